Source: an optimization exercise on an open RTL-to-GDS flow (aim: small area and a short achievable clock period). Production flows keep margins and buffers that such runs may drop. In this exercise RTL edits were held to simulation tests only and were not proved equivalent to the original. Order is by start time. A run may have started before the one above it ended, and the first run may already hold edits. Some runs may be left out. An edit can pass the tests and still lose a function that they never use.

==> flow/design.v <==
module UC (instruction,alucode,op1,op2,imControl,writecode,pcControl,flag,flag1,stackSelect);
  input [31:0] instruction;
  output [2:0] op1;
  output [20:0] op2;
  output flag;
  output flag1;
  output reg [3:0] alucode;
  output reg imControl;
  output reg writecode;
  output reg [4:0] pcControl;
  output reg [1:0] stackSelect;
  localparam [5:0] ADD = 6'd0,SUB=6'd1,MUL=6'd2,DIV=6'd3,
  ADDI=6'd4,SUBI=6'd5,MULI=6'd6,DIVI=6'd7,NOT=6'd8,AND=6'd9,
  OR=6'd10,XOR=6'd11,MOD=6'd12,SL=6'd13,SR=6'd14,JMP=6'd15,
  JE=6'd16,JB=6'd17,JA=6'd18,JNE=6'd19,JBE=6'd20,JAE=6'd21,
  JZ=6'd22,JNZ=6'd23,MOV=6'd24,NOP=6'd25,HLT=6'd26,PUSH=6'd27,
  POP=6'd28,MOVI=6'd29;
  assign op1 = instruction[24:22];
  assign flag = instruction[25];
  assign flag1 = instruction[21];
  assign op2 = instruction[20:0];
  always @(*) begin
    case(instruction[31:26])
      ADD:  begin alucode=4'd1;  imControl=1'd0; writecode=1'd0; pcControl=5'd0;  stackSelect=2'd0; end
      ADDI: begin alucode=4'd1;  imControl=1'd1; writecode=1'd0; pcControl=5'd0;  stackSelect=2'd0; end
      SUB:  begin alucode=4'd2;  imControl=1'd0; writecode=1'd0; pcControl=5'd0;  stackSelect=2'd0; end
      SUBI: begin alucode=4'd2;  imControl=1'd1; writecode=1'd0; pcControl=5'd0;  stackSelect=2'd0; end
      MUL:  begin alucode=4'd3;  imControl=1'd0; writecode=1'd0; pcControl=5'd0;  stackSelect=2'd0; end
      MULI: begin alucode=4'd3;  imControl=1'd1; writecode=1'd0; pcControl=5'd0;  stackSelect=2'd0; end
      DIV:  begin alucode=4'd4;  imControl=1'd0; writecode=1'd0; pcControl=5'd0;  stackSelect=2'd0; end
      DIVI: begin alucode=4'd4;  imControl=1'd1; writecode=1'd0; pcControl=5'd0;  stackSelect=2'd0; end
      NOT:  begin alucode=4'd9;  imControl=1'd0; writecode=1'd0; pcControl=5'd0;  stackSelect=2'd0; end
      AND:  begin alucode=4'd7;  imControl=1'd0; writecode=1'd0; pcControl=5'd0;  stackSelect=2'd0; end
      OR:   begin alucode=4'd6;  imControl=1'd0; writecode=1'd0; pcControl=5'd0;  stackSelect=2'd0; end
      XOR:  begin alucode=4'd11; imControl=1'd0; writecode=1'd0; pcControl=5'd0;  stackSelect=2'd0; end
      MOD:  begin alucode=4'd5;  imControl=1'd0; writecode=1'd0; pcControl=5'd0;  stackSelect=2'd0; end
      SL:   begin alucode=4'd11; imControl=1'd0; writecode=1'd0; pcControl=5'd0;  stackSelect=2'd0; end
      SR:   begin alucode=4'd10; imControl=1'd0; writecode=1'd0; pcControl=5'd0;  stackSelect=2'd0; end
      JMP:  begin alucode=4'd14; imControl=1'd0; writecode=1'd0; pcControl=5'd9;  stackSelect=2'd0; end
      JE:   begin alucode=4'd14; imControl=1'd0; writecode=1'd0; pcControl=5'd1;  stackSelect=2'd0; end
      JB:   begin alucode=4'd14; imControl=1'd0; writecode=1'd0; pcControl=5'd2;  stackSelect=2'd0; end
      JA:   begin alucode=4'd14; imControl=1'd0; writecode=1'd0; pcControl=5'd3;  stackSelect=2'd0; end
      JNE:  begin alucode=4'd14; imControl=1'd0; writecode=1'd0; pcControl=5'd4;  stackSelect=2'd0; end
      JBE:  begin alucode=4'd14; imControl=1'd0; writecode=1'd0; pcControl=5'd5;  stackSelect=2'd0; end
      JAE:  begin alucode=4'd14; imControl=1'd0; writecode=1'd0; pcControl=5'd6;  stackSelect=2'd0; end
      JNZ:  begin alucode=4'd14; imControl=1'd0; writecode=1'd0; pcControl=5'd7;  stackSelect=2'd0; end
      JZ:   begin alucode=4'd14; imControl=1'd0; writecode=1'd0; pcControl=5'd8;  stackSelect=2'd0; end
      NOP:  begin alucode=4'd0;  imControl=1'd0; writecode=1'd0; pcControl=5'd0;  stackSelect=2'd0; end
      HLT:  begin alucode=4'd0;  imControl=1'd0; writecode=1'd0; pcControl=5'd10; stackSelect=2'd0; end
      MOV:  begin alucode=4'd14; imControl=1'd0; writecode=1'd1; pcControl=5'd0;  stackSelect=2'd0; end
      MOVI: begin alucode=4'd14; imControl=1'd1; writecode=1'd1; pcControl=5'd0;  stackSelect=2'd0; end
      PUSH: begin alucode=4'd0;  imControl=1'd1; writecode=1'd0; pcControl=5'd0;  stackSelect=2'd1; end
      POP:  begin alucode=4'd0;  imControl=1'd1; writecode=1'd0; pcControl=5'd0;  stackSelect=2'd2; end
      default: begin alucode=4'd0; imControl=1'd0; writecode=1'd0; pcControl=5'd10; stackSelect=2'd0; end
    endcase
  end
endmodule
module DP (clock,rst,in,butin,alucode,flag,flag1,op1,op2,imControl,pcControl,writecode,stackSelect,PC,result,display1,display2,display3);
  input [17:0] in;
  input butin;
  input clock;
  input rst;
  input imControl;
  input [4:0] pcControl;
  input [3:0] alucode;
  input [2:0] op1;
  input flag;
  input flag1;
  input writecode;
  input [20:0] op2;
  input [1:0] stackSelect;
  output reg [31:0] PC;
  output reg [31:0] result;
  output [6:0] display1;
  output [6:0] display2;
  output [6:0] display3;
  reg [255:0] regs;   
  reg [31:0] stackPointer;
  reg [351:0] RAM;    
  reg lastbut;
  reg [31:0] num1;
  reg [31:0] num2;
  wire [31:0] num3;
  assign num3 = regs[op2[17:15]*32 +: 32];
  reg [31:0] towrite;
  reg [31:0] pcjump;
  reg [31:0] alu;
  reg [31:0] spNext;
  reg [31:0] butword;
  reg        wrRam;
  reg [9:0]  wrAddr;
  reg [31:0] wrData;
  reg        wrReg;
  assign display1 = RAM[6:0];
  assign display2 = RAM[38:32];
  assign display3 = RAM[70:64];
  function [31:0] ramRead;
    input [9:0] a;
    begin
      if (a == 10'd3)
        ramRead = {14'b0, in};
      else if (a == 10'd4)
        ramRead = butword;
      else if (a < 10'd11)
        ramRead = RAM[a[3:0]*32 +: 32];
      else
        ramRead = 32'd0;
    end
  endfunction
  always @(*) begin
    if (lastbut == 1'b0 && butin == 1'b0)
      butword = 32'd1;
    else
      butword = {31'd0, butin};
    if (flag)
      num1 = ramRead(regs[op1*32 +: 10]);
    else
      num1 = regs[op1*32 +: 32];
    if (imControl) begin
      if (op2[20] == 1'b1)
        num2 = {11'b11111111111, op2};
      else
        num2 = {11'b00000000000, op2};
    end
    else begin
      if (flag1)
        num2 = ramRead(regs[op2[20:18]*32 +: 10]);
      else
        num2 = regs[op2[20:18]*32 +: 32];
    end
    case (alucode)
      4'd0: alu = num1;
      4'd1: alu = num1 + num2;
      4'd2: alu = num1 - num2;
      4'd3: alu = num1 * num2;
      4'd4: alu = (num2 == 32'd0) ? 32'hffffffff : num1 / num2;
      4'd5: alu = (num2 == 32'd0) ? num1 : num1 % num2;
      4'd6: alu = num1 | num2;
      4'd7: alu = num1 & num2;
      4'd8: alu = num1 ^ num2;
      4'd9: alu = ~num1;
      4'd10: alu = num1 >> 1;
      4'd11: alu = num1 << 1;
      default: alu = 32'hffffffff;
    endcase
    if (writecode)
      towrite = num2;
    else
      towrite = alu;
    spNext = stackPointer;
    if (stackSelect == 2'd2) begin  
      spNext = stackPointer + 1;
      towrite = ramRead(spNext[9:0]);
    end
    wrRam = 1'b0;
    wrReg = 1'b0;
    wrAddr = regs[op1*32 +: 10];
    wrData = towrite;
    if (pcControl == 5'd0) begin
      if (stackSelect == 2'd1) begin  
        wrRam = 1'b1;
        wrAddr = stackPointer[9:0];
        wrData = num1;
        spNext = stackPointer - 1;
      end
      else if (flag)
        wrRam = 1'b1;
      else
        wrReg = 1'b1;
    end
    case (pcControl)
      5'd0: pcjump = 32'd1;
      5'd1: pcjump = (num1 == num2) ? num3 : 32'd1;
      5'd2: pcjump = (num1 < num2) ? num3 : 32'd1;
      5'd3: pcjump = (num1 > num2) ? num3 : 32'd1;
      5'd4: pcjump = (num1 != num2) ? num3 : 32'd1;
      5'd5: pcjump = (num1 <= num2) ? num3 : 32'd1;
      5'd6: pcjump = (num1 >= num2) ? num3 : 32'd1;
      5'd7: pcjump = (num1 != 32'd0) ? num2 : 32'd1;
      5'd8: pcjump = (num1 == 32'd0) ? num2 : 32'd1;
      5'd9: pcjump = num1;
      default: pcjump = 32'd0;
    endcase
  end
  always @(posedge clock) begin
    if (rst) begin
      PC <= 32'd0;
      result <= 32'd0;
      stackPointer <= 32'd10;
      lastbut <= 1'b0;
      regs <= 256'd0;
      RAM <= 352'd0;
    end
    else begin
      PC <= PC + pcjump;
      result <= alu;
      stackPointer <= spNext;
      lastbut <= butin;
      if (wrReg)
        regs[op1*32 +: 32] <= wrData;
      if (wrRam && wrAddr < 10'd11)
        RAM[wrAddr[3:0]*32 +: 32] <= wrData;
    end
  end
endmodule
module j17_core (
  input         clk,
  input         rst,
  input  [31:0] instr,
  input  [17:0] sw,
  input         btn,
  output [31:0] pc,
  output [31:0] result,
  output [6:0]  display1,
  output [6:0]  display2,
  output [6:0]  display3
);
  wire [3:0]  alucode;
  wire [2:0]  op1;
  wire [20:0] op2;
  wire [4:0]  pcControl;
  wire        flag;
  wire        flag1;
  wire        imControl;
  wire        writecode;
  wire [1:0]  stackSelect;
  UC ControlUnit (
    .instruction(instr),
    .alucode(alucode),
    .op1(op1),
    .op2(op2),
    .imControl(imControl),
    .writecode(writecode),
    .pcControl(pcControl),
    .flag(flag),
    .flag1(flag1),
    .stackSelect(stackSelect)
  );
  DP DataPath (
    .clock(clk),
    .rst(rst),
    .alucode(alucode),
    .in(sw),
    .butin(btn),
    .flag(flag),
    .flag1(flag1),
    .op1(op1),
    .op2(op2),
    .imControl(imControl),
    .pcControl(pcControl),
    .writecode(writecode),
    .stackSelect(stackSelect),
    .PC(pc),
    .result(result),
    .display1(display1),
    .display2(display2),
    .display3(display3)
  );
endmodule
==> flow/run.sh <==
#!/bin/bash
# synth_recipe.tcl (not shown) runs the flow's synth.tcl, then flattens the netlist and writes it again
# the make line also repeats each setting of config.mk as NAME=value (left out here)
make -C /OpenROAD-flow-scripts/flow DESIGN_CONFIG=/design/flow/config.mk WORK_HOME=/design/flow/orfs CLKGATE_MAP_FILE= SYNTH_SCRIPT=/design/flow/synth_recipe.tcl finish
==> flow/config.mk <==
export PLATFORM = sky130hd
export DESIGN_NAME = j17_core
export DESIGN_NICKNAME = j17_core
export VERILOG_FILES = /design/flow/design.v
export SDC_FILE = /design/flow/constraint.sdc
export NUM_CORES = 4
export LEC_CHECK = 0
export CAP_MARGIN = 20
export CORE_MARGIN = 2
export CORE_UTILIZATION = 40
export PLACE_DENSITY = 0.6
export SLEW_MARGIN = 20
==> flow/constraint.sdc <==
create_clock -name core_clock -period 120.0 [get_ports {clk}]
set_input_delay 24.0000 -clock core_clock [delete_from_list [all_inputs] [get_ports {clk}]]
set_output_delay 24.0000 -clock core_clock [all_outputs]
set_load 0.01 [all_outputs]
==> results of run 1 <==
-- placed cells by master, fill, tap and decap left out, drive strengths merged, types with 52 or more instances in the layout --
cell type and instances:
a211oi 156, a21o 207, a21oi 866, a221oi 72, a22o 109, a22oi 67, a31oi 165, and2 90
and3 61, buf 555, clkbuf 110, clkdlybuf4s50 125, dfxtp 683, fa 412, ha 796, inv 762
mux2 110, mux2i 309, mux4 281, nand2 1671, nand2b 82, nand3 285, nand4 80, nor2 994
nor2b 113, nor3 294, nor4 59, o211ai 111, o21a 139, o21ai 849, o21bai 52, o22ai 60
o31ai 70, or2 61, or3 112, xnor2 303, xor2 167
-- synthesized netlist by cell type, types with 32 or more instances --
cell | count | area (µm²)
inv_1 | 747 | 2800
and3_1 | 61 | 382
a2111oi_0 | 43 | 377
xor2_1 | 167 | 1460
o21ai_0 | 811 | 4060
o21ai_1 | 37 | 185
o211ai_1 | 111 | 833
buf_4 | 44 | 330
clkbuf_1 | 539 | 2020
nand4_1 | 79 | 494
a22o_1 | 109 | 955
a211oi_1 | 153 | 1150
mux2_2 | 106 | 1190
a21oi_1 | 860 | 4300
nand2b_1 | 82 | 513
mux2i_1 | 308 | 3080
xnor2_1 | 303 | 2650
o21bai_1 | 52 | 390
nor2_1 | 989 | 3710
ha_1 | 796 | 9960
o21a_1 | 139 | 1040
buf_1 | 111 | 417
nor2b_1 | 113 | 707
mux4_2 | 277 | 6240
buf_2 | 88 | 440
a31oi_1 | 163 | 1020
o31ai_1 | 65 | 488
or3_1 | 111 | 694
fa_1 | 412 | 8250
nor3_1 | 289 | 1450
o221ai_1 | 32 | 280
and2_1 | 85 | 532
a221oi_1 | 71 | 622
a21o_1 | 207 | 1550
nand3_1 | 285 | 1430
nand2_1 | 1668 | 6260
a22oi_1 | 65 | 488
a221o_1 | 42 | 420
o22ai_1 | 59 | 369
nor4_1 | 55 | 344
or2_2 | 60 | 375
dfxtp_1 | 683 | 13700
-- layout make-up --
class	instances	area, µm²	area share
antenna	28	70.1	0.000678
clock inverter	27	437	0.00423
tap	3026	3790	0.0366
inverter	767	2890	0.0279
timing repair buffer	684	5650	0.0547
multi-input combinational	9757	74600	0.722
sequential	683	13700	0.132
clock buffer	108	2200	0.0213
-- cells by family after synthesis --
logic type               Yosys count  synth area share
XOR/XNOR                         472            0.0449
adder cells (fa/ha/maj)         1208             0.196
multiplexers                     696             0.114
flip-flops                       683             0.147
AO/OA/AOI/OAI                   3390             0.238
buffers and inverters           1565            0.0676
AND/OR/NAND/NOR                 3983             0.192
-- repair_timing --
action                     in CTS  in global routing
buffers inserted                3                 22
gates cloned                    2                  6
gates resized for setup        17                176
pin swaps                       2                 16
setup endpoints to repair     588                640
-- metal layers --
metal	part of all wire	global-route usage	vias up
li1	-	-	43000
met1	0.36	0.508	49300
met2	0.41	0.617	7396
met3	0.13	0.136	2177
met4	0.11	0.362	38
met5	0.00053	0	-
-- stage by stage --
step,util,cell area [µm²]
6_report,0.449,103000
5_1_grt,0.448,103000
4_1_cts,0.443,102000
3_3_place_gp,0.431,99300
2_1_floorplan,-,92700
3_5_place_dp,0.431,99400
-- registers in the layout, indices dropped and copies added, names as in the netlist --
signal                 count
DataPath.RAM             352
DataPath.regs            256
DataPath.PC               32
DataPath.result           32
DataPath.stackPointer     10
DataPath.lastbut           1
-- worst max-delay path by stage --
stage                          from                 end  slack (ns)  cells past startpoint
final                     instr[19]   DataPath.regs[79]        4.99                    396
after global routing      instr[18]     DataPath.RAM[8]       -0.40                    402
after CTS                 instr[18]   DataPath.RAM[348]        0.02                    391
after detailed placement  instr[20]   DataPath.regs[29]       -2.30                    389
after global placement    instr[20]  DataPath.regs[253]       -0.57                    385
after floorplan           instr[18]     DataPath.RAM[7]        5.23                    426
-- worst max-delay path, delay by kind of cell --
kind	cells	cell delay, ns
compound gates	205	47.46
fa+ha+maj	31	9.92
buf+inv	36	7.93
mux	8	2.09
simple gates	116	23.79
==> results by group, run 1 <==
CTS
  – H-tree Lvls: 3
  – Clock buffer depth: 3
  – Clock transition at the registers of the reported paths: roughly 0.070 ns
  – Clock tree sinks: between 600 and 700
  – Clock latency on the worst-skew pair: between 0.7 and 0.8 ns
  – Total CTS buffers: 74
  – Root Buffer: clkbuf_16
  – CTS tree: yes
  – # hold bufs at CTS: 0

Drt
  – Drt drc: 0
  – Via count: 102000
  – Pre-antenna DRT Iters: 7
  – ANT nets after route: 0
  – Vias per cell: 6.76
  – Starting DRT DRC Count: ~14000
  – WL per Instance: 34.6 µm
  – Detailed Route WL: 521 mm

Synth
  – Ys Warns: 2
  – Mapped Avg Cell Area: 7.73 µm²
  – Yosys cell types: 120
  – Mapped cell area: 0.0927 mm²
  – Post-synthesis sequential area ratio: 0.147
  – Post-synth EDFFs: 0
  – Synth Register Bits: 683
  – Syn_nets: 13300
  – Post-synthesis async set-or-reset flop share: 0
  – Main synth FF type: dfxtp_1
  – Post-Syn Instances: around 12000

Worst setup path
  – CP most frequent cell: ha_1
  – CP Data Required Time: 120.59 ns
  – CP arrival: 115.61 ns
  – CP Capture Type: register
  – R2r worst-path depth: ~400
  – Reg2reg setup slack: 28.21 ns
  – Worst reg2reg path startpoint: DataPath.regs[1]
  – CP max FO: 47
  – CP Class: in -> reg
  – Crit path launch type: input port
  – CP peak stage delay: 0.70 ns
  – R2r endpoint: DataPath.regs[79]
  – Critical-path top delay cell: or4b_2

GRT
  – Vias in the first global route: 96800
  – Grt total ovfl: 0
  – Tot GR Track Use: 0.425
  – First-pass GRT wire length: 727 mm
  – Initial antenna violation count: 51
  – Pin count of the biggest net entering global routing: 93

STA
  – Tightest Pin Transition: ~1.3 ns
  – Final number of hold-violating endpoints: 0
  – Min Hold Slack: between 0.4 and 0.5 ns
  – Max-slew violation count: 0
  – Final Cycle Share: 0.958
  – Clock Skews: 0.0501 ns
  – Setup violators final: 0
  – Achievable frequency: 8.69 MHz
  – Setup TNS: 0 ns
  – Post-route minimum period: 115.01 ns
  – Worst slew margin: 0.101
  – PnR worst setup slack: 4.99 ns

Worst hold path
  – Min-delay src: DataPath.regs[11]
  – Hold depth: 2
  – Hold Path Class: reg -> reg
  – Hold EP: DataPath.regs[11]

Floorplan
  – Core area: 0.230 mm²
  – Initial Util: 0.403
  – Die ar.: 0.236 mm²
  – Die height: 485 µm
  – I/O pin count: 138
  – Die Span X: ~490 µm
  – FP Rows: 176

Outcome
  – Status: finished clean

Final layout
  – Nets: 13200
  – Area growth syn-to-layout: 11.4%
  – Fillers: 23200
  – Layout cells sized above 1: 0.124
  – Layout Cells excl Fill: around 15000

Placed design
  – Placer Congestion: 1.08
  – Placed cells: 14900
  – Setup Slack @ Placement: -2.30 ns
  – Dpl hpwl: approximately 380 mm
  – I/O Buffers: about 140

Job
  – Max cap viols: 0
Power of run 1 is left out: the tool's default activity adds up to more than one toggle a clock period on the data nets, which glitch-free logic cannot reach.
## Run 2: large edit since run 1, in outline
flow/design.v: 259 -> 5038 lines; modules unchanged: 0
  UC: edited, 57 -> 49 lines
  MD: new, 4857 lines, shown in part
  j17_core: edited, 54 -> 132 lines
  removed: DP
==> module UC as of run 2 <==
module UC (
  input  [31:0] instruction,
  output        is_imm,     
  output        c_add,      
  output        c_sub,      
  output        c_mul,      
  output        c_div,      
  output        c_mod,      
  output        c_not,      
  output        c_and,      
  output        c_or,       
  output        c_shl,      
  output        c_shr,      
  output        c_ones,     
  output        w_alu,      
  output        w_b,        
  output        push,
  output        pop,
  output        j_a,        
  output        j_cmp,      
  output        j_z,        
  output        j_nz,       
  output        halt,       
  output [2:0]  cmp_sel     
);
  wire [5:0] op = instruction[31:26];
  assign is_imm = (op[5:2] == 4'd1) || op == 6'd27 || op == 6'd28 || op == 6'd29;
  assign c_add  = op == 6'd0 || op == 6'd4;
  assign c_sub  = op == 6'd1 || op == 6'd5;
  assign c_mul  = op == 6'd2 || op == 6'd6;
  assign c_div  = op == 6'd3 || op == 6'd7;
  assign c_mod  = op == 6'd12;
  assign c_not  = op == 6'd8;
  assign c_and  = op == 6'd9;
  assign c_or   = op == 6'd10;
  assign c_shl  = op == 6'd11 || op == 6'd13;
  assign c_shr  = op == 6'd14;
  assign c_ones = (op >= 6'd15 && op <= 6'd24) || op == 6'd29;
  assign w_alu  = op <= 6'd14;
  assign w_b    = op == 6'd24 || op == 6'd29;
  assign push   = op == 6'd27;
  assign pop    = op == 6'd28;
  assign j_a    = op == 6'd15;
  assign j_cmp  = op >= 6'd16 && op <= 6'd21;
  assign j_z    = op == 6'd22;
  assign j_nz   = op == 6'd23;
  assign halt   = op == 6'd26 || op >= 6'd30;
  assign cmp_sel = op[2:0];
endmodule
==> module MD as of run 2, first 53 of 4857 lines <==
module MD (
  input         div,
  input  [31:0] a,
  input  [31:0] b,
  output [31:0] acc,
  output [31:0] q
);
  wire [31:0] m = div ? b : a;
  wire [33:0] m3 = {2'b00, m} + {1'b0, m, 1'b0};
  wire [31:0] x1 = div ? ~m : m;
  wire [31:0] x2 = div ? ~{m[30:0], 1'b0} : {m[30:0], 1'b0};
  wire [31:0] x3 = div ? ~m3[31:0] : m3[31:0];
  wire [33:0] hz1, hz2, hz3;   
  assign hz1[0] = 1'b1;
  assign hz1[1] = hz1[0] & ~b[31];
  assign hz1[2] = hz1[1] & ~b[30];
  assign hz1[3] = hz1[2] & ~b[29];
  assign hz1[4] = hz1[3] & ~b[28];
  assign hz1[5] = hz1[4] & ~b[27];
  assign hz1[6] = hz1[5] & ~b[26];
  assign hz1[7] = hz1[6] & ~b[25];
  assign hz1[8] = hz1[7] & ~b[24];
  assign hz1[9] = hz1[8] & ~b[23];
  assign hz1[10] = hz1[9] & ~b[22];
  assign hz1[11] = hz1[10] & ~b[21];
  assign hz1[12] = hz1[11] & ~b[20];
  assign hz1[13] = hz1[12] & ~b[19];
  assign hz1[14] = hz1[13] & ~b[18];
  assign hz1[15] = hz1[14] & ~b[17];
  assign hz1[16] = hz1[15] & ~b[16];
  assign hz1[17] = hz1[16] & ~b[15];
  assign hz1[18] = hz1[17] & ~b[14];
  assign hz1[19] = hz1[18] & ~b[13];
  assign hz1[20] = hz1[19] & ~b[12];
  assign hz1[21] = hz1[20] & ~b[11];
  assign hz1[22] = hz1[21] & ~b[10];
  assign hz1[23] = hz1[22] & ~b[9];
  assign hz1[24] = hz1[23] & ~b[8];
  assign hz1[25] = hz1[24] & ~b[7];
  assign hz1[26] = hz1[25] & ~b[6];
  assign hz1[27] = hz1[26] & ~b[5];
  assign hz1[28] = hz1[27] & ~b[4];
  assign hz1[29] = hz1[28] & ~b[3];
  assign hz1[30] = hz1[29] & ~b[2];
  assign hz1[31] = hz1[30] & ~b[1];
  assign hz1[32] = hz1[31] & ~b[0];
  assign hz2[0] = ~b[31];
  assign hz2[1] = hz2[0] & ~b[30];
  assign hz2[2] = hz2[1] & ~b[29];
  assign hz2[3] = hz2[2] & ~b[28];
  assign hz2[4] = hz2[3] & ~b[27];
  assign hz2[5] = hz2[4] & ~b[26];
  assign hz2[6] = hz2[5] & ~b[25];
==> module j17_core as of run 2 <==
module j17_core (
  input         clk,
  input         rst,
  input  [31:0] instr,
  input  [17:0] sw,
  input         btn,
  output [31:0] pc,
  output [31:0] result,
  output [6:0]  display1,
  output [6:0]  display2,
  output [6:0]  display3
);
  wire is_imm, c_add, c_sub, c_mul, c_div, c_mod, c_not, c_and, c_or, c_shl, c_shr, c_ones;
  wire w_alu, w_b, push, pop, j_a, j_cmp, j_z, j_nz, halt;
  wire [2:0] cmp_sel;
  UC uc (
    .instruction(instr), .is_imm(is_imm), .c_add(c_add), .c_sub(c_sub), .c_mul(c_mul),
    .c_div(c_div), .c_mod(c_mod), .c_not(c_not), .c_and(c_and), .c_or(c_or),
    .c_shl(c_shl), .c_shr(c_shr), .c_ones(c_ones), .w_alu(w_alu), .w_b(w_b),
    .push(push), .pop(pop), .j_a(j_a), .j_cmp(j_cmp), .j_z(j_z), .j_nz(j_nz),
    .halt(halt), .cmp_sel(cmp_sel)
  );
  wire       f   = instr[25];
  wire [2:0] ra  = instr[24:22];
  wire       f1  = instr[21];
  wire [2:0] rb  = instr[20:18];
  wire [2:0] rt  = instr[17:15];
  wire [20:0] imm = instr[20:0];
  reg [31:0] PC, RES;
  reg [31:0] R [0:7];
  reg [31:0] D0, D1, D2, D5, D6, D7, D8, D9, D10;    
  reg [9:0]  SP;                                      
  reg        LB;
  assign pc = PC;
  assign result = RES;
  assign display1 = D0[6:0];
  assign display2 = D1[6:0];
  assign display3 = D2[6:0];
  wire [31:0] bw = (!LB && !btn) ? 32'd1 : {31'd0, btn};
  function [31:0] mrd;
    input [9:0] ad;
    input [31:0] d0, d1, d2, d5, d6, d7, d8, d9, d10, p3, p4;
    begin
      case (ad)
        10'd0: mrd = d0;
        10'd1: mrd = d1;
        10'd2: mrd = d2;
        10'd3: mrd = p3;
        10'd4: mrd = p4;
        10'd5: mrd = d5;
        10'd6: mrd = d6;
        10'd7: mrd = d7;
        10'd8: mrd = d8;
        10'd9: mrd = d9;
        10'd10: mrd = d10;
        default: mrd = 32'd0;
      endcase
    end
  endfunction
  wire [31:0] sw_word = {14'd0, sw};
  wire [31:0] rA = R[ra];
  wire [31:0] rB = R[rb];
  wire [31:0] rT = R[rt];
  wire [9:0]  sp1 = SP + 10'd1;
  wire [9:0]  adB = pop ? sp1 : rB[9:0];
  wire [31:0] mA = mrd(rA[9:0], D0, D1, D2, D5, D6, D7, D8, D9, D10, sw_word, bw);
  wire [31:0] mB = mrd(adB,     D0, D1, D2, D5, D6, D7, D8, D9, D10, sw_word, bw);
  wire [31:0] A = f ? mA : rA;
  wire [31:0] B = is_imm ? {{11{imm[20]}}, imm} : (f1 ? mB : rB);
  wire        sub = !c_add;
  wire [32:0] as = {1'b0, A} + {1'b0, B ^ {32{sub}}} + {32'd0, sub};
  wire        eq = (A == B);
  wire        lt = !as[32];
  reg         cond;
  always @(*) begin
    case (cmp_sel)
      3'd0: cond = eq;
      3'd1: cond = lt;
      3'd2: cond = !lt && !eq;
      3'd3: cond = !eq;
      3'd4: cond = lt || eq;
      default: cond = !lt;
    endcase
  end
  wire az = (A == 32'd0);
  wire [31:0] md_acc, md_q;
  MD md (.div(!c_mul), .a(A), .b(B), .acc(md_acc), .q(md_q));
  wire [31:0] F_lo =
      ({32{c_add | c_sub}} & as[31:0]) |
      ({32{c_not}} & ~A) |
      ({32{c_and}} & (A & B)) |
      ({32{c_or}}  & (A | B)) |
      ({32{c_shl}} & {A[30:0], 1'b0}) |
      ({32{c_shr}} & {1'b0, A[31:1]}) |
      ({32{c_ones}}) |
      ({32{!w_alu && !c_ones}} & A);
  wire [31:0] F = c_div ? md_q : ((c_mul | c_mod) ? md_acc : F_lo);
  wire [31:0] W = pop ? mB : (w_b ? B : F);
  wire do_wr  = w_alu | w_b | pop;
  wire wr_reg = do_wr && !f;
  wire wr_ram = (do_wr && f) || push;
  wire [9:0] wad = push ? SP : rA[9:0];
  reg [31:0] J;
  always @(*) begin
    if (halt) J = 32'd0;
    else if (j_a) J = A;
    else if (j_cmp && cond) J = rT;
    else if ((j_z && az) || (j_nz && !az)) J = B;
    else J = 32'd1;
  end
  wire [31:0] wd = rst ? 32'd0 : W;
  integer k;
  always @(posedge clk) begin
    PC  <= rst ? 32'd0 : PC + J;
    RES <= rst ? 32'd0 : F;
    LB  <= rst ? 1'b0 : btn;
    if (rst) SP <= 10'd10;
    else if (push) SP <= SP - 10'd1;
    else if (pop) SP <= sp1;
    for (k = 0; k < 8; k = k + 1)
      if (rst || (wr_reg && ra == k)) R[k] <= wd;
    if (rst || (wr_ram && wad == 10'd0)) D0 <= wd;
    if (rst || (wr_ram && wad == 10'd1)) D1 <= wd;
    if (rst || (wr_ram && wad == 10'd2)) D2 <= wd;
    if (rst || (wr_ram && wad == 10'd5)) D5 <= wd;
    if (rst || (wr_ram && wad == 10'd6)) D6 <= wd;
    if (rst || (wr_ram && wad == 10'd7)) D7 <= wd;
    if (rst || (wr_ram && wad == 10'd8)) D8 <= wd;
    if (rst || (wr_ram && wad == 10'd9)) D9 <= wd;
    if (rst || (wr_ram && wad == 10'd10)) D10 <= wd;
  end
endmodule
==> run 2 against run 1 <==
Critical endpoint is now R[4][20]. Still clean. Non-clock buffer count shrank 100. Highest routed layer unchanged. Routed wire length is essentially flat. Final cell count shrank 11%. Critical path type unchanged. Sequential cell count shrank 64. Cell area shrank 8.3%. Worst hold slack gained 0.091 ns. Via count shrank 6.6%. Synthesized area shrank 7.7%.
==> results by group, run 2 <==
Worst hold path
  – Min-delay src: SP[9]
  – Hold Path Class: reg -> reg

CTS
  – Clock transition at the registers of the reported paths: 0.07 ns
  – PostCTS Resize Cnt: 0
  – Clock buffer depth: 3
  – Total CTS buffers: 57
  – Clock latency on the worst-skew pair: 0.68 ns
  – Clock tree sinks: around 620
  – Root Buffer: clkbuf_16
  – CTS tree: yes
  – # hold bufs at CTS: 0
  – H-tree Lvls: 2
  – Post CTS Setup Buffer Count: 0

STA
  – Final Cycle Share: 0.874
  – Setup TNS: 0 ns
  – RSZ-0062 raised after global routing: no
  – Tightest Pin Transition: roughly 1.4 ns
  – Min Hold Slack: 0.569 ns
  – Max-slew violation count: 0
  – Achievable frequency: 9.53 MHz
  – Worst slew margin: 0.0591
  – PnR worst setup slack: 15.11 ns
  – Post-route minimum period: 104.89 ns
  – Final number of hold-violating endpoints: 0
  – Clock Skews: 0.0202 ns
  – Setup violators final: 0

Worst setup path
  – Critical-path top delay cell: a22oi_1
  – CP Capture Type: register
  – CP most frequent cell: o21ai_0
  – CP Class: in -> reg
  – CP max FO: 45
  – CP Data Required Time: 120.39 ns
  – CP peak stage delay: between 1 and 1.5 ns
  – CP arrival: 105.28 ns
  – Worst reg2reg path startpoint: SP[0]
  – Crit path launch type: input port
  – CP Launch Point: instr[19]

Drt
  – Detailed Route WL: 521 mm
  – Via count: 95200
  – Drt drc: 0
  – Starting DRT DRC Count: 14600
  – ANT nets after route: 0
  – WL per Instance: 38.9 µm
  – Pre-antenna DRT Iters: 7
  – Vias per cell: 7.10

GRT
  – Pin count of the biggest net entering global routing: 111
  – Vias in the first global route: about 90000
  – Grt total ovfl: 0
  – Tot GR Track Use: 0.460
  – First-pass GRT wire length: 711 mm
  – Initial antenna violation count: 34

Synth
  – Post-synth top area share: 0.191
  – Post-Syn Instances: 10400
  – Post-synthesis sequential area ratio: 0.208
  – Post-synthesis async set-or-reset flop share: 0
  – Count leader, synth: ha_1
  – Mapped Avg Cell Area: 8.24 µm²
  – Post-synth EDFFs: 544
  – Top cells by area, synth: edfxtp_1 (19%), ha_1 (14%), a21oi_1 (5.2%), xnor2_1 (4.1%), o21ai_0 (3.8%)
  – Biggest area consumer among synthesized cells: edfxtp_1
  – Syn_nets: 11600
  – Yosys cell types: around 130
  – Main synth FF type: edfxtp_1
  – Synth Register Bits: 619
  – Ys Warns: 2
  – Mapped cell area: 0.0856 mm²
  – Synth cell count leaders: ha_1 (975), a21oi_1 (886), nor2_1 (857), nand2_1 (804), o21ai_0 (649)

Final layout
  – Nets: 11700
  – Area growth syn-to-layout: 10.6%
  – Max reg flops: 256
  – Layout Cells excl Fill: 13400
  – Most frequent cells in the layout: ha_1 (975), a21oi_1 (865), nor2_1 (846)
  – Layout cells sized above 1: 0.0924
  – Biggest register: R
  – Fillers: 21100
  – Commonest non-fill, non-tap cell in the layout: ha_1

Floorplan
  – I/O pin count: 138
  – Die height: 467 µm
  – Initial Util: 0.403
  – Core area: 0.213 mm²
  – FP Rows: 169
  – Die Span X: 467 µm
  – Die ar.: roughly 0.22 mm²

Placed design
  – I/O Buffers: 137
  – Dpl hpwl: 392 mm
  – Setup Slack @ Placement: 17.40 ns
  – Placer Congestion: between 1 and 1.5
  – Placed cells: 13300

Job
  – Max cap viols: 0

Outcome
  – Status: finished clean
run 2: cell families (layout without fill, tap and decap cells):
group,count (synthesis),after routing,synth area share
buf+inv,917,1085,0.0436
flops,619,619,0.208
xor+xnor,661,661,0.0676
fa+ha+maj,1125,1125,0.178
compound gates,3681,3681,0.292
mux,261,261,0.0354
simple gates,3122,3122,0.175
other cells,0,21,0
run 2: routing by layer:
| metal | vias to the layer above | GRT usage | wire [µm] |
|---|---|---|---|
| li1 | 39800 | - | - |
| met1 | 46100 | 0.546 | 188000 |
| met2 | 7138 | 0.683 | 217000 |
| met3 | 2043 | 0.116 | 58500 |
| met4 | 16 | 0.416 | 57400 |
| met5 | - | 0 | 117 |
run 2: layout make-up:
class                      count  area, µm²  share of cell area
clock inverter                32        263             0.00277
clock buffer                  72       1570              0.0166
multi-input combinational   8850      65200               0.689
sequential                   619      17800               0.188
inverter                     397       1500              0.0158
timing repair buffer         584       4750              0.0501
antenna                       21       52.6            0.000555
tap                         2821       3530              0.0373
run 2: final timing paths:
path,end,slack [ns],cells after the start
worst max-delay path,R[4][20],15.11,283
worst min-delay path,SP[9],0.57,2
worst max register to register,R[4][20],38.72,283
worst min register to register,SP[9],0.57,2
run 2: stage by stage:
stage | util | cell area, µm²
5_1_grt | 0.445 | 94700
2_1_floorplan | - | 85600
3_5_place_dp | 0.436 | 92600
6_report | 0.446 | 94700
3_3_place_gp | 0.435 | 92500
4_1_cts | 0.445 | 94500
run 2: critical path: cells and delay by family:
| kind | cells | cell delay, ns |
|---|---|---|
| muxes | 5 | 1.58 |
| buffers and inverters | 20 | 5.33 |
| and+or+nand+nor | 73 | 19.73 |
| AOI/OAI and AO/OA | 162 | 46.45 |
| adders and majority gates | 20 | 7.29 |
| xor gates and xnor gates | 3 | 0.53 |
Power of run 2 is not shown: the default activity estimate is doubtful for this run.
--- run 3: outline of the changes from run 2 ---
flow/design.v: 5038 -> 3904 lines; modules unchanged: 2
  MD: edited, 4857 -> 3723 lines, shown in part
==> module MD, changes in run 3, first 39 of 7788 lines <==
@@ -160,10 +160,8 @@
   wire pp28_1_0 = p28_1_0[1] & p28_1_0[0];
-  wire gg28_1_1 = g28_1_0[3] | (p28_1_0[3] & g28_1_0[2]);
-  wire pp28_1_1 = p28_1_0[3] & p28_1_0[2];
-  wire gg28_1_2 = g28_1_0[2] | (p28_1_0[2] & gg28_1_0);
-  wire pp28_1_2 = p28_1_0[2] & pp28_1_0;
-  wire gg28_1_3 = gg28_1_1 | (pp28_1_1 & gg28_1_0);
-  wire pp28_1_3 = pp28_1_1 & pp28_1_0;
-  wire gg28_1_4 = g28_1_0[4] | (p28_1_0[4] & gg28_1_3);
-  wire pp28_1_4 = p28_1_0[4] & pp28_1_3;
+  wire gg28_1_1 = g28_1_0[2] | (p28_1_0[2] & gg28_1_0);
+  wire pp28_1_1 = p28_1_0[2] & pp28_1_0;
+  wire gg28_1_2 = g28_1_0[3] | (p28_1_0[3] & gg28_1_1);
+  wire pp28_1_2 = p28_1_0[3] & pp28_1_1;
+  wire gg28_1_3 = g28_1_0[4] | (p28_1_0[4] & gg28_1_2);
+  wire pp28_1_3 = p28_1_0[4] & pp28_1_2;
   wire [3:0] s28_1;
@@ -171,4 +169,4 @@
   assign s28_1[1] = p28_1_0[2] ^ gg28_1_0;
-  assign s28_1[2] = p28_1_0[3] ^ gg28_1_2;
-  assign s28_1[3] = p28_1_0[4] ^ gg28_1_3;
+  assign s28_1[2] = p28_1_0[3] ^ gg28_1_1;
+  assign s28_1[3] = p28_1_0[4] ^ gg28_1_2;
   wire [4:0] g28_2_0, p28_2_0;
@@ -179,10 +177,8 @@
   wire pp28_2_0 = p28_2_0[1] & p28_2_0[0];
-  wire gg28_2_1 = g28_2_0[3] | (p28_2_0[3] & g28_2_0[2]);
-  wire pp28_2_1 = p28_2_0[3] & p28_2_0[2];
-  wire gg28_2_2 = g28_2_0[2] | (p28_2_0[2] & gg28_2_0);
-  wire pp28_2_2 = p28_2_0[2] & pp28_2_0;
-  wire gg28_2_3 = gg28_2_1 | (pp28_2_1 & gg28_2_0);
-  wire pp28_2_3 = pp28_2_1 & pp28_2_0;
-  wire gg28_2_4 = g28_2_0[4] | (p28_2_0[4] & gg28_2_3);
-  wire pp28_2_4 = p28_2_0[4] & pp28_2_3;
+  wire gg28_2_1 = g28_2_0[2] | (p28_2_0[2] & gg28_2_0);
+  wire pp28_2_1 = p28_2_0[2] & pp28_2_0;
+  wire gg28_2_2 = g28_2_0[3] | (p28_2_0[3] & gg28_2_1);
+  wire pp28_2_2 = p28_2_0[3] & pp28_2_1;
+  wire gg28_2_3 = g28_2_0[4] | (p28_2_0[4] & gg28_2_2);
--- a/flow/config.mk
+++ b/flow/config.mk
@@ -7,2 +7,3 @@
 export LEC_CHECK = 0
+export ABC_AREA = 1
 export CAP_MARGIN = 20
==> run 3 against run 2 <==
Die area is 6.2% lower. Core utilization down 0.071 points. Routed wire length fell by 22%. Global-route usage shrank 7.2 points. Sequential share of layout area increased by 1.2 points. Via count down 14%. Cell area fell by 6.2%. Critical path depth rose by 60.
==> results by group, run 3 <==
STA
  – Achievable frequency: roughly 10 MHz
  – Max-slew violation count: 0
  – Clock Skews: 0.0687 ns
  – Post-route minimum period: 97.24 ns
  – Setup violators final: 0
  – Final number of hold-violating endpoints: 0
  – RSZ-0062 raised after global routing: no
  – Setup TNS: 0 ns
  – Tightest Pin Transition: 1.25 ns
  – Final Cycle Share: 0.810
  – Worst slew margin: 0.154

CTS
  – Clock buffer depth: 3
  – Clock latency on the worst-skew pair: slightly above 0.7 ns
  – # hold bufs at CTS: 0
  – Clock transition at the registers of the reported paths: 0.06 ns
  – CTS tree: yes
  – PostCTS Resize Cnt: 0
  – Post CTS Setup Buffer Count: 0
  – Clock tree sinks: 619
  – Total CTS buffers: 61
  – Root Buffer: clkbuf_16
  – H-tree Lvls: 2

Worst setup path
  – Worst reg2reg path startpoint: R[5][4]
  – CP arrival: 97.73 ns
  – R2r endpoint: D5[18]
  – Crit path launch type: input port
  – CP peak stage delay: 0.88 ns
  – CP most frequent cell: nand2_1
  – CP max FO: 34
  – Reg2reg setup slack: about 47 ns
  – CP Data Required Time: 120.49 ns
  – R2r worst-path depth: 343
  – CP Class: in -> reg
  – CP Capture Type: register
  – Critical-path top delay cell: nand4_1

GRT
  – Grt total ovfl: 0
  – Pin count of the biggest net entering global routing: 67
  – First-pass GRT wire length: 573 mm
  – Tot GR Track Use: 0.388
  – Vias in the first global route: 79700
  – Initial antenna violation count: 19

Placed design
  – Placer Congestion: 1.11
  – I/O Buffers: between 100 and 150
  – Cell Area, Placed: 0.0866 mm²
  – Dpl hpwl: 296 mm

Final layout
  – Area growth syn-to-layout: 10.7%
  – Layout cells sized above 1: 0.0840
  – Max reg flops: 256
  – Nets: between 10000 and 15000
  – Most frequent cells in the layout: nand2_1 (1379), inv_1 (1264), ha_1 (992)
  – Commonest non-fill, non-tap cell in the layout: nand2_1
  – Fin area: a little under 0.09 mm²
  – Biggest register: R

Drt
  – Vias per cell: 6.48
  – Starting DRT DRC Count: 11700
  – ANT nets after route: 0
  – Detailed Route WL: around 410 mm
  – WL per Instance: 32.2 µm
  – Via count: 81900
  – Drt drc: 0
  – Pre-antenna DRT Iters: 7

Synth
  – Top cells by area, synth: edfxtp_1 (20%), ha_1 (15%), fa_1 (14%), nand2_1 (6.5%), inv_1 (5.9%)
  – Ys Warns: 2
  – Post-Syn Instances: 9744
  – Post-synth top area share: 0.204
  – Mapped Avg Cell Area: 8.24 µm²
  – Yosys cell types: 84
  – Mapped cell area: 0.0803 mm²
  – Biggest area consumer among synthesized cells: edfxtp_1
  – Post-synth EDFFs: 544
  – Synth Register Bits: 619
  – Synth cell count leaders: nand2_1 (1380), inv_1 (1268), ha_1 (992), a21oi_1 (807), nor2_1 (618)
  – Main synth FF type: edfxtp_1
  – Post-synthesis sequential area ratio: 0.222
  – Syn_nets: around 11000
  – Count leader, synth: nand2_1
  – Post-synthesis async set-or-reset flop share: 0

Floorplan
  – I/O pin count: ~140
  – Core area: 0.200 mm²
  – Die Span X: 452 µm
  – Die ar.: 0.204 mm²
  – Die height: 452 µm
  – Initial Util: 0.402
  – FP Rows: 164

Job
  – Max cap viols: 0

Outcome
  – Status: finished clean

Worst hold path
  – Hold Path Class: reg -> reg
  – Hold EP: SP[7]
  – Hold depth: 2
  – Min-delay src: SP[7]
-- run 3: metal layers --
metal,share of wire,GRT usage
met1,0.35,0.453
met2,0.42,0.587
met4,0.11,0.327
met3,0.12,0.113
met5,0.00026,0
-- run 3: per-stage QoR --
| step | util | hold slack, ns | std cells | worst slack, ns |
|---|---|---|---|---|
| after floorplan | - | 0.528 | 9744 | 43.54 |
| after global placement | 0.433 | 0.567 | 12500 | 24.57 |
| after detailed placement | 0.434 | 0.567 | 12500 | 24.01 |
| after CTS | 0.445 | 0.585 | 12600 | 24.50 |
| after global routing | 0.445 | 0.627 | 12600 | 17.08 |
| final | 0.445 | 0.581 | 12600 | 22.76 |
-- run 3: worst max-delay path: cells and delay by family --
kind                     cells  cell delay, ns
adder cells (fa/ha/maj)     17            5.98
AO/OA/AOI/OAI              126           30.08
buffers and inverters       59           12.74
AND/OR/NAND/NOR            141           24.63
-- run 3: cells by family (layout without fill, tap and decap cells) --
| logic type | count (synthesis) | in the layout | synth area share |
|---|---|---|---|
| other | 0 | 8 | 0 |
| AOI/OAI and AO/OA | 2641 | 2641 | 0.206 |
| xor gates and xnor gates | 334 | 334 | 0.0365 |
| DFF | 619 | 619 | 0.222 |
| and+or+nand+nor | 2953 | 2953 | 0.164 |
| adders and majority gates | 1538 | 1538 | 0.291 |
| buffers and inverters | 1659 | 1892 | 0.0805 |
-- run 3: layout make-up --
type                            instances  area (µm²)
Antenna cell                            8        20.0
Clock buffer                           72        1600
Clock inverter                         44         577
Fill cell                           19600      111000
Inverter                             1327        4990
Multi-Input combinational cell       7466       56700
Sequential cell                       619       17800
Tap cell                             2656        3320
Timing Repair Buffer                  449        3750
-- run 3: worst max path at each step --
stage | from | endpoint | slack, ns | depth (start not counted)
after floorplan | instr[31] | D0[9] | 43.54 | 312
after global placement | instr[27] | R[1][13] | 24.57 | 343
after detailed placement | instr[27] | R[6][13] | 24.01 | 350
after CTS | instr[27] | R[0][13] | 24.50 | 350
after global routing | instr[27] | D5[18] | 17.08 | 348
final | instr[20] | D5[18] | 22.76 | 343
Power of run 3 is left out: the tool's default activity adds up to more than one toggle a clock period on the data nets, which glitch-free logic cannot reach.
==> run 4, diff against run 3 <==
--- a/flow/design.v
+++ b/flow/design.v
@@ -127,3 +127,3 @@
   assign hz2[31] = hz2[30] & ~b[0];
-  wire [33:0] b3 = {2'b00, b} + {1'b0, b, 1'b0};
+  wire [33:0] b3 = m3;   
   assign hz3[0] = ~b3[33] & ~b3[32];
@@ -3843,3 +3843,3 @@
   wire [32:0] as = {1'b0, A} + {1'b0, B ^ {32{sub}}} + {32'd0, sub};
-  wire        eq = (A == B);
+  wire        eq = (as[31:0] == 32'd0);    
   wire        lt = !as[32];
--- a/flow/config.mk
+++ b/flow/config.mk
@@ -10,4 +10,4 @@
 export CORE_MARGIN = 2
-export CORE_UTILIZATION = 40
-export PLACE_DENSITY = 0.6
+export CORE_UTILIZATION = 60
+export PLACE_DENSITY = 0.72
 export SLEW_MARGIN = 20
==> run 4 against run 3 <==
Cell area decreased by 4.9%. Register-to-register slack lost 2.0 ns. Core utilization rose by 22 points. Synthesized area decreased by 3.4%. Via count shrank 0.30%. Non-clock buffer count down 46. Maximum frequency down 2.3%. Final cell count down 11%. Worst setup slack worse by 2.3 ns. Worst hold slack got worse by 0.035 ns. First-iteration DRC count is 16% higher. Highest routed layer unchanged.
==> results by group, run 4 <==
Worst setup path
  – CP Class: in -> reg
  – CP Capture Type: register
  – Critical-path top delay cell: o21ai_0
  – Crit path launch type: input port
  – CP peak stage delay: 1.07 ns
  – CP max FO: 28
  – CP most frequent cell: nand2_1
  – Worst Path Buf+Inv: 50
  – CP Data Required Time: between 100 and 150 ns
  – CP arrival: 99.85 ns
  – Crit-path leading delay family: compound AO/OA/AOI/OAI gates

Final layout
  – Most frequent cells in the layout: nand2_1 (1276), inv_1 (1200), ha_1 (869)
  – Commonest non-fill, non-tap cell in the layout: nand2_1
  – Biggest register: R
  – Nets: 10900
  – Area growth syn-to-layout: 9.06%
  – Final Core Density: 0.661
  – Layout cells sized above 1: 0.0806
  – Layout Cells excl Fill: 11200
  – Max reg flops: 256
  – Fillers: 10800

Outcome
  – Status: finished clean

Synth
  – Main synth FF type: edfxtp_1
  – Biggest area consumer among synthesized cells: edfxtp_1
  – Count leader, synth: nand2_1
  – Post-synth top area share: 0.211
  – Mapped Avg Cell Area: 8.31 µm²
  – Top cells by area, synth: edfxtp_1 (21%), fa_1 (14%), ha_1 (14%), nand2_1 (6.2%), inv_1 (5.9%)
  – Post-Syn Instances: 9330
  – Ys Warns: 2
  – Mapped cell area: a little under 0.08 mm²
  – Post-synthesis sequential area ratio: 0.230
  – Post-synthesis async set-or-reset flop share: 0
  – Yosys cell types: between 80 and 90
  – Synth Register Bits: 619
  – Post-synth EDFFs: about 540
  – Syn_nets: 10800
  – Synth cell count leaders: nand2_1 (1277), inv_1 (1208), ha_1 (869), a21oi_1 (783), o21ai_0 (595)

Drt
  – WL per Instance: 33.3 µm
  – ANT nets after route: 0
  – Pre-antenna DRT Iters: 14
  – Vias per cell: 7.28
  – Via count: around 82000
  – Starting DRT DRC Count: 13600
  – Detailed Route WL: 373 mm
  – Drt drc: 0

STA
  – Final Cycle Share: 0.829
  – Setup TNS: 0 ns
  – Max-slew violation count: 0
  – Post-route minimum period: 99.50 ns
  – RSZ-0062 raised after global routing: no
  – Tightest Pin Transition: approximately 1.3 ns
  – Final number of hold-violating endpoints: 0
  – Worst slew margin: 0.116
  – Setup violators final: 0
  – Achievable frequency: 10.0 MHz
  – Clock Skews: roughly 0.031 ns

CTS
  – Clock latency on the worst-skew pair: 0.71 ns
  – # hold bufs at CTS: 0
  – Post CTS Setup Buffer Count: 0
  – CTS tree: yes
  – Total CTS buffers: 66
  – Clock buffer depth: 3
  – H-tree Lvls: 3
  – Clock transition at the registers of the reported paths: 0.06 ns
  – Root Buffer: clkbuf_16
  – Clock tree sinks: between 600 and 700
  – PostCTS Resize Cnt: 0

GRT
  – GR Layer Usage met1: 0.609
  – Pin count of the biggest net entering global routing: 117
  – Global Route met3 Usage: 0.262
  – Grt total ovfl: 0
  – Gr busiest metal: met2
  – First-pass GRT wire length: 529 mm
  – Tot GR Track Use: 0.554
  – Initial antenna violation count: 39
  – M2 GR Usage: 0.774
  – Vias in the first global route: 78700

Floorplan
  – I/O pin count: ~140
  – FP Rows: between 100 and 150
  – Initial Util: 0.606
  – Die ar.: 0.132 mm²
  – Die Span X: 363 µm
  – Core area: 0.128 mm²
  – Die height: 363 µm

Placed design
  – Placed cells: 11100
  – Dpl hpwl: 264 mm
  – Placer Congestion: ~1.1
  – I/O Buffers: 137

Job
  – Max cap viols: 0

Worst hold path
  – Hold Path Class: reg -> reg
==> run 4: cell count changes in the layout (fill, tap and decap cells not counted), sizes merged, moves of 21 or more <==
cell   change
ha       -123
nor2     -117
nand2    -106
a31oi     -47
buf       -44
inv       -39
o21ai     +34
nand3     +29
a21oi     -26
diode     +23
or2       -22
o22ai     -21
==> run 4: worst paths after layout <==
path	from	to	slack, ns	cells after the start
setup reg to reg	R[7][0]	R[7][6]	45.34	311
setup / recovery	instr[24]	R[7][6]	20.50	311
hold / removal	SP[9]	SP[9]	0.55	2
hold reg to reg	SP[9]	SP[9]	0.55	2
==> run 4: logic make-up after synthesis <==
family / count (synthesis) / share of synthesized area
AND/OR/NAND/NOR: 2745 / 0.160
AO/OA/AOI/OAI: 2595 / 0.209
buffers and inverters: 1619 / 0.0816
adder cells (fa/ha/maj): 1415 / 0.281
flip-flops: 619 / 0.230
XOR/XNOR: 336 / 0.0380
multiplexers: 1 / 0.000129
==> run 4: layer usage <==
layer	part of all wire	up-vias
li1	-	33500
met1	0.31	37700
met2	0.39	7806
met3	0.17	2722
met4	0.12	22
met5	0.0013	-
==> run 4: final cells by class <==
class	instances	area, µm²	area share
multi-input cells	7092	54000	0.639
flip-flops and latches	619	17800	0.211
inverters	1286	4840	0.0572
repair buffers	403	3360	0.0397
well taps	1662	2080	0.0246
clock buffers	75	1720	0.0203
clock inverters	46	602	0.00712
diodes	31	77.6	0.000918
==> run 4: tightest hold or removal path: cells and delay by family (launching register included) <==
| kind | cells | cell delay (ns) |
|---|---|---|
| flops | 1 | 0.35 |
| simple gates | 1 | 0.08 |
| compound gates | 1 | 0.06 |
==> run 4: stage by stage <==
step                      instance area, µm²  setup WS (ns)  hold slack (ns)
after floorplan                        77500          45.54            0.487
after global placement                 82100          25.14            0.517
after detailed placement               82100          23.20            0.534
after CTS                              84400          23.60            0.544
after global routing                   84400          15.94            0.577
final                                  84500          20.50            0.546
Power of run 4 is left out for the same reason.
==> run 5, diff against run 4 <==
--- a/flow/design.v
+++ b/flow/design.v
@@ -127,36 +127,36 @@
   assign hz2[31] = hz2[30] & ~b[0];
-  wire [33:0] b3 = m3;   
-  assign hz3[0] = ~b3[33] & ~b3[32];
-  assign hz3[1] = hz3[0] & ~b3[31];
-  assign hz3[2] = hz3[1] & ~b3[30];
-  assign hz3[3] = hz3[2] & ~b3[29];
-  assign hz3[4] = hz3[3] & ~b3[28];
-  assign hz3[5] = hz3[4] & ~b3[27];
-  assign hz3[6] = hz3[5] & ~b3[26];
-  assign hz3[7] = hz3[6] & ~b3[25];
-  assign hz3[8] = hz3[7] & ~b3[24];
-  assign hz3[9] = hz3[8] & ~b3[23];
-  assign hz3[10] = hz3[9] & ~b3[22];
-  assign hz3[11] = hz3[10] & ~b3[21];
-  assign hz3[12] = hz3[11] & ~b3[20];
-  assign hz3[13] = hz3[12] & ~b3[19];
-  assign hz3[14] = hz3[13] & ~b3[18];
-  assign hz3[15] = hz3[14] & ~b3[17];
-  assign hz3[16] = hz3[15] & ~b3[16];
-  assign hz3[17] = hz3[16] & ~b3[15];
-  assign hz3[18] = hz3[17] & ~b3[14];
-  assign hz3[19] = hz3[18] & ~b3[13];
-  assign hz3[20] = hz3[19] & ~b3[12];
-  assign hz3[21] = hz3[20] & ~b3[11];
-  assign hz3[22] = hz3[21] & ~b3[10];
-  assign hz3[23] = hz3[22] & ~b3[9];
-  assign hz3[24] = hz3[23] & ~b3[8];
-  assign hz3[25] = hz3[24] & ~b3[7];
-  assign hz3[26] = hz3[25] & ~b3[6];
-  assign hz3[27] = hz3[26] & ~b3[5];
-  assign hz3[28] = hz3[27] & ~b3[4];
-  assign hz3[29] = hz3[28] & ~b3[3];
-  assign hz3[30] = hz3[29] & ~b3[2];
-  assign hz3[31] = hz3[30] & ~b3[1];
-  assign hz3[32] = hz3[31] & ~b3[0];
+  wire [32:0] t3;
+  assign t3[0] = 1'b1;
+  assign t3[2] = ~b[1] & (~b[0] | t3[0]);
+  assign t3[4] = ~b[3] & (~b[2] | t3[2]);
+  assign t3[6] = ~b[5] & (~b[4] | t3[4]);
+  assign t3[8] = ~b[7] & (~b[6] | t3[6]);
+  assign t3[10] = ~b[9] & (~b[8] | t3[8]);
+  assign t3[12] = ~b[11] & (~b[10] | t3[10]);
+  assign t3[14] = ~b[13] & (~b[12] | t3[12]);
+  assign t3[16] = ~b[15] & (~b[14] | t3[14]);
+  assign t3[18] = ~b[17] & (~b[16] | t3[16]);
+  assign t3[20] = ~b[19] & (~b[18] | t3[18]);
+  assign t3[22] = ~b[21] & (~b[20] | t3[20]);
+  assign t3[24] = ~b[23] & (~b[22] | t3[22]);
+  assign t3[26] = ~b[25] & (~b[24] | t3[24]);
+  assign t3[28] = ~b[27] & (~b[26] | t3[26]);
+  assign t3[30] = ~b[29] & (~b[28] | t3[28]);
+  assign t3[32] = ~b[31] & (~b[30] | t3[30]);
+  assign hz3[0] = hz1[0] & t3[32];
+  assign hz3[2] = hz1[2] & t3[30];
+  assign hz3[4] = hz1[4] & t3[28];
+  assign hz3[6] = hz1[6] & t3[26];
+  assign hz3[8] = hz1[8] & t3[24];
+  assign hz3[10] = hz1[10] & t3[22];
+  assign hz3[12] = hz1[12] & t3[20];
+  assign hz3[14] = hz1[14] & t3[18];
+  assign hz3[16] = hz1[16] & t3[16];
+  assign hz3[18] = hz1[18] & t3[14];
+  assign hz3[20] = hz1[20] & t3[12];
+  assign hz3[22] = hz1[22] & t3[10];
+  assign hz3[24] = hz1[24] & t3[8];
+  assign hz3[26] = hz1[26] & t3[6];
+  assign hz3[28] = hz1[28] & t3[4];
+  assign hz3[30] = hz1[30] & t3[2];
   wire [31:0] r32 = div ? a : 32'd0;
==> flow/flow/run.sh (new file) <==
#!/bin/bash
set -uo pipefail
bash standard.sh SETUP_SLACK_MARGIN=40 finish > flow_make.log 2>&1
status=$?
tail -n 40 flow_make.log
exit $status
==> flow/standard.sh (new file) <==
#!/bin/bash
# synth_recipe.tcl (not shown) runs the flow's synth.tcl, then flattens the netlist and writes it again
# the make line also repeats each setting of config.mk as NAME=value (left out here)
make -C /OpenROAD-flow-scripts/flow DESIGN_CONFIG=/design/flow/config.mk WORK_HOME=/design/flow/orfs CLKGATE_MAP_FILE= SYNTH_SCRIPT=/design/flow/synth_recipe.tcl "${@:-finish}"
--- a/flow/config.mk
+++ b/flow/config.mk
@@ -10,4 +10,4 @@
 export CORE_MARGIN = 2
-export CORE_UTILIZATION = 60
-export PLACE_DENSITY = 0.72
+export CORE_UTILIZATION = 40
+export PLACE_DENSITY = 0.6
 export SLEW_MARGIN = 20
removed: flow/run.sh
==> run 5 against run 4 <==
Routed wire length is 7.6% higher. Global-route usage down 16 points. Synthesized cell count is 0.65% lower. Still clean on timing, DRC and antenna. Sequential cell count is the same. Non-clock buffer count is 240 higher. Worst hold slack gained 0.022 ns. Count of clock-buffer cells in the layout grew 7. Critical endpoint is now D7[27]. Sequential share of layout area is 1.2 points lower.
==> results by group, run 5 <==
STA
  – Final number of hold-violating endpoints: 0
  – Clock Skews: 0.0706 ns
  – Setup TNS: 0 ns
  – Final Cycle Share: 0.647
  – Achievable frequency: 12.9 MHz
  – RSZ-0062 raised after global routing: no
  – Worst slew margin: 0.105
  – Post-route minimum period: 77.61 ns
  – Tightest Pin Transition: ~1.3 ns
  – Max-slew violation count: 0
  – Setup violators final: 0

CTS
  – Clock latency on the worst-skew pair: 0.72 ns
  – # hold bufs at CTS: 0
  – CTS tree: yes
  – Clock transition at the registers of the reported paths: ~0.070 ns
  – Total CTS buffers: 71
  – Clock buffer depth: 3
  – H-tree Lvls: 3
  – Root Buffer: clkbuf_16
  – Clock tree sinks: a little over 600

Floorplan
  – Die height: between 400 and 500 µm
  – Initial Util: 0.402
  – Die Span X: 443 µm
  – Die ar.: 0.196 mm²
  – I/O pin count: 138
  – Core area: around 0.19 mm²
  – FP Rows: roughly 160

Drt
  – Via count: 79800
  – Vias per cell: 6.52
  – ANT nets after route: 0
  – Drt drc: 0
  – Starting DRT DRC Count: between 10000 and 15000
  – WL per Instance: 32.8 µm
  – Detailed Route WL: 402 mm
  – Pre-antenna DRT Iters: 9

Worst setup path
  – Crit path launch type: input port
  – CP max FO: 25
  – Reg2reg setup slack: around 66 ns
  – CP peak stage delay: 0.49 ns
  – CP Data Required Time: 120.48 ns
  – Worst reg2reg path startpoint: SP[0]
  – CP Class: in -> reg
  – CP Capture Type: register
  – R2r worst-path depth: a little under 300
  – R2r endpoint: D7[27]
  – CP arrival: a little under 80 ns
  – CP most frequent cell: nand2_1
  – Critical-path top delay cell: ha_1

GRT
  – Global Route met3 Usage: 0.106
  – First-pass GRT wire length: 560 mm
  – Initial antenna violation count: 23
  – Gr busiest metal: met2
  – Vias in the first global route: a little under 80000
  – Pin count of the biggest net entering global routing: 109
  – M2 GR Usage: 0.596
  – GR Layer Usage met1: 0.464
  – Tot GR Track Use: 0.395
  – Grt total ovfl: 0

Synth
  – Largest family of logic cells by synthesized area: adder cells
  – Biggest area consumer among synthesized cells: edfxtp_1
  – Main synth FF type: edfxtp_1
  – Count leader, synth: nand2_1
  – Post-synthesis sequential area ratio: 0.231
  – Mapped cell area: just under 0.08 mm²
  – Synth Area in XOR/XNOR: 0.0382
  – Yosys cell types: 88
  – Synth Register Bits: 619
  – Syn_nets: ~11000
  – Synth Area in Simple Gates: 0.151
  – Post-synth top area share: 0.212
  – Synth cell count leaders: nand2_1 (1224), inv_1 (1195), ha_1 (864), a21oi_1 (798), o21ai_0 (588)
  – Post-synthesis mux area share: 0.000389
  – Ys Warns: 2
  – Post-synthesis async set-or-reset flop share: 0
  – Synth Area in Compound Gates: 0.215
  – Mapped Avg Cell Area: between 8 and 9 µm²
  – Top cells by area, synth: edfxtp_1 (21%), fa_1 (14%), ha_1 (14%), nand2_1 (6.0%), inv_1 (5.8%)
  – Synth Area in Adders: 0.282
  – Post-Syn Instances: a little over 9000
  – Post-synth EDFFs: 544

Placed design
  – Placer Congestion: 1.06
  – I/O Buffers: about 140
  – Dpl hpwl: 285 mm

Worst hold path
  – Hold EP: SP[0]
  – Hold depth: 1
  – Hold Path Class: reg -> reg
  – Min-delay src: SP[0]

Final layout
  – Max reg flops: approximately 260
  – Area growth syn-to-layout: 16.0%
  – Storage cell area: about 0.018 mm²
  – Nets: 11100
  – Layout cells sized above 1: 0.139
  – Biggest register: R
  – Fillers: ~19000
  – Area taken by multi-input logic gates: 0.0553 mm²
  – Commonest non-fill, non-tap cell in the layout: nand2_1
  – Most frequent cells in the layout: nand2_1 (1177), inv_1 (1147), ha_1 (863)

Outcome
  – Status: finished clean

Job
  – Max cap viols: 0
[run 5: changes by cell type in the layout (fill, tap and decap cells not counted), moves of 40 or more]
cell	before	now
buf_4	264	464
nand2_1	1276	1177
o21ai_2	31	103
a221oi_1	297	232
inv_1	1200	1147
o211ai_1	64	117
o21ai_0	561	511
nor2_1	503	455
o21ai_1	155	196
a211oi_1	76	36
clkinvlp_4	5	45
[run 5: how the worst max path moves through the flow]
stage,end,startpoint,cells after the start
2_1_floorplan,D0[3],instr[31],282
3_3_place_gp,R[1][8],instr[18],305
3_5_place_dp,R[1][8],instr[30],304
4_1_cts,D10[10],instr[29],321
5_1_grt,R[0][12],instr[19],326
6_report,D7[27],instr[19],293
[run 5: per-layer routing]
metal / share of wire / vias to the layer above
met2: 0.43 / 5726
li1: - / 33800
met1: 0.35 / 38600
met3: 0.11 / 1694
met5: 0.00085 / -
met4: 0.10 / 16
[run 5: through the flow]
| step | cells | area (µm²) | hold slack, ns | worst slack, ns | utilization |
|---|---|---|---|---|---|
| 3_3_place_gp | 11900 | 82900 | 0.534 | 26.59 | 0.432 |
| 3_5_place_dp | 11900 | 82900 | 0.542 | 25.96 | 0.432 |
| 5_1_grt | 12200 | 89400 | 0.572 | 39.45 | 0.466 |
| 2_1_floorplan | 9269 | 77100 | 0.482 | 45.69 | - |
| 4_1_cts | 12100 | 86800 | 0.557 | 40.02 | 0.452 |
| 6_report | 12300 | 89500 | 0.568 | 42.39 | 0.466 |
[run 5: area by class of cell]
type,instances,area share
inverter,1270,0.0559
sequential,619,0.199
tap,2526,0.0353
clock buffer,82,0.0206
timing repair inverter,8,0.000503
antenna,13,0.000364
clock inverter,50,0.00748
timing repair buffer,643,0.0622
multi-input combinational,7040,0.618
[run 5: what timing repair did]
item / 4_1_cts / 5_1_grt
buffers inserted: 44 / 167
gates resized for setup: 266 / 305
pin swaps: 16 / 94
setup endpoints to repair: 576 / 576
cloned: 7 / 8
[run 5: cells by family after synthesis]
logic type,Yosys count
fa+ha+maj,1410
compound gates,2682
xor+xnor,336
buf+inv,1612
flops,619
simple gates,2607
mux,3
[run 5: critical path, delay by kind of cell]
kind	cells	cell delay, ns
buf+inv	48	7.84
compound gates	118	23.27
simple gates	107	15.44
xor+xnor	1	0.16
fa+ha+maj	19	6.96
Power of run 5 is left out for the same reason.
==> run 6, diff against run 5 <==
--- a/flow/design.v
+++ b/flow/design.v
@@ -202,3 +202,6 @@
   assign q[31] = c30_2; assign q[30] = c30_3 | (c30_1 & ~c30_2);
-  wire [31:0] r30 = {(u30_3 ? s30_3 : u30_2 ? s30_2 : u30_1 ? s30_1 : r32[31:30]), r32[29:0]};
+  wire h30 = div ? c30_2 : b[31];
+  wire l30_3 = div ? c30_3 : b[30];
+  wire l30_1 = div ? c30_1 : b[30];
+  wire [31:0] r30 = {(h30 ? (l30_3 ? s30_3 : s30_2) : (l30_1 ? s30_1 : r32[31:30])), r32[29:0]};
   wire [4:0] g28_1_0, p28_1_0;
@@ -261,3 +264,6 @@
   assign q[29] = c28_2; assign q[28] = c28_3 | (c28_1 & ~c28_2);
-  wire [31:0] r28 = {(u28_3 ? s28_3 : u28_2 ? s28_2 : u28_1 ? s28_1 : r30[31:28]), r30[27:0]};
+  wire h28 = div ? c28_2 : b[29];
+  wire l28_3 = div ? c28_3 : b[28];
+  wire l28_1 = div ? c28_1 : b[28];
+  wire [31:0] r28 = {(h28 ? (l28_3 ? s28_3 : s28_2) : (l28_1 ? s28_1 : r30[31:28])), r30[27:0]};
   wire [6:0] g26_1_0, p26_1_0;
@@ -350,3 +356,6 @@
   assign q[27] = c26_2; assign q[26] = c26_3 | (c26_1 & ~c26_2);
-  wire [31:0] r26 = {(u26_3 ? s26_3 : u26_2 ? s26_2 : u26_1 ? s26_1 : r28[31:26]), r28[25:0]};
+  wire h26 = div ? c26_2 : b[27];
+  wire l26_3 = div ? c26_3 : b[26];
+  wire l26_1 = div ? c26_1 : b[26];
+  wire [31:0] r26 = {(h26 ? (l26_3 ? s26_3 : s26_2) : (l26_1 ? s26_1 : r28[31:26])), r28[25:0]};
   wire [8:0] g24_1_0, p24_1_0;
@@ -463,3 +472,6 @@
   assign q[25] = c24_2; assign q[24] = c24_3 | (c24_1 & ~c24_2);
-  wire [31:0] r24 = {(u24_3 ? s24_3 : u24_2 ? s24_2 : u24_1 ? s24_1 : r26[31:24]), r26[23:0]};
+  wire h24 = div ? c24_2 : b[25];
+  wire l24_3 = div ? c24_3 : b[24];
+  wire l24_1 = div ? c24_1 : b[24];
+  wire [31:0] r24 = {(h24 ? (l24_3 ? s24_3 : s24_2) : (l24_1 ? s24_1 : r26[31:24])), r26[23:0]};
   wire [10:0] g22_1_0, p22_1_0;
@@ -603,3 +615,6 @@
   assign q[23] = c22_2; assign q[22] = c22_3 | (c22_1 & ~c22_2);
-  wire [31:0] r22 = {(u22_3 ? s22_3 : u22_2 ? s22_2 : u22_1 ? s22_1 : r24[31:22]), r24[21:0]};
+  wire h22 = div ? c22_2 : b[23];
+  wire l22_3 = div ? c22_3 : b[22];
+  wire l22_1 = div ? c22_1 : b[22];
+  wire [31:0] r22 = {(h22 ? (l22_3 ? s22_3 : s22_2) : (l22_1 ? s22_1 : r24[31:22])), r24[21:0]};
   wire [12:0] g20_1_0, p20_1_0;
@@ -767,3 +782,6 @@
   assign q[21] = c20_2; assign q[20] = c20_3 | (c20_1 & ~c20_2);
-  wire [31:0] r20 = {(u20_3 ? s20_3 : u20_2 ? s20_2 : u20_1 ? s20_1 : r22[31:20]), r22[19:0]};
+  wire h20 = div ? c20_2 : b[21];
+  wire l20_3 = div ? c20_3 : b[20];
+  wire l20_1 = div ? c20_1 : b[20];
+  wire [31:0] r20 = {(h20 ? (l20_3 ? s20_3 : s20_2) : (l20_1 ? s20_1 : r22[31:20])), r22[19:0]};
   wire [14:0] g18_1_0, p18_1_0;
@@ -952,3 +970,6 @@
   assign q[19] = c18_2; assign q[18] = c18_3 | (c18_1 & ~c18_2);
-  wire [31:0] r18 = {(u18_3 ? s18_3 : u18_2 ? s18_2 : u18_1 ? s18_1 : r20[31:18]), r20[17:0]};
+  wire h18 = div ? c18_2 : b[19];
+  wire l18_3 = div ? c18_3 : b[18];
+  wire l18_1 = div ? c18_1 : b[18];
+  wire [31:0] r18 = {(h18 ? (l18_3 ? s18_3 : s18_2) : (l18_1 ? s18_1 : r20[31:18])), r20[17:0]};
   wire [16:0] g16_1_0, p16_1_0;
@@ -1161,3 +1182,6 @@
   assign q[17] = c16_2; assign q[16] = c16_3 | (c16_1 & ~c16_2);
-  wire [31:0] r16 = {(u16_3 ? s16_3 : u16_2 ? s16_2 : u16_1 ? s16_1 : r18[31:16]), r18[15:0]};
+  wire h16 = div ? c16_2 : b[17];
+  wire l16_3 = div ? c16_3 : b[16];
+  wire l16_1 = div ? c16_1 : b[16];
+  wire [31:0] r16 = {(h16 ? (l16_3 ? s16_3 : s16_2) : (l16_1 ? s16_1 : r18[31:16])), r18[15:0]};
   wire [18:0] g14_1_0, p14_1_0;
@@ -1397,3 +1421,6 @@
   assign q[15] = c14_2; assign q[14] = c14_3 | (c14_1 & ~c14_2);
-  wire [31:0] r14 = {(u14_3 ? s14_3 : u14_2 ? s14_2 : u14_1 ? s14_1 : r16[31:14]), r16[13:0]};
+  wire h14 = div ? c14_2 : b[15];
+  wire l14_3 = div ? c14_3 : b[14];
+  wire l14_1 = div ? c14_1 : b[14];
+  wire [31:0] r14 = {(h14 ? (l14_3 ? s14_3 : s14_2) : (l14_1 ? s14_1 : r16[31:14])), r16[13:0]};
   wire [20:0] g12_1_0, p12_1_0;
@@ -1657,3 +1684,6 @@
   assign q[13] = c12_2; assign q[12] = c12_3 | (c12_1 & ~c12_2);
-  wire [31:0] r12 = {(u12_3 ? s12_3 : u12_2 ? s12_2 : u12_1 ? s12_1 : r14[31:12]), r14[11:0]};
+  wire h12 = div ? c12_2 : b[13];
+  wire l12_3 = div ? c12_3 : b[12];
+  wire l12_1 = div ? c12_1 : b[12];
+  wire [31:0] r12 = {(h12 ? (l12_3 ? s12_3 : s12_2) : (l12_1 ? s12_1 : r14[31:12])), r14[11:0]};
   wire [22:0] g10_1_0, p10_1_0;
@@ -1944,3 +1974,6 @@
   assign q[11] = c10_2; assign q[10] = c10_3 | (c10_1 & ~c10_2);
-  wire [31:0] r10 = {(u10_3 ? s10_3 : u10_2 ? s10_2 : u10_1 ? s10_1 : r12[31:10]), r12[9:0]};
+  wire h10 = div ? c10_2 : b[11];
+  wire l10_3 = div ? c10_3 : b[10];
+  wire l10_1 = div ? c10_1 : b[10];
+  wire [31:0] r10 = {(h10 ? (l10_3 ? s10_3 : s10_2) : (l10_1 ? s10_1 : r12[31:10])), r12[9:0]};
   wire [24:0] g8_1_0, p8_1_0;
@@ -2255,3 +2288,6 @@
   assign q[9] = c8_2; assign q[8] = c8_3 | (c8_1 & ~c8_2);
-  wire [31:0] r8 = {(u8_3 ? s8_3 : u8_2 ? s8_2 : u8_1 ? s8_1 : r10[31:8]), r10[7:0]};
+  wire h8 = div ? c8_2 : b[9];
+  wire l8_3 = div ? c8_3 : b[8];
+  wire l8_1 = div ? c8_1 : b[8];
+  wire [31:0] r8 = {(h8 ? (l8_3 ? s8_3 : s8_2) : (l8_1 ? s8_1 : r10[31:8])), r10[7:0]};
   wire [26:0] g6_1_0, p6_1_0;
@@ -2599,3 +2635,6 @@
   assign q[7] = c6_2; assign q[6] = c6_3 | (c6_1 & ~c6_2);
-  wire [31:0] r6 = {(u6_3 ? s6_3 : u6_2 ? s6_2 : u6_1 ? s6_1 : r8[31:6]), r8[5:0]};
+  wire h6 = div ? c6_2 : b[7];
+  wire l6_3 = div ? c6_3 : b[6];
+  wire l6_1 = div ? c6_1 : b[6];
+  wire [31:0] r6 = {(h6 ? (l6_3 ? s6_3 : s6_2) : (l6_1 ? s6_1 : r8[31:6])), r8[5:0]};
   wire [28:0] g4_1_0, p4_1_0;
@@ -2967,3 +3006,6 @@
   assign q[5] = c4_2; assign q[4] = c4_3 | (c4_1 & ~c4_2);
-  wire [31:0] r4 = {(u4_3 ? s4_3 : u4_2 ? s4_2 : u4_1 ? s4_1 : r6[31:4]), r6[3:0]};
+  wire h4 = div ? c4_2 : b[5];
+  wire l4_3 = div ? c4_3 : b[4];
+  wire l4_1 = div ? c4_1 : b[4];
+  wire [31:0] r4 = {(h4 ? (l4_3 ? s4_3 : s4_2) : (l4_1 ? s4_1 : r6[31:4])), r6[3:0]};
   wire [30:0] g2_1_0, p2_1_0;
@@ -3356,3 +3398,6 @@
   assign q[3] = c2_2; assign q[2] = c2_3 | (c2_1 & ~c2_2);
-  wire [31:0] r2 = {(u2_3 ? s2_3 : u2_2 ? s2_2 : u2_1 ? s2_1 : r4[31:2]), r4[1:0]};
+  wire h2 = div ? c2_2 : b[3];
+  wire l2_3 = div ? c2_3 : b[2];
+  wire l2_1 = div ? c2_1 : b[2];
+  wire [31:0] r2 = {(h2 ? (l2_3 ? s2_3 : s2_2) : (l2_1 ? s2_1 : r4[31:2])), r4[1:0]};
   wire [32:0] g0_1_0, p0_1_0;
@@ -3769,3 +3814,6 @@
   assign q[1] = c0_2; assign q[0] = c0_3 | (c0_1 & ~c0_2);
-  wire [31:0] r0 = (u0_3 ? s0_3 : u0_2 ? s0_2 : u0_1 ? s0_1 : r2[31:0]);
+  wire h0 = div ? c0_2 : b[1];
+  wire l0_3 = div ? c0_3 : b[0];
+  wire l0_1 = div ? c0_1 : b[0];
+  wire [31:0] r0 = (h0 ? (l0_3 ? s0_3 : s0_2) : (l0_1 ? s0_1 : r2[31:0]));
   assign acc = r0;
==> run 6 against run 5 <==
Die area is 3.3% higher. Final cell count rose by 2.4%. Worst setup slack better by 0.60 ns. Register-to-register slack better by 0.80 ns. Synthesized area is 3.4% higher. Via count is 0.27% higher. Clock skew is 0.030 ns lower. Highest routed layer unchanged.
==> results by group, run 6 <==
Floorplan
  – I/O pin count: 138
  – Die height: 450 µm
  – Die ar.: 0.203 mm²
  – Die Span X: 450 µm
  – Initial Util: 0.403
  – Core area: 0.198 mm²
  – FP Rows: 163

Drt
  – Pre-antenna DRT Iters: 12
  – WL per Instance: 30.9 µm
  – Vias per cell: 6.38
  – ANT nets after route: 0
  – Via count: 80000
  – Starting DRT DRC Count: 10600
  – Detailed Route WL: between 300 and 400 mm
  – Drt drc: 0

Worst setup path
  – CP peak stage delay: 0.56 ns
  – Crit path launch type: input port
  – Worst Path Buf+Inv: 57
  – CP Launch Point: instr[23]
  – Crit path capture: D7[16]
  – CP Class: in -> reg
  – CP max FO: 44
  – CP Capture Type: register
  – CP most frequent cell: nand2_1
  – Critical-path top delay cell: clkdlybuf4s50_1
  – Worst reg2reg path startpoint: SP[0]
  – Reg2reg setup slack: 66.59 ns
  – R2r endpoint: D7[16]
  – CP arrival: 77.41 ns
  – R2r worst-path depth: 294
  – Levels on crit path: 282
  – Crit-path leading delay family: compound AO/OA/AOI/OAI gates
  – CP Data Required Time: about 120 ns

GRT
  – First-pass GRT wire length: between 500 and 600 mm
  – Grt total ovfl: 0
  – Initial antenna violation count: 13
  – Pin count of the biggest net entering global routing: 59
  – Tot GR Track Use: 0.368
  – Vias in the first global route: just under 80000

Outcome
  – Status: finished clean

STA
  – Clock Skews: 0.0404 ns
  – Setup TNS: 0 ns
  – Final Cycle Share: 0.642
  – Achievable frequency: 13.0 MHz
  – RSZ-0062 raised after global routing: no
  – Final number of hold-violating endpoints: 0
  – Setup violators final: 0
  – Worst slew margin: 0.182
  – Tightest Pin Transition: 1.23 ns
  – Max-slew violation count: 0
  – Post-route minimum period: 77.01 ns

Synth
  – Post-synthesis sequential area ratio: 0.224
  – Synth Register Bits: 619
  – Syn_nets: 11100
  – Synth cell count leaders: nand2_1 (1399), inv_1 (1173), ha_1 (864), a21oi_1 (795), o21ai_0 (609)
  – Top cells by area, synth: edfxtp_1 (20%), fa_1 (14%), ha_1 (14%), nand2_1 (6.6%), inv_1 (5.5%)
  – Biggest area consumer among synthesized cells: edfxtp_1
  – Post-synth top area share: 0.205
  – Ys Warns: 2
  – Main synth FF type: edfxtp_1
  – Post-synth EDFFs: 544
  – Post-Syn Instances: about 9600
  – Count leader, synth: nand2_1
  – Post-synthesis async set-or-reset flop share: 0
  – Yosys cell types: 101
  – Mapped cell area: 0.0797 mm²
  – Mapped Avg Cell Area: between 8 and 9 µm²

CTS
  – Clock buffer depth: 3
  – Clock tree sinks: 619
  – Clock latency on the worst-skew pair: 0.68 ns
  – H-tree Lvls: 2
  – # hold bufs at CTS: 0
  – CTS tree: yes
  – Total CTS buffers: 61
  – Root Buffer: clkbuf_16
  – Clock transition at the registers of the reported paths: 0.07 ns

Final layout
  – Layout Cells excl Fill: between 10000 and 15000
  – Most frequent cells in the layout: nand2_1 (1366), inv_1 (1146), ha_1 (864)
  – Max reg flops: 256
  – Commonest non-fill, non-tap cell in the layout: nand2_1
  – Layout cells sized above 1: 0.114
  – Area growth syn-to-layout: 11.7%
  – Biggest register: R
  – Nets: 11300

Placed design
  – Placed cells: 12300
  – Placer Congestion: 1.08
  – I/O Buffers: 137
  – Dpl hpwl: between 200 and 300 mm

Worst hold path
  – Min-delay src: SP[4]
  – Hold Path Class: reg -> reg

Job
  – Max cap viols: 0
-- run 6: repair_timing --
item / in CTS / in global routing
pin swaps: 8 / 27
gates cloned: 5 / 3
buffers inserted: 26 / 79
endpoints found under the setup margin: 576 / 576
gates resized for setup: 142 / 173
-- run 6: cell type report --
| class | count | area [µm²] |
|---|---|---|
| Fill cell | 19400 | 109000 |
| Multi-Input combinational cell | 7354 | 56300 |
| Sequential cell | 619 | 17800 |
| Inverter | 1247 | 4860 |
| Timing Repair Buffer | 552 | 4620 |
| Tap cell | 2640 | 3300 |
| Clock buffer | 71 | 1560 |
| Clock inverter | 42 | 457 |
| Timing Repair inverter | 7 | 40.0 |
| Antenna cell | 14 | 35.0 |
-- run 6: through the flow --
stage / hold slack, ns / utilization / instance area [µm²] / setup WS, ns
CTS: 0.524 / 0.444 / 87700 / 40.03
floorplan: 0.480 / - / 79700 / 47.93
finish: 0.532 / 0.450 / 89000 / 42.99
global placement: 0.524 / 0.430 / 84900 / 31.85
global route: 0.568 / 0.450 / 89000 / 39.81
detailed placement: 0.517 / 0.430 / 84900 / 30.70
-- run 6: logic make-up (layout without fill, tap and decap cells) --
logic type	Yosys count	in the layout	synth area share
AO/OA/AOI/OAI	2667	2667	0.209
XOR/XNOR	344	344	0.0378
adder cells (fa/ha/maj)	1410	1410	0.273
buffers and inverters	1617	1919	0.0900
flip-flops	619	619	0.224
multiplexers	1	1	0.000126
other	0	14	0
AND/OR/NAND/NOR	2931	2932	0.166
-- run 6: worst register-to-register path, delay by kind of cell (launching register included) --
family | cells | cell delay (ns)
DFF | 1 | 0.48
and+or+nand+nor | 120 | 18.10
adders and majority gates | 22 | 7.54
buffers and inverters | 51 | 8.51
AOI/OAI and AO/OA | 101 | 18.47
-- run 6: routing by layer --
layer	wire, µm	global-route usage	share of wire
met5	24	0	0.000062
met4	41300	0.324	0.11
met1	139000	0.440	0.36
met2	164000	0.552	0.42
met3	43900	0.0881	0.11
-- run 6: worst min-delay path by stage --
stage	end	slack (ns)	cells past startpoint
2_1_floorplan	SP[4]	0.48	2
3_3_place_gp	SP[4]	0.52	2
3_5_place_dp	SP[4]	0.52	2
4_1_cts	SP[4]	0.52	2
5_1_grt	SP[9]	0.57	2
6_report	SP[4]	0.53	2
Power of run 6 is left out for the same reason.
==> run 7, diff against run 6 <==
==> flow/design.v: back to that of run 5 <==
==> flow/flow/run.sh (replaced) <==
#!/bin/bash
set -uo pipefail
bash standard.sh SETUP_SLACK_MARGIN=40 SETUP_MOVE_SEQUENCE=sizeup SKIP_PIN_SWAP=1 \
  SKIP_GATE_CLONING=1 finish > flow_make.log 2>&1
status=$?
tail -n 40 flow_make.log
exit $status
==> run 7 against run 6 <==
Critical path type unchanged. Synthesized area down 3.3%. Critical endpoint is now D2[23]. First-iteration DRC count down 2.5%. Largest cell class unchanged. Sequential share of layout area down 0.13 points. Count of clock-buffer cells in the layout increased by 11.
==> results by group, run 7 <==
Final layout
  – Commonest non-fill, non-tap cell in the layout: inv_1
  – Most frequent cells in the layout: inv_1 (1129), nand2_1 (1120), ha_1 (832)
  – Area taken by multi-input logic gates: ~0.057 mm²
  – Fillers: about 19000
  – Storage cell area: 0.0178 mm²
  – Area growth syn-to-layout: 16.2%
  – Max reg flops: 256
  – Nets: 10900
  – Layout Cells excl Fill: roughly 12000
  – Biggest register: R
  – Layout cells sized above 1: 0.146

Drt
  – Vias per cell: 6.55
  – Via count: 78700
  – ANT nets after route: 0
  – Starting DRT DRC Count: 10300
  – Drt drc: 0
  – WL per Instance: 33.2 µm
  – Detailed Route WL: about 400 mm
  – Pre-antenna DRT Iters: 9

Placed design
  – Dpl hpwl: roughly 290 mm
  – I/O Buffers: 137
  – Placed cells: 11900
  – Placer Congestion: 1.06
  – Setup Slack @ Placement: 25.96 ns

Worst setup path
  – Worst Path Buf+Inv: 48
  – Crit path launch type: input port
  – Levels on crit path: between 300 and 400
  – Crit-path leading delay family: compound AO/OA/AOI/OAI gates
  – CP Capture Type: register
  – R2r endpoint: D2[23]
  – Critical-path top delay cell: a21oi_4
  – CP Class: in -> reg
  – CP arrival: 77.88 ns
  – R2r worst-path depth: 303
  – Reg2reg setup slack: 65.89 ns
  – CP most frequent cell: nand2_1
  – CP max FO: 36
  – CP peak stage delay: approximately 0.60 ns
  – Worst reg2reg path startpoint: SP[0]
  – CP Data Required Time: 120.38 ns

STA
  – PnR worst setup slack: 42.49 ns
  – Achievable frequency: around 13 MHz
  – RSZ-0062 raised after global routing: no
  – Final Cycle Share: 0.646
  – Post-route minimum period: 77.51 ns
  – Max-slew violation count: 0
  – Clock Skews: between 0.06 and 0.07 ns
  – Worst slew margin: 0.120
  – Tightest Pin Transition: 1.32 ns
  – Setup TNS: 0 ns
  – Setup violators final: 0
  – Final number of hold-violating endpoints: 0

CTS
  – Root Buffer: clkbuf_16
  – Clock buffer depth: 3
  – Clock tree sinks: 619
  – Post CTS Setup Buffer Count: 0
  – Clock latency on the worst-skew pair: between 0.7 and 0.8 ns
  – H-tree Lvls: 3
  – Clock transition at the registers of the reported paths: 0.07 ns
  – CTS tree: yes
  – Total CTS buffers: 71

Floorplan
  – Die Span X: about 440 µm
  – Die ar.: slightly below 0.2 mm²
  – Core area: 0.192 mm²
  – FP Rows: 161
  – Initial Util: 0.402
  – I/O pin count: ~140
  – Die height: roughly 440 µm

GRT
  – Tot GR Track Use: 0.394
  – Initial antenna violation count: 19
  – Pin count of the biggest net entering global routing: ~110
  – Vias in the first global route: 76600
  – Grt total ovfl: 0
  – First-pass GRT wire length: 559 mm

Worst hold path
  – Hold EP: SP[4]
  – Hold depth: 2
  – Min-delay src: SP[4]
  – Hold Path Class: reg -> reg

Synth
  – Main synth FF type: edfxtp_1
  – Top cells by area, synth: edfxtp_1 (21%), fa_1 (14%), ha_1 (14%), nand2_1 (6.0%), inv_1 (5.8%)
  – Count leader, synth: nand2_1
  – Synth Register Bits: between 600 and 700
  – Post-Syn Instances: ~9300
  – Post-synth EDFFs: roughly 540
  – Yosys cell types: just under 90
  – Post-synthesis sequential area ratio: 0.231
  – Mapped Avg Cell Area: approximately 8.3 µm²
  – Synth cell count leaders: nand2_1 (1224), inv_1 (1195), ha_1 (864), a21oi_1 (798), o21ai_0 (588)
  – Mapped cell area: 0.0771 mm²
  – Post-synth top area share: 0.212
  – Post-synthesis async set-or-reset flop share: 0
  – Ys Warns: 2
  – Biggest area consumer among synthesized cells: edfxtp_1
  – Syn_nets: 10700

Outcome
  – Status: finished clean

Job
  – Max cap viols: 0
## run 7: cell count changes in the layout (fill, tap and decap cells not counted), sizes merged, moves of 44 or more
cell    before   now
a221oi     153   239
o211ai     272   118
o21ai      704   837
buf        419   301
nand2     1485  1272
a21boi      57    13
nor2       565   517
## run 7: logic make-up after synthesis
group                      synth area share
and+or+nand+nor                       0.151
muxes                              0.000389
buffers and inverters                0.0822
adders and majority gates             0.282
AOI/OAI and AO/OA                     0.215
xor gates and xnor gates             0.0382
DFF                                   0.231
## run 7: repair_timing
item                       CTS  global route
cloned                       0             0
hold buffers                 0             0
gates resized for setup    365           694
setup endpoints to repair  576           576
## run 7: metal layers
metal,global-route usage,up-vias,part of all wire
met2,0.595,5507,0.43
met1,0.467,38100,0.36
met5,0.00342,-,0.00075
met4,0.338,10,0.11
li1,-,33300,-
met3,0.102,1741,0.11
## run 7: area by class of cell
type,count,area share
multi-input combinational,7038,0.638
sequential,619,0.199
inverter,1270,0.0567
timing repair buffer,428,0.0426
tap,2526,0.0353
clock buffer,82,0.0205
clock inverter,50,0.00747
antenna,11,0.000307
## run 7: worst max-delay path by stage
stage / startpoint / endpoint / slack [ns]
5_1_grt: instr[20] / D8[20] / 39.67
6_report: instr[19] / D2[23] / 42.49
4_1_cts: instr[31] / R[1][17] / 40.04
2_1_floorplan: instr[31] / D0[3] / 45.69
3_3_place_gp: instr[18] / R[1][8] / 26.59
3_5_place_dp: instr[30] / R[1][8] / 25.96
## run 7: through the flow
stage	instance area (µm²)	hold WS, ns	util
6_report	89600	0.563	0.467
2_1_floorplan	77100	0.482	-
4_1_cts	86800	0.557	0.452
3_5_place_dp	82900	0.542	0.432
3_3_place_gp	82900	0.534	0.432
5_1_grt	89600	0.566	0.467
## run 7: worst register-to-register path, delay by kind of cell, from the launching register on
family	cells	cell delay, ns
fa+ha+maj	17	5.18
simple gates	120	16.85
xor+xnor	1	0.25
flops	1	0.46
compound gates	119	23.26
buf+inv	46	7.81
Power of run 7 is left out for the same reason.
==> run 8, diff against run 7 <==
==> flow/flow/run.sh (replaced) <==
#!/bin/bash
set -uo pipefail
bash standard.sh SETUP_SLACK_MARGIN=40 SETUP_MOVE_SEQUENCE=sizeup SKIP_PIN_SWAP=1 \
  SKIP_GATE_CLONING=1 BUFFER_PORTS_ARGS="-buffer_cell sky130_fd_sc_hd__buf_2" finish > flow_make.log 2>&1
status=$?
tail -n 40 flow_make.log
exit $status
--- a/flow/config.mk
+++ b/flow/config.mk
@@ -11,2 +11,3 @@
 export CORE_UTILIZATION = 40
+export CTS_BUF_LIST = sky130_fd_sc_hd__clkbuf_8
 export PLACE_DENSITY = 0.6
==> run 8 against run 7 <==
Synthesized cell count stayed put. Routed wire length shrank 0.88%. Critical path type unchanged. First-iteration DRC count increased by 0.45%. Sequential share of layout area grew 0.42 points. Clock skew increased by 0.026 ns. Core utilization down 0.95 points. Still clean on timing, DRC and antenna. Largest cell class unchanged. Global-route usage is 0.32 points lower.
==> results by group, run 8 <==
Outcome
  – Status: finished clean

CTS
  – Root Buffer: clkbuf_8
  – Clock tree sinks: between 600 and 700
  – H-tree Lvls: 3
  – PostCTS Resize Cnt: between 200 and 300
  – CTS tree: yes
  – Post CTS Setup Buffer Count: 0
  – Clock buffer depth: 3
  – Clock transition at the registers of the reported paths: 0.06 ns
  – Total CTS buffers: about 110
  – Clock latency on the worst-skew pair: 0.85 ns
  – # hold bufs at CTS: 0

Placed design
  – Dpl hpwl: 285 mm
  – I/O Buffers: 137
  – Placer Congestion: 1.07

Worst setup path
  – CP peak stage delay: around 0.54 ns
  – CP Capture Type: register
  – Worst reg2reg path startpoint: SP[0]
  – CP max FO: 27
  – Crit path launch type: input port
  – Reg2reg setup slack: approximately 66 ns
  – CP arrival: 78.15 ns
  – Critical-path top delay cell: clkinvlp_4
  – R2r endpoint: D1[21]
  – CP Class: in -> reg
  – CP most frequent cell: nand2_1
  – R2r worst-path depth: roughly 290
  – CP Data Required Time: between 100 and 150 ns

Drt
  – ANT nets after route: 0
  – Detailed Route WL: 396 mm
  – Drt drc: 0
  – WL per Instance: 32.7 µm
  – Vias per cell: between 6 and 7
  – Pre-antenna DRT Iters: 7
  – Starting DRT DRC Count: 10400
  – Via count: slightly below 80000

STA
  – Tightest Pin Transition: roughly 1.3 ns
  – Achievable frequency: 12.9 MHz
  – Setup TNS: 0 ns
  – RSZ-0062 raised after global routing: no
  – Clock Skews: between 0.08 and 0.09 ns
  – Final number of hold-violating endpoints: 0
  – Final Cycle Share: 0.646
  – Max-slew violation count: 0
  – Worst slew margin: 0.154
  – Post-route minimum period: 77.51 ns
  – Setup violators final: 0

Worst hold path
  – Hold Path Class: reg -> reg
  – Hold EP: SP[4]
  – Min-delay src: SP[4]
  – Hold depth: 2

Floorplan
  – Initial Util: 0.402
  – Die height: about 440 µm
  – Die ar.: 0.196 mm²
  – Core area: about 0.19 mm²
  – FP Rows: 161
  – I/O pin count: 138
  – Die Span X: 443 µm

Synth
  – Ys Warns: 2
  – Syn_nets: 10700
  – Biggest area consumer among synthesized cells: edfxtp_1
  – Post-synth top area share: 0.212
  – Top cells by area, synth: edfxtp_1 (21%), fa_1 (14%), ha_1 (14%), nand2_1 (6.0%), inv_1 (5.8%)
  – Synth Register Bits: roughly 620
  – Mapped cell area: 0.0771 mm²
  – Synth cell count leaders: nand2_1 (1224), inv_1 (1195), ha_1 (864), a21oi_1 (798), o21ai_0 (588)
  – Post-synth EDFFs: ~540
  – Mapped Avg Cell Area: 8.32 µm²
  – Count leader, synth: nand2_1
  – Post-synthesis sequential area ratio: 0.231
  – Yosys cell types: between 80 and 90
  – Main synth FF type: edfxtp_1
  – Post-Syn Instances: 9269
  – Post-synthesis async set-or-reset flop share: 0

Final layout
  – Max reg flops: 256
  – Commonest non-fill, non-tap cell in the layout: inv_1
  – Area growth syn-to-layout: 13.8%
  – Nets: 10900
  – Layout cells sized above 1: 0.150
  – Most frequent cells in the layout: inv_1 (1154), nand2_1 (1144), ha_1 (844)
  – Biggest register: R
  – Fillers: 18800

Job
  – Max cap viols: 0

GRT
  – Initial antenna violation count: 18
  – Grt total ovfl: 0
  – Vias in the first global route: roughly 77000
  – Tot GR Track Use: 0.391
  – First-pass GRT wire length: 558 mm
  – Pin count of the biggest net entering global routing: between 80 and 90
[run 8: cell count changes in the layout (fill, tap and decap cells not counted), sizes merged]
cell           previous run  this run
buf                     301       432
bufinv                   11         9
clkbuf                   84       110
clkdlybuf4s50           122         0
clkinv                   54        74
clkinvlp                 43        36
diode                    11        14
dlymetal6s2s              3         0
inv                    1212      1241
[run 8: worst max-delay path, delay by kind of cell]
kind | cells | cell delay (ns)
AO/OA/AOI/OAI | 114 | 23.80
AND/OR/NAND/NOR | 111 | 15.11
buffers and inverters | 47 | 8.38
XOR/XNOR | 1 | 0.14
adder cells (fa/ha/maj) | 19 | 6.34
[run 8: metrics by stage]
step           utilization  hold WS, ns  instances  instance area, µm²  setup slack [ns]
2_1_floorplan            -        0.482       9269               77100             45.69
3_3_place_gp         0.429        0.527      11900               82300             27.37
3_5_place_dp         0.429        0.548      11900               82300             26.19
4_1_cts              0.446        0.561      12100               85500             40.01
5_1_grt              0.457        0.622      12100               87700             39.71
6_report             0.457        0.563      12100               87800             42.49
[run 8: final cells by class]
cell class	instances	area, µm²	share of cell area
multi-input cells	7038	56300	0.642
flip-flops and latches	619	17800	0.203
inverters	1270	4990	0.0568
repair buffers	434	3200	0.0365
well taps	2526	3160	0.0360
clock buffers	108	1490	0.0169
clock inverters	90	751	0.00855
diodes	14	35.0	0.000399
[run 8: worst max path at each step]
stage	start	to	slack [ns]	depth (start not counted)
2_1_floorplan	instr[31]	D0[3]	45.69	282
3_3_place_gp	instr[18]	D10[8]	27.37	299
3_5_place_dp	instr[18]	D10[8]	26.19	298
4_1_cts	instr[30]	R[2][12]	40.01	315
5_1_grt	instr[26]	D1[16]	39.71	302
6_report	instr[28]	D1[21]	42.49	292
[run 8: layer usage]
layer	routed length [µm]	track usage
met5	27	0.00855
met4	43600	0.350
met3	43700	0.0931
met2	169000	0.593
met1	139000	0.460
[run 8: cell families (layout without fill, tap and decap cells)]
| kind of cell | count (synthesis) | count (layout) | share of synthesized area |
|---|---|---|---|
| other cells | 0 | 14 | 0 |
| compound gates | 2682 | 2682 | 0.215 |
| simple gates | 2607 | 2607 | 0.151 |
| fa+ha+maj | 1410 | 1410 | 0.282 |
| flops | 619 | 619 | 0.231 |
| buf+inv | 1612 | 1902 | 0.0822 |
| mux | 3 | 3 | 0.000389 |
| xor+xnor | 336 | 336 | 0.0382 |
Power of run 8 is left out for the same reason.
==> run 9, diff against run 8 <==
--- a/flow/design.v
+++ b/flow/design.v
@@ -62,67 +62,147 @@
   wire [33:0] hz1, hz2, hz3;   
+  wire ob0_1 = b[30] | b[31];
+  wire ob0_3 = b[28] | b[29];
+  wire ob0_5 = b[26] | b[27];
+  wire ob0_7 = b[24] | b[25];
+  wire ob0_9 = b[22] | b[23];
+  wire ob0_11 = b[20] | b[21];
+  wire ob0_13 = b[18] | b[19];
+  wire ob0_15 = b[16] | b[17];
+  wire ob0_17 = b[14] | b[15];
+  wire ob0_19 = b[12] | b[13];
+  wire ob0_21 = b[10] | b[11];
+  wire ob0_23 = b[8] | b[9];
+  wire ob0_25 = b[6] | b[7];
+  wire ob0_27 = b[4] | b[5];
+  wire ob0_29 = b[2] | b[3];
+  wire ob0_31 = b[0] | b[1];
+  wire ob1_2 = b[29] | ob0_1;
+  wire ob1_3 = ob0_3 | ob0_1;
+  wire ob1_6 = b[25] | ob0_5;
+  wire ob1_7 = ob0_7 | ob0_5;
+  wire ob1_10 = b[21] | ob0_9;
+  wire ob1_11 = ob0_11 | ob0_9;
+  wire ob1_14 = b[17] | ob0_13;
+  wire ob1_15 = ob0_15 | ob0_13;
+  wire ob1_18 = b[13] | ob0_17;
+  wire ob1_19 = ob0_19 | ob0_17;
+  wire ob1_22 = b[9] | ob0_21;
+  wire ob1_23 = ob0_23 | ob0_21;
+  wire ob1_26 = b[5] | ob0_25;
+  wire ob1_27 = ob0_27 | ob0_25;
+  wire ob1_30 = b[1] | ob0_29;
+  wire ob1_31 = ob0_31 | ob0_29;
+  wire ob2_4 = b[27] | ob1_3;
+  wire ob2_5 = ob0_5 | ob1_3;
+  wire ob2_6 = ob1_6 | ob1_3;
+  wire ob2_7 = ob1_7 | ob1_3;
+  wire ob2_12 = b[19] | ob1_11;
+  wire ob2_13 = ob0_13 | ob1_11;
+  wire ob2_14 = ob1_14 | ob1_11;
+  wire ob2_15 = ob1_15 | ob1_11;
+  wire ob2_20 = b[11] | ob1_19;
+  wire ob2_21 = ob0_21 | ob1_19;
+  wire ob2_22 = ob1_22 | ob1_19;
+  wire ob2_23 = ob1_23 | ob1_19;
+  wire ob2_28 = b[3] | ob1_27;
+  wire ob2_29 = ob0_29 | ob1_27;
+  wire ob2_30 = ob1_30 | ob1_27;
+  wire ob2_31 = ob1_31 | ob1_27;
+  wire ob3_8 = b[23] | ob2_7;
+  wire ob3_9 = ob0_9 | ob2_7;
+  wire ob3_10 = ob1_10 | ob2_7;
+  wire ob3_11 = ob1_11 | ob2_7;
+  wire ob3_12 = ob2_12 | ob2_7;
+  wire ob3_13 = ob2_13 | ob2_7;
+  wire ob3_14 = ob2_14 | ob2_7;
+  wire ob3_15 = ob2_15 | ob2_7;
+  wire ob3_24 = b[7] | ob2_23;
+  wire ob3_25 = ob0_25 | ob2_23;
+  wire ob3_26 = ob1_26 | ob2_23;
+  wire ob3_27 = ob1_27 | ob2_23;
+  wire ob3_28 = ob2_28 | ob2_23;
+  wire ob3_29 = ob2_29 | ob2_23;
+  wire ob3_30 = ob2_30 | ob2_23;
+  wire ob3_31 = ob2_31 | ob2_23;
+  wire ob4_16 = b[15] | ob3_15;
+  wire ob4_17 = ob0_17 | ob3_15;
+  wire ob4_18 = ob1_18 | ob3_15;
+  wire ob4_19 = ob1_19 | ob3_15;
+  wire ob4_20 = ob2_20 | ob3_15;
+  wire ob4_21 = ob2_21 | ob3_15;
+  wire ob4_22 = ob2_22 | ob3_15;
+  wire ob4_23 = ob2_23 | ob3_15;
+  wire ob4_24 = ob3_24 | ob3_15;
+  wire ob4_25 = ob3_25 | ob3_15;
+  wire ob4_26 = ob3_26 | ob3_15;
+  wire ob4_27 = ob3_27 | ob3_15;
+  wire ob4_28 = ob3_28 | ob3_15;
+  wire ob4_29 = ob3_29 | ob3_15;
+  wire ob4_30 = ob3_30 | ob3_15;
+  wire ob4_31 = ob3_31 | ob3_15;
   assign hz1[0] = 1'b1;
-  assign hz1[1] = hz1[0] & ~b[31];
-  assign hz1[2] = hz1[1] & ~b[30];
-  assign hz1[3] = hz1[2] & ~b[29];
-  assign hz1[4] = hz1[3] & ~b[28];
-  assign hz1[5] = hz1[4] & ~b[27];
-  assign hz1[6] = hz1[5] & ~b[26];
-  assign hz1[7] = hz1[6] & ~b[25];
-  assign hz1[8] = hz1[7] & ~b[24];
-  assign hz1[9] = hz1[8] & ~b[23];
-  assign hz1[10] = hz1[9] & ~b[22];
-  assign hz1[11] = hz1[10] & ~b[21];
-  assign hz1[12] = hz1[11] & ~b[20];
-  assign hz1[13] = hz1[12] & ~b[19];
-  assign hz1[14] = hz1[13] & ~b[18];
-  assign hz1[15] = hz1[14] & ~b[17];
-  assign hz1[16] = hz1[15] & ~b[16];
-  assign hz1[17] = hz1[16] & ~b[15];
-  assign hz1[18] = hz1[17] & ~b[14];
-  assign hz1[19] = hz1[18] & ~b[13];
-  assign hz1[20] = hz1[19] & ~b[12];
-  assign hz1[21] = hz1[20] & ~b[11];
-  assign hz1[22] = hz1[21] & ~b[10];
-  assign hz1[23] = hz1[22] & ~b[9];
-  assign hz1[24] = hz1[23] & ~b[8];
-  assign hz1[25] = hz1[24] & ~b[7];
-  assign hz1[26] = hz1[25] & ~b[6];
-  assign hz1[27] = hz1[26] & ~b[5];
-  assign hz1[28] = hz1[27] & ~b[4];
-  assign hz1[29] = hz1[28] & ~b[3];
-  assign hz1[30] = hz1[29] & ~b[2];
-  assign hz1[31] = hz1[30] & ~b[1];
-  assign hz1[32] = hz1[31] & ~b[0];
+  assign hz1[1] = ~b[31];
+  assign hz1[2] = ~ob0_1;
+  assign hz1[3] = ~ob1_2;
+  assign hz1[4] = ~ob1_3;
+  assign hz1[5] = ~ob2_4;
+  assign hz1[6] = ~ob2_5;
+  assign hz1[7] = ~ob2_6;
+  assign hz1[8] = ~ob2_7;
+  assign hz1[9] = ~ob3_8;
+  assign hz1[10] = ~ob3_9;
+  assign hz1[11] = ~ob3_10;
+  assign hz1[12] = ~ob3_11;
+  assign hz1[13] = ~ob3_12;
+  assign hz1[14] = ~ob3_13;
+  assign hz1[15] = ~ob3_14;
+  assign hz1[16] = ~ob3_15;
+  assign hz1[17] = ~ob4_16;
+  assign hz1[18] = ~ob4_17;
+  assign hz1[19] = ~ob4_18;
+  assign hz1[20] = ~ob4_19;
+  assign hz1[21] = ~ob4_20;
+  assign hz1[22] = ~ob4_21;
+  assign hz1[23] = ~ob4_22;
+  assign hz1[24] = ~ob4_23;
+  assign hz1[25] = ~ob4_24;
+  assign hz1[26] = ~ob4_25;
+  assign hz1[27] = ~ob4_26;
+  assign hz1[28] = ~ob4_27;
+  assign hz1[29] = ~ob4_28;
+  assign hz1[30] = ~ob4_29;
+  assign hz1[31] = ~ob4_30;
+  assign hz1[32] = ~ob4_31;
   assign hz2[0] = ~b[31];
-  assign hz2[1] = hz2[0] & ~b[30];
-  assign hz2[2] = hz2[1] & ~b[29];
-  assign hz2[3] = hz2[2] & ~b[28];
-  assign hz2[4] = hz2[3] & ~b[27];
-  assign hz2[5] = hz2[4] & ~b[26];
-  assign hz2[6] = hz2[5] & ~b[25];
-  assign hz2[7] = hz2[6] & ~b[24];
-  assign hz2[8] = hz2[7] & ~b[23];
-  assign hz2[9] = hz2[8] & ~b[22];
-  assign hz2[10] = hz2[9] & ~b[21];
-  assign hz2[11] = hz2[10] & ~b[20];
-  assign hz2[12] = hz2[11] & ~b[19];
-  assign hz2[13] = hz2[12] & ~b[18];
-  assign hz2[14] = hz2[13] & ~b[17];
-  assign hz2[15] = hz2[14] & ~b[16];
-  assign hz2[16] = hz2[15] & ~b[15];
-  assign hz2[17] = hz2[16] & ~b[14];
-  assign hz2[18] = hz2[17] & ~b[13];
-  assign hz2[19] = hz2[18] & ~b[12];
-  assign hz2[20] = hz2[19] & ~b[11];
-  assign hz2[21] = hz2[20] & ~b[10];
-  assign hz2[22] = hz2[21] & ~b[9];
-  assign hz2[23] = hz2[22] & ~b[8];
-  assign hz2[24] = hz2[23] & ~b[7];
-  assign hz2[25] = hz2[24] & ~b[6];
-  assign hz2[26] = hz2[25] & ~b[5];
-  assign hz2[27] = hz2[26] & ~b[4];
-  assign hz2[28] = hz2[27] & ~b[3];
-  assign hz2[29] = hz2[28] & ~b[2];
-  assign hz2[30] = hz2[29] & ~b[1];
-  assign hz2[31] = hz2[30] & ~b[0];
+  assign hz2[1] = ~ob0_1;
+  assign hz2[2] = ~ob1_2;
+  assign hz2[3] = ~ob1_3;
+  assign hz2[4] = ~ob2_4;
+  assign hz2[5] = ~ob2_5;
+  assign hz2[6] = ~ob2_6;
+  assign hz2[7] = ~ob2_7;
+  assign hz2[8] = ~ob3_8;
+  assign hz2[9] = ~ob3_9;
+  assign hz2[10] = ~ob3_10;
+  assign hz2[11] = ~ob3_11;
+  assign hz2[12] = ~ob3_12;
+  assign hz2[13] = ~ob3_13;
+  assign hz2[14] = ~ob3_14;
+  assign hz2[15] = ~ob3_15;
+  assign hz2[16] = ~ob4_16;
+  assign hz2[17] = ~ob4_17;
+  assign hz2[18] = ~ob4_18;
+  assign hz2[19] = ~ob4_19;
+  assign hz2[20] = ~ob4_20;
+  assign hz2[21] = ~ob4_21;
+  assign hz2[22] = ~ob4_22;
+  assign hz2[23] = ~ob4_23;
+  assign hz2[24] = ~ob4_24;
+  assign hz2[25] = ~ob4_25;
+  assign hz2[26] = ~ob4_26;
+  assign hz2[27] = ~ob4_27;
+  assign hz2[28] = ~ob4_28;
+  assign hz2[29] = ~ob4_29;
+  assign hz2[30] = ~ob4_30;
+  assign hz2[31] = ~ob4_31;
   wire [32:0] t3;
@@ -202,3 +282,6 @@
   assign q[31] = c30_2; assign q[30] = c30_3 | (c30_1 & ~c30_2);
-  wire [31:0] r30 = {(u30_3 ? s30_3 : u30_2 ? s30_2 : u30_1 ? s30_1 : r32[31:30]), r32[29:0]};
+  wire h30 = div ? c30_2 : b[31];
+  wire l30_3 = div ? c30_3 : b[30];
+  wire l30_1 = div ? c30_1 : b[30];
+  wire [31:0] r30 = {(h30 ? (l30_3 ? s30_3 : s30_2) : (l30_1 ? s30_1 : r32[31:30])), r32[29:0]};
   wire [4:0] g28_1_0, p28_1_0;
@@ -261,3 +344,6 @@
   assign q[29] = c28_2; assign q[28] = c28_3 | (c28_1 & ~c28_2);
-  wire [31:0] r28 = {(u28_3 ? s28_3 : u28_2 ? s28_2 : u28_1 ? s28_1 : r30[31:28]), r30[27:0]};
+  wire h28 = div ? c28_2 : b[29];
+  wire l28_3 = div ? c28_3 : b[28];
+  wire l28_1 = div ? c28_1 : b[28];
+  wire [31:0] r28 = {(h28 ? (l28_3 ? s28_3 : s28_2) : (l28_1 ? s28_1 : r30[31:28])), r30[27:0]};
   wire [6:0] g26_1_0, p26_1_0;
@@ -350,3 +436,6 @@
   assign q[27] = c26_2; assign q[26] = c26_3 | (c26_1 & ~c26_2);
-  wire [31:0] r26 = {(u26_3 ? s26_3 : u26_2 ? s26_2 : u26_1 ? s26_1 : r28[31:26]), r28[25:0]};
+  wire h26 = div ? c26_2 : b[27];
+  wire l26_3 = div ? c26_3 : b[26];
+  wire l26_1 = div ? c26_1 : b[26];
+  wire [31:0] r26 = {(h26 ? (l26_3 ? s26_3 : s26_2) : (l26_1 ? s26_1 : r28[31:26])), r28[25:0]};
   wire [8:0] g24_1_0, p24_1_0;
@@ -463,3 +552,6 @@
   assign q[25] = c24_2; assign q[24] = c24_3 | (c24_1 & ~c24_2);
-  wire [31:0] r24 = {(u24_3 ? s24_3 : u24_2 ? s24_2 : u24_1 ? s24_1 : r26[31:24]), r26[23:0]};
+  wire h24 = div ? c24_2 : b[25];
+  wire l24_3 = div ? c24_3 : b[24];
+  wire l24_1 = div ? c24_1 : b[24];
+  wire [31:0] r24 = {(h24 ? (l24_3 ? s24_3 : s24_2) : (l24_1 ? s24_1 : r26[31:24])), r26[23:0]};
   wire [10:0] g22_1_0, p22_1_0;
@@ -603,3 +695,6 @@
   assign q[23] = c22_2; assign q[22] = c22_3 | (c22_1 & ~c22_2);
-  wire [31:0] r22 = {(u22_3 ? s22_3 : u22_2 ? s22_2 : u22_1 ? s22_1 : r24[31:22]), r24[21:0]};
+  wire h22 = div ? c22_2 : b[23];
+  wire l22_3 = div ? c22_3 : b[22];
+  wire l22_1 = div ? c22_1 : b[22];
+  wire [31:0] r22 = {(h22 ? (l22_3 ? s22_3 : s22_2) : (l22_1 ? s22_1 : r24[31:22])), r24[21:0]};
   wire [12:0] g20_1_0, p20_1_0;
@@ -767,3 +862,6 @@
   assign q[21] = c20_2; assign q[20] = c20_3 | (c20_1 & ~c20_2);
-  wire [31:0] r20 = {(u20_3 ? s20_3 : u20_2 ? s20_2 : u20_1 ? s20_1 : r22[31:20]), r22[19:0]};
+  wire h20 = div ? c20_2 : b[21];
+  wire l20_3 = div ? c20_3 : b[20];
+  wire l20_1 = div ? c20_1 : b[20];
+  wire [31:0] r20 = {(h20 ? (l20_3 ? s20_3 : s20_2) : (l20_1 ? s20_1 : r22[31:20])), r22[19:0]};
   wire [14:0] g18_1_0, p18_1_0;
@@ -952,3 +1050,6 @@
   assign q[19] = c18_2; assign q[18] = c18_3 | (c18_1 & ~c18_2);
-  wire [31:0] r18 = {(u18_3 ? s18_3 : u18_2 ? s18_2 : u18_1 ? s18_1 : r20[31:18]), r20[17:0]};
+  wire h18 = div ? c18_2 : b[19];
+  wire l18_3 = div ? c18_3 : b[18];
+  wire l18_1 = div ? c18_1 : b[18];
+  wire [31:0] r18 = {(h18 ? (l18_3 ? s18_3 : s18_2) : (l18_1 ? s18_1 : r20[31:18])), r20[17:0]};
   wire [16:0] g16_1_0, p16_1_0;
@@ -1161,3 +1262,6 @@
   assign q[17] = c16_2; assign q[16] = c16_3 | (c16_1 & ~c16_2);
-  wire [31:0] r16 = {(u16_3 ? s16_3 : u16_2 ? s16_2 : u16_1 ? s16_1 : r18[31:16]), r18[15:0]};
+  wire h16 = div ? c16_2 : b[17];
+  wire l16_3 = div ? c16_3 : b[16];
+  wire l16_1 = div ? c16_1 : b[16];
+  wire [31:0] r16 = {(h16 ? (l16_3 ? s16_3 : s16_2) : (l16_1 ? s16_1 : r18[31:16])), r18[15:0]};
   wire [18:0] g14_1_0, p14_1_0;
@@ -1397,3 +1501,6 @@
   assign q[15] = c14_2; assign q[14] = c14_3 | (c14_1 & ~c14_2);
-  wire [31:0] r14 = {(u14_3 ? s14_3 : u14_2 ? s14_2 : u14_1 ? s14_1 : r16[31:14]), r16[13:0]};
+  wire h14 = div ? c14_2 : b[15];
+  wire l14_3 = div ? c14_3 : b[14];
+  wire l14_1 = div ? c14_1 : b[14];
+  wire [31:0] r14 = {(h14 ? (l14_3 ? s14_3 : s14_2) : (l14_1 ? s14_1 : r16[31:14])), r16[13:0]};
   wire [20:0] g12_1_0, p12_1_0;
@@ -1657,3 +1764,6 @@
   assign q[13] = c12_2; assign q[12] = c12_3 | (c12_1 & ~c12_2);
-  wire [31:0] r12 = {(u12_3 ? s12_3 : u12_2 ? s12_2 : u12_1 ? s12_1 : r14[31:12]), r14[11:0]};
+  wire h12 = div ? c12_2 : b[13];
+  wire l12_3 = div ? c12_3 : b[12];
+  wire l12_1 = div ? c12_1 : b[12];
+  wire [31:0] r12 = {(h12 ? (l12_3 ? s12_3 : s12_2) : (l12_1 ? s12_1 : r14[31:12])), r14[11:0]};
   wire [22:0] g10_1_0, p10_1_0;
@@ -1944,3 +2054,6 @@
   assign q[11] = c10_2; assign q[10] = c10_3 | (c10_1 & ~c10_2);
-  wire [31:0] r10 = {(u10_3 ? s10_3 : u10_2 ? s10_2 : u10_1 ? s10_1 : r12[31:10]), r12[9:0]};
+  wire h10 = div ? c10_2 : b[11];
+  wire l10_3 = div ? c10_3 : b[10];
+  wire l10_1 = div ? c10_1 : b[10];
+  wire [31:0] r10 = {(h10 ? (l10_3 ? s10_3 : s10_2) : (l10_1 ? s10_1 : r12[31:10])), r12[9:0]};
   wire [24:0] g8_1_0, p8_1_0;
@@ -2255,3 +2368,6 @@
   assign q[9] = c8_2; assign q[8] = c8_3 | (c8_1 & ~c8_2);
-  wire [31:0] r8 = {(u8_3 ? s8_3 : u8_2 ? s8_2 : u8_1 ? s8_1 : r10[31:8]), r10[7:0]};
+  wire h8 = div ? c8_2 : b[9];
+  wire l8_3 = div ? c8_3 : b[8];
+  wire l8_1 = div ? c8_1 : b[8];
+  wire [31:0] r8 = {(h8 ? (l8_3 ? s8_3 : s8_2) : (l8_1 ? s8_1 : r10[31:8])), r10[7:0]};
   wire [26:0] g6_1_0, p6_1_0;
@@ -2599,3 +2715,6 @@
   assign q[7] = c6_2; assign q[6] = c6_3 | (c6_1 & ~c6_2);
-  wire [31:0] r6 = {(u6_3 ? s6_3 : u6_2 ? s6_2 : u6_1 ? s6_1 : r8[31:6]), r8[5:0]};
+  wire h6 = div ? c6_2 : b[7];
+  wire l6_3 = div ? c6_3 : b[6];
+  wire l6_1 = div ? c6_1 : b[6];
+  wire [31:0] r6 = {(h6 ? (l6_3 ? s6_3 : s6_2) : (l6_1 ? s6_1 : r8[31:6])), r8[5:0]};
   wire [28:0] g4_1_0, p4_1_0;
@@ -2967,3 +3086,6 @@
   assign q[5] = c4_2; assign q[4] = c4_3 | (c4_1 & ~c4_2);
-  wire [31:0] r4 = {(u4_3 ? s4_3 : u4_2 ? s4_2 : u4_1 ? s4_1 : r6[31:4]), r6[3:0]};
+  wire h4 = div ? c4_2 : b[5];
+  wire l4_3 = div ? c4_3 : b[4];
+  wire l4_1 = div ? c4_1 : b[4];
+  wire [31:0] r4 = {(h4 ? (l4_3 ? s4_3 : s4_2) : (l4_1 ? s4_1 : r6[31:4])), r6[3:0]};
   wire [30:0] g2_1_0, p2_1_0;
@@ -3356,3 +3478,6 @@
   assign q[3] = c2_2; assign q[2] = c2_3 | (c2_1 & ~c2_2);
-  wire [31:0] r2 = {(u2_3 ? s2_3 : u2_2 ? s2_2 : u2_1 ? s2_1 : r4[31:2]), r4[1:0]};
+  wire h2 = div ? c2_2 : b[3];
+  wire l2_3 = div ? c2_3 : b[2];
+  wire l2_1 = div ? c2_1 : b[2];
+  wire [31:0] r2 = {(h2 ? (l2_3 ? s2_3 : s2_2) : (l2_1 ? s2_1 : r4[31:2])), r4[1:0]};
   wire [32:0] g0_1_0, p0_1_0;
@@ -3769,3 +3894,6 @@
   assign q[1] = c0_2; assign q[0] = c0_3 | (c0_1 & ~c0_2);
-  wire [31:0] r0 = (u0_3 ? s0_3 : u0_2 ? s0_2 : u0_1 ? s0_1 : r2[31:0]);
+  wire h0 = div ? c0_2 : b[1];
+  wire l0_3 = div ? c0_3 : b[0];
+  wire l0_1 = div ? c0_1 : b[0];
+  wire [31:0] r0 = (h0 ? (l0_3 ? s0_3 : s0_2) : (l0_1 ? s0_1 : r2[31:0]));
   assign acc = r0;
==> run 9 against run 8 <==
Die area grew 4.2%. Synthesized cell count grew 8.7%. Largest cell class unchanged. Final cell count grew 6.8%. Sequential share of layout area shrank 0.21 points. Synthesized area grew 4.3%. Core utilization shrank 1.3 points. First-iteration DRC count grew 3.3%. Clock skew shrank 0.014 ns. Cell area grew 1.0%. Non-clock buffer count shrank 28.
==> results by group, run 9 <==
Outcome
  – Status: finished clean

GRT
  – Pin count of the biggest net entering global routing: 91
  – Tot GR Track Use: 0.380
  – Grt total ovfl: 0
  – First-pass GRT wire length: 564 mm
  – Initial antenna violation count: 24
  – Vias in the first global route: 78900

Synth
  – Post-synthesis mux area share: 0
  – Biggest area consumer among synthesized cells: edfxtp_1
  – Synth Area in Adders: 0.270
  – Synth Area in XOR/XNOR: 0.0375
  – Synth Area in Simple Gates: 0.193
  – Post-Syn Instances: 10100
  – Synth Register Bits: approximately 620
  – Post-synth EDFFs: 544
  – Post-synthesis async set-or-reset flop share: 0
  – Main synth FF type: edfxtp_1
  – Ys Warns: 2
  – Yosys cell types: 82
  – Syn_nets: 11500
  – Post-synth top area share: 0.203
  – Mapped Avg Cell Area: 7.99 µm²
  – Synth cell count leaders: nand2_1 (1735), inv_1 (1226), ha_1 (864), a21oi_1 (762), o21ai_0 (673)
  – Post-synthesis sequential area ratio: 0.222
  – Synth Area in Compound Gates: 0.193
  – Top cells by area, synth: edfxtp_1 (20%), fa_1 (14%), ha_1 (13%), nand2_1 (8.1%), inv_1 (5.7%)
  – Count leader, synth: nand2_1
  – Mapped cell area: between 0.08 and 0.09 mm²
  – Largest family of logic cells by synthesized area: adder cells

Worst setup path
  – Crit path launch type: input port
  – CP Data Required Time: 120.64 ns
  – CP peak stage delay: 0.61 ns
  – Critical-path top delay cell: a21boi_0
  – CP max FO: 42
  – R2r endpoint: D8[16]
  – Worst reg2reg path startpoint: SP[0]
  – Reg2reg setup slack: 66.41 ns
  – R2r worst-path depth: 283
  – CP arrival: approximately 77 ns
  – CP Class: in -> reg
  – CP most frequent cell: nand2_1
  – CP Capture Type: register

Job
  – Max cap viols: 0

Floorplan
  – Die ar.: 0.205 mm²
  – Initial Util: 0.402
  – FP Rows: 164
  – Die height: roughly 450 µm
  – Core area: 0.200 mm²
  – Die Span X: 452 µm
  – I/O pin count: 138

Drt
  – Vias per cell: 6.30
  – ANT nets after route: 0
  – Drt drc: 0
  – Pre-antenna DRT Iters: 7
  – Detailed Route WL: 399 mm
  – Starting DRT DRC Count: approximately 11000
  – WL per Instance: between 30 and 40 µm
  – Via count: 81400

STA
  – Final Cycle Share: 0.640
  – Setup violators final: 0
  – Post-route minimum period: 76.83 ns
  – Worst slew margin: 0.133
  – RSZ-0062 raised after global routing: no
  – Max-slew violation count: 0
  – Clock Skews: 0.0755 ns
  – Achievable frequency: 13.0 MHz
  – Tightest Pin Transition: 1.30 ns
  – Setup TNS: 0 ns
  – Final number of hold-violating endpoints: 0

Worst hold path
  – Min-delay src: SP[6]
  – Hold depth: 2
  – Hold EP: SP[6]
  – Hold Path Class: reg -> reg

Placed design
  – Dpl hpwl: 290 mm
  – Placer Congestion: 1.04
  – I/O Buffers: ~140
  – Placed cells: 12700

Final layout
  – Area growth syn-to-layout: 10.3%
  – Layout cells sized above 1: 0.118
  – Nets: 11600
  – Biggest register: R
  – Layout Cells excl Fill: between 10000 and 15000
  – Max reg flops: 256
  – Commonest non-fill, non-tap cell in the layout: nand2_1
  – Final Core Density: 0.444
  – Most frequent cells in the layout: nand2_1 (1687), inv_1 (1224), ha_1 (864)
  – Fillers: 20000

CTS
  – Root Buffer: clkbuf_8
  – H-tree Lvls: 3
  – Total CTS buffers: 99
  – CTS tree: yes
  – Clock buffer depth: 3
  – Clock tree sinks: 619
  – Clock latency on the worst-skew pair: 0.87 ns
  – Clock transition at the registers of the reported paths: 0.07 ns
  – # hold bufs at CTS: 0
==> run 9: changes by cell type in the layout (fill, tap and decap cells not counted), sizes merged, moves of 69 or more <==
cell    previous run  this run
nor2             517       593
o211ai           118       235
nand2           1272      1821
a221oi           239       133
o22ai            218       141
nand3            446       553
nand4            208       277
==> run 9: per-stage QoR <==
stage / worst slack [ns] / hold slack (ns) / area (µm²)
after global placement: 30.82 / 0.533 / 85200
after global routing: 39.92 / 0.593 / 88700
after detailed placement: 30.43 / 0.537 / 85200
final: 43.17 / 0.556 / 88700
after floorplan: 48.17 / 0.482 / 80400
after CTS: 40.04 / 0.549 / 87700
==> run 9: worst max-delay path, delay by kind of cell <==
kind                       cells  cell delay [ns]
AOI/OAI and AO/OA            105            22.31
xor gates and xnor gates       3             0.48
adders and majority gates     24             8.19
buffers and inverters         50             8.42
and+or+nand+nor              102            13.79
==> run 9: logic make-up after synthesis <==
logic type / Yosys count
simple gates: 3462
fa+ha+maj: 1410
buf+inv: 1699
flops: 619
xor+xnor: 344
compound gates: 2537
==> run 9: final cells by class <==
cell class | count | area [µm²] | area share
clock buffer | 111 | 1530 | 0.0172
clock inverter | 71 | 542 | 0.00611
tap | 2656 | 3320 | 0.0375
inverter | 1296 | 4990 | 0.0563
sequential | 619 | 17800 | 0.201
timing repair buffer | 406 | 2940 | 0.0332
multi-input combinational | 7753 | 57500 | 0.648
antenna | 11 | 27.5 | 0.000310
==> run 9: worst max path at each step <==
| stage | startpoint | end | cells after the start |
|---|---|---|---|
| 3_5_place_dp | instr[24] | R[0][3] | 291 |
| 6_report | instr[24] | D9[16] | 284 |
| 5_1_grt | instr[24] | D0[2] | 299 |
| 3_3_place_gp | instr[24] | D0[9] | 298 |
| 2_1_floorplan | instr[27] | D0[1] | 281 |
| 4_1_cts | instr[24] | D7[25] | 298 |
==> run 9: metal layers <==
metal,global-route usage,vias to the layer above,share of wire,wire length (µm)
li1,-,35300,-,-
met1,0.454,39000,0.36,144000
met2,0.581,5455,0.43,172000
met3,0.0911,1641,0.11,43500
met4,0.309,18,0.10,40000
met5,0,-,0.00034,135
==> run 9: timing repair <==
item | 4_1_cts | 5_1_grt
endpoints found under the setup margin | 576 | 576
pin swaps | 0 | 0
setup buffers | 0 | 0
resized for setup | 127 | 237
Power of run 9 is left out for the same reason.
==> run 10, diff against run 9 <==
--- a/flow/config.mk
+++ b/flow/config.mk
@@ -8,3 +8,3 @@
 export ABC_AREA = 1
-export CAP_MARGIN = 20
+export CAP_MARGIN = 10
 export CORE_MARGIN = 2
@@ -13,2 +13,2 @@
 export PLACE_DENSITY = 0.6
-export SLEW_MARGIN = 20
+export SLEW_MARGIN = 10
==> run 10 against run 9 <==
Highest routed layer unchanged. Sequential share of layout area hardly changed. Final cell count is 0.12% lower. Critical endpoint is now D0[28]. Non-clock buffer count did not move. Die area is the same. Cell area decreased by 0.22%. Largest cell class unchanged. Synthesized area unchanged. Global-route usage decreased by 0.082 points. Count of clock-buffer cells in the layout is 9 lower.
==> results by group, run 10 <==
Floorplan
  – Initial Util: 0.402
  – Die ar.: 0.205 mm²
  – Core area: between 0.15 and 0.2 mm²
  – Die height: 452 µm
  – Die Span X: 452 µm
  – I/O pin count: 138
  – FP Rows: between 150 and 200

Worst setup path
  – CP Capture Type: register
  – CP Data Required Time: between 100 and 150 ns
  – Critical-path top delay cell: clkinvlp_4
  – R2r endpoint: D0[28]
  – CP max FO: slightly below 50
  – Worst reg2reg path startpoint: SP[0]
  – CP arrival: roughly 77 ns
  – Crit path launch type: input port
  – R2r worst-path depth: 294
  – Crit path capture: D0[28]
  – CP Launch Point: instr[24]
  – CP Class: in -> reg
  – CP peak stage delay: roughly 0.52 ns
  – CP most frequent cell: nand2_1
  – Reg2reg setup slack: around 66 ns

Drt
  – Drt drc: 0
  – Starting DRT DRC Count: 10800
  – Vias per cell: between 6 and 7
  – Detailed Route WL: 399 mm
  – ANT nets after route: 0
  – Via count: 81500
  – Pre-antenna DRT Iters: 8
  – WL per Instance: roughly 31 µm

Synth
  – Post-synth EDFFs: 544
  – Syn_nets: around 12000
  – Synth cell count leaders: nand2_1 (1735), inv_1 (1226), ha_1 (864), a21oi_1 (762), o21ai_0 (673)
  – Mapped Avg Cell Area: 7.99 µm²
  – Ys Warns: 2
  – Synth Register Bits: 619
  – Top cells by area, synth: edfxtp_1 (20%), fa_1 (14%), ha_1 (13%), nand2_1 (8.1%), inv_1 (5.7%)
  – Post-synthesis async set-or-reset flop share: 0
  – Mapped cell area: 0.0804 mm²
  – Yosys cell types: 82
  – Count leader, synth: nand2_1
  – Post-synthesis sequential area ratio: 0.222
  – Biggest area consumer among synthesized cells: edfxtp_1
  – Main synth FF type: edfxtp_1
  – Post-Syn Instances: a little over 10000
  – Post-synth top area share: 0.203

STA
  – Final number of hold-violating endpoints: 0
  – Setup violators final: 0
  – Setup TNS: 0 ns
  – Achievable frequency: between 10 and 15 MHz
  – Post-route minimum period: 76.75 ns
  – RSZ-0062 raised after global routing: no
  – Tightest Pin Transition: 1.34 ns
  – Worst slew margin: 0.103
  – Max-slew violation count: 0
  – Final Cycle Share: 0.640
  – Clock Skews: 0.0920 ns

CTS
  – Clock buffer depth: 3
  – Clock latency on the worst-skew pair: 0.88 ns
  – H-tree Lvls: 3
  – CTS tree: yes
  – Total CTS buffers: 96
  – Post CTS Setup Buffer Count: 0
  – Clock transition at the registers of the reported paths: 0.07 ns
  – Clock tree sinks: 619
  – Root Buffer: clkbuf_8

Worst hold path
  – Hold Path Class: reg -> reg
  – Hold depth: 2

Final layout
  – Biggest register: R
  – Layout cells sized above 1: 0.116
  – Commonest non-fill, non-tap cell in the layout: nand2_1
  – Nets: approximately 12000
  – Area growth syn-to-layout: 10.0%
  – Max reg flops: 256
  – Most frequent cells in the layout: nand2_1 (1686), inv_1 (1222), ha_1 (864)

Outcome
  – Status: finished clean

GRT
  – Vias in the first global route: about 80000
  – First-pass GRT wire length: 563 mm
  – Initial antenna violation count: 16
  – Grt total ovfl: 0
  – Pin count of the biggest net entering global routing: 91
  – Tot GR Track Use: 0.379

Placed design
  – Placer Congestion: approximately 1.0
  – Dpl hpwl: just under 300 mm
  – I/O Buffers: 137

Job
  – Max cap viols: 0
## run 10: cell counts after synthesis
No cell type changed its count.
## run 10: stage by stage
| step | instance area [µm²] | hold slack (ns) | instances | setup slack (ns) | utilization |
|---|---|---|---|---|---|
| floorplan | 80400 | 0.482 | 10100 | 48.17 | - |
| finish | 88500 | 0.559 | 12900 | 43.25 | 0.443 |
| global placement | 85200 | 0.533 | 12700 | 30.82 | 0.426 |
| CTS | 87500 | 0.561 | 12900 | 40.05 | 0.438 |
| global route | 88500 | 0.596 | 12900 | 39.88 | 0.443 |
| detailed placement | 85200 | 0.541 | 12700 | 30.28 | 0.426 |
## run 10: per-layer routing
layer | routed length (µm) | track usage
met5 | 42 | 0
met4 | 39900 | 0.314
met2 | 172000 | 0.578
met1 | 143000 | 0.454
met3 | 44400 | 0.0886
## run 10: how the worst min path moves through the flow
stage | from | to | slack, ns
final | SP[6] | SP[6] | 0.56
after CTS | SP[6] | SP[6] | 0.56
after global routing | SP[6] | SP[6] | 0.60
after floorplan | SP[0] | SP[0] | 0.48
after detailed placement | SP[4] | SP[4] | 0.54
after global placement | SP[4] | SP[4] | 0.53
## run 10: logic make-up after synthesis
logic type      Yosys count  share of synthesized area
buf+inv                1699                     0.0847
compound gates         2537                      0.193
flops                   619                      0.222
simple gates           3462                      0.193
fa+ha+maj              1410                      0.270
xor+xnor                344                     0.0375
## run 10: what timing repair did
action                                  in CTS  in global routing
hold buffers                                 0                  0
resized for setup                          127                263
endpoints found under the setup margin     576                576
## run 10: area by class of cell
| class | instances | area (µm²) |
|---|---|---|
| Clock buffer | 102 | 1400 |
| Fill cell | 20000 | 111000 |
| Timing Repair Buffer | 406 | 2970 |
| Clock inverter | 64 | 443 |
| Inverter | 1296 | 5000 |
| Multi-Input combinational cell | 7753 | 57500 |
| Sequential cell | 619 | 17800 |
| Antenna cell | 12 | 30.0 |
| Tap cell | 2656 | 3320 |
## run 10: critical path, delay by kind of cell
family          cells  cell delay, ns
compound gates    103           19.59
simple gates      120           17.36
buf+inv            49            9.82
fa+ha+maj          19            6.15
Power of run 10 is left out for the same reason.
==> run 11, diff against run 10 <==
--- a/flow/config.mk
+++ b/flow/config.mk
@@ -8,3 +8,3 @@
 export ABC_AREA = 1
-export CAP_MARGIN = 10
+export CAP_MARGIN = 20
 export CORE_MARGIN = 2
@@ -12,3 +12,3 @@
 export CTS_BUF_LIST = sky130_fd_sc_hd__clkbuf_8
-export PLACE_DENSITY = 0.6
-export SLEW_MARGIN = 10
+export PLACE_DENSITY = 0.7
+export SLEW_MARGIN = 20
==> run 11 against run 10 <==
Still clean on timing, DRC and antenna. Core utilization hardly changed. Final cell count is 0.13% higher. Sequential cell count stayed put. Critical path depth stayed put. Worst setup slack worse by 0.072 ns. Global-route usage is 0.30 points higher. Count of clock-buffer cells in the layout is 4 lower. Largest cell class unchanged. Highest routed layer unchanged.
==> results by group, run 11 <==
Synth
  – Synth Register Bits: 619
  – Syn_nets: 11500
  – Synth cell count leaders: nand2_1 (1735), inv_1 (1226), ha_1 (864), a21oi_1 (762), o21ai_0 (673)
  – Biggest area consumer among synthesized cells: edfxtp_1
  – Post-synth EDFFs: around 540
  – Count leader, synth: nand2_1
  – Mapped cell area: 0.0804 mm²
  – Post-synthesis async set-or-reset flop share: 0
  – Post-synth top area share: 0.203
  – Ys Warns: 2
  – Post-Syn Instances: 10100
  – Top cells by area, synth: edfxtp_1 (20%), fa_1 (14%), ha_1 (13%), nand2_1 (8.1%), inv_1 (5.7%)
  – Post-synthesis sequential area ratio: 0.222
  – Mapped Avg Cell Area: roughly 8.0 µm²
  – Yosys cell types: 82
  – Main synth FF type: edfxtp_1

STA
  – Post-route minimum period: 76.82 ns
  – Final number of hold-violating endpoints: 0
  – Final Cycle Share: 0.640
  – PnR worst setup slack: roughly 43 ns
  – Clock Skews: 0.0782 ns
  – Max-slew violation count: 0
  – Setup TNS: 0 ns
  – Tightest Pin Transition: 1.35 ns
  – Setup violators final: 0
  – Worst slew margin: 0.0904
  – RSZ-0062 raised after global routing: no
  – Achievable frequency: 13.0 MHz

Final layout
  – Max reg flops: 256
  – Layout cells sized above 1: 0.118
  – Area growth syn-to-layout: 10.1%
  – Fin area: 0.0886 mm²
  – Most frequent cells in the layout: nand2_1 (1684), inv_1 (1222), ha_1 (864)
  – Commonest non-fill, non-tap cell in the layout: nand2_1
  – Biggest register: R
  – Layout Cells excl Fill: roughly 13000
  – Nets: 11600

CTS
  – Total CTS buffers: between 90 and 100
  – CTS tree: yes
  – Clock tree sinks: 619
  – Clock buffer depth: 3
  – Root Buffer: clkbuf_8
  – H-tree Lvls: 3
  – Clock latency on the worst-skew pair: 0.87 ns
  – # hold bufs at CTS: 0
  – Clock transition at the registers of the reported paths: 0.06 ns

Worst hold path
  – Hold Path Class: reg -> reg

Floorplan
  – Die ar.: between 0.2 and 0.25 mm²
  – Initial Util: 0.402
  – Core area: 0.200 mm²
  – Die height: 452 µm
  – I/O pin count: 138
  – Die Span X: roughly 450 µm
  – FP Rows: between 150 and 200

GRT
  – Pin count of the biggest net entering global routing: 79
  – Grt total ovfl: 0
  – Initial antenna violation count: 29
  – Vias in the first global route: 80100
  – First-pass GRT wire length: 569 mm
  – Tot GR Track Use: 0.382

Placed design
  – Cell Area, Placed: 0.0852 mm²
  – Dpl hpwl: 293 mm
  – Placer Congestion: roughly 1.1
  – Placed cells: 12700
  – I/O Buffers: about 140
  – Setup Slack @ Placement: 29.98 ns

Worst setup path
  – CP arrival: 77.43 ns
  – Crit path launch type: input port
  – CP Class: in -> reg
  – CP peak stage delay: 0.51 ns
  – CP max FO: 42
  – Critical-path top delay cell: clkinvlp_4
  – CP Data Required Time: 120.61 ns
  – CP Capture Type: register
  – CP most frequent cell: nand2_1

Drt
  – Via count: approximately 83000
  – ANT nets after route: 0
  – Starting DRT DRC Count: between 10000 and 15000
  – WL per Instance: 31.1 µm
  – Pre-antenna DRT Iters: 10
  – Vias per cell: 6.44
  – Detailed Route WL: roughly 400 mm
  – Drt drc: 0

Outcome
  – Status: finished clean

Job
  – Max cap viols: 0
==> run 11: cell families (layout without fill, tap and decap cells) <==
group	after synthesis	count (layout)	synth area share
simple gates	3462	3462	0.193
compound gates	2537	2537	0.193
buf+inv	1699	1879	0.0847
fa+ha+maj	1410	1410	0.270
flops	619	619	0.222
xor+xnor	344	344	0.0375
other cells	0	18	0
==> run 11: layout make-up <==
type                    instances  area [µm²]
inverters                    1296        5010
multi-input cells            7753       57400
flip-flops and latches        619       17800
well taps                    2656        3320
clock buffers                  98        1350
clock inverters                64         524
repair buffers                421        3080
diodes                         18        45.0
fillers                     19700      111000
==> run 11: critical path: cells and delay by family <==
family / cells / cell delay [ns]
buffers and inverters: 53 / 10.23
adder cells (fa/ha/maj): 21 / 7.39
AND/OR/NAND/NOR: 111 / 15.02
AO/OA/AOI/OAI: 104 / 20.15
XOR/XNOR: 2 / 0.33
==> run 11: routing by layer <==
metal | track usage | wire length [µm] | vias up
met5 | 0 | 202 | -
met4 | 0.340 | 44600 | 16
met3 | 0.112 | 51300 | 1947
met2 | 0.563 | 167000 | 6403
met1 | 0.451 | 139000 | 39600
li1 | - | - | 35300
==> run 11: path summary, 6_finish.rpt <==
check	cells after the start	to	slack (ns)	startpoint
hold reg to reg	2	SP[4]	0.56	SP[4]
hold / removal	2	SP[4]	0.56	SP[4]
setup / recovery	291	R[3][16]	43.18	instr[24]
setup reg to reg	287	R[3][16]	66.22	SP[0]
==> run 11: metrics by stage <==
stage	util	hold slack [ns]
after global routing	0.443	0.599
final	0.443	0.563
after CTS	0.438	0.561
after floorplan	-	0.482
after global placement	0.426	0.544
after detailed placement	0.426	0.550
==> run 11: repair_timing <==
item / in CTS / in global routing
endpoints found under the setup margin: 576 / 576
cloned: 0 / 0
setup buffers: 0 / 0
resized for setup: 140 / 243
endpoints found under the hold margin: 0 / 0
Power of run 11 is left out for the same reason.
==> run 12, diff against run 11 <==
--- a/flow/design.v
+++ b/flow/design.v
@@ -282,6 +282,3 @@
   assign q[31] = c30_2; assign q[30] = c30_3 | (c30_1 & ~c30_2);
-  wire h30 = div ? c30_2 : b[31];
-  wire l30_3 = div ? c30_3 : b[30];
-  wire l30_1 = div ? c30_1 : b[30];
-  wire [31:0] r30 = {(h30 ? (l30_3 ? s30_3 : s30_2) : (l30_1 ? s30_1 : r32[31:30])), r32[29:0]};
+  wire [31:0] r30 = {(u30_3 ? s30_3 : u30_2 ? s30_2 : u30_1 ? s30_1 : r32[31:30]), r32[29:0]};
   wire [4:0] g28_1_0, p28_1_0;
@@ -344,6 +341,3 @@
   assign q[29] = c28_2; assign q[28] = c28_3 | (c28_1 & ~c28_2);
-  wire h28 = div ? c28_2 : b[29];
-  wire l28_3 = div ? c28_3 : b[28];
-  wire l28_1 = div ? c28_1 : b[28];
-  wire [31:0] r28 = {(h28 ? (l28_3 ? s28_3 : s28_2) : (l28_1 ? s28_1 : r30[31:28])), r30[27:0]};
+  wire [31:0] r28 = {(u28_3 ? s28_3 : u28_2 ? s28_2 : u28_1 ? s28_1 : r30[31:28]), r30[27:0]};
   wire [6:0] g26_1_0, p26_1_0;
@@ -436,6 +430,3 @@
   assign q[27] = c26_2; assign q[26] = c26_3 | (c26_1 & ~c26_2);
-  wire h26 = div ? c26_2 : b[27];
-  wire l26_3 = div ? c26_3 : b[26];
-  wire l26_1 = div ? c26_1 : b[26];
-  wire [31:0] r26 = {(h26 ? (l26_3 ? s26_3 : s26_2) : (l26_1 ? s26_1 : r28[31:26])), r28[25:0]};
+  wire [31:0] r26 = {(u26_3 ? s26_3 : u26_2 ? s26_2 : u26_1 ? s26_1 : r28[31:26]), r28[25:0]};
   wire [8:0] g24_1_0, p24_1_0;
@@ -552,6 +543,3 @@
   assign q[25] = c24_2; assign q[24] = c24_3 | (c24_1 & ~c24_2);
-  wire h24 = div ? c24_2 : b[25];
-  wire l24_3 = div ? c24_3 : b[24];
-  wire l24_1 = div ? c24_1 : b[24];
-  wire [31:0] r24 = {(h24 ? (l24_3 ? s24_3 : s24_2) : (l24_1 ? s24_1 : r26[31:24])), r26[23:0]};
+  wire [31:0] r24 = {(u24_3 ? s24_3 : u24_2 ? s24_2 : u24_1 ? s24_1 : r26[31:24]), r26[23:0]};
   wire [10:0] g22_1_0, p22_1_0;
@@ -695,6 +683,3 @@
   assign q[23] = c22_2; assign q[22] = c22_3 | (c22_1 & ~c22_2);
-  wire h22 = div ? c22_2 : b[23];
-  wire l22_3 = div ? c22_3 : b[22];
-  wire l22_1 = div ? c22_1 : b[22];
-  wire [31:0] r22 = {(h22 ? (l22_3 ? s22_3 : s22_2) : (l22_1 ? s22_1 : r24[31:22])), r24[21:0]};
+  wire [31:0] r22 = {(u22_3 ? s22_3 : u22_2 ? s22_2 : u22_1 ? s22_1 : r24[31:22]), r24[21:0]};
   wire [12:0] g20_1_0, p20_1_0;
@@ -862,6 +847,3 @@
   assign q[21] = c20_2; assign q[20] = c20_3 | (c20_1 & ~c20_2);
-  wire h20 = div ? c20_2 : b[21];
-  wire l20_3 = div ? c20_3 : b[20];
-  wire l20_1 = div ? c20_1 : b[20];
-  wire [31:0] r20 = {(h20 ? (l20_3 ? s20_3 : s20_2) : (l20_1 ? s20_1 : r22[31:20])), r22[19:0]};
+  wire [31:0] r20 = {(u20_3 ? s20_3 : u20_2 ? s20_2 : u20_1 ? s20_1 : r22[31:20]), r22[19:0]};
   wire [14:0] g18_1_0, p18_1_0;
@@ -1050,6 +1032,3 @@
   assign q[19] = c18_2; assign q[18] = c18_3 | (c18_1 & ~c18_2);
-  wire h18 = div ? c18_2 : b[19];
-  wire l18_3 = div ? c18_3 : b[18];
-  wire l18_1 = div ? c18_1 : b[18];
-  wire [31:0] r18 = {(h18 ? (l18_3 ? s18_3 : s18_2) : (l18_1 ? s18_1 : r20[31:18])), r20[17:0]};
+  wire [31:0] r18 = {(u18_3 ? s18_3 : u18_2 ? s18_2 : u18_1 ? s18_1 : r20[31:18]), r20[17:0]};
   wire [16:0] g16_1_0, p16_1_0;
@@ -1262,6 +1241,3 @@
   assign q[17] = c16_2; assign q[16] = c16_3 | (c16_1 & ~c16_2);
-  wire h16 = div ? c16_2 : b[17];
-  wire l16_3 = div ? c16_3 : b[16];
-  wire l16_1 = div ? c16_1 : b[16];
-  wire [31:0] r16 = {(h16 ? (l16_3 ? s16_3 : s16_2) : (l16_1 ? s16_1 : r18[31:16])), r18[15:0]};
+  wire [31:0] r16 = {(u16_3 ? s16_3 : u16_2 ? s16_2 : u16_1 ? s16_1 : r18[31:16]), r18[15:0]};
   wire [18:0] g14_1_0, p14_1_0;
@@ -1501,6 +1477,3 @@
   assign q[15] = c14_2; assign q[14] = c14_3 | (c14_1 & ~c14_2);
-  wire h14 = div ? c14_2 : b[15];
-  wire l14_3 = div ? c14_3 : b[14];
-  wire l14_1 = div ? c14_1 : b[14];
-  wire [31:0] r14 = {(h14 ? (l14_3 ? s14_3 : s14_2) : (l14_1 ? s14_1 : r16[31:14])), r16[13:0]};
+  wire [31:0] r14 = {(u14_3 ? s14_3 : u14_2 ? s14_2 : u14_1 ? s14_1 : r16[31:14]), r16[13:0]};
   wire [20:0] g12_1_0, p12_1_0;
@@ -1764,6 +1737,3 @@
   assign q[13] = c12_2; assign q[12] = c12_3 | (c12_1 & ~c12_2);
-  wire h12 = div ? c12_2 : b[13];
-  wire l12_3 = div ? c12_3 : b[12];
-  wire l12_1 = div ? c12_1 : b[12];
-  wire [31:0] r12 = {(h12 ? (l12_3 ? s12_3 : s12_2) : (l12_1 ? s12_1 : r14[31:12])), r14[11:0]};
+  wire [31:0] r12 = {(u12_3 ? s12_3 : u12_2 ? s12_2 : u12_1 ? s12_1 : r14[31:12]), r14[11:0]};
   wire [22:0] g10_1_0, p10_1_0;
@@ -2054,6 +2024,3 @@
   assign q[11] = c10_2; assign q[10] = c10_3 | (c10_1 & ~c10_2);
-  wire h10 = div ? c10_2 : b[11];
-  wire l10_3 = div ? c10_3 : b[10];
-  wire l10_1 = div ? c10_1 : b[10];
-  wire [31:0] r10 = {(h10 ? (l10_3 ? s10_3 : s10_2) : (l10_1 ? s10_1 : r12[31:10])), r12[9:0]};
+  wire [31:0] r10 = {(u10_3 ? s10_3 : u10_2 ? s10_2 : u10_1 ? s10_1 : r12[31:10]), r12[9:0]};
   wire [24:0] g8_1_0, p8_1_0;
@@ -2368,6 +2335,3 @@
   assign q[9] = c8_2; assign q[8] = c8_3 | (c8_1 & ~c8_2);
-  wire h8 = div ? c8_2 : b[9];
-  wire l8_3 = div ? c8_3 : b[8];
-  wire l8_1 = div ? c8_1 : b[8];
-  wire [31:0] r8 = {(h8 ? (l8_3 ? s8_3 : s8_2) : (l8_1 ? s8_1 : r10[31:8])), r10[7:0]};
+  wire [31:0] r8 = {(u8_3 ? s8_3 : u8_2 ? s8_2 : u8_1 ? s8_1 : r10[31:8]), r10[7:0]};
   wire [26:0] g6_1_0, p6_1_0;
@@ -2715,6 +2679,3 @@
   assign q[7] = c6_2; assign q[6] = c6_3 | (c6_1 & ~c6_2);
-  wire h6 = div ? c6_2 : b[7];
-  wire l6_3 = div ? c6_3 : b[6];
-  wire l6_1 = div ? c6_1 : b[6];
-  wire [31:0] r6 = {(h6 ? (l6_3 ? s6_3 : s6_2) : (l6_1 ? s6_1 : r8[31:6])), r8[5:0]};
+  wire [31:0] r6 = {(u6_3 ? s6_3 : u6_2 ? s6_2 : u6_1 ? s6_1 : r8[31:6]), r8[5:0]};
   wire [28:0] g4_1_0, p4_1_0;
@@ -3086,6 +3047,3 @@
   assign q[5] = c4_2; assign q[4] = c4_3 | (c4_1 & ~c4_2);
-  wire h4 = div ? c4_2 : b[5];
-  wire l4_3 = div ? c4_3 : b[4];
-  wire l4_1 = div ? c4_1 : b[4];
-  wire [31:0] r4 = {(h4 ? (l4_3 ? s4_3 : s4_2) : (l4_1 ? s4_1 : r6[31:4])), r6[3:0]};
+  wire [31:0] r4 = {(u4_3 ? s4_3 : u4_2 ? s4_2 : u4_1 ? s4_1 : r6[31:4]), r6[3:0]};
   wire [30:0] g2_1_0, p2_1_0;
@@ -3478,6 +3436,3 @@
   assign q[3] = c2_2; assign q[2] = c2_3 | (c2_1 & ~c2_2);
-  wire h2 = div ? c2_2 : b[3];
-  wire l2_3 = div ? c2_3 : b[2];
-  wire l2_1 = div ? c2_1 : b[2];
-  wire [31:0] r2 = {(h2 ? (l2_3 ? s2_3 : s2_2) : (l2_1 ? s2_1 : r4[31:2])), r4[1:0]};
+  wire [31:0] r2 = {(u2_3 ? s2_3 : u2_2 ? s2_2 : u2_1 ? s2_1 : r4[31:2]), r4[1:0]};
   wire [32:0] g0_1_0, p0_1_0;
@@ -3894,6 +3849,3 @@
   assign q[1] = c0_2; assign q[0] = c0_3 | (c0_1 & ~c0_2);
-  wire h0 = div ? c0_2 : b[1];
-  wire l0_3 = div ? c0_3 : b[0];
-  wire l0_1 = div ? c0_1 : b[0];
-  wire [31:0] r0 = (h0 ? (l0_3 ? s0_3 : s0_2) : (l0_1 ? s0_1 : r2[31:0]));
+  wire [31:0] r0 = (u0_3 ? s0_3 : u0_2 ? s0_2 : u0_1 ? s0_1 : r2[31:0]);
   assign acc = r0;
--- a/flow/config.mk
+++ b/flow/config.mk
@@ -12,3 +12,3 @@
 export CTS_BUF_LIST = sky130_fd_sc_hd__clkbuf_8
-export PLACE_DENSITY = 0.7
+export PLACE_DENSITY = 0.6
 export SLEW_MARGIN = 20
==> run 12 against run 11 <==
Routed wire length is 2.1% higher. Count of clock-buffer cells in the layout fell by 1. First-iteration DRC count fell by 12%. Sequential cell count is the same. Critical path type unchanged. Clock skew up 0.023 ns.
==> results by group, run 12 <==
Floorplan
  – Die ar.: 0.202 mm²
  – FP Rows: 163
  – Initial Util: 0.402
  – Die height: 449 µm
  – Die Span X: approximately 450 µm
  – I/O pin count: 138
  – Core area: 0.197 mm²

Synth
  – Yosys cell types: 88
  – Post-synthesis sequential area ratio: 0.225
  – Ys Warns: 2
  – Post-synth top area share: 0.206
  – Post-Syn Instances: between 9000 and 10000
  – Synth Area in Adders: 0.275
  – Mapped cell area: between 0.07 and 0.08 mm²
  – Post-synthesis async set-or-reset flop share: 0
  – Synth cell count leaders: nand2_1 (1703), inv_1 (1203), ha_1 (864), a21oi_1 (754), nor2_1 (621)
  – Biggest area consumer among synthesized cells: edfxtp_1
  – Post-synth EDFFs: 544
  – Synth Area in Simple Gates: 0.198
  – Synth Register Bits: a little over 600
  – Top cells by area, synth: edfxtp_1 (21%), fa_1 (14%), ha_1 (14%), nand2_1 (8.1%), inv_1 (5.7%)
  – Synth Area in XOR/XNOR: 0.0382
  – Count leader, synth: nand2_1
  – Mapped Avg Cell Area: 8.07 µm²
  – Synth Area in Compound Gates: 0.181
  – Largest family of logic cells by synthesized area: adder cells
  – Post-synthesis mux area share: 0.000885
  – Main synth FF type: edfxtp_1
  – Syn_nets: 11300

Outcome
  – Status: finished clean

Worst setup path
  – Critical-path top delay cell: clkinvlp_4
  – CP max FO: 32
  – CP Class: in -> reg
  – CP most frequent cell: nand2_1
  – CP Data Required Time: roughly 120 ns
  – CP arrival: slightly below 80 ns
  – CP peak stage delay: 0.80 ns
  – Crit path launch type: input port
  – CP Capture Type: register

STA
  – PnR worst setup slack: 42.96 ns
  – Tightest Pin Transition: 1.23 ns
  – Final number of hold-violating endpoints: 0
  – Setup violators final: 0
  – Max-slew violation count: 0
  – Achievable frequency: about 13 MHz
  – RSZ-0062 raised after global routing: no
  – Post-route minimum period: 77.04 ns
  – Worst slew margin: 0.178
  – Final Cycle Share: 0.642
  – Setup TNS: 0 ns
  – Clock Skews: 0.101 ns

Job
  – Max cap viols: 0

CTS
  – CTS tree: yes
  – Post CTS Setup Buffer Count: 0
  – Clock transition at the registers of the reported paths: about 0.06 ns
  – H-tree Lvls: 3
  – Clock tree sinks: between 600 and 700
  – Root Buffer: clkbuf_8
  – Total CTS buffers: 96
  – # hold bufs at CTS: 0
  – Clock latency on the worst-skew pair: 0.87 ns
  – Clock buffer depth: 3

GRT
  – Grt total ovfl: 0
  – Tot GR Track Use: 0.393
  – Vias in the first global route: 78700
  – Initial antenna violation count: 27
  – First-pass GRT wire length: 573 mm
  – Pin count of the biggest net entering global routing: 100

Worst hold path
  – Hold Path Class: reg -> reg

Drt
  – Met3 WL: 44.6 mm
  – Drt drc: 0
  – WL per Instance: 32.3 µm
  – WL met1: 148 mm
  – Detailed Route WL: 410 mm
  – WL met2: between 150 and 200 mm
  – Via count: ~80000
  – Pre-antenna DRT Iters: 8
  – Vias per cell: 6.37
  – Starting DRT DRC Count: approximately 11000
  – DR top layer: met5
  – ANT nets after route: 0

Placed design
  – I/O Buffers: 137
  – Setup Slack @ Placement: 29.93 ns
  – Placer Congestion: 1.05
  – Dpl hpwl: 300 mm

Final layout
  – Biggest register: R
  – Max reg flops: 256
  – Nets: 11400
  – Commonest non-fill, non-tap cell in the layout: nand2_1
  – Final Core Density: 0.449
  – Layout cells sized above 1: 0.133
  – Most frequent cells in the layout: nand2_1 (1648), inv_1 (1172), ha_1 (855)
  – Area growth syn-to-layout: 11.6%
run 12: cell count changes after synthesis, moves of 42 or more:
cell,before,now
a211oi_1,47,89
o211ai_1,225,49
nor2_1,557,621
o21ai_0,673,530
a221oi_1,133,243
or2_2,113,163
run 12: critical path, delay by kind of cell:
family / cells / cell delay [ns]
AOI/OAI and AO/OA: 113 / 22.74
buffers and inverters: 56 / 10.33
adders and majority gates: 16 / 4.93
muxes: 2 / 0.67
and+or+nand+nor: 111 / 14.64
run 12: cells by family (layout without fill, tap and decap cells):
| logic type | Yosys count | after routing |
|---|---|---|
| XOR/XNOR | 345 | 345 |
| buffers and inverters | 1631 | 1871 |
| multiplexers | 7 | 7 |
| AO/OA/AOI/OAI | 2307 | 2307 |
| flip-flops | 619 | 619 |
| AND/OR/NAND/NOR | 3499 | 3499 |
| adder cells (fa/ha/maj) | 1410 | 1410 |
| other | 0 | 16 |
run 12: worst paths after layout:
path | from | endpoint | slack [ns] | cells past startpoint
min reg2reg | SP[9] | SP[9] | 0.52 | 2
min | SP[9] | SP[9] | 0.52 | 2
max | instr[23] | D7[19] | 42.96 | 298
max reg2reg | SP[0] | D7[19] | 66.46 | 303
run 12: metrics by stage:
step	hold WS (ns)	std cells	cell area, µm²
3_5_place_dp	0.516	12500	84300
4_1_cts	0.521	12700	86900
6_report	0.523	12700	88400
3_3_place_gp	0.499	12500	84300
5_1_grt	0.549	12700	88300
2_1_floorplan	0.477	9818	79200
run 12: metal layers:
metal / up-vias / GRT usage
met2: 5598 / 0.595
met4: 20 / 0.327
met5: - / 0.00237
li1: 34600 / -
met3: 1669 / 0.102
met1: 39100 / 0.469
run 12: area by class of cell:
type / instances / area (µm²)
Fill cell: 19700 / 109000
Multi-Input combinational cell: 7568 / 57200
Timing Repair Buffer: 415 / 3040
Clock inverter: 81 / 604
Tap cell: 2640 / 3300
Clock buffer: 97 / 1340
Inverter: 1278 / 5040
Sequential cell: 619 / 17800
Antenna cell: 16 / 40.0
run 12: timing repair:
| item | in CTS | in global routing |
|---|---|---|
| cloned | 0 | 0 |
| pin swaps | 0 | 0 |
| endpoints found under the setup margin | 576 | 576 |
| hold endpoints to repair | 0 | 0 |
| gates resized for setup | 174 | 373 |
Power of run 12 is left out for the same reason.
==> run 13, diff against run 12 <==
--- a/flow/config.mk
+++ b/flow/config.mk
@@ -8,3 +8,3 @@
 export ABC_AREA = 1
-export CAP_MARGIN = 20
+export CAP_MARGIN = 10
 export CORE_MARGIN = 2
@@ -13,2 +13,2 @@
 export PLACE_DENSITY = 0.6
-export SLEW_MARGIN = 20
+export SLEW_MARGIN = 10
==> run 13 against run 12 <==
Maximum frequency is essentially flat. Routed wire length shrank 0.18%. Via count shrank 0.12%. Non-clock buffer count shrank 1. Synthesized area is the same. Synthesized cell count is the same. Highest routed layer unchanged. Final cell count is essentially flat. Sequential cell count is the same. Global-route usage shrank 0.10 points. Still clean. First-iteration DRC count grew 1.9%. Sequential share of layout area is essentially flat.
==> results by group, run 13 <==
Outcome
  – Status: finished clean

Placed design
  – I/O Buffers: 137
  – Cell Area, Placed: ~0.084 mm²
  – Setup Slack @ Placement: 29.51 ns
  – Placer Congestion: 1.05
  – Placed cells: 12500
  – Dpl hpwl: 300 mm

Synth
  – Synth Register Bits: 619
  – Main synth FF type: edfxtp_1
  – Mapped cell area: 0.0792 mm²
  – Syn_nets: 11300
  – Ys Warns: 2
  – Count leader, synth: nand2_1
  – Post-synthesis sequential area ratio: 0.225
  – Biggest area consumer among synthesized cells: edfxtp_1
  – Mapped Avg Cell Area: 8.07 µm²
  – Post-Syn Instances: 9818
  – Synth cell count leaders: nand2_1 (1703), inv_1 (1203), ha_1 (864), a21oi_1 (754), nor2_1 (621)
  – Top cells by area, synth: edfxtp_1 (21%), fa_1 (14%), ha_1 (14%), nand2_1 (8.1%), inv_1 (5.7%)
  – Post-synth top area share: 0.206
  – Post-synth EDFFs: 544
  – Yosys cell types: 88
  – Post-synthesis async set-or-reset flop share: 0

CTS
  – Clock tree sinks: 619
  – Root Buffer: clkbuf_8
  – CTS tree: yes
  – Clock transition at the registers of the reported paths: 0.06 ns
  – Clock buffer depth: 3
  – H-tree Lvls: 3
  – Total CTS buffers: 96
  – Clock latency on the worst-skew pair: 0.83 ns

Final layout
  – Most frequent cells in the layout: nand2_1 (1643), inv_1 (1169), ha_1 (854)
  – Layout Cells excl Fill: 12700
  – Biggest register: R
  – Commonest non-fill, non-tap cell in the layout: nand2_1
  – Fin area: around 0.09 mm²
  – Layout cells sized above 1: 0.136
  – Nets: 11400
  – Area growth syn-to-layout: 11.8%
  – Max reg flops: 256

Floorplan
  – Die height: between 400 and 500 µm
  – I/O pin count: between 100 and 150
  – FP Rows: 163
  – Die ar.: 0.202 mm²
  – Die Span X: 449 µm
  – Initial Util: 0.402
  – Core area: 0.197 mm²

Drt
  – WL per Instance: 32.2 µm
  – Starting DRT DRC Count: 10900
  – Drt drc: 0
  – Via count: 80900
  – Pre-antenna DRT Iters: 9
  – ANT nets after route: 0
  – Detailed Route WL: 410 mm
  – Vias per cell: 6.36

Worst setup path
  – Crit path capture: D9[1]
  – R2r endpoint: D9[1]
  – Critical-path top delay cell: nor2_4
  – Worst reg2reg path startpoint: SP[0]
  – CP most frequent cell: nand2_1
  – CP Data Required Time: 120.50 ns
  – CP Class: in -> reg
  – Crit path launch type: input port
  – R2r worst-path depth: 296
  – CP Launch Point: instr[18]
  – CP Capture Type: register
  – CP max FO: 35
  – CP peak stage delay: 0.69 ns
  – CP arrival: between 70 and 80 ns
  – Reg2reg setup slack: 66.50 ns

STA
  – Clock Skews: ~0.055 ns
  – Final Cycle Share: 0.642
  – Setup TNS: 0 ns
  – Final number of hold-violating endpoints: 0
  – Post-route minimum period: between 70 and 80 ns
  – RSZ-0062 raised after global routing: no
  – Max-slew violation count: 0
  – Setup violators final: 0
  – PnR worst setup slack: approximately 43 ns
  – Worst slew margin: 0.127
  – Achievable frequency: 13.0 MHz
  – Tightest Pin Transition: 1.31 ns

GRT
  – Tot GR Track Use: 0.392
  – Vias in the first global route: between 70000 and 80000
  – First-pass GRT wire length: ~570 mm
  – Pin count of the biggest net entering global routing: 100
  – Grt total ovfl: 0
  – Initial antenna violation count: 26

Job
  – Max cap viols: 0

Worst hold path
  – Min-delay src: SP[9]
  – Hold Path Class: reg -> reg
run 13: how the worst min path moves through the flow:
stage               depth (start not counted)     to  slack, ns
floorplan                                   2  SP[9]       0.48
global placement                            2  SP[9]       0.50
detailed placement                          2  SP[9]       0.51
CTS                                         2  SP[9]       0.52
global route                                2  SP[9]       0.55
finish                                      2  SP[9]       0.52
run 13: repair_timing:
item                                    4_1_cts  5_1_grt
gates cloned                                  0        0
hold buffers                                  0        0
endpoints found under the setup margin      576      576
pin swaps                                     0        0
gates resized for setup                     176      388
buffers inserted                              0        0
run 13: critical path, delay by kind of cell:
kind | cells | cell delay (ns)
muxes | 2 | 0.71
and+or+nand+nor | 111 | 15.21
xor gates and xnor gates | 2 | 0.37
adders and majority gates | 21 | 7.04
AOI/OAI and AO/OA | 115 | 22.18
buffers and inverters | 46 | 7.58
run 13: cell families after synthesis:
group | count (synthesis) | synth area share
and+or+nand+nor | 3499 | 0.198
buffers and inverters | 1631 | 0.0822
adders and majority gates | 1410 | 0.275
muxes | 7 | 0.000885
AOI/OAI and AO/OA | 2307 | 0.181
xor gates and xnor gates | 345 | 0.0382
DFF | 619 | 0.225
run 13: routing by layer:
metal  share of wire  wire [µm]  track usage
met5         0.00024         98            0
met4            0.11      43100        0.332
met3            0.11      45300        0.103
met2            0.42     174000        0.591
met1            0.36     147000        0.467
run 13: through the flow:
step | utilization | hold WS [ns]
3_5_place_dp | 0.428 | 0.513
6_report | 0.449 | 0.523
3_3_place_gp | 0.428 | 0.499
4_1_cts | 0.442 | 0.521
2_1_floorplan | - | 0.477
5_1_grt | 0.449 | 0.548
run 13: layout make-up:
type	instances	area [µm²]
fill	19700	108000
sequential	619	17800
tap	2640	3300
inverter	1278	5020
timing repair buffer	414	3050
clock buffer	104	1430
clock inverter	77	623
antenna	16	40.0
multi-input combinational	7568	57200
Power of run 13 is left out for the same reason.
==> run 14, diff against run 13 <==
==> flow/design.v: back to that of run 9 <==
==> flow/flow/run.sh (replaced) <==
#!/bin/bash
set -uo pipefail
bash standard.sh SETUP_SLACK_MARGIN=41 SETUP_MOVE_SEQUENCE=sizeup SKIP_PIN_SWAP=1 \
  SKIP_GATE_CLONING=1 BUFFER_PORTS_ARGS="-buffer_cell sky130_fd_sc_hd__buf_2" finish > flow_make.log 2>&1
status=$?
tail -n 40 flow_make.log
exit $status
==> run 14 against run 13 <==
Clock skew rose by 0.039 ns. Still clean. Non-clock buffer count fell by 8. Register-to-register slack improved by 0.52 ns. Cell area barely moved. Critical path type unchanged. Highest routed layer unchanged. Worst hold slack improved by 0.037 ns. Critical path depth fell by 18. Sequential cell count did not move. Via count rose by 1.3%. Critical endpoint is now D0[28]. Die area rose by 1.6%. Final cell count rose by 1.5%. Core utilization fell by 0.60 points.
==> results by group, run 14 <==
Outcome
  – Status: finished clean

Final layout
  – Fin area: 0.0886 mm²
  – Area growth syn-to-layout: 10.2%
  – Nets: between 10000 and 15000
  – Max reg flops: 256
  – Commonest non-fill, non-tap cell in the layout: nand2_1
  – Final Core Density: 0.443
  – Most frequent cells in the layout: nand2_1 (1681), inv_1 (1222), ha_1 (864)
  – Biggest register: R
  – Layout cells sized above 1: 0.118

Worst setup path
  – Worst Path Buf+Inv: between 40 and 50
  – CP peak stage delay: 0.80 ns
  – Reg2reg setup slack: 67.02 ns
  – Critical-path top delay cell: a21boi_0
  – CP most frequent cell: nand2_1
  – CP max FO: 44
  – Worst reg2reg path startpoint: SP[0]
  – CP Class: in -> reg
  – Crit-path leading delay family: compound AO/OA/AOI/OAI gates
  – CP Capture Type: register
  – R2r worst-path depth: 281
  – CP arrival: about 77 ns
  – R2r endpoint: D0[28]
  – Crit path launch type: input port
  – CP Data Required Time: 120.60 ns

Synth
  – Mapped Avg Cell Area: 7.99 µm²
  – Yosys cell types: 82
  – Post-Syn Instances: roughly 10000
  – Post-synth top area share: 0.203
  – Ys Warns: 2
  – Main synth FF type: edfxtp_1
  – Synth cell count leaders: nand2_1 (1735), inv_1 (1226), ha_1 (864), a21oi_1 (762), o21ai_0 (673)
  – Biggest area consumer among synthesized cells: edfxtp_1
  – Post-synthesis sequential area ratio: 0.222
  – Post-synth EDFFs: 544
  – Synth Register Bits: between 600 and 700
  – Post-synthesis async set-or-reset flop share: 0
  – Mapped cell area: 0.0804 mm²
  – Syn_nets: roughly 12000
  – Top cells by area, synth: edfxtp_1 (20%), fa_1 (14%), ha_1 (13%), nand2_1 (8.1%), inv_1 (5.7%)
  – Count leader, synth: nand2_1

Drt
  – Drt drc: 0
  – Pre-antenna DRT Iters: 8
  – Vias per cell: 6.35
  – DR top layer: met5
  – Via count: 81900
  – WL met2: around 170 mm
  – Starting DRT DRC Count: 11000
  – Detailed Route WL: approximately 400 mm
  – Met3 WL: 44.0 mm
  – ANT nets after route: 0
  – WL per Instance: 30.9 µm
  – WL met1: 143 mm

Worst hold path
  – Min-delay src: SP[6]
  – Hold depth: 2
  – Hold EP: SP[6]
  – Hold Path Class: reg -> reg

STA
  – Min Hold Slack: 0.560 ns
  – Tightest Pin Transition: 1.39 ns
  – Clock Skews: 0.0939 ns
  – Max-slew violation count: 0
  – Worst slew margin: 0.0747
  – Setup violators final: 0
  – Setup TNS: 0 ns
  – Achievable frequency: 13.1 MHz
  – Final number of hold-violating endpoints: 0
  – Post-route minimum period: 76.29 ns
  – RSZ-0062 raised after global routing: no
  – Final Cycle Share: 0.636

Floorplan
  – Die ar.: 0.205 mm²
  – I/O pin count: between 100 and 150
  – FP Rows: 164
  – Core area: between 0.15 and 0.2 mm²
  – Initial Util: 0.402
  – Die height: around 450 µm
  – Die Span X: 452 µm

GRT
  – Tot GR Track Use: 0.379
  – Grt total ovfl: 0
  – First-pass GRT wire length: 564 mm
  – Pin count of the biggest net entering global routing: 91
  – Vias in the first global route: between 70000 and 80000
  – Initial antenna violation count: 19

Placed design
  – Placer Congestion: 1.04
  – Dpl hpwl: 290 mm
  – I/O Buffers: 137
  – Cell Area, Placed: between 0.08 and 0.09 mm²

Job
  – Max cap viols: 0

CTS
  – Clock transition at the registers of the reported paths: 0.07 ns
  – Post CTS Setup Buffer Count: 0
  – Total CTS buffers: 96
  – Root Buffer: clkbuf_8
  – Clock buffer depth: 3
  – # hold bufs at CTS: 0
  – H-tree Lvls: 3
  – Clock latency on the worst-skew pair: 0.89 ns
  – Clock tree sinks: 619
  – CTS tree: yes
-- run 14: cell count changes after synthesis, moves of 23 or more --
cell      delta
o21ai_0    +143
nand2_1     +32
o211ai_1   +176
a211oi_1    -42
nand2_2     +24
a21boi_0    +32
nor2_1      -64
a221oi_1   -110
or2_2       -50
inv_1       +23
-- run 14: kinds of logic after synthesis --
kind of cell    count (synthesis)  synth area share
xor+xnor                      344            0.0375
flops                         619             0.222
buf+inv                      1699            0.0847
simple gates                 3462             0.193
compound gates               2537             0.193
fa+ha+maj                    1410             0.270
-- run 14: layer usage --
metal / vias to the layer above / global-route usage
li1: 35300 / -
met1: 39300 / 0.455
met2: 5704 / 0.578
met3: 1698 / 0.0892
met4: 10 / 0.311
met5: - / 0
-- run 14: worst min-delay path, stage by stage, from the launching register on --
cell	delay, ns
dfxtp_1	0.36
nand2_1	0.08
a31oi_1	0.07
-- run 14: per-stage QoR --
stage	worst slack (ns)	std cells
after detailed placement	30.28	12700
after global routing	40.78	12900
after global placement	30.82	12700
final	43.71	12900
after CTS	41.05	12900
after floorplan	48.17	10100
-- run 14: how the worst max path moves through the flow --
stage | from | to | slack (ns) | depth (start not counted)
floorplan | instr[27] | D0[1] | 48.17 | 281
global placement | instr[24] | D0[9] | 30.82 | 298
detailed placement | instr[24] | D0[9] | 30.28 | 290
CTS | instr[24] | D0[25] | 41.05 | 301
global route | instr[24] | D0[28] | 40.78 | 291
finish | instr[24] | D0[28] | 43.71 | 279
-- run 14: timing repair --
item,4_1_cts,5_1_grt
pin swaps,0,0
resized for setup,167,255
setup endpoints to repair,576,576
gates cloned,0,0
-- run 14: final cells by class --
| type | count | area [µm²] |
|---|---|---|
| diodes | 13 | 32.5 |
| clock buffers | 102 | 1400 |
| clock inverters | 64 | 443 |
| fillers | 20000 | 111000 |
| inverters | 1296 | 5000 |
| multi-input cells | 7753 | 57600 |
| flip-flops and latches | 619 | 17800 |
| well taps | 2656 | 3320 |
| repair buffers | 406 | 3000 |
Power of run 14 is left out for the same reason.
==> run 15, diff against run 14 <==
==> flow/flow/run.sh (replaced) <==
#!/bin/bash
set -uo pipefail
bash standard.sh SETUP_SLACK_MARGIN=43 SETUP_MOVE_SEQUENCE=sizeup SKIP_PIN_SWAP=1 \
  SKIP_GATE_CLONING=1 BUFFER_PORTS_ARGS="-buffer_cell sky130_fd_sc_hd__buf_2" finish > flow_make.log 2>&1
status=$?
tail -n 40 flow_make.log
exit $status
==> run 15 against run 14 <==
Highest routed layer unchanged. Global-route usage is essentially flat. Routed wire length rose by 0.11%. Largest cell class unchanged. Synthesized cell count unchanged.
==> results by group, run 15 <==
Outcome
  – Status: finished clean

STA
  – PnR worst setup slack: 45.77 ns
  – Max-slew violation count: 0
  – Achievable frequency: 13.5 MHz
  – RSZ-0062 raised after global routing: no
  – Post-route minimum period: 74.23 ns
  – Worst slew margin: 0.0473
  – Final Cycle Share: 0.619
  – Setup TNS: 0 ns
  – Setup violators final: 0
  – Final number of hold-violating endpoints: 0
  – Tightest Pin Transition: 1.43 ns
  – Clock Skews: 0.0971 ns

Placed design
  – Dpl hpwl: 290 mm
  – I/O Buffers: 137
  – Placer Congestion: 1.04
  – Setup Slack @ Placement: 30.28 ns
  – Cell Area, Placed: 0.0852 mm²

Worst setup path
  – CP most frequent cell: nand2_1
  – Crit-path leading delay family: compound AO/OA/AOI/OAI gates
  – CP Capture Type: register
  – Worst Path Buf+Inv: 46
  – CP max FO: 42
  – CP peak stage delay: 0.77 ns
  – Critical-path top delay cell: a21boi_0
  – Crit path launch type: input port
  – CP arrival: 74.87 ns
  – CP Data Required Time: between 100 and 150 ns
  – CP Class: in -> reg

Synth
  – Top cells by area, synth: edfxtp_1 (20%), fa_1 (14%), ha_1 (13%), nand2_1 (8.1%), inv_1 (5.7%)
  – Synth cell count leaders: nand2_1 (1735), inv_1 (1226), ha_1 (864), a21oi_1 (762), o21ai_0 (673)
  – Post-synth EDFFs: 544
  – Mapped cell area: between 0.08 and 0.09 mm²
  – Yosys cell types: approximately 80
  – Ys Warns: 2
  – Post-synth top area share: 0.203
  – Post-synthesis sequential area ratio: 0.222
  – Main synth FF type: edfxtp_1
  – Synth Register Bits: 619
  – Mapped Avg Cell Area: 7.99 µm²
  – Post-synthesis async set-or-reset flop share: 0
  – Syn_nets: 11500
  – Post-Syn Instances: 10100
  – Biggest area consumer among synthesized cells: edfxtp_1
  – Count leader, synth: nand2_1

Final layout
  – Commonest non-fill, non-tap cell in the layout: nand2_1
  – Biggest register: R
  – Max reg flops: 256
  – Area taken by multi-input logic gates: between 0.05 and 0.06 mm²
  – Nets: 11600
  – Area growth syn-to-layout: 11.2%
  – Fin area: 0.0894 mm²
  – Fillers: roughly 20000
  – Most frequent cells in the layout: nand2_1 (1653), inv_1 (1210), ha_1 (861)
  – Storage cell area: around 0.018 mm²
  – Final Core Density: 0.447
  – Layout cells sized above 1: 0.130

Floorplan
  – FP Rows: 164
  – Initial Util: 0.402
  – Core area: 0.200 mm²
  – I/O pin count: 138
  – Die Span X: 452 µm
  – Die height: between 400 and 500 µm
  – Die ar.: a little over 0.2 mm²

GRT
  – Grt total ovfl: 0
  – Tot GR Track Use: 0.380
  – Initial antenna violation count: 13
  – First-pass GRT wire length: around 560 mm
  – Pin count of the biggest net entering global routing: 91
  – Vias in the first global route: 79300

CTS
  – Clock tree sinks: 619
  – Clock buffer depth: 3
  – H-tree Lvls: 3
  – Total CTS buffers: 96
  – Clock latency on the worst-skew pair: 0.89 ns
  – CTS tree: yes
  – Root Buffer: clkbuf_8
  – Clock transition at the registers of the reported paths: ~0.070 ns

Drt
  – ANT nets after route: 0
  – Starting DRT DRC Count: 10700
  – Vias per cell: 6.33
  – WL per Instance: 31.0 µm
  – Pre-antenna DRT Iters: 8
  – Via count: 81600
  – Drt drc: 0
  – Detailed Route WL: 400 mm

Job
  – Max cap viols: 0

Worst hold path
  – Hold Path Class: reg -> reg
[run 15: cell count changes in the layout (fill, tap and decap cells not counted), moves of 6 or more]
cell,before,now
inv_1,1222,1210
o21ai_0,620,597
nand3_1,523,515
nand3_2,26,34
diode_2,13,7
nand2_1,1681,1653
buf_12,12,18
buf_4,229,213
nand2_2,106,127
a21oi_2,47,73
buf_6,23,33
o21ai_2,29,49
a21oi_1,703,673
[run 15: final timing paths]
path | slack (ns) | from | cells past startpoint | end
worst max-delay path | 45.77 | instr[24] | 277 | D8[27]
worst min-delay path | 0.56 | SP[6] | 2 | SP[6]
worst max register to register | 68.93 | SP[0] | 276 | D8[27]
worst min register to register | 0.56 | SP[6] | 2 | SP[6]
[run 15: through the flow]
stage | cells | hold WS (ns)
after floorplan | 10100 | 0.482
after global placement | 12700 | 0.533
after detailed placement | 12700 | 0.541
after CTS | 12900 | 0.561
after global routing | 12900 | 0.596
final | 12900 | 0.559
[run 15: logic make-up (layout without fill, tap and decap cells)]
kind of cell | after synthesis | after routing | share of synthesized area
and+or+nand+nor | 3462 | 3462 | 0.193
AOI/OAI and AO/OA | 2537 | 2537 | 0.193
buffers and inverters | 1699 | 1869 | 0.0847
adders and majority gates | 1410 | 1410 | 0.270
DFF | 619 | 619 | 0.222
xor gates and xnor gates | 344 | 344 | 0.0375
other | 0 | 7 | 0
[run 15: final cells by class]
type / instances / share of cell area
multi-input combinational: 7753 / 0.651
sequential: 619 / 0.200
inverter: 1296 / 0.0566
tap: 2656 / 0.0372
timing repair buffer: 407 / 0.0350
clock buffer: 102 / 0.0157
clock inverter: 64 / 0.00495
antenna: 7 / 0.000196
[run 15: repair_timing]
action                                 4_1_cts  5_1_grt
hold buffers                                 0        0
endpoints found under the hold margin        0        0
gates resized for setup                    255      389
setup endpoints to repair                  576      576
setup buffers                                0        0
[run 15: per-layer routing]
metal | vias to the layer above | routed length (µm) | global-route usage
li1 | 35300 | - | -
met4 | 8 | 41100 | 0.322
met3 | 1635 | 44900 | 0.0914
met2 | 5575 | 171000 | 0.576
met5 | - | 69 | 0
met1 | 39200 | 143000 | 0.453
[run 15: worst min-delay path, delay by kind of cell, from the launching register on]
family,cells,cell delay [ns]
AND/OR/NAND/NOR,1,0.08
AO/OA/AOI/OAI,1,0.07
flip-flops,1,0.36
Power of run 15 is left out for the same reason.
==> run 16, diff against run 15 <==
==> flow/flow/run.sh (replaced) <==
#!/bin/bash
set -uo pipefail
bash standard.sh SETUP_SLACK_MARGIN=42 SETUP_MOVE_SEQUENCE=sizeup SKIP_PIN_SWAP=1 \
  SKIP_GATE_CLONING=1 BUFFER_PORTS_ARGS="-buffer_cell sky130_fd_sc_hd__buf_2" finish > flow_make.log 2>&1
status=$?
tail -n 40 flow_make.log
exit $status
==> run 16 against run 15 <==
Still clean. Final cell count barely moved. Non-clock buffer count fell by 1. Sequential cell count did not move. Sequential share of layout area rose by 0.10 points. Critical path type unchanged. Largest cell class unchanged.
==> results by group, run 16 <==
CTS
  – Post CTS Setup Buffer Count: 0
  – Root Buffer: clkbuf_8
  – Clock latency on the worst-skew pair: between 0.8 and 0.9 ns
  – H-tree Lvls: 3
  – # hold bufs at CTS: 0
  – Total CTS buffers: between 90 and 100
  – PostCTS Resize Cnt: 202
  – Clock transition at the registers of the reported paths: 0.07 ns
  – Clock tree sinks: 619
  – CTS tree: yes
  – Clock buffer depth: 3

Final layout
  – Layout cells sized above 1: 0.124
  – Max reg flops: 256
  – Most frequent cells in the layout: nand2_1 (1663), inv_1 (1219), ha_1 (864)
  – Biggest register: R
  – Commonest non-fill, non-tap cell in the layout: nand2_1
  – Nets: about 12000
  – Area growth syn-to-layout: 10.6%
  – Fillers: 20000

GRT
  – Initial antenna violation count: 13
  – Grt total ovfl: 0
  – Tot GR Track Use: 0.379
  – Vias in the first global route: 79100
  – First-pass GRT wire length: 564 mm
  – Pin count of the biggest net entering global routing: between 90 and 100

Placed design
  – Placer Congestion: 1.04
  – Setup Slack @ Placement: slightly above 30 ns
  – I/O Buffers: 137
  – Dpl hpwl: around 290 mm

Synth
  – Ys Warns: 2
  – Synth cell count leaders: nand2_1 (1735), inv_1 (1226), ha_1 (864), a21oi_1 (762), o21ai_0 (673)
  – Count leader, synth: nand2_1
  – Syn_nets: 11500
  – Post-synth EDFFs: 544
  – Top cells by area, synth: edfxtp_1 (20%), fa_1 (14%), ha_1 (13%), nand2_1 (8.1%), inv_1 (5.7%)
  – Synth Register Bits: approximately 620
  – Post-synthesis async set-or-reset flop share: 0
  – Mapped cell area: 0.0804 mm²
  – Mapped Avg Cell Area: 7.99 µm²
  – Post-synthesis sequential area ratio: 0.222
  – Post-synth top area share: 0.203
  – Post-Syn Instances: between 10000 and 15000
  – Yosys cell types: 82
  – Main synth FF type: edfxtp_1
  – Biggest area consumer among synthesized cells: edfxtp_1

Worst setup path
  – CP arrival: approximately 76 ns
  – CP Class: in -> reg
  – CP most frequent cell: nand2_1
  – Crit path launch type: input port
  – CP peak stage delay: approximately 0.82 ns
  – CP Data Required Time: between 100 and 150 ns
  – CP Capture Type: register
  – CP max FO: 42
  – Critical-path top delay cell: a21boi_0

Floorplan
  – Core area: 0.200 mm²
  – Die ar.: 0.205 mm²
  – Die Span X: roughly 450 µm
  – Initial Util: 0.402
  – Die height: 452 µm
  – I/O pin count: 138
  – FP Rows: 164

Outcome
  – Status: finished clean

Drt
  – Pre-antenna DRT Iters: 6
  – Starting DRT DRC Count: 11000
  – Vias per cell: between 6 and 7
  – WL per Instance: 30.9 µm
  – Detailed Route WL: 399 mm
  – ANT nets after route: 0
  – Via count: roughly 81000
  – Drt drc: 0

Worst hold path
  – Hold Path Class: reg -> reg

STA
  – Post-route minimum period: between 70 and 80 ns
  – Worst slew margin: 0.0575
  – Setup violators final: 0
  – Final Cycle Share: 0.627
  – Setup TNS: 0 ns
  – Achievable frequency: 13.3 MHz
  – Max-slew violation count: 0
  – PnR worst setup slack: approximately 45 ns
  – Clock Skews: 0.0942 ns
  – Final number of hold-violating endpoints: 0
  – RSZ-0062 raised after global routing: no
  – Tightest Pin Transition: 1.41 ns

Job
  – Max cap viols: 0
## run 16: changes by cell type in the layout (fill, tap and decap cells not counted), sizes merged
cell,change
diode,+5
inv,+4
clkinv,-2
clkinvlp,-2
clkbuf,-1
## run 16: final cells by class
cell class,instances,area (µm²),area share
multi-input cells,7753,57800,0.650
flip-flops and latches,619,17800,0.201
inverters,1296,5020,0.0564
well taps,2656,3320,0.0374
repair buffers,406,3060,0.0344
clock buffers,102,1400,0.0158
clock inverters,64,443,0.00498
diodes,12,30.0,0.000338
## run 16: through the flow
| step | util | instance area, µm² | hold slack (ns) | cells |
|---|---|---|---|---|
| floorplan | - | 80400 | 0.482 | 10100 |
| global placement | 0.426 | 85200 | 0.533 | 12700 |
| detailed placement | 0.426 | 85200 | 0.541 | 12700 |
| CTS | 0.439 | 87800 | 0.561 | 12900 |
| global route | 0.445 | 89000 | 0.596 | 12900 |
| finish | 0.445 | 89000 | 0.563 | 12900 |
## run 16: kinds of logic (layout without fill, tap and decap cells)
| kind of cell | count (synthesis) | count (layout) | synth area share |
|---|---|---|---|
| other | 0 | 12 | 0 |
| adder cells (fa/ha/maj) | 1410 | 1410 | 0.270 |
| AO/OA/AOI/OAI | 2537 | 2537 | 0.193 |
| flip-flops | 619 | 619 | 0.222 |
| XOR/XNOR | 344 | 344 | 0.0375 |
| AND/OR/NAND/NOR | 3462 | 3462 | 0.193 |
| buffers and inverters | 1699 | 1868 | 0.0847 |
## run 16: worst paths after layout
check,start,to,slack (ns),cells past startpoint
worst max-delay path,instr[24],D8[18],44.79,287
worst min-delay path,SP[6],SP[6],0.56,2
worst max register to register,SP[0],D8[18],68.00,286
worst min register to register,SP[6],SP[6],0.56,2
## run 16: worst max-delay path: cells and delay by family
kind,cells,cell delay (ns)
compound gates,102,19.89
xor+xnor,2,0.33
fa+ha+maj,23,8.05
buf+inv,47,8.53
simple gates,113,14.71
## run 16: layer usage
metal  vias up  global-route usage  wire length [µm]
li1      35300                   -                 -
met1     39100               0.454            144000
met2      5482               0.576            172000
met3      1611              0.0885             43200
met4         4               0.319             40300
met5         -                   0                39
Power of run 16 is left out for the same reason.
==> run 17, diff against run 16 <==
==> flow/flow/run.sh (replaced) <==
#!/bin/bash
set -uo pipefail
bash standard.sh SETUP_SLACK_MARGIN=44 SETUP_MOVE_SEQUENCE=sizeup SKIP_PIN_SWAP=1 \
  SKIP_GATE_CLONING=1 BUFFER_PORTS_ARGS="-buffer_cell sky130_fd_sc_hd__buf_2" finish > flow_make.log 2>&1
status=$?
tail -n 40 flow_make.log
exit $status
==> run 17 against run 16 <==
Non-clock buffer count decreased by 1. Maximum frequency increased by 2.5%. Worst hold slack got worse by 0.0044 ns. Final cell count about the same. Routed wire length increased by 0.30%. Critical path type unchanged. Still clean. Synthesized area unchanged. Count of clock-buffer cells in the layout unchanged. Sequential share of layout area decreased by 0.20 points. Worst setup slack improved by 1.9 ns. Via count increased by 0.46%. Synthesized cell count unchanged. First-iteration DRC count decreased by 1.5%.
==> results by group, run 17 <==
Worst setup path
  – CP Capture Type: register
  – CP max FO: 42
  – Crit path launch type: input port
  – CP arrival: 74.01 ns
  – CP Data Required Time: 120.66 ns
  – CP peak stage delay: 0.52 ns
  – Critical-path top delay cell: clkinvlp_4
  – CP Class: in -> reg
  – CP most frequent cell: nand2_1

Floorplan
  – Core area: approximately 0.20 mm²
  – I/O pin count: 138
  – Initial Util: 0.402
  – Die height: 452 µm
  – Die ar.: 0.205 mm²
  – Die Span X: 452 µm
  – FP Rows: 164

CTS
  – H-tree Lvls: 3
  – Clock tree sinks: 619
  – Post CTS Setup Buffer Count: 0
  – # hold bufs at CTS: 0
  – CTS tree: yes
  – Root Buffer: clkbuf_8
  – Clock transition at the registers of the reported paths: 0.07 ns
  – Clock latency on the worst-skew pair: 0.88 ns
  – Clock buffer depth: 3
  – Total CTS buffers: 96

Synth
  – Yosys cell types: 82
  – Post-synthesis async set-or-reset flop share: 0
  – Syn_nets: 11500
  – Ys Warns: 2
  – Count leader, synth: nand2_1
  – Post-synth EDFFs: approximately 540
  – Biggest area consumer among synthesized cells: edfxtp_1
  – Post-synth top area share: 0.203
  – Synth cell count leaders: nand2_1 (1735), inv_1 (1226), ha_1 (864), a21oi_1 (762), o21ai_0 (673)
  – Post-synthesis sequential area ratio: 0.222
  – Post-Syn Instances: 10100
  – Mapped Avg Cell Area: around 8 µm²
  – Top cells by area, synth: edfxtp_1 (20%), fa_1 (14%), ha_1 (13%), nand2_1 (8.1%), inv_1 (5.7%)
  – Mapped cell area: ~0.080 mm²
  – Synth Register Bits: 619
  – Main synth FF type: edfxtp_1

Placed design
  – Setup Slack @ Placement: 30.28 ns
  – I/O Buffers: 137
  – Placer Congestion: 1.04
  – Dpl hpwl: 290 mm
  – Cell Area, Placed: 0.0852 mm²

STA
  – PnR worst setup slack: between 40 and 50 ns
  – Worst slew margin: 0.0532
  – Achievable frequency: 13.6 MHz
  – Post-route minimum period: 73.36 ns
  – Setup violators final: 0
  – Clock Skews: 0.0945 ns
  – RSZ-0062 raised after global routing: no
  – Tightest Pin Transition: 1.42 ns
  – Final Cycle Share: 0.611
  – Setup TNS: 0 ns
  – Final number of hold-violating endpoints: 0
  – Max-slew violation count: 0

Drt
  – ANT nets after route: 0
  – Detailed Route WL: 400 mm
  – WL per Instance: 31.0 µm
  – Starting DRT DRC Count: 10800
  – Vias per cell: 6.34
  – Pre-antenna DRT Iters: 7
  – Drt drc: 0
  – Via count: 81800

Final layout
  – Nets: 11600
  – Fin area: 0.0899 mm²
  – Fillers: about 20000
  – Biggest register: R
  – Area growth syn-to-layout: 11.7%
  – Most frequent cells in the layout: nand2_1 (1630), inv_1 (1194), ha_1 (854)
  – Layout cells sized above 1: 0.139
  – Max reg flops: 256
  – Commonest non-fill, non-tap cell in the layout: nand2_1

GRT
  – Vias in the first global route: around 80000
  – First-pass GRT wire length: 565 mm
  – Tot GR Track Use: 0.379
  – Grt total ovfl: 0
  – Initial antenna violation count: 15
  – Pin count of the biggest net entering global routing: 91

Job
  – Max cap viols: 0

Outcome
  – Status: finished clean

Worst hold path
  – Hold Path Class: reg -> reg
run 17: what timing repair did:
item                                    in CTS  in global routing
hold endpoints to repair                     0                  0
resized for setup                          296                486
endpoints found under the setup margin     576                576
run 17: layout make-up:
| cell class | instances | area [µm²] | share of cell area |
|---|---|---|---|
| Antenna cell | 8 | 20.0 | 0.000223 |
| Clock buffer | 102 | 1400 | 0.0156 |
| Clock inverter | 64 | 443 | 0.00493 |
| Inverter | 1296 | 5080 | 0.0566 |
| Multi-Input combinational cell | 7753 | 58600 | 0.652 |
| Sequential cell | 619 | 17800 | 0.199 |
| Tap cell | 2656 | 3320 | 0.0370 |
| Timing Repair Buffer | 405 | 3150 | 0.0351 |
run 17: cells by family (layout without fill, tap and decap cells):
family / count (synthesis) / count (layout) / share of synthesized area
other: 0 / 8 / 0
adder cells (fa/ha/maj): 1410 / 1410 / 0.270
AO/OA/AOI/OAI: 2537 / 2537 / 0.193
flip-flops: 619 / 619 / 0.222
buffers and inverters: 1699 / 1867 / 0.0847
AND/OR/NAND/NOR: 3462 / 3462 / 0.193
XOR/XNOR: 344 / 344 / 0.0375
run 17: through the flow:
step	utilization	hold slack (ns)	cells
2_1_floorplan	-	0.482	10100
3_3_place_gp	0.426	0.533	12700
3_5_place_dp	0.426	0.541	12700
4_1_cts	0.441	0.561	12900
5_1_grt	0.450	0.596	12900
6_report	0.450	0.559	12900
run 17: routing by layer:
metal  global-route usage  share of wire  up-vias
met4                0.323           0.10       10
met3               0.0849           0.11     1638
met1                0.456           0.36    39400
met2                0.576           0.43     5538
li1                     -              -    35300
met5                    0        0.00022        -
run 17: critical path: cells and delay by family:
family / cells / cell delay, ns
fa+ha+maj: 21 / 6.91
xor+xnor: 2 / 0.31
simple gates: 122 / 15.75
compound gates: 106 / 18.45
buf+inv: 50 / 8.20
run 17: path summary, 6_finish.rpt:
kind,startpoint,endpoint,slack (ns),cells past startpoint
max,instr[24],D8[18],46.64,301
min,SP[6],SP[6],0.56,2
max reg2reg,SP[0],D8[18],69.77,300
min reg2reg,SP[6],SP[6],0.56,2
Power of run 17 is left out for the same reason.
==> run 18, diff against run 17 <==
==> flow/flow/run.sh (replaced) <==
#!/bin/bash
set -uo pipefail
bash standard.sh SETUP_SLACK_MARGIN=45 SETUP_MOVE_SEQUENCE=sizeup SKIP_PIN_SWAP=1 \
  SKIP_GATE_CLONING=1 BUFFER_PORTS_ARGS="-buffer_cell sky130_fd_sc_hd__buf_2" finish > flow_make.log 2>&1
status=$?
tail -n 40 flow_make.log
exit $status
==> run 18 against run 17 <==
Still clean. Routed wire length hardly changed. Final cell count hardly changed. Maximum frequency is 0.78% higher. Die area stayed put. Sequential cell count stayed put. Global-route usage hardly changed. Cell area is 0.98% higher.
==> results by group, run 18 <==
GRT
  – Vias in the first global route: 79300
  – Pin count of the biggest net entering global routing: 91
  – Grt total ovfl: 0
  – Tot GR Track Use: 0.379
  – Initial antenna violation count: 14
  – First-pass GRT wire length: 565 mm

Worst setup path
  – CP Data Required Time: 120.62 ns
  – CP peak stage delay: 0.53 ns
  – CP arrival: 73.41 ns
  – Crit path launch type: input port
  – Critical-path top delay cell: clkinvlp_4
  – CP max FO: 49
  – CP Class: in -> reg
  – CP Capture Type: register

Synth
  – Mapped Avg Cell Area: roughly 8.0 µm²
  – Top cells by area, synth: edfxtp_1 (20%), fa_1 (14%), ha_1 (13%), nand2_1 (8.1%), inv_1 (5.7%)
  – Yosys cell types: 82
  – Post-synth top area share: 0.203
  – Mapped cell area: a little over 0.08 mm²
  – Post-synth EDFFs: 544
  – Post-Syn Instances: 10100
  – Post-synthesis async set-or-reset flop share: 0
  – Main synth FF type: edfxtp_1
  – Post-synthesis sequential area ratio: 0.222
  – Synth Register Bits: 619
  – Syn_nets: 11500
  – Ys Warns: 2
  – Count leader, synth: nand2_1
  – Synth cell count leaders: nand2_1 (1735), inv_1 (1226), ha_1 (864), a21oi_1 (762), o21ai_0 (673)
  – Biggest area consumer among synthesized cells: edfxtp_1

Drt
  – Via count: 81500
  – Starting DRT DRC Count: roughly 11000
  – Drt drc: 0
  – Vias per cell: 6.31
  – Detailed Route WL: 400 mm
  – WL per Instance: ~31 µm
  – ANT nets after route: 0
  – Pre-antenna DRT Iters: 9

Floorplan
  – Die height: 452 µm
  – FP Rows: 164
  – I/O pin count: approximately 140
  – Core area: 0.200 mm²
  – Die Span X: around 450 µm
  – Initial Util: 0.402
  – Die ar.: 0.205 mm²

STA
  – Max-slew violation count: 0
  – Setup violators final: 0
  – Post-route minimum period: about 73 ns
  – Final Cycle Share: 0.607
  – Clock Skews: 0.0984 ns
  – Worst slew margin: 0.0579
  – RSZ-0062 raised after global routing: no
  – Setup TNS: 0 ns
  – Final number of hold-violating endpoints: 0
  – Achievable frequency: ~14 MHz
  – PnR worst setup slack: 47.21 ns
  – Tightest Pin Transition: 1.41 ns

Final layout
  – Biggest register: R
  – Fin area: just over 0.09 mm²
  – Commonest non-fill, non-tap cell in the layout: nand2_1
  – Layout cells sized above 1: 0.150
  – Nets: 11600
  – Area growth syn-to-layout: 12.8%
  – Max reg flops: roughly 260
  – Most frequent cells in the layout: nand2_1 (1610), inv_1 (1176), ha_1 (840)

CTS
  – Post CTS Setup Buffer Count: 0
  – CTS tree: yes
  – Clock transition at the registers of the reported paths: 0.07 ns
  – # hold bufs at CTS: 0
  – Clock latency on the worst-skew pair: 0.88 ns
  – H-tree Lvls: 3
  – Total CTS buffers: 96
  – Root Buffer: clkbuf_8
  – Clock tree sinks: between 600 and 700
  – Clock buffer depth: 3

Placed design
  – I/O Buffers: between 100 and 150
  – Setup Slack @ Placement: about 30 ns
  – Placer Congestion: between 1 and 1.5
  – Cell Area, Placed: 0.0852 mm²
  – Dpl hpwl: 290 mm

Worst hold path
  – Hold Path Class: reg -> reg

Outcome
  – Status: finished clean

Job
  – Max cap viols: 0
-- run 18: timing repair --
item | CTS | global route
resized for setup | 354 | 639
endpoints found under the setup margin | 576 | 576
hold endpoints to repair | 0 | 0
-- run 18: final timing paths --
check,end,slack [ns],startpoint,depth (start not counted)
worst min-delay path,SP[6],0.56,SP[6],2
worst max register to register,D1[8],70.46,SP[0],288
worst max-delay path,D1[8],47.21,instr[24],290
worst min register to register,SP[6],0.56,SP[6],2
-- run 18: kinds of logic (layout without fill, tap and decap cells) --
| group | count (synthesis) | in the layout | synth area share |
|---|---|---|---|
| fa+ha+maj | 1410 | 1410 | 0.270 |
| other cells | 0 | 12 | 0 |
| simple gates | 3462 | 3462 | 0.193 |
| flops | 619 | 619 | 0.222 |
| compound gates | 2537 | 2537 | 0.193 |
| buf+inv | 1699 | 1867 | 0.0847 |
| xor+xnor | 344 | 344 | 0.0375 |
-- run 18: critical path: cells and delay by family --
family / cells / cell delay (ns)
compound gates: 96 / 17.07
buf+inv: 51 / 9.82
xor+xnor: 1 / 0.16
fa+ha+maj: 21 / 6.38
simple gates: 121 / 15.63
-- run 18: routing by layer --
metal | vias to the layer above | track usage | wire (µm)
li1 | 35300 | - | -
met3 | 1613 | 0.0870 | 43500
met5 | - | 0 | 22
met2 | 5378 | 0.579 | 173000
met4 | 4 | 0.317 | 40400
met1 | 39200 | 0.455 | 144000
-- run 18: metrics by stage --
stage                     utilization  hold slack (ns)  cells
after detailed placement        0.426            0.541  12700
after CTS                       0.442            0.561  12900
final                           0.454            0.559  12900
after floorplan                     -            0.482  10100
after global placement          0.426            0.533  12700
after global routing            0.454            0.596  12900
-- run 18: final cells by class --
type                       instances  area, µm²
fill                           19800     109000
multi-input combinational       7753      59300
sequential                       619      17800
inverter                        1296       5150
tap                             2656       3320
timing repair buffer             405       3220
clock buffer                     102       1400
clock inverter                    64        443
antenna                           12       30.0
Power of run 18 is left out for the same reason.

## port drivers added, routing unchanged
No port has a modelled driver above. Below, the same layouts with a new extraction and two added sets of constraints. Step 1: set_driving_cell puts a clkbuf_16 on clk and a buf_2 on each other input, an assumption about the parent block. Step 2, shift: input delay + t, output delay - t, t = (earliest + latest rising clock arrival at the registers) / 2. This alone moves slack from input paths to output paths. Three values: no drivers, after step 1, after step 2; two values: the first two.
| run | t (ns) | slack for setup (ns) | hold slack, ns | pins driven straight from the clock port |
|---|---|---|---|---|
| run 1 | 0.795 | 4.986 / 5.032 / 4.237 | 0.478 / 0.478 / 0.478 | 1 |
| run 2 | 0.745 | 15.110 / 15.142 / 14.397 | 0.569 / 0.569 / 0.569 | 1 |
| run 3 | 0.754 | 22.759 / 22.807 / 22.053 | 0.581 / 0.581 / 0.581 | 1 |
| run 4 | 0.778 | 20.495 / 20.549 / 19.772 | 0.546 / 0.546 / 0.546 | 1 |
| run 5 | 0.761 | 42.392 / 42.409 / 41.648 | 0.568 / 0.568 / 0.568 | 1 |
| run 6 | 0.732 | 42.993 / 43.010 / 42.277 | 0.532 / 0.532 / 0.532 | 1 |
| run 7 | 0.756 | 42.492 / 42.490 / 41.734 | 0.563 / 0.563 / 0.563 | 1 |
| run 8 | 0.887 | 42.489 / 42.416 / 41.529 | 0.563 / 0.563 / 0.563 | 1 |
| run 9 | 0.900 | 43.173 / 43.215 / 42.315 | 0.556 / 0.556 / 0.556 | 1 |
| run 10 | 0.898 | 43.248 / 43.283 / 42.385 | 0.559 / 0.559 / 0.559 | 1 |
| run 11 | 0.897 | 43.176 / 43.218 / 42.321 | 0.563 / 0.563 / 0.563 | 1 |
| run 12 | 0.885 | 42.957 / 42.925 / 42.039 | 0.523 / 0.523 / 0.523 | 1 |
| run 13 | 0.875 | 42.997 / 42.904 / 42.029 | 0.523 / 0.523 / 0.523 | 1 |
| run 14 | 0.909 | 43.706 / 43.742 / 42.832 | 0.560 / 0.560 / 0.560 | 1 |
| run 15 | 0.906 | 45.768 / 45.803 / 44.897 | 0.559 / 0.559 / 0.559 | 1 |
| run 16 | 0.898 | 44.787 / 44.824 / 43.926 | 0.563 / 0.563 / 0.563 | 1 |
| run 17 | 0.900 | 46.642 / 46.679 / 45.779 | 0.559 / 0.559 / 0.559 | 1 |
| run 18 | 0.899 | 47.212 / 47.232 / 46.333 | 0.559 / 0.559 / 0.559 | 1 |
After both steps every run listed still meets setup and hold. For run 13, which loses most, drivers alone change the setup slack by -0.093 ns; drivers and shift together by -0.968 ns.
